This design comes from an exercise in tuning for small area on the open sky130 flow, not from production work. Where RTL was checked, it was by simulation tests only, not by an equivalence proof against the original. Runs are listed by start time; runs that overlapped did not see each other's results, and the first one shown may already differ from the original design. Not every run is shown, and edits may drop behaviour that the tests do not exercise. The RTL of run 2 was laid out without a check of its function. No activity file was given, so power comes from the tool's default toggle rates.

[config.mk]
export PLATFORM = sky130hd
export DESIGN_NAME = exec
export DESIGN_NICKNAME = exec
export VERILOG_FILES = /design/flow/design.v
export SDC_FILE = /design/flow/constraint.sdc
export NUM_CORES = 4
export LEC_CHECK = 0
export CAP_MARGIN = 40
export CORE_MARGIN = 2
export CORE_UTILIZATION = 35
export SLEW_MARGIN = 40
[constraint.sdc]
create_clock -name core_clock -period 18.0 [get_ports {clk}]
set_input_delay 3.6000 -clock core_clock [delete_from_list [all_inputs] [get_ports {clk}]]
set_output_delay 3.6000 -clock core_clock [all_outputs]
set_load 0.01 [all_outputs]
[design.v]
module mux8_16(sel, in0, in1, in2, in3, in4, in5, in6, in7, out);
  input  [2:0]  sel;
  input  [15:0] in0, in1, in2, in3, in4, in5, in6, in7;
  output [15:0] out;
  reg    [15:0] out;
  always @(sel or in0 or in1 or in2 or in3 or in4 or in5 or in6 or in7)
    case(sel)
     3'd0:  out = in0;
     3'd1:  out = in1;
     3'd2:  out = in2;
     3'd3:  out = in3;
     3'd4:  out = in4;
     3'd5:  out = in5;
     3'd6:  out = in6;
     3'd7:  out = in7;
    endcase
endmodule
module mux8_1(sel, in0, in1, in2, in3, in4, in5, in6, in7, out);
  input  [2:0]  sel;
  input  in0, in1, in2, in3, in4, in5, in6, in7;
  output out;
  reg    out;
  always @(sel or in0 or in1 or in2 or in3 or in4 or in5 or in6 or in7)
    case(sel)
     3'd0:  out = in0;
     3'd1:  out = in1;
     3'd2:  out = in2;
     3'd3:  out = in3;
     3'd4:  out = in4;
     3'd5:  out = in5;
     3'd6:  out = in6;
     3'd7:  out = in7;
    endcase
endmodule
module mux4_16(sel, in0, in1, in2, in3, out);
  input  [1:0]  sel;
  input  [15:0] in0, in1, in2, in3;
  output [15:0] out;
  reg    [15:0] out;
  always @(sel or in0 or in1 or in2 or in3)
    case(sel)
     2'd0:  out = in0;
     2'd1:  out = in1;
     2'd2:  out = in2;
     2'd3:  out = in3;
    endcase
endmodule
module fulladd16 (
    input  [15:0] x,
    input  [15:0] y,
    input         ci,
    output        co,
    output [15:0] z,
    input         s
  );
  assign {co,z} = {1'b0, x} + {s, y} + ci;
endmodule
`timescale 1ns/10ps
module div_uu(clk, ena, z, d, q, s, div0, ovf);
	parameter z_width = 16;
	parameter d_width = z_width /2;
	input clk;                
	input ena;                
	input  [z_width -1:0] z;  
	input  [d_width -1:0] d;  
	output [d_width -1:0] q;  
	output [d_width -1:0] s;  
	output div0;
	output ovf;
	reg [d_width-1:0] q;
	reg [d_width-1:0] s;
	reg div0;
	reg ovf;
	function [z_width:0] gen_s;
		input [z_width:0] si;
		input [z_width:0] di;
	begin
	  if(si[z_width])
	    gen_s = {si[z_width-1:0], 1'b0} + di;
	  else
	    gen_s = {si[z_width-1:0], 1'b0} - di;
	end
	endfunction
	function [d_width-1:0] gen_q;
		input [d_width-1:0] qi;
		input [z_width:0] si;
	begin
	  gen_q = {qi[d_width-2:0], ~si[z_width]};
	end
	endfunction
	function [d_width-1:0] assign_s;
		input [z_width:0] si;
		input [z_width:0] di;
		reg [z_width:0] tmp;
	begin
	  if(si[z_width])
	    tmp = si + di;
	  else
	    tmp = si;
	  assign_s = tmp[z_width-1:z_width-d_width];
	end
	endfunction
	reg [d_width-1:0] q_pipe  [d_width-1:0];
	reg [z_width:0] s_pipe  [d_width:1];
	reg [z_width:0] d_pipe  [d_width:1];
	reg [d_width:1] div0_pipe, ovf_pipe;
	wire [z_width:0] d_pipe0    = {1'b0, d, {(z_width-d_width){1'b0}} };
	wire [z_width:0] s_pipe0    = {1'b0, z};
	wire             ovf_pipe0  = !(z[z_width-1:d_width] < d);
	wire             div0_pipe0 = ~|d;
	integer n0, n1, n2, n3;
	always @(posedge clk)
	  if(ena)
	  begin
	    d_pipe[1] <= d_pipe0;
	    for(n0=2; n0 <= d_width; n0=n0+1)
	       d_pipe[n0] <= d_pipe[n0-1];
	  end
	always @(posedge clk)
	  if(ena)
	  begin
	    s_pipe[1] <= gen_s(s_pipe0, d_pipe0);
	    for(n1=2; n1 <= d_width; n1=n1+1)
	       s_pipe[n1] <= gen_s(s_pipe[n1-1], d_pipe[n1-1]);
	  end
	always @(posedge clk)
	  q_pipe[0] <= 0;
	always @(posedge clk)
	  if(ena)
	    for(n2=1; n2 < d_width; n2=n2+1)
	       q_pipe[n2] <= gen_q(q_pipe[n2-1], s_pipe[n2]);
	always @(posedge clk)
	  if(ena)
	  begin
	    ovf_pipe[1]  <= ovf_pipe0;
	    div0_pipe[1] <= div0_pipe0;
	    for(n3=2; n3 <= d_width; n3=n3+1)
	    begin
	        ovf_pipe[n3] <= ovf_pipe[n3-1];
	        div0_pipe[n3] <= div0_pipe[n3-1];
	    end
	  end
	always @(posedge clk)
	  if(ena)
	    ovf <= ovf_pipe[d_width];
	always @(posedge clk)
	  if(ena)
	    div0 <= div0_pipe[d_width];
	always @(posedge clk)
	  if(ena)
	    q <= gen_q(q_pipe[d_width-1], s_pipe[d_width]);
	always @(posedge clk)
	  if(ena)
	    s <= assign_s(s_pipe[d_width], d_pipe[d_width]);
endmodule
`timescale 1ns/10ps
module div_su(clk, ena, z, d, q, s, div0, ovf);
  parameter z_width = 16;
  parameter d_width = z_width /2;
  input clk;               
  input ena;               
  input  [z_width-1:0] z;  
  input  [d_width-1:0] d;  
  output [d_width  :0] q;  
  output [d_width  :0] s;  
  output div0;
  output ovf;
  reg [d_width:0] q, s;
  reg div0;
  reg ovf;
  reg [z_width -1:0] iz;
  reg [d_width -1:0] id;
  reg [d_width +1:0] szpipe, sdpipe;
  wire [d_width -1:0] iq, is;
  wire                idiv0, iovf;
  always @(posedge clk)
    if (ena)
      if (d[d_width-1])
         id <= ~d +1'h1;
      else
         id <= d;
  always @(posedge clk)
    if (ena)
      if (z[z_width-1])
         iz <= ~z +1'h1;
      else
         iz <= z;
  integer n;
  always @(posedge clk)
    if(ena)
    begin
        szpipe[0] <= z[z_width-1];
        for(n=1; n <= d_width+1; n=n+1)
           szpipe[n] <= szpipe[n-1];
    end
  integer m;
  always @(posedge clk)
    if(ena)
    begin
        sdpipe[0] <= d[d_width-1];
        for(m=1; m <= d_width+1; m=m+1)
           sdpipe[m] <= sdpipe[m-1];
    end
  div_uu #(z_width, d_width)
  divider (
    .clk(clk),
    .ena(ena),
    .z(iz),
    .d(id),
    .q(iq),
    .s(is),
    .div0(idiv0),
    .ovf(iovf)
  );
  always @(posedge clk)
    if(ena)
      begin
         q <= (szpipe[d_width+1]^sdpipe[d_width+1]) ?
              ((~iq) + 1'h1) : ({1'b0, iq});
         s <= (szpipe[d_width+1]) ?
              ((~is) + 1'h1) : ({1'b0, is});
      end
  always @(posedge clk)
    if(ena)
    begin
        div0 <= idiv0;
        ovf  <= iovf;
    end
endmodule
`timescale 1ns/10ps
module mult (
    input                    clk,
    input      signed [16:0] a,
    input      signed [16:0] b,
    output reg signed [33:0] p
  );
  always @(posedge clk)
    p <= a * b;
endmodule
`timescale 1ns/10ps
module rotate (
    input  [15:0] x,
    input  [ 4:0] y,
    input  [ 1:0] func,   
    input         cfi,
    input         word_op,
    output [15:0] out,
    output        cfo,
    input         ofi,
    output        ofo
  );
  wire [4:0] ror16, rol16, rcr16, rcl16, rot16;
  wire [3:0] ror8, rol8, rcr8, rcl8, rot8;
  wire [7:0] out8;
  wire [15:0] out16;
  wire co8, co16;
  wire unchanged;
  rxr8 rxr8_0 (
    .x  (x[7:0]),
    .ci (cfi),
    .y  (rot8),
    .e  (func[1]),
    .w  (out8),
    .co (co8)
  );
  rxr16 rxr16_0 (
    .x  (x),
    .ci (cfi),
    .y  (rot16),
    .e  (func[1]),
    .w  (out16),
    .co (co16)
  );
  assign unchanged = word_op ? (y==5'b0) : (y[3:0]==4'b0);
  assign ror16 = { 1'b0, y[3:0] };
  assign rol16 = { 1'b0, -y[3:0] };
  assign ror8  = { 1'b0, y[2:0] };
  assign rol8  = { 1'b0, -y[2:0] };
  assign rcr16 = (y <= 5'd16) ? y : { 1'b0, y[3:0] - 4'b1 };
  assign rcl16 = (y <= 5'd17) ? 5'd17 - y : 6'd34 - y;
  assign rcr8  = y[3:0] <= 4'd8 ? y[3:0] : { 1'b0, y[2:0] - 3'b1 };
  assign rcl8  = y[3:0] <= 4'd9 ? 4'd9 - y[3:0] : 5'd18 - y[3:0];
  assign rot8 = func[1] ? (func[0] ? rcl8 : rcr8 )
                        : (func[0] ? rol8 : ror8 );
  assign rot16 = func[1] ? (func[0] ? rcl16 : rcr16 )
                         : (func[0] ? rol16 : ror16 );
  assign out = word_op ? out16 : { x[15:8], out8 };
  assign cfo = unchanged ? cfi : (func[1] ? (word_op ? co16 : co8)
                                          : (func[0] ? out[0]
                                            : (word_op ? out[15] : out[7])));
  assign ofo = unchanged ? ofi : (func[0] ?  
                         (word_op ? cfo^out[15] : cfo^out[7])
                       :  
                         (word_op ? out[15]^out[14] : out[7]^out[6]));
endmodule
module rxr16 (
    input      [15:0] x,
    input             ci,
    input      [ 4:0] y,
    input             e,
    output reg [15:0] w,
    output reg        co
  );
  always @(x or ci or y or e)
    case (y)
      default: {co,w} <= {ci,x};
      5'd01: {co,w} <= e ? {x[0], ci, x[15:1]} : {ci, x[0], x[15:1]};
      5'd02: {co,w} <= e ? {x[ 1:0], ci, x[15: 2]} : {ci, x[ 1:0], x[15: 2]};
      5'd03: {co,w} <= e ? {x[ 2:0], ci, x[15: 3]} : {ci, x[ 2:0], x[15: 3]};
      5'd04: {co,w} <= e ? {x[ 3:0], ci, x[15: 4]} : {ci, x[ 3:0], x[15: 4]};
      5'd05: {co,w} <= e ? {x[ 4:0], ci, x[15: 5]} : {ci, x[ 4:0], x[15: 5]};
      5'd06: {co,w} <= e ? {x[ 5:0], ci, x[15: 6]} : {ci, x[ 5:0], x[15: 6]};
      5'd07: {co,w} <= e ? {x[ 6:0], ci, x[15: 7]} : {ci, x[ 6:0], x[15: 7]};
      5'd08: {co,w} <= e ? {x[ 7:0], ci, x[15: 8]} : {ci, x[ 7:0], x[15: 8]};
      5'd09: {co,w} <= e ? {x[ 8:0], ci, x[15: 9]} : {ci, x[ 8:0], x[15: 9]};
      5'd10: {co,w} <= e ? {x[ 9:0], ci, x[15:10]} : {ci, x[ 9:0], x[15:10]};
      5'd11: {co,w} <= e ? {x[10:0], ci, x[15:11]} : {ci, x[10:0], x[15:11]};
      5'd12: {co,w} <= e ? {x[11:0], ci, x[15:12]} : {ci, x[11:0], x[15:12]};
      5'd13: {co,w} <= e ? {x[12:0], ci, x[15:13]} : {ci, x[12:0], x[15:13]};
      5'd14: {co,w} <= e ? {x[13:0], ci, x[15:14]} : {ci, x[13:0], x[15:14]};
      5'd15: {co,w} <= e ? {x[14:0], ci, x[15]} : {ci, x[14:0], x[15]};
      5'd16: {co,w} <= {x,ci};
    endcase
endmodule
module rxr8 (
    input      [7:0] x,
    input            ci,
    input      [3:0] y,
    input            e,
    output reg [7:0] w,
    output reg       co
  );
  always @(x or ci or y or e)
    case (y)
      default: {co,w} <= {ci,x};
      5'd01: {co,w} <= e ? {x[0], ci, x[7:1]} : {ci, x[0], x[7:1]};
      5'd02: {co,w} <= e ? {x[1:0], ci, x[7:2]} : {ci, x[1:0], x[7:2]};
      5'd03: {co,w} <= e ? {x[2:0], ci, x[7:3]} : {ci, x[2:0], x[7:3]};
      5'd04: {co,w} <= e ? {x[3:0], ci, x[7:4]} : {ci, x[3:0], x[7:4]};
      5'd05: {co,w} <= e ? {x[4:0], ci, x[7:5]} : {ci, x[4:0], x[7:5]};
      5'd06: {co,w} <= e ? {x[5:0], ci, x[7:6]} : {ci, x[5:0], x[7:6]};
      5'd07: {co,w} <= e ? {x[6:0], ci, x[7]} : {ci, x[6:0], x[7]};
      5'd08: {co,w} <= {x,ci};
    endcase
endmodule
`timescale 1ns/10ps
module alu (
    input  [31:0] x,
    input  [15:0] y,
    output [31:0] out,
    input  [ 2:0] t,
    input  [ 2:0] func,
    input  [15:0] iflags,
    output [ 8:0] oflags,
    input         word_op,
    input  [15:0] seg,
    input  [15:0] off,
    input         clk,
    output        div_exc
  );
  wire [15:0] add, log, shi, rot;
  wire  [8:0] othflags;
  wire [19:0] oth;
  wire [31:0] cnv, mul;
  wire af_add, af_cnv;
  wire cf_cnv, cf_add, cf_mul, cf_log, cf_shi, cf_rot;
  wire of_cnv, of_add, of_mul, of_log, of_shi, of_rot;
  wire ofi, sfi, zfi, afi, pfi, cfi;
  wire ofo, sfo, zfo, afo, pfo, cfo;
  wire flags_unchanged;
  wire dexc;
  addsub add1 (x[15:0], y, add, func, word_op, cfi, cf_add, af_add, of_add);
  conv cnv2 (
    .x      (x[15:0]),
    .func   (func),
    .out    (cnv),
    .iflags ({afi, cfi}),
    .oflags ({af_cnv, of_cnv, cf_cnv})
  );
  muldiv mul3 (
    .x       (x),
    .y       (y),
    .o       (mul),
    .f       (func),
    .word_op (word_op),
    .cfo     (cf_mul),
    .ofo     (of_mul),
    .clk     (clk),
    .exc     (dexc)
  );
  bitlog log4 (x[15:0], y, log, func, cf_log, of_log);
  shifts shi5 (x[15:0], y[4:0], shi, func[1:0], word_op, cfi, ofi, cf_shi, of_shi);
  rotate rot6 (x[15:0], y[4:0], func[1:0], cfi, word_op, rot, cf_rot, ofi, of_rot);
  othop  oth7 (x[15:0], y, seg, off, iflags, func, word_op, oth, othflags);
  mux8_16 m0(t, {8'd0, y[7:0]}, add, cnv[15:0],
             mul[15:0], log, shi, rot, oth[15:0], out[15:0]);
  mux8_16 m1(t, 16'd0, 16'd0, cnv[31:16], mul[31:16],
             16'd0, 16'd0, 16'd0, {12'b0,oth[19:16]}, out[31:16]);
  mux8_1  a1(t, 1'b0, cf_add, cf_cnv, cf_mul, cf_log, cf_shi, cf_rot, 1'b0, cfo);
  mux8_1  a2(t, 1'b0, af_add, af_cnv, 1'b0, 1'b0, 1'b0, afi, 1'b0, afo);
  mux8_1  a3(t, 1'b0, of_add, of_cnv, of_mul, of_log, of_shi, of_rot, 1'b0, ofo);
  assign pfo = flags_unchanged ? pfi : ^~ out[7:0];
  assign zfo = flags_unchanged ? zfi
             : ((word_op && (t!=3'd2)) ? ~|out[15:0] : ~|out[7:0]);
  assign sfo = flags_unchanged ? sfi
             : ((word_op && (t!=3'd2)) ? out[15] : out[7]);
  assign oflags = (t == 3'd7) ? othflags 
                 : { ofo, iflags[10:8], sfo, zfo, afo, pfo, cfo };
  assign ofi = iflags[11];
  assign sfi = iflags[7];
  assign zfi = iflags[6];
  assign afi = iflags[4];
  assign pfi = iflags[2];
  assign cfi = iflags[0];
  assign flags_unchanged = (t == 3'd4 && func == 3'd2
                         || t == 3'd5 && y[4:0] == 5'h0
                         || t == 3'd6);
  assign div_exc = func[1] && (t==3'd3) && dexc;
endmodule
module addsub (
    input  [15:0] x,
    input  [15:0] y,
    output [15:0] out,
    input  [ 2:0] f,
    input         word_op,
    input         cfi,
    output        cfo,
    output        afo,
    output        ofo
  );
  wire [15:0] op2;
  wire ci;
  wire cfoadd;
  wire xs, ys, os;
  fulladd16 fa0 (  
    .x  (x),       
    .y  (op2),
    .ci (ci),
    .co (cfoadd),
    .z  (out),
    .s  (f[2])
  );
  assign op2 = f[2] ? ~y
             : ((f[1:0]==2'b11) ? { 8'b0, y[7:0] } : y);
  assign ci  = f[2] & f[1] | f[2] & ~f[0] & ~cfi
             | f[2] & f[0] | (f==3'b0) & cfi;
  assign afo = f[1] ? (f[2] ? &out[3:0] : ~|out[3:0] )
                    : (x[4] ^ y[4] ^ out[4]);
  assign cfo = f[1] ? cfi  
             : (word_op ? cfoadd : (x[8]^y[8]^out[8]));
  assign xs  = word_op ? x[15] : x[7];
  assign ys  = word_op ? y[15] : y[7];
  assign os  = word_op ? out[15] : out[7];
  assign ofo = f[2] ? (~xs & ys & os | xs & ~ys & ~os)
                    : (~xs & ~ys & os | xs & ys & ~os);
endmodule
module conv (
    input  [15:0] x,
    input  [ 2:0] func,
    output [31:0] out,
    input  [ 1:0] iflags,  
    output [ 2:0] oflags   
  );
  wire        afi, cfi;
  wire        ofo, afo, cfo;
  wire [15:0] aaa, aas;
  wire [ 7:0] daa, tmpdaa, das, tmpdas;
  wire [15:0] cbw, cwd;
  wire        acond, dcond;
  wire        tmpcf;
  mux8_16 m0(func, cbw, aaa, aas, 16'd0,
                   cwd, {x[15:8], daa}, {x[15:8], das}, 16'd0, out[15:0]);
  assign aaa = (acond ? (x + 16'h0106) : x) & 16'hff0f;
  assign aas = (acond ? (x - 16'h0106) : x) & 16'hff0f;
  assign tmpdaa = acond ? (x[7:0] + 8'h06) : x[7:0];
  assign daa    = dcond ? (tmpdaa + 8'h60) : tmpdaa;
  assign tmpdas = acond ? (x[7:0] - 8'h06) : x[7:0];
  assign das    = dcond ? (tmpdas - 8'h60) : tmpdas;
  assign               cbw   = { { 8{x[ 7]}}, x[7:0] };
  assign { out[31:16], cwd } = { {16{x[15]}}, x      };
  assign acond = ((x[7:0] & 8'h0f) > 8'h09) | afi;
  assign dcond = (x[7:0] > 8'h99) | cfi;
  assign afi = iflags[1];
  assign cfi = iflags[0];
  assign afo = acond;
  assign ofo = 1'b0;
  assign tmpcf = (x[7:0] < 8'h06) | cfi;
  assign cfo = func[2] ? (dcond ? 1'b1 : (acond & tmpcf))
             : acond;
  assign oflags = { afo, ofo, cfo };
endmodule
module muldiv (
    input  [31:0] x,   
    input  [15:0] y,
    output [31:0] o,
    input  [ 2:0] f,
    input         word_op,
    output        cfo,
    output        ofo,
    input         clk,
    output        exc
  );
  wire as, bs, cfs, cfu;
  wire [16:0] a, b;
  wire [33:0] p;
  wire div0, over, ovf, mint;
  wire [33:0] zi;
  wire [16:0] di;
  wire [17:0] q;
  wire [17:0] s;
  mult signmul17 (
    .clk (clk),
    .a   (a),
    .b   (b),
    .p   (p)
  );
  div_su #(34) dut (
    .clk  (clk),
    .ena  (1'b1),
    .z    (zi),
    .d    (di),
    .q    (q),
    .s    (s),
    .ovf  (ovf),
    .div0 (div0)
  );
  assign as  = f[0] & (word_op ? x[15] : x[7]);
  assign bs  = f[0] & (word_op ? y[15] : y[7]);
  assign a   = word_op ? { as, x[15:0] }
                       : { {9{as}}, x[7:0] };
  assign b   = word_op ? { bs, y } : { {9{bs}}, y[7:0] };
  assign zi  = f[2] ? { 26'h0, x[7:0] }
               : (word_op ? (f[0] ? { {2{x[31]}}, x }
                               : { 2'b0, x })
                       : (f[0] ? { {18{x[15]}}, x[15:0] }
                               : { 18'b0, x[15:0] }));
  assign di  = word_op ? (f[0] ? { y[15], y } : { 1'b0, y })
                       : (f[0] ? { {9{y[7]}}, y[7:0] }
                               : { 9'h000, y[7:0] });
  assign o   = f[2] ? { 16'h0, q[7:0], s[7:0] }
               : (f[1] ? ( word_op ? {s[15:0], q[15:0]}
                                : {16'h0, s[7:0], q[7:0]})
                    : p[31:0]);
  assign ofo = f[1] ? 1'b0 : cfo;
  assign cfo = f[1] ? 1'b0 : !(f[0] ? cfs : cfu);
  assign cfu = word_op ? (o[31:16] == 16'h0)
                       : (o[15:8] == 8'h0);
  assign cfs = word_op ? (o[31:16] == {16{o[15]}})
                       : (o[15:8] == {8{o[7]}});
  assign over = f[2] ? 1'b0
              : (word_op ? (f[0] ? (q[17:16]!={2{q[15]}})
                                : (q[17:16]!=2'b0) )
                        : (f[0] ? (q[17:8]!={10{q[7]}})
                                : (q[17:8]!=10'h000)));
  assign mint = f[0] & (word_op ? (x==32'h80000000)
                                : (x==16'h8000));
  assign exc  = div0 | (!f[2] & ovf) | over | mint;
endmodule
module bitlog(x, y, out, func, cfo, ofo);
  input  [15:0] x, y;
  input  [2:0]  func;
  output [15:0] out;
  output        cfo, ofo;
  wire [15:0] and_n, or_n, not_n, xor_n;
  mux8_16 m0(func, and_n, or_n, not_n, xor_n, 16'd0, 16'd0, 16'd0, 16'd0, out);
  assign and_n  = x & y;
  assign or_n   = x | y;
  assign not_n  = ~x;
  assign xor_n  = x ^ y;
  assign cfo = 1'b0;
  assign ofo = 1'b0;
endmodule
module shifts(x, y, out, func, word_op, cfi, ofi, cfo, ofo);
  input  [15:0] x;
  input  [ 4:0] y;
  input   [1:0] func;
  input         word_op;
  output [15:0] out;
  output        cfo, ofo;
  input         cfi, ofi;
  wire [15:0] sal, sar, shr, sal16, sar16, shr16;
  wire [7:0]  sal8, sar8, shr8;
  wire ofo_shl, ofo_sar, ofo_shr;
  wire cfo_sal8, cfo_sal16, cfo_sar8, cfo_sar16, cfo_shr8, cfo_shr16;
  wire cfo16, cfo8;
  wire unchanged;
  mux4_16 m0(func, sal, sar, shr, 16'd0, out);
  assign { cfo_sal16, sal16 } = x << y;
  assign { sar16, cfo_sar16 } = (y > 5'd16) ? 17'h1ffff
    : (({x,1'b0} >> y) | (x[15] ? (17'h1ffff << (17 - y))
                                     : 17'h0));
  assign { shr16, cfo_shr16 } = ({x,1'b0} >> y);
  assign { cfo_sal8, sal8 } = x[7:0] << y;
  assign { sar8, cfo_sar8 } = (y > 5'd8) ? 9'h1ff
    : (({x[7:0],1'b0} >> y) | (x[7] ? (9'h1ff << (9 - y))
                                         : 9'h0));
  assign { shr8, cfo_shr8 } = ({x[7:0],1'b0} >> y);
  assign sal     = word_op ? sal16 : { 8'd0, sal8 };
  assign shr     = word_op ? shr16 : { 8'd0, shr8 };
  assign sar     = word_op ? sar16 : { {8{sar8[7]}}, sar8 };
  assign ofo = unchanged ? ofi
             : (func[1] ? ofo_shr : (func[0] ? ofo_sar : ofo_shl));
  assign cfo16 = func[1] ? cfo_shr16
               : (func[0] ? cfo_sar16 : cfo_sal16);
  assign cfo8  = func[1] ? cfo_shr8
               : (func[0] ? cfo_sar8 : cfo_sal8);
  assign cfo = unchanged ? cfi : (word_op ? cfo16 : cfo8);
  assign ofo_shl = word_op ? (out[15] != cfo) : (out[7] != cfo);
  assign ofo_sar = 1'b0;
  assign ofo_shr = word_op ? x[15] : x[7];
  assign unchanged = word_op ? (y==5'b0) : (y[3:0]==4'b0);
endmodule
module othop (x, y, seg, off, iflags, func, word_op, out, oflags);
  input [15:0] x, y, off, seg, iflags;
  input [2:0] func;
  input word_op;
  output [19:0] out;
  output [8:0] oflags;
  wire [15:0] deff, deff2, outf, clcm, setf, intf, strf;
  wire [19:0] dcmp, dcmp2; 
  wire dfi;
  mux8_16 m0(func, dcmp[15:0], dcmp2[15:0], deff, outf, clcm, setf, 
                   intf, strf, out[15:0]);
  assign out[19:16] = func ? dcmp2[19:16] : dcmp[19:16];
  assign dcmp  = (seg << 4) + deff;
  assign dcmp2 = (seg << 4) + deff2;
  assign deff  = x + y + off;
  assign deff2 = x + y + off + 16'd2;
  assign outf  = y;
  assign clcm  = y[2] ? (y[1] ?   {iflags[15:1], 1'b0} 
                         :   {iflags[15:11], 1'b0, iflags[9:0]})
                     : (y[1] ?   {iflags[15:10], 1'b0, iflags[8:0]}
                       :   {iflags[15:1], ~iflags[0]});
  assign setf  = y[2] ? (y[1] ?   {iflags[15:1], 1'b1} 
                         :   {iflags[15:11], 1'b1, iflags[9:0]})
                     : (y[1] ?   {iflags[15:10], 1'b1, iflags[8:0]}
                       :   iflags);
  assign intf = {iflags[15:10], 2'b0, iflags[7:0]};
  assign dfi  = iflags[10];
  assign strf = dfi ? (x - y) : (x + y);
  assign oflags = word_op ? { out[11:6], out[4], out[2], out[0] }
                           : { iflags[11:8], out[7:6], out[4], out[2], out[0] };
endmodule
`timescale 1ns/10ps
module regfile (
    output [15:0] a,
    output [15:0] b,
    output [15:0] c,
    output [15:0] cs,
    output [15:0] ip,
    input  [31:0] d,
    output [15:0] s,
    output reg [8:0] flags,
    input         wr,
    input         wrfl,
    input         wrhi,
    input         clk,
    input         rst,
    input  [ 3:0] addr_a,
    input  [ 3:0] addr_b,
    input  [ 3:0] addr_c,
    input  [ 3:0] addr_d,
    input  [ 1:0] addr_s,
    input  [ 8:0] iflags,
    input         word_op,
    input         a_byte,
    input         b_byte,
    input         c_byte,
    output        cx_zero,
    input         wr_ip0
  );
  reg [15:0] r[15:0];
  wire [7:0] a8, b8, c8;
  assign a = (a_byte & ~addr_a[3]) ? { {8{a8[7]}}, a8} : r[addr_a];
  assign a8 = addr_a[2] ? r[addr_a[1:0]][15:8] : r[addr_a][7:0];
  assign b = (b_byte & ~addr_b[3]) ? { {8{b8[7]}}, b8} : r[addr_b];
  assign b8 = addr_b[2] ? r[addr_b[1:0]][15:8] : r[addr_b][7:0];
  assign c = (c_byte & ~addr_c[3]) ? { {8{c8[7]}}, c8} : r[addr_c];
  assign c8 = addr_c[2] ? r[addr_c[1:0]][15:8] : r[addr_c][7:0];
  assign s = r[{2'b10,addr_s}];
  assign cs = r[9];
  assign cx_zero = (addr_d==4'd1) ? (d==16'd0) : (r[1]==16'd0);
  assign ip = r[15];
  always @(posedge clk)
    if (rst) begin
      r[0]  <= 16'd0; r[1]  <= 16'd0;
      r[2]  <= 16'd0; r[3]  <= 16'd0;
      r[4]  <= 16'd0; r[5]  <= 16'd0;
      r[6]  <= 16'd0; r[7]  <= 16'd0;
      r[8]  <= 16'd0; r[9]  <= 16'hf000;
      r[10] <= 16'd0; r[11] <= 16'd0;
      r[12] <= 16'd0; r[13] <= 16'd0;
      r[14] <= 16'd0; r[15] <= 16'hfff0;
      flags <= 9'd0;
    end else
      begin
        if (wr) begin
          if (word_op | addr_d[3:2]==2'b10)
             r[addr_d] <= word_op ? d[15:0] : {{8{d[7]}},d[7:0]};
          else if (addr_d[3]~^addr_d[2]) r[addr_d][7:0] <= d[7:0];
          else r[{2'b0,addr_d[1:0]}][15:8] <= d[7:0];
        end
        if (wrfl) flags <= iflags;
        if (wrhi) r[4'd2] <= d[31:16];
        if (wr_ip0) r[14] <= ip;
      end
endmodule
`timescale 1ns/10ps
module jmp_cond (
    input [4:0]  logic_flags,
    input [3:0]  cond,
    input        is_cx,
    input [15:0] cx,
    output reg   jmp
  );
  wire of, sf, zf, pf, cf;
  wire cx_zero;
  assign of = logic_flags[4];
  assign sf = logic_flags[3];
  assign zf = logic_flags[2];
  assign pf = logic_flags[1];
  assign cf = logic_flags[0];
  assign cx_zero = ~(|cx);
  always @(cond or is_cx or cx_zero or zf or of or cf or sf or pf)
    if (is_cx) case (cond)
        4'b0000: jmp <= cx_zero;          
        4'b0001: jmp <= ~cx_zero;         
        4'b0010: jmp <= zf & ~cx_zero;    
        default: jmp <= ~zf & ~cx_zero;  
      endcase
    else case (cond)
      4'b0000: jmp <= of;
      4'b0001: jmp <= ~of;
      4'b0010: jmp <= cf;
      4'b0011: jmp <= ~cf;
      4'b0100: jmp <= zf;
      4'b0101: jmp <= ~zf;
      4'b0110: jmp <= cf | zf;
      4'b0111: jmp <= ~cf & ~zf;
      4'b1000: jmp <= sf;
      4'b1001: jmp <= ~sf;
      4'b1010: jmp <= pf;
      4'b1011: jmp <= ~pf;
      4'b1100: jmp <= (sf ^ of);
      4'b1101: jmp <= (sf ^~ of);
      4'b1110: jmp <= zf | (sf ^ of);
      4'b1111: jmp <= ~zf & (sf ^~ of);
    endcase
endmodule
`timescale 1ns/10ps
module exec (
    input [36-1:0] ir,
    input [15:0]  off,
    input [15:0]  imm,
    output [15:0] cs,
    output [15:0] ip,
    output        of,
    output        zf,
    output        cx_zero,
    input         clk,
    input         rst,
    input [15:0]  memout,
    output [15:0] wr_data,
    output [19:0] addr,
    output        we,
    output        m_io,
    output        byteop,
    input         block,
    output        div_exc,
    input         wrip0,
    output        ifl
  );
  wire [15:0] c;
  wire [15:0] omemalu;
  wire [ 3:0] addr_c;
  wire [ 3:0] addr_d;
  wire  [8:0] flags;
  wire [15:0] a, b, s, alu_iflags, bus_b;
  wire [31:0] aluout;
  wire [3:0]  addr_a, addr_b;
  wire [2:0]  t, func;
  wire [1:0]  addr_s;
  wire        wrfl, high, memalu, r_byte, c_byte;
  wire        wr, wr_reg;
  wire        wr_cnd;
  wire        jmp;
  wire        b_imm;
  wire  [8:0] iflags, oflags;
  wire  [4:0] logic_flags;
  wire        alu_word;
  wire        a_byte;
  wire        b_byte;
  wire        wr_high;
  wire        dive;
  alu     alu0( {c, a }, bus_b, aluout, t, func, alu_iflags, oflags,
               alu_word, s, off, clk, dive);
  regfile reg0 (
    a, b, c, cs, ip, {aluout[31:16], omemalu}, s, flags, wr_reg, wrfl,
                wr_high, clk, rst, addr_a, addr_b, addr_c, addr_d, addr_s, iflags,
                ~byteop, a_byte, b_byte, c_byte, cx_zero, wrip0);
  jmp_cond jc0( logic_flags, addr_b, addr_c[0], c, jmp);
  assign addr_s = ir[1:0];
  assign addr_a = ir[5:2];
  assign addr_b = ir[9:6];
  assign addr_c = ir[13:10];
  assign addr_d = ir[17:14];
  assign wrfl   = ir[18];
  assign we     = ir[19];
  assign wr     = ir[20];
  assign wr_cnd = ir[21];
  assign high   = ir[22];
  assign t      = ir[25:23];
  assign func   = ir[28:26];
  assign byteop = ir[29];
  assign memalu = ir[30];
  assign m_io   = ir[32];
  assign b_imm  = ir[33];
  assign r_byte = ir[34];
  assign c_byte = ir[35];
  assign omemalu = memalu ? aluout[15:0] : memout;
  assign bus_b   = b_imm ? imm : b;
  assign addr = aluout[19:0];
  assign wr_data = c;
  assign wr_reg  = (wr | (jmp & wr_cnd)) && !block && !div_exc;
  assign wr_high = high && !block && !div_exc;
  assign of  = flags[8];
  assign ifl = flags[6];
  assign zf  = flags[3];
  assign iflags = oflags;
  assign alu_iflags = { 4'b0, flags[8:3], 1'b0, flags[2], 1'b0, flags[1],
                        1'b1, flags[0] };
  assign logic_flags = { flags[8], flags[4], flags[3], flags[1], flags[0] };
  assign alu_word = (t==3'b011) ? ~r_byte : ~byteop;
  assign a_byte = (t==3'b011 && func[1]) ? 1'b0 : r_byte;
  assign b_byte = r_byte;
  assign div_exc = dive && wr;
endmodule
[run.sh]
#!/bin/bash
# synth_recipe.tcl (not shown) runs the flow's synth.tcl, then flattens the netlist and writes it again
# the make line also repeats each setting of config.mk as NAME=value (left out here)
make -C /OpenROAD-flow-scripts/flow DESIGN_CONFIG=/design/flow/config.mk WORK_HOME=/design/flow/orfs CLKGATE_MAP_FILE= SYNTH_SCRIPT=/design/flow/synth_recipe.tcl finish
==> results of run 1 <==
-- registers in the layout (all words and copies together), names as in the netlist, 17 cells and up --
name,flops
alu0.mul3.signmul17.p,32
alu0.mul3.dut.q,18
alu0.mul3.dut.iz,34
alu0.mul3.dut.divider.div0_pipe,17
alu0.mul3.dut.id,17
alu0.mul3.dut.szpipe,19
alu0.mul3.dut.divider.d_pipe,288
alu0.mul3.dut.divider.q_pipe,136
alu0.mul3.dut.sdpipe,19
alu0.mul3.dut.divider.q,17
reg0.r,256
alu0.mul3.dut.divider.ovf_pipe,17
alu0.mul3.dut.divider.s_pipe,441
-- cell families after synthesis --
| family | synth area share [%] |
|---|---|
| other | 0.00439 |
| adders and majority gates | 15.1 |
| muxes | 8.08 |
| DFF | 34.8 |
| xor gates and xnor gates | 7.53 |
| AOI/OAI and AO/OA | 16.1 |
| and+or+nand+nor | 13.0 |
| buffers and inverters | 5.40 |
-- power breakdown --
part / switching [mW] / internal, mW / leakage, nW
registers: 0.584 / 4.15 / 11.9
clock network: 1.30 / 1.83 / 2.47
logic: 5.66 / 4.47 / 25.1
-- through the flow --
stage / hold WS [ps] / util (%) / instances / worst slack, ps / instance area [µm²]
2_1_floorplan: 310 / - / 9021 / 2440 / 85500
3_3_place_gp: 310 / 37.6 / 12239 / 1010 / 91500
3_5_place_dp: 312 / 37.7 / 12247 / 1000 / 91700
4_1_cts: 305 / 39.8 / 12520 / 905 / 96800
5_1_grt: 314 / 39.9 / 12527 / 186 / 96900
6_report: 297 / 39.9 / 12536 / 483 / 96900
-- cells in the mapped netlist (121+ instances only) --
cell type / number / share of area [%]
xor2_1: 248 / 2.5
clkbuf_1: 280 / 1.2
nor3_1: 206 / 1.2
mux4_2: 217 / 5.7
nand2_1: 714 / 3.1
o21ai_0: 355 / 2.1
dfxtp_1: 1100 / 26
edfxtp_1: 256 / 9.0
xnor2_1: 487 / 5.0
nand3_1: 121 / 0.71
fa_1: 305 / 7.1
ha_1: 539 / 7.9
a21oi_1: 583 / 3.4
nor2_1: 921 / 4.0
o21bai_1: 200 / 1.8
inv_1: 686 / 3.0
-- placed cells by master, fill, tap and decap left out, drive strengths merged, types with 39 or more instances in the layout --
master         instances
a21o                  76
or3                   51
nor2                 926
nand2b                55
a211oi                74
xor2                 248
o22ai                 69
a21oi                586
o211ai                62
o21ai                399
clkdlybuf4s50        148
buf                  322
fa                   305
and3                  39
dfxtp               1100
nand3                125
mux4                 217
a31oi                 94
o21bai               200
nand2                715
clkinv                55
a22oi                 41
edfxtp               256
nor3                 215
clkbuf               201
xnor2                487
ha                   539
mux2i                102
inv                  702
nor4                  78
nand4                 51
mux2                  88
nor2b                 54
-- final timing paths --
check	to	start	slack (ps)	depth (start not counted)
hold reg to reg	alu0.mul3.dut.divider.s_pipe[13][16]	alu0.mul3.dut.divider.s_pipe[12][15]	300	0
setup reg to reg	alu0.mul3.signmul17.p[31]	reg0.r[15][7]	7230	29
setup / recovery	cx_zero	ir[34]	480	38
hold / removal	alu0.mul3.dut.divider.s_pipe[13][16]	alu0.mul3.dut.divider.s_pipe[12][15]	300	0
-- area by class of cell --
cell class | count | area (µm²)
diodes | 12 | 30.0
clock buffers | 200 | 4130
clock inverters | 73 | 1010
fillers | 23728 | 146000
inverters | 708 | 2660
multi-input cells | 6513 | 51400
flip-flops and latches | 1356 | 29700
well taps | 3202 | 4010
repair buffers | 472 | 3950
-- per-layer routing --
metal  track usage (%)  vias to the layer above  part of all wire (%)
met4              12.8                       30                   5.6
met2              39.2                     3860                    43
met3              7.48                      895                    11
met1              33.9                    35257                    41
li1                  -                    32183                     -
met5                 0                        -                 0.060
==> impl_metrics.tcl, run 1 <==
set metrics [dict create \
    endpoint_kind "output port" \
    syn-cell-area_um2 85500 \
    synth.yosys.seq_area_share_pct 34.8 \
    core_um2 243000 \
    hold_viol 0 \
    cts_resized 0 \
    grt_pass1_vias 71196 \
    critPathMaxFanout 9 \
    first_iter_violations 8220 \
    fin_nets 10131 \
    criticalPathCategory "in -> out" \
    fmax_mhz 57.1 \
    async_reset_ff_share_pct 0 \
    grt_max_degree 74 \
    num_vias 72225 \
    drv_slew 0 \
    synth_warnings 13 \
    cp_num_buf_inv 6 \
    start_util_pct 35.2 \
    rsz0062_at_grt "no" \
    cts_buffers 148 \
    cts_sinks 1356 \
    die_h_um 498 \
    cp.arrival_ps 13920 \
    holdCritPathClass "reg -> reg" \
    path_delay_family "compound AO/OA/AOI/OAI gates" \
    hpwlAfterDp_um 255000 \
    holdBufCountCts 0 \
    drive_gt1_share_pct 11.1 \
    areaGrowthSynthToFinish_pct 13.4 \
    crit_path_max_incr_delay_ps 810 \
    clk_latency_ps 840 \
    drt_first_pass_iters 8 \
    crit_required_ps 14400 \
    p_per_area_nw_per_um2 186 \
    fp.dieW_um 498 \
    grt_pass1_wl_um 480000 \
    port_buffers 158 \
    setup_viol 0 \
    synth_cells 9019 \
    wl_per_cell_um 26.4 \
    ant_nets 0 \
    grtUsageTotal_pct 26.0 \
    ir_drop_uv 181 \
    critPathSlowestCell "clkdlybuf4s50_1" \
    ys.flop_type "dfxtp_1" \
    htreeDepth 4 \
    post-cts-setup-buffers 0 \
    cap_violations 0 \
    die_area_um2 248000 \
    syn-mean-instance-area_um2 9.47 \
    globalplace.congestion 1.03 \
    clock_path_buffers 3 \
    vias_per_cell 5.76 \
    drc 0 \
    drt_wl_total_um 331000 \
    slew_headroom_pct 29.9 \
    grt_antenna_before_repair 35 \
    tritoncts "built" \
    fin_crit_sh_pct 97.3 \
    status "no timing/DRC/antenna violations" \
    p_leak_nw 39.4 \
    fin_skew_ps 97.9 \
    layout_min_cycle_time_ps 17520 \
    grt_overflow 0 \
    root_buffer "clkbuf_16" \
    cp-start-kind "input port" \
    tightest_slew_ps 1040 \
    path_clk_slew_ps 60 \
    rows 181 \
    finalPower_mw 18.0 \
    yosys.cell_types.count 132 \
    pin_count 164 \
    synth_seq_cells 1356 \
    fin_setup_tns_ps 0 \
    synth_edf_count 256 \
]
==> inputs of run 2 (changes only) <==
--- a/design.v
+++ b/design.v
@@ -56,176 +56,112 @@
   assign {co,z} = {1'b0, x} + {s, y} + ci;
 endmodule
 `timescale 1ns/10ps
-module div_uu(clk, ena, z, d, q, s, div0, ovf);
-	parameter z_width = 16;
-	parameter d_width = z_width /2;
-	input clk;                
-	input ena;                
-	input  [z_width -1:0] z;  
-	input  [d_width -1:0] d;  
-	output [d_width -1:0] q;  
-	output [d_width -1:0] s;  
-	output div0;
-	output ovf;
-	reg [d_width-1:0] q;
-	reg [d_width-1:0] s;
-	reg div0;
-	reg ovf;
-	function [z_width:0] gen_s;
-		input [z_width:0] si;
-		input [z_width:0] di;
-	begin
-	  if(si[z_width])
-	    gen_s = {si[z_width-1:0], 1'b0} + di;
-	  else
-	    gen_s = {si[z_width-1:0], 1'b0} - di;
-	end
-	endfunction
-	function [d_width-1:0] gen_q;
-		input [d_width-1:0] qi;
-		input [z_width:0] si;
-	begin
-	  gen_q = {qi[d_width-2:0], ~si[z_width]};
-	end
-	endfunction
-	function [d_width-1:0] assign_s;
-		input [z_width:0] si;
-		input [z_width:0] di;
-		reg [z_width:0] tmp;
-	begin
-	  if(si[z_width])
-	    tmp = si + di;
-	  else
-	    tmp = si;
-	  assign_s = tmp[z_width-1:z_width-d_width];
-	end
-	endfunction
-	reg [d_width-1:0] q_pipe  [d_width-1:0];
-	reg [z_width:0] s_pipe  [d_width:1];
-	reg [z_width:0] d_pipe  [d_width:1];
-	reg [d_width:1] div0_pipe, ovf_pipe;
-	wire [z_width:0] d_pipe0    = {1'b0, d, {(z_width-d_width){1'b0}} };
-	wire [z_width:0] s_pipe0    = {1'b0, z};
-	wire             ovf_pipe0  = !(z[z_width-1:d_width] < d);
-	wire             div0_pipe0 = ~|d;
-	integer n0, n1, n2, n3;
-	always @(posedge clk)
-	  if(ena)
-	  begin
-	    d_pipe[1] <= d_pipe0;
-	    for(n0=2; n0 <= d_width; n0=n0+1)
-	       d_pipe[n0] <= d_pipe[n0-1];
-	  end
-	always @(posedge clk)
-	  if(ena)
-	  begin
-	    s_pipe[1] <= gen_s(s_pipe0, d_pipe0);
-	    for(n1=2; n1 <= d_width; n1=n1+1)
-	       s_pipe[n1] <= gen_s(s_pipe[n1-1], d_pipe[n1-1]);
-	  end
-	always @(posedge clk)
-	  q_pipe[0] <= 0;
-	always @(posedge clk)
-	  if(ena)
-	    for(n2=1; n2 < d_width; n2=n2+1)
-	       q_pipe[n2] <= gen_q(q_pipe[n2-1], s_pipe[n2]);
-	always @(posedge clk)
-	  if(ena)
-	  begin
-	    ovf_pipe[1]  <= ovf_pipe0;
-	    div0_pipe[1] <= div0_pipe0;
-	    for(n3=2; n3 <= d_width; n3=n3+1)
-	    begin
-	        ovf_pipe[n3] <= ovf_pipe[n3-1];
-	        div0_pipe[n3] <= div0_pipe[n3-1];
-	    end
-	  end
-	always @(posedge clk)
-	  if(ena)
-	    ovf <= ovf_pipe[d_width];
-	always @(posedge clk)
-	  if(ena)
-	    div0 <= div0_pipe[d_width];
-	always @(posedge clk)
-	  if(ena)
-	    q <= gen_q(q_pipe[d_width-1], s_pipe[d_width]);
-	always @(posedge clk)
-	  if(ena)
-	    s <= assign_s(s_pipe[d_width], d_pipe[d_width]);
+module rca #(parameter W = 16) (
+    input  [W-1:0] x,
+    input  [W-1:0] y,
+    input          ci,
+    output [W-1:0] z,
+    output         co
+  );
+  wire [W:0] c;
+  assign c[0] = ci;
+  genvar i;
+  generate
+    for (i = 0; i < W; i = i + 1) begin : b
+      assign z[i]   = x[i] ^ y[i] ^ c[i];
+      assign c[i+1] = (x[i] & y[i]) | (c[i] & (x[i] ^ y[i]));
+    end
+  endgenerate
+  assign co = c[W];
+endmodule
+module div_step (
+    input  [34:0] wi,
+    input  [15:0] d,
+    output [34:0] wo
+  );
+  wire        neg = wi[34];
+  wire [17:0] a   = {wi[33:17], wi[16]};
+  wire [17:0] b   = {{2{~neg}}, d ^ {16{~neg}}};
+  wire [17:0] h;
+  wire        co;
+  rca #(18) add (.x(a), .y(b), .ci(~neg), .z(h), .co(co));
+  assign wo = {h, wi[15:0], ~h[17]};
 endmodule
 `timescale 1ns/10ps
-module div_su(clk, ena, z, d, q, s, div0, ovf);
-  parameter z_width = 16;
-  parameter d_width = z_width /2;
-  input clk;               
-  input ena;               
-  input  [z_width-1:0] z;  
-  input  [d_width-1:0] d;  
-  output [d_width  :0] q;  
-  output [d_width  :0] s;  
-  output div0;
-  output ovf;
-  reg [d_width:0] q, s;
-  reg div0;
-  reg ovf;
-  reg [z_width -1:0] iz;
-  reg [d_width -1:0] id;
-  reg [d_width +1:0] szpipe, sdpipe;
-  wire [d_width -1:0] iq, is;
-  wire                idiv0, iovf;
-  always @(posedge clk)
-    if (ena)
-      if (d[d_width-1])
-         id <= ~d +1'h1;
-      else
-         id <= d;
-  always @(posedge clk)
-    if (ena)
-      if (z[z_width-1])
-         iz <= ~z +1'h1;
-      else
-         iz <= z;
-  integer n;
-  always @(posedge clk)
-    if(ena)
-    begin
-        szpipe[0] <= z[z_width-1];
-        for(n=1; n <= d_width+1; n=n+1)
-           szpipe[n] <= szpipe[n-1];
-    end
-  integer m;
-  always @(posedge clk)
-    if(ena)
-    begin
-        sdpipe[0] <= d[d_width-1];
-        for(m=1; m <= d_width+1; m=m+1)
-           sdpipe[m] <= sdpipe[m-1];
-    end
-  div_uu #(z_width, d_width)
-  divider (
-    .clk(clk),
-    .ena(ena),
-    .z(iz),
-    .d(id),
-    .q(iq),
-    .s(is),
-    .div0(idiv0),
-    .ovf(iovf)
-  );
-  always @(posedge clk)
-    if(ena)
-      begin
-         q <= (szpipe[d_width+1]^sdpipe[d_width+1]) ?
-              ((~iq) + 1'h1) : ({1'b0, iq});
-         s <= (szpipe[d_width+1]) ?
-              ((~is) + 1'h1) : ({1'b0, is});
+module div_su (
+    input         clk,
+    input  [31:0] x,
+    input  [15:0] y,
+    input         f0,        
+    input         f2,        
+    input         word_op,
+    output [15:0] q,
+    output [15:0] s,
+    output        div0,
+    output        ovfc0,     
+    output        ovfc1      
+  );
+  localparam K = 2;              
+  localparam NR = 16 / K;        
+  localparam L = 19 - NR;        
+  wire        zs = ~f2 & f0 & (word_op ? x[31] : x[15]);
+  wire [31:0] zv = f2 ? {24'h0, x[7:0]}
+                 : (word_op ? x : {{16{f0 & x[15]}}, x[15:0]});
+  wire        ds = f0 & (word_op ? y[15] : y[7]);
+  wire [15:0] dv = word_op ? y : {{8{ds}}, y[7:0]};
+  reg  [31:0] iz;
+  reg  [15:0] id;
+  reg         rzs, rqs;
+  always @(posedge clk) begin
+    iz  <= zs ? -zv : zv;
+    id  <= ds ? -dv : dv;
+    rzs <= zs;
+    rqs <= zs ^ ds;
+  end
+  wire iovf = ~({2'b00, iz[31:17]} < {1'b0, id});
+  wire [34:0] wc [1:17];
+  wire [34:0] wi [0:17];
+  wire [15:0] di [0:17];
+  wire [ 2:0] fi [0:17];    
+  assign wi[0] = {3'b000, iz};
+  assign di[0] = id;
+  assign fi[0] = {rzs, rqs, iovf};
+  genvar k;
+  generate
+    for (k = 1; k <= 17; k = k + 1) begin : st
+      div_step u (.wi(wi[k-1]), .d(di[k-1]), .wo(wc[k]));
+      if (k % K == 0 && k < 17) begin : r
+        reg [34:0] w;
+        reg [15:0] d;
+        reg [ 2:0] f;
+        always @(posedge clk) begin
+          w <= wc[k];
+          d <= di[k-1];
+          f <= fi[k-1];
+        end
+        assign wi[k] = w;
+        assign di[k] = d;
+        assign fi[k] = f;
+      end else begin : c
+        assign wi[k] = wc[k];
+        assign di[k] = di[k-1];
+        assign fi[k] = fi[k-1];
       end
-  always @(posedge clk)
-    if(ena)
-    begin
-        div0 <= idiv0;
-        ovf  <= iovf;
     end
+  endgenerate
+  wire [17:0] h17 = wi[17][34:17];
+  wire [16:0] uq  = wi[17][16:0];
+  wire [16:0] us  = h17[16:0] + (h17[17] ? {1'b0, di[17]} : 17'd0);
+  wire [17:0] sq  = fi[17][1] ? -{1'b0, uq} : {1'b0, uq};
+  wire [15:0] ss  = fi[17][2] ? -us[15:0] : us[15:0];
+  wire        ov  = fi[17][0];
+  wire        dz  = ~|di[17];
+  wire        c0  = ov | (sq[17:16] == 2'b00);
+  wire        c1  = ov | (sq[17:16] == 2'b11);
+  reg [35*L-1:0] dl;
+  always @(posedge clk)
+    dl <= {dl[35*L-36:0], sq[15:0], ss, dz, c0, c1};
+  assign {q, s, div0, ovfc0, ovfc1} = dl[35*L-1:35*L-35];
 endmodule
 `timescale 1ns/10ps
 module mult (
@@ -504,39 +440,32 @@
   wire [16:0] a, b;
   wire [33:0] p;
   wire div0, over, ovf, mint;
-  wire [33:0] zi;
-  wire [16:0] di;
-  wire [17:0] q;
-  wire [17:0] s;
+  wire [15:0] q, s;
+  wire        c0, c1;
   mult signmul17 (
     .clk (clk),
     .a   (a),
     .b   (b),
     .p   (p)
   );
-  div_su #(34) dut (
-    .clk  (clk),
-    .ena  (1'b1),
-    .z    (zi),
-    .d    (di),
-    .q    (q),
-    .s    (s),
-    .ovf  (ovf),
-    .div0 (div0)
+  div_su dut (
+    .clk     (clk),
+    .x       (x),
+    .y       (y),
+    .f0      (f[0]),
+    .f2      (f[2]),
+    .word_op (word_op),
+    .q       (q),
+    .s       (s),
+    .div0    (div0),
+    .ovfc0   (c0),
+    .ovfc1   (c1)
   );
   assign as  = f[0] & (word_op ? x[15] : x[7]);
   assign bs  = f[0] & (word_op ? y[15] : y[7]);
   assign a   = word_op ? { as, x[15:0] }
                        : { {9{as}}, x[7:0] };
   assign b   = word_op ? { bs, y } : { {9{bs}}, y[7:0] };
-  assign zi  = f[2] ? { 26'h0, x[7:0] }
-               : (word_op ? (f[0] ? { {2{x[31]}}, x }
-                               : { 2'b0, x })
-                       : (f[0] ? { {18{x[15]}}, x[15:0] }
-                               : { 18'b0, x[15:0] }));
-  assign di  = word_op ? (f[0] ? { y[15], y } : { 1'b0, y })
-                       : (f[0] ? { {9{y[7]}}, y[7:0] }
-                               : { 9'h000, y[7:0] });
   assign o   = f[2] ? { 16'h0, q[7:0], s[7:0] }
                : (f[1] ? ( word_op ? {s[15:0], q[15:0]}
                                 : {16'h0, s[7:0], q[7:0]})
@@ -547,11 +476,13 @@
                        : (o[15:8] == 8'h0);
   assign cfs = word_op ? (o[31:16] == {16{o[15]}})
                        : (o[15:8] == {8{o[7]}});
+  assign ovf  = c0 & c1;
   assign over = f[2] ? 1'b0
-              : (word_op ? (f[0] ? (q[17:16]!={2{q[15]}})
-                                : (q[17:16]!=2'b0) )
-                        : (f[0] ? (q[17:8]!={10{q[7]}})
-                                : (q[17:8]!=10'h000)));
+              : (word_op ? (f[0] ? !(q[15] ? c1 : c0)
+                                : !c0)
+                        : (f[0] ? !(q[7] ? (c1 && q[15:8]==8'hff)
+                                         : (c0 && q[15:8]==8'h00))
+                                : !(c0 && q[15:8]==8'h00)));
   assign mint = f[0] & (word_op ? (x==32'h80000000)
                                 : (x==16'h8000));
   assign exc  = div0 | (!f[2] & ovf) | over | mint;
==> run 2 against run 1 <==
Net effect:
- routed wire length down 17%
- non-clock buffer count down 69
- synthesized cell count down 22%
- global-route usage down 0.31 points
- hold slack worse by 31 ps
- area after synthesis down 15%
- clock power down 22%
- combinational power up 15%
- largest cell class unchanged
==> impl_metrics.tcl, run 2 <==
set metrics [dict create \
    status "no timing/DRC/antenna violations" \
    largest_reg_flops 385 \
    crit_required_ps 14400 \
    core_um2 207000 \
    grtUsageTotal_pct 25.7 \
    drt_first_pass_iters 9 \
    setup_viol 0 \
    hold_depth 0 \
    setup_ws_ps 961 \
    drt_wl_total_um 275000 \
    port_buffers 158 \
    cts_buffers 112 \
    cp_num_buf_inv 5 \
    grt_pass1_vias 57019 \
    cap_violations 0 \
    drv_slew 0 \
    cp-start-kind "input port" \
    globalplace.congestion 1.02 \
    regArea_um2 25900 \
    synth_edf_count 256 \
    crit_path_max_incr_delay_ps 780 \
    htreeDepth 3 \
    synth_area_leader_cell "dfxtp_1" \
    post-cts-setup-buffers 0 \
    p_leak_nw 32.4 \
    rows 167 \
    cts_resized 0 \
    first_iter_violations 7314 \
    critPathSlowestCell "nand4b_1" \
    holdBufCountCts 0 \
    clock_path_buffers 3 \
    critPathMaxFanout 8 \
    path_delay_family "compound AO/OA/AOI/OAI gates" \
    final_common_cell "dfxtp_1" \
    grt_overflow 0 \
    path_depth 38 \
    rsz0062_at_grt "no" \
    synth_area_leaders "dfxtp_1, fa_1, edfxtp_1, mux4_2, xnor2_1" \
    grt_max_degree 61 \
    fp.dieW_um 461 \
    criticalPathCategory "in -> out" \
    pin_count 164 \
    fin_nets 8018 \
    holdCritPathClass "reg -> reg" \
    vias_per_cell 5.75 \
    ant_nets 0 \
    hpwlAfterDp_um 209000 \
    most-common-layout-cells "dfxtp_1, nand2_1, nor2_1" \
    num_vias 57568 \
    areaGrowthSynthToFinish_pct 12.4 \
    cp.arrival_ps 13440 \
    die_area_um2 212000 \
    ir_drop_uv 190 \
    synth_seq_cells 1164 \
    yosys.cell_types.count 128 \
    root_buffer "clkbuf_16" \
    grt_antenna_before_repair 28 \
    grt_pass1_wl_um 398000 \
    synth_cells 7061 \
    dp_slack_ps 1260 \
    async_reset_ff_share_pct 0 \
    top_register "alu0.mul3.dut.dl" \
    syn-cell-area_um2 73000 \
    fin_skew_ps 85.7 \
    fin_setup_tns_ps 0 \
    cts_sinks 1164 \
    tightest_slew_ps 1010 \
    synth.yosys.seq_area_share_pct 35.4 \
    drc 0 \
    endpoint_kind "output port" \
    multi_input_area_um2 43400 \
    critical-path-top-cell-by-count "o21ai_0" \
    syn-mean-instance-area_um2 10.3 \
    ys_top_cells_by_count "dfxtp_1, nand2_1, nor2_1" \
    start_util_pct 35.2 \
    synth_top_cell_area_share_pct 24.9 \
    wl_per_cell_um 27.5 \
    fmax_mhz 58.7 \
    layout_min_cycle_time_ps 17040 \
    slew_headroom_pct 31.6 \
    path_clk_slew_ps 70 \
    clk_latency_ps 790 \
    synth.most_common_cell "dfxtp_1" \
    rr_worst_depth 44 \
    die_h_um 461 \
    synth_warnings 9 \
    reg.largest.list "alu0.mul3.dut.dl: 385 flops, alu0.mul3.dut.st.r.w: 280 flops, reg0.r: 256 flops" \
    ys.flop_type "dfxtp_1" \
    nFillCells 20257 \
    hold_viol 0 \
    p_per_area_nw_per_um2 223 \
    fin_crit_sh_pct 94.7 \
    drive_gt1_share_pct 12.0 \
    tritoncts "built" \
]
run 2: kinds of logic (layout without fill, tap and decap cells):
family / Yosys count / after routing / synth area share [%]
adder cells (fa/ha/maj): 800 / 800 / 19.5
flip-flops: 1164 / 1164 / 35.4
buffers and inverters: 977 / 1137 / 5.53
AND/OR/NAND/NOR: 1892 / 1892 / 11.8
AO/OA/AOI/OAI: 1316 / 1316 / 12.3
other: 0 / 11 / 0
multiplexers: 403 / 403 / 9.33
XOR/XNOR: 509 / 509 / 6.14
run 2: routing by layer:
| metal | share of wire [%] | global-route usage [%] |
|---|---|---|
| met5 | 0.040 | 0 |
| met4 | 6.2 | 14.2 |
| met3 | 12 | 7.01 |
| met2 | 44 | 39.1 |
| met1 | 39 | 33.0 |
run 2: path summary, 6_finish.rpt:
kind	startpoint	endpoint	slack [ps]
worst max-delay path	ir[25]	cx_zero	960
worst min-delay path	alu0.mul3.dut.st[14].r.f[1]	alu0.mul3.dut.st[16].r.f[1]	270
worst max register to register	alu0.mul3.dut.st[14].r.w[34]	alu0.mul3.dut.st[16].r.w[34]	2990
worst min register to register	alu0.mul3.dut.st[14].r.f[1]	alu0.mul3.dut.st[16].r.f[1]	270
run 2: power by group:
part / switching (mW) / internal (mW) / leakage, nW / total (mW)
sequential: 0.441 / 3.88 / 10.3 / 4.32
combinational: 6.60 / 4.95 / 20.3 / 11.6
clock: 1.04 / 1.39 / 1.88 / 2.43
total: 8.09 / 10.2 / 32.4 / 18.3
run 2: stage by stage:
step | total power [mW] | instance area [µm²] | hold WS [ps] | util, % | instances
final | 18.3 | 82100 | 267 | 39.6 | 10020
after global routing | 20.5 | 82000 | 258 | 39.6 | 10013
after CTS | 18.6 | 82000 | 246 | 39.5 | 10006
after detailed placement | 16.1 | 78100 | 312 | 37.7 | 9801
after global placement | 15.9 | 77900 | 310 | 37.6 | 9796
after floorplan | 12.9 | 73000 | 310 | - | 7061
run 2: layout make-up:
class / count / area share (%)
Antenna cell: 11 / 0.0335
Timing Repair Buffer: 403 / 4.19
Clock buffer: 158 / 3.87
Multi-Input combinational cell: 4920 / 52.8
Clock inverter: 47 / 0.852
Sequential cell: 1164 / 31.5
Tap cell: 2788 / 4.25
Inverter: 529 / 2.43
run 2: worst reg2reg max path: cells and delay by family (launching register included):
family	cells	cell delay, ps
buffers and inverters	6	660
xor gates and xnor gates	5	1020
AOI/OAI and AO/OA	1	230
DFF	1	640
adders and majority gates	32	12330
==> inputs of run 3 (changes only) <==
--- a/design.v
+++ b/design.v
@@ -165,13 +165,478 @@
 endmodule
 `timescale 1ns/10ps
 module mult (
-    input                    clk,
-    input      signed [16:0] a,
-    input      signed [16:0] b,
-    output reg signed [33:0] p
-  );
+    input             clk,
+    input      [16:0] a,
+    input      [16:0] b,
+    output reg [31:0] p
+  );
+  wire [18:0] bx = {b[16], b, 1'b0};
+  wire one0 = bx[1] ^ bx[0];
+  wire two0 = (bx[2] & ~bx[1] & ~bx[0]) | (~bx[2] & bx[1] & bx[0]);
+  wire neg0 = bx[2];
+  wire one1 = bx[3] ^ bx[2];
+  wire two1 = (bx[4] & ~bx[3] & ~bx[2]) | (~bx[4] & bx[3] & bx[2]);
+  wire neg1 = bx[4];
+  wire one2 = bx[5] ^ bx[4];
+  wire two2 = (bx[6] & ~bx[5] & ~bx[4]) | (~bx[6] & bx[5] & bx[4]);
+  wire neg2 = bx[6];
+  wire one3 = bx[7] ^ bx[6];
+  wire two3 = (bx[8] & ~bx[7] & ~bx[6]) | (~bx[8] & bx[7] & bx[6]);
+  wire neg3 = bx[8];
+  wire one4 = bx[9] ^ bx[8];
+  wire two4 = (bx[10] & ~bx[9] & ~bx[8]) | (~bx[10] & bx[9] & bx[8]);
+  wire neg4 = bx[10];
+  wire one5 = bx[11] ^ bx[10];
+  wire two5 = (bx[12] & ~bx[11] & ~bx[10]) | (~bx[12] & bx[11] & bx[10]);
+  wire neg5 = bx[12];
+  wire one6 = bx[13] ^ bx[12];
+  wire two6 = (bx[14] & ~bx[13] & ~bx[12]) | (~bx[14] & bx[13] & bx[12]);
+  wire neg6 = bx[14];
+  wire one7 = bx[15] ^ bx[14];
+  wire two7 = (bx[16] & ~bx[15] & ~bx[14]) | (~bx[16] & bx[15] & bx[14]);
+  wire neg7 = bx[16];
+  wire one8 = bx[17] ^ bx[16];
+  wire two8 = (bx[18] & ~bx[17] & ~bx[16]) | (~bx[18] & bx[17] & bx[16]);
+  wire neg8 = bx[18];
+  wire [18:0] ax = {a[16], a, 1'b0};
+  wire e0_0 = ((one0 & ax[1]) | (two0 & ax[0])) ^ neg0;
+  wire e0_1 = ((one0 & ax[2]) | (two0 & ax[1])) ^ neg0;
+  wire e0_2 = ((one0 & ax[3]) | (two0 & ax[2])) ^ neg0;
+  wire e0_3 = ((one0 & ax[4]) | (two0 & ax[3])) ^ neg0;
+  wire e0_4 = ((one0 & ax[5]) | (two0 & ax[4])) ^ neg0;
+  wire e0_5 = ((one0 & ax[6]) | (two0 & ax[5])) ^ neg0;
+  wire e0_6 = ((one0 & ax[7]) | (two0 & ax[6])) ^ neg0;
+  wire e0_7 = ((one0 & ax[8]) | (two0 & ax[7])) ^ neg0;
+  wire e0_8 = ((one0 & ax[9]) | (two0 & ax[8])) ^ neg0;
+  wire e0_9 = ((one0 & ax[10]) | (two0 & ax[9])) ^ neg0;
+  wire e0_10 = ((one0 & ax[11]) | (two0 & ax[10])) ^ neg0;
+  wire e0_11 = ((one0 & ax[12]) | (two0 & ax[11])) ^ neg0;
+  wire e0_12 = ((one0 & ax[13]) | (two0 & ax[12])) ^ neg0;
+  wire e0_13 = ((one0 & ax[14]) | (two0 & ax[13])) ^ neg0;
+  wire e0_14 = ((one0 & ax[15]) | (two0 & ax[14])) ^ neg0;
+  wire e0_15 = ((one0 & ax[16]) | (two0 & ax[15])) ^ neg0;
+  wire e0_16 = ((one0 & ax[17]) | (two0 & ax[16])) ^ neg0;
+  wire e0_17 = ~(((one0 & ax[17]) | (two0 & ax[17])) ^ neg0);
+  wire e1_0 = ((one1 & ax[1]) | (two1 & ax[0])) ^ neg1;
+  wire e1_1 = ((one1 & ax[2]) | (two1 & ax[1])) ^ neg1;
+  wire e1_2 = ((one1 & ax[3]) | (two1 & ax[2])) ^ neg1;
+  wire e1_3 = ((one1 & ax[4]) | (two1 & ax[3])) ^ neg1;
+  wire e1_4 = ((one1 & ax[5]) | (two1 & ax[4])) ^ neg1;
+  wire e1_5 = ((one1 & ax[6]) | (two1 & ax[5])) ^ neg1;
+  wire e1_6 = ((one1 & ax[7]) | (two1 & ax[6])) ^ neg1;
+  wire e1_7 = ((one1 & ax[8]) | (two1 & ax[7])) ^ neg1;
+  wire e1_8 = ((one1 & ax[9]) | (two1 & ax[8])) ^ neg1;
+  wire e1_9 = ((one1 & ax[10]) | (two1 & ax[9])) ^ neg1;
+  wire e1_10 = ((one1 & ax[11]) | (two1 & ax[10])) ^ neg1;
+  wire e1_11 = ((one1 & ax[12]) | (two1 & ax[11])) ^ neg1;
+  wire e1_12 = ((one1 & ax[13]) | (two1 & ax[12])) ^ neg1;
+  wire e1_13 = ((one1 & ax[14]) | (two1 & ax[13])) ^ neg1;
+  wire e1_14 = ((one1 & ax[15]) | (two1 & ax[14])) ^ neg1;
+  wire e1_15 = ((one1 & ax[16]) | (two1 & ax[15])) ^ neg1;
+  wire e1_16 = ((one1 & ax[17]) | (two1 & ax[16])) ^ neg1;
+  wire e1_17 = ~(((one1 & ax[17]) | (two1 & ax[17])) ^ neg1);
+  wire e2_0 = ((one2 & ax[1]) | (two2 & ax[0])) ^ neg2;
+  wire e2_1 = ((one2 & ax[2]) | (two2 & ax[1])) ^ neg2;
+  wire e2_2 = ((one2 & ax[3]) | (two2 & ax[2])) ^ neg2;
+  wire e2_3 = ((one2 & ax[4]) | (two2 & ax[3])) ^ neg2;
+  wire e2_4 = ((one2 & ax[5]) | (two2 & ax[4])) ^ neg2;
+  wire e2_5 = ((one2 & ax[6]) | (two2 & ax[5])) ^ neg2;
+  wire e2_6 = ((one2 & ax[7]) | (two2 & ax[6])) ^ neg2;
+  wire e2_7 = ((one2 & ax[8]) | (two2 & ax[7])) ^ neg2;
+  wire e2_8 = ((one2 & ax[9]) | (two2 & ax[8])) ^ neg2;
+  wire e2_9 = ((one2 & ax[10]) | (two2 & ax[9])) ^ neg2;
+  wire e2_10 = ((one2 & ax[11]) | (two2 & ax[10])) ^ neg2;
+  wire e2_11 = ((one2 & ax[12]) | (two2 & ax[11])) ^ neg2;
+  wire e2_12 = ((one2 & ax[13]) | (two2 & ax[12])) ^ neg2;
+  wire e2_13 = ((one2 & ax[14]) | (two2 & ax[13])) ^ neg2;
+  wire e2_14 = ((one2 & ax[15]) | (two2 & ax[14])) ^ neg2;
+  wire e2_15 = ((one2 & ax[16]) | (two2 & ax[15])) ^ neg2;
+  wire e2_16 = ((one2 & ax[17]) | (two2 & ax[16])) ^ neg2;
+  wire e2_17 = ~(((one2 & ax[17]) | (two2 & ax[17])) ^ neg2);
+  wire e3_0 = ((one3 & ax[1]) | (two3 & ax[0])) ^ neg3;
+  wire e3_1 = ((one3 & ax[2]) | (two3 & ax[1])) ^ neg3;
+  wire e3_2 = ((one3 & ax[3]) | (two3 & ax[2])) ^ neg3;
+  wire e3_3 = ((one3 & ax[4]) | (two3 & ax[3])) ^ neg3;
+  wire e3_4 = ((one3 & ax[5]) | (two3 & ax[4])) ^ neg3;
+  wire e3_5 = ((one3 & ax[6]) | (two3 & ax[5])) ^ neg3;
+  wire e3_6 = ((one3 & ax[7]) | (two3 & ax[6])) ^ neg3;
+  wire e3_7 = ((one3 & ax[8]) | (two3 & ax[7])) ^ neg3;
+  wire e3_8 = ((one3 & ax[9]) | (two3 & ax[8])) ^ neg3;
+  wire e3_9 = ((one3 & ax[10]) | (two3 & ax[9])) ^ neg3;
+  wire e3_10 = ((one3 & ax[11]) | (two3 & ax[10])) ^ neg3;
+  wire e3_11 = ((one3 & ax[12]) | (two3 & ax[11])) ^ neg3;
+  wire e3_12 = ((one3 & ax[13]) | (two3 & ax[12])) ^ neg3;
+  wire e3_13 = ((one3 & ax[14]) | (two3 & ax[13])) ^ neg3;
+  wire e3_14 = ((one3 & ax[15]) | (two3 & ax[14])) ^ neg3;
+  wire e3_15 = ((one3 & ax[16]) | (two3 & ax[15])) ^ neg3;
+  wire e3_16 = ((one3 & ax[17]) | (two3 & ax[16])) ^ neg3;
+  wire e3_17 = ~(((one3 & ax[17]) | (two3 & ax[17])) ^ neg3);
+  wire e4_0 = ((one4 & ax[1]) | (two4 & ax[0])) ^ neg4;
+  wire e4_1 = ((one4 & ax[2]) | (two4 & ax[1])) ^ neg4;
+  wire e4_2 = ((one4 & ax[3]) | (two4 & ax[2])) ^ neg4;
+  wire e4_3 = ((one4 & ax[4]) | (two4 & ax[3])) ^ neg4;
+  wire e4_4 = ((one4 & ax[5]) | (two4 & ax[4])) ^ neg4;
+  wire e4_5 = ((one4 & ax[6]) | (two4 & ax[5])) ^ neg4;
+  wire e4_6 = ((one4 & ax[7]) | (two4 & ax[6])) ^ neg4;
+  wire e4_7 = ((one4 & ax[8]) | (two4 & ax[7])) ^ neg4;
+  wire e4_8 = ((one4 & ax[9]) | (two4 & ax[8])) ^ neg4;
+  wire e4_9 = ((one4 & ax[10]) | (two4 & ax[9])) ^ neg4;
+  wire e4_10 = ((one4 & ax[11]) | (two4 & ax[10])) ^ neg4;
+  wire e4_11 = ((one4 & ax[12]) | (two4 & ax[11])) ^ neg4;
+  wire e4_12 = ((one4 & ax[13]) | (two4 & ax[12])) ^ neg4;
+  wire e4_13 = ((one4 & ax[14]) | (two4 & ax[13])) ^ neg4;
+  wire e4_14 = ((one4 & ax[15]) | (two4 & ax[14])) ^ neg4;
+  wire e4_15 = ((one4 & ax[16]) | (two4 & ax[15])) ^ neg4;
+  wire e4_16 = ((one4 & ax[17]) | (two4 & ax[16])) ^ neg4;
+  wire e4_17 = ~(((one4 & ax[17]) | (two4 & ax[17])) ^ neg4);
+  wire e5_0 = ((one5 & ax[1]) | (two5 & ax[0])) ^ neg5;
+  wire e5_1 = ((one5 & ax[2]) | (two5 & ax[1])) ^ neg5;
+  wire e5_2 = ((one5 & ax[3]) | (two5 & ax[2])) ^ neg5;
+  wire e5_3 = ((one5 & ax[4]) | (two5 & ax[3])) ^ neg5;
+  wire e5_4 = ((one5 & ax[5]) | (two5 & ax[4])) ^ neg5;
+  wire e5_5 = ((one5 & ax[6]) | (two5 & ax[5])) ^ neg5;
+  wire e5_6 = ((one5 & ax[7]) | (two5 & ax[6])) ^ neg5;
+  wire e5_7 = ((one5 & ax[8]) | (two5 & ax[7])) ^ neg5;
+  wire e5_8 = ((one5 & ax[9]) | (two5 & ax[8])) ^ neg5;
+  wire e5_9 = ((one5 & ax[10]) | (two5 & ax[9])) ^ neg5;
+  wire e5_10 = ((one5 & ax[11]) | (two5 & ax[10])) ^ neg5;
+  wire e5_11 = ((one5 & ax[12]) | (two5 & ax[11])) ^ neg5;
+  wire e5_12 = ((one5 & ax[13]) | (two5 & ax[12])) ^ neg5;
+  wire e5_13 = ((one5 & ax[14]) | (two5 & ax[13])) ^ neg5;
+  wire e5_14 = ((one5 & ax[15]) | (two5 & ax[14])) ^ neg5;
+  wire e5_15 = ((one5 & ax[16]) | (two5 & ax[15])) ^ neg5;
+  wire e5_16 = ((one5 & ax[17]) | (two5 & ax[16])) ^ neg5;
+  wire e5_17 = ~(((one5 & ax[17]) | (two5 & ax[17])) ^ neg5);
+  wire e6_0 = ((one6 & ax[1]) | (two6 & ax[0])) ^ neg6;
+  wire e6_1 = ((one6 & ax[2]) | (two6 & ax[1])) ^ neg6;
+  wire e6_2 = ((one6 & ax[3]) | (two6 & ax[2])) ^ neg6;
+  wire e6_3 = ((one6 & ax[4]) | (two6 & ax[3])) ^ neg6;
+  wire e6_4 = ((one6 & ax[5]) | (two6 & ax[4])) ^ neg6;
+  wire e6_5 = ((one6 & ax[6]) | (two6 & ax[5])) ^ neg6;
+  wire e6_6 = ((one6 & ax[7]) | (two6 & ax[6])) ^ neg6;
+  wire e6_7 = ((one6 & ax[8]) | (two6 & ax[7])) ^ neg6;
+  wire e6_8 = ((one6 & ax[9]) | (two6 & ax[8])) ^ neg6;
+  wire e6_9 = ((one6 & ax[10]) | (two6 & ax[9])) ^ neg6;
+  wire e6_10 = ((one6 & ax[11]) | (two6 & ax[10])) ^ neg6;
+  wire e6_11 = ((one6 & ax[12]) | (two6 & ax[11])) ^ neg6;
+  wire e6_12 = ((one6 & ax[13]) | (two6 & ax[12])) ^ neg6;
+  wire e6_13 = ((one6 & ax[14]) | (two6 & ax[13])) ^ neg6;
+  wire e6_14 = ((one6 & ax[15]) | (two6 & ax[14])) ^ neg6;
+  wire e6_15 = ((one6 & ax[16]) | (two6 & ax[15])) ^ neg6;
+  wire e6_16 = ((one6 & ax[17]) | (two6 & ax[16])) ^ neg6;
+  wire e6_17 = ~(((one6 & ax[17]) | (two6 & ax[17])) ^ neg6);
+  wire e7_0 = ((one7 & ax[1]) | (two7 & ax[0])) ^ neg7;
+  wire e7_1 = ((one7 & ax[2]) | (two7 & ax[1])) ^ neg7;
+  wire e7_2 = ((one7 & ax[3]) | (two7 & ax[2])) ^ neg7;
+  wire e7_3 = ((one7 & ax[4]) | (two7 & ax[3])) ^ neg7;
+  wire e7_4 = ((one7 & ax[5]) | (two7 & ax[4])) ^ neg7;
+  wire e7_5 = ((one7 & ax[6]) | (two7 & ax[5])) ^ neg7;
+  wire e7_6 = ((one7 & ax[7]) | (two7 & ax[6])) ^ neg7;
+  wire e7_7 = ((one7 & ax[8]) | (two7 & ax[7])) ^ neg7;
+  wire e7_8 = ((one7 & ax[9]) | (two7 & ax[8])) ^ neg7;
+  wire e7_9 = ((one7 & ax[10]) | (two7 & ax[9])) ^ neg7;
+  wire e7_10 = ((one7 & ax[11]) | (two7 & ax[10])) ^ neg7;
+  wire e7_11 = ((one7 & ax[12]) | (two7 & ax[11])) ^ neg7;
+  wire e7_12 = ((one7 & ax[13]) | (two7 & ax[12])) ^ neg7;
+  wire e7_13 = ((one7 & ax[14]) | (two7 & ax[13])) ^ neg7;
+  wire e7_14 = ((one7 & ax[15]) | (two7 & ax[14])) ^ neg7;
+  wire e7_15 = ((one7 & ax[16]) | (two7 & ax[15])) ^ neg7;
+  wire e7_16 = ((one7 & ax[17]) | (two7 & ax[16])) ^ neg7;
+  wire e7_17 = ~(((one7 & ax[17]) | (two7 & ax[17])) ^ neg7);
+  wire e8_0 = ((one8 & ax[1]) | (two8 & ax[0])) ^ neg8;
+  wire e8_1 = ((one8 & ax[2]) | (two8 & ax[1])) ^ neg8;
+  wire e8_2 = ((one8 & ax[3]) | (two8 & ax[2])) ^ neg8;
+  wire e8_3 = ((one8 & ax[4]) | (two8 & ax[3])) ^ neg8;
+  wire e8_4 = ((one8 & ax[5]) | (two8 & ax[4])) ^ neg8;
+  wire e8_5 = ((one8 & ax[6]) | (two8 & ax[5])) ^ neg8;
+  wire e8_6 = ((one8 & ax[7]) | (two8 & ax[6])) ^ neg8;
+  wire e8_7 = ((one8 & ax[8]) | (two8 & ax[7])) ^ neg8;
+  wire e8_8 = ((one8 & ax[9]) | (two8 & ax[8])) ^ neg8;
+  wire e8_9 = ((one8 & ax[10]) | (two8 & ax[9])) ^ neg8;
+  wire e8_10 = ((one8 & ax[11]) | (two8 & ax[10])) ^ neg8;
+  wire e8_11 = ((one8 & ax[12]) | (two8 & ax[11])) ^ neg8;
+  wire e8_12 = ((one8 & ax[13]) | (two8 & ax[12])) ^ neg8;
+  wire e8_13 = ((one8 & ax[14]) | (two8 & ax[13])) ^ neg8;
+  wire e8_14 = ((one8 & ax[15]) | (two8 & ax[14])) ^ neg8;
+  wire e8_15 = ((one8 & ax[16]) | (two8 & ax[15])) ^ neg8;
+  wire s1 = e0_16 ^ e1_14;
+  wire c1 = e0_16 & e1_14;
+  wire s2 = e0_17 ^ e1_15 ^ e2_13;
+  wire c2 = (e0_17 & e1_15) | (e0_17 & e2_13) | (e1_15 & e2_13);
+  wire s3 = e1_16 ^ e2_14;
+  wire c3 = e1_16 & e2_14;
+  wire s4 = e0_10 ^ e1_8;
+  wire c4 = e0_10 & e1_8;
+  wire s5 = e0_11 ^ e1_9;
+  wire c5 = e0_11 & e1_9;
+  wire s6 = e0_12 ^ e1_10 ^ e2_8;
+  wire c6 = (e0_12 & e1_10) | (e0_12 & e2_8) | (e1_10 & e2_8);
+  wire s7 = e3_6 ^ e4_4;
+  wire c7 = e3_6 & e4_4;
+  wire s8 = e0_13 ^ e1_11 ^ e2_9;
+  wire c8 = (e0_13 & e1_11) | (e0_13 & e2_9) | (e1_11 & e2_9);
+  wire s9 = e3_7 ^ e4_5;
+  wire c9 = e3_7 & e4_5;
+  wire s10 = e0_14 ^ e1_12 ^ e2_10;
+  wire c10 = (e0_14 & e1_12) | (e0_14 & e2_10) | (e1_12 & e2_10);
+  wire s11 = e3_8 ^ e4_6 ^ e5_4;
+  wire c11 = (e3_8 & e4_6) | (e3_8 & e5_4) | (e4_6 & e5_4);
+  wire s12 = e6_2 ^ e7_0;
+  wire c12 = e6_2 & e7_0;
+  wire s13 = e0_15 ^ e1_13 ^ e2_11;
+  wire c13 = (e0_15 & e1_13) | (e0_15 & e2_11) | (e1_13 & e2_11);
+  wire s14 = e3_9 ^ e4_7 ^ e5_5;
+  wire c14 = (e3_9 & e4_7) | (e3_9 & e5_5) | (e4_7 & e5_5);
+  wire s15 = e6_3 ^ e7_1;
+  wire c15 = e6_3 & e7_1;
+  wire s16 = s1 ^ e2_12 ^ e3_10;
+  wire c16 = (s1 & e2_12) | (s1 & e3_10) | (e2_12 & e3_10);
+  wire s17 = e4_8 ^ e5_6 ^ e6_4;
+  wire c17 = (e4_8 & e5_6) | (e4_8 & e6_4) | (e5_6 & e6_4);
+  wire s18 = e7_2 ^ e8_0 ^ neg8;
+  wire c18 = (e7_2 & e8_0) | (e7_2 & neg8) | (e8_0 & neg8);
+  wire s19 = c1 ^ s2 ^ e3_11;
+  wire c19 = (c1 & s2) | (c1 & e3_11) | (s2 & e3_11);
+  wire s20 = e4_9 ^ e5_7 ^ e6_5;
+  wire c20 = (e4_9 & e5_7) | (e4_9 & e6_5) | (e5_7 & e6_5);
+  wire s21 = e7_3 ^ e8_1 ^ 1'b1;
+  wire c21 = (e7_3 & e8_1) | (e7_3 & 1'b1) | (e8_1 & 1'b1);
+  wire s22 = c2 ^ s3 ^ e3_12;
+  wire c22 = (c2 & s3) | (c2 & e3_12) | (s3 & e3_12);
+  wire s23 = e4_10 ^ e5_8 ^ e6_6;
+  wire c23 = (e4_10 & e5_8) | (e4_10 & e6_6) | (e5_8 & e6_6);
+  wire s24 = e7_4 ^ e8_2 ^ 1'b1;
+  wire c24 = (e7_4 & e8_2) | (e7_4 & 1'b1) | (e8_2 & 1'b1);
+  wire s25 = c3 ^ e1_17 ^ e2_15;
+  wire c25 = (c3 & e1_17) | (c3 & e2_15) | (e1_17 & e2_15);
+  wire s26 = e3_13 ^ e4_11 ^ e5_9;
+  wire c26 = (e3_13 & e4_11) | (e3_13 & e5_9) | (e4_11 & e5_9);
+  wire s27 = e6_7 ^ e7_5 ^ e8_3;
+  wire c27 = (e6_7 & e7_5) | (e6_7 & e8_3) | (e7_5 & e8_3);
+  wire s28 = e2_16 ^ e3_14 ^ e4_12;
+  wire c28 = (e2_16 & e3_14) | (e2_16 & e4_12) | (e3_14 & e4_12);
+  wire s29 = e5_10 ^ e6_8 ^ e7_6;
+  wire c29 = (e5_10 & e6_8) | (e5_10 & e7_6) | (e6_8 & e7_6);
+  wire s30 = e8_4 ^ 1'b1;
+  wire c30 = e8_4 & 1'b1;
+  wire s31 = e2_17 ^ e3_15 ^ e4_13;
+  wire c31 = (e2_17 & e3_15) | (e2_17 & e4_13) | (e3_15 & e4_13);
+  wire s32 = e5_11 ^ e6_9 ^ e7_7;
+  wire c32 = (e5_11 & e6_9) | (e5_11 & e7_7) | (e6_9 & e7_7);
+  wire s33 = e3_16 ^ e4_14 ^ e5_12;
+  wire c33 = (e3_16 & e4_14) | (e3_16 & e5_12) | (e4_14 & e5_12);
+  wire s34 = e6_10 ^ e7_8;
+  wire c34 = e6_10 & e7_8;
+  wire s35 = e3_17 ^ e4_15 ^ e5_13;
+  wire c35 = (e3_17 & e4_15) | (e3_17 & e5_13) | (e4_15 & e5_13);
+  wire s36 = e4_16 ^ e5_14;
+  wire c36 = e4_16 & e5_14;
+  wire s37 = e0_6 ^ e1_4;
+  wire c37 = e0_6 & e1_4;
+  wire s38 = e0_7 ^ e1_5;
+  wire c38 = e0_7 & e1_5;
+  wire s39 = e0_8 ^ e1_6 ^ e2_4;
+  wire c39 = (e0_8 & e1_6) | (e0_8 & e2_4) | (e1_6 & e2_4);
+  wire s40 = e3_2 ^ e4_0;
+  wire c40 = e3_2 & e4_0;
+  wire s41 = e0_9 ^ e1_7 ^ e2_5;
+  wire c41 = (e0_9 & e1_7) | (e0_9 & e2_5) | (e1_7 & e2_5);
+  wire s42 = e3_3 ^ e4_1;
+  wire c42 = e3_3 & e4_1;
+  wire s43 = s4 ^ e2_6 ^ e3_4;
+  wire c43 = (s4 & e2_6) | (s4 & e3_4) | (e2_6 & e3_4);
+  wire s44 = e4_2 ^ e5_0 ^ neg5;
+  wire c44 = (e4_2 & e5_0) | (e4_2 & neg5) | (e5_0 & neg5);
+  wire s45 = c4 ^ s5 ^ e2_7;
+  wire c45 = (c4 & s5) | (c4 & e2_7) | (s5 & e2_7);
+  wire s46 = e3_5 ^ e4_3 ^ e5_1;
+  wire c46 = (e3_5 & e4_3) | (e3_5 & e5_1) | (e4_3 & e5_1);
+  wire s47 = c5 ^ s6 ^ s7;
+  wire c47 = (c5 & s6) | (c5 & s7) | (s6 & s7);
+  wire s48 = e5_2 ^ e6_0 ^ neg6;
+  wire c48 = (e5_2 & e6_0) | (e5_2 & neg6) | (e6_0 & neg6);
+  wire s49 = c6 ^ c7 ^ s8;
+  wire c49 = (c6 & c7) | (c6 & s8) | (c7 & s8);
+  wire s50 = s9 ^ e5_3 ^ e6_1;
+  wire c50 = (s9 & e5_3) | (s9 & e6_1) | (e5_3 & e6_1);
+  wire s51 = c8 ^ c9 ^ s10;
+  wire c51 = (c8 & c9) | (c8 & s10) | (c9 & s10);
+  wire s52 = s11 ^ s12 ^ neg7;
+  wire c52 = (s11 & s12) | (s11 & neg7) | (s12 & neg7);
+  wire s53 = c10 ^ c11 ^ c12;
+  wire c53 = (c10 & c11) | (c10 & c12) | (c11 & c12);
+  wire s54 = s13 ^ s14 ^ s15;
+  wire c54 = (s13 & s14) | (s13 & s15) | (s14 & s15);
+  wire s55 = c13 ^ c14 ^ c15;
+  wire c55 = (c13 & c14) | (c13 & c15) | (c14 & c15);
+  wire s56 = s16 ^ s17 ^ s18;
+  wire c56 = (s16 & s17) | (s16 & s18) | (s17 & s18);
+  wire s57 = c16 ^ c17 ^ c18;
+  wire c57 = (c16 & c17) | (c16 & c18) | (c17 & c18);
+  wire s58 = s19 ^ s20 ^ s21;
+  wire c58 = (s19 & s20) | (s19 & s21) | (s20 & s21);
+  wire s59 = c19 ^ c20 ^ c21;
+  wire c59 = (c19 & c20) | (c19 & c21) | (c20 & c21);
+  wire s60 = s22 ^ s23 ^ s24;
+  wire c60 = (s22 & s23) | (s22 & s24) | (s23 & s24);
+  wire s61 = c22 ^ c23 ^ c24;
+  wire c61 = (c22 & c23) | (c22 & c24) | (c23 & c24);
+  wire s62 = s25 ^ s26 ^ s27;
+  wire c62 = (s25 & s26) | (s25 & s27) | (s26 & s27);
+  wire s63 = c25 ^ c26 ^ c27;
+  wire c63 = (c25 & c26) | (c25 & c27) | (c26 & c27);
+  wire s64 = s28 ^ s29 ^ s30;
+  wire c64 = (s28 & s29) | (s28 & s30) | (s29 & s30);
+  wire s65 = c28 ^ c29 ^ c30;
+  wire c65 = (c28 & c29) | (c28 & c30) | (c29 & c30);
+  wire s66 = s31 ^ s32 ^ e8_5;
+  wire c66 = (s31 & s32) | (s31 & e8_5) | (s32 & e8_5);
+  wire s67 = c31 ^ c32 ^ s33;
+  wire c67 = (c31 & c32) | (c31 & s33) | (c32 & s33);
+  wire s68 = s34 ^ e8_6 ^ 1'b1;
+  wire c68 = (s34 & e8_6) | (s34 & 1'b1) | (e8_6 & 1'b1);
+  wire s69 = c33 ^ c34 ^ s35;
+  wire c69 = (c33 & c34) | (c33 & s35) | (c34 & s35);
+  wire s70 = e6_11 ^ e7_9 ^ e8_7;
+  wire c70 = (e6_11 & e7_9) | (e6_11 & e8_7) | (e7_9 & e8_7);
+  wire s71 = c35 ^ s36 ^ e6_12;
+  wire c71 = (c35 & s36) | (c35 & e6_12) | (s36 & e6_12);
+  wire s72 = e7_10 ^ e8_8 ^ 1'b1;
+  wire c72 = (e7_10 & e8_8) | (e7_10 & 1'b1) | (e8_8 & 1'b1);
+  wire s73 = c36 ^ e4_17 ^ e5_15;
+  wire c73 = (c36 & e4_17) | (c36 & e5_15) | (e4_17 & e5_15);
+  wire s74 = e6_13 ^ e7_11 ^ e8_9;
+  wire c74 = (e6_13 & e7_11) | (e6_13 & e8_9) | (e7_11 & e8_9);
+  wire s75 = e5_16 ^ e6_14 ^ e7_12;
+  wire c75 = (e5_16 & e6_14) | (e5_16 & e7_12) | (e6_14 & e7_12);
+  wire s76 = e8_10 ^ 1'b1;
+  wire c76 = e8_10 & 1'b1;
+  wire s77 = e5_17 ^ e6_15 ^ e7_13;
+  wire c77 = (e5_17 & e6_15) | (e5_17 & e7_13) | (e6_15 & e7_13);
+  wire s78 = e6_16 ^ e7_14;
+  wire c78 = e6_16 & e7_14;
+  wire s79 = e0_4 ^ e1_2;
+  wire c79 = e0_4 & e1_2;
+  wire s80 = e0_5 ^ e1_3;
+  wire c80 = e0_5 & e1_3;
+  wire s81 = s37 ^ e2_2 ^ e3_0;
+  wire c81 = (s37 & e2_2) | (s37 & e3_0) | (e2_2 & e3_0);
+  wire s82 = c37 ^ s38 ^ e2_3;
+  wire c82 = (c37 & s38) | (c37 & e2_3) | (s38 & e2_3);
+  wire s83 = c38 ^ s39 ^ s40;
+  wire c83 = (c38 & s39) | (c38 & s40) | (s39 & s40);
+  wire s84 = c39 ^ c40 ^ s41;
+  wire c84 = (c39 & c40) | (c39 & s41) | (c40 & s41);
+  wire s85 = c41 ^ c42 ^ s43;
+  wire c85 = (c41 & c42) | (c41 & s43) | (c42 & s43);
+  wire s86 = c43 ^ c44 ^ s45;
+  wire c86 = (c43 & c44) | (c43 & s45) | (c44 & s45);
+  wire s87 = c45 ^ c46 ^ s47;
+  wire c87 = (c45 & c46) | (c45 & s47) | (c46 & s47);
+  wire s88 = c47 ^ c48 ^ s49;
+  wire c88 = (c47 & c48) | (c47 & s49) | (c48 & s49);
+  wire s89 = c49 ^ c50 ^ s51;
+  wire c89 = (c49 & c50) | (c49 & s51) | (c50 & s51);
+  wire s90 = c51 ^ c52 ^ s53;
+  wire c90 = (c51 & c52) | (c51 & s53) | (c52 & s53);
+  wire s91 = c53 ^ c54 ^ s55;
+  wire c91 = (c53 & c54) | (c53 & s55) | (c54 & s55);
+  wire s92 = c55 ^ c56 ^ s57;
+  wire c92 = (c55 & c56) | (c55 & s57) | (c56 & s57);
+  wire s93 = c57 ^ c58 ^ s59;
+  wire c93 = (c57 & c58) | (c57 & s59) | (c58 & s59);
+  wire s94 = c59 ^ c60 ^ s61;
+  wire c94 = (c59 & c60) | (c59 & s61) | (c60 & s61);
+  wire s95 = c61 ^ c62 ^ s63;
+  wire c95 = (c61 & c62) | (c61 & s63) | (c62 & s63);
+  wire s96 = c63 ^ c64 ^ s65;
+  wire c96 = (c63 & c64) | (c63 & s65) | (c64 & s65);
+  wire s97 = c65 ^ c66 ^ s67;
+  wire c97 = (c65 & c66) | (c65 & s67) | (c66 & s67);
+  wire s98 = c67 ^ c68 ^ s69;
+  wire c98 = (c67 & c68) | (c67 & s69) | (c68 & s69);
+  wire s99 = c69 ^ c70 ^ s71;
+  wire c99 = (c69 & c70) | (c69 & s71) | (c70 & s71);
+  wire s100 = c71 ^ c72 ^ s73;
+  wire c100 = (c71 & c72) | (c71 & s73) | (c72 & s73);
+  wire s101 = c73 ^ c74 ^ s75;
+  wire c101 = (c73 & c74) | (c73 & s75) | (c74 & s75);
+  wire s102 = c75 ^ c76 ^ s77;
+  wire c102 = (c75 & c76) | (c75 & s77) | (c76 & s77);
+  wire s103 = c77 ^ s78 ^ e8_12;
+  wire c103 = (c77 & s78) | (c77 & e8_12) | (s78 & e8_12);
+  wire s104 = c78 ^ e6_17 ^ e7_15;
+  wire c104 = (c78 & e6_17) | (c78 & e7_15) | (e6_17 & e7_15);
+  wire s105 = e7_16 ^ e8_14;
+  wire c105 = e7_16 & e8_14;
+  wire s106 = e0_2 ^ e1_0;
+  wire c106 = e0_2 & e1_0;
+  wire s107 = e0_3 ^ e1_1;
+  wire c107 = e0_3 & e1_1;
+  wire s108 = s79 ^ e2_0 ^ neg2;
+  wire c108 = (s79 & e2_0) | (s79 & neg2) | (e2_0 & neg2);
+  wire s109 = c79 ^ s80 ^ e2_1;
+  wire c109 = (c79 & s80) | (c79 & e2_1) | (s80 & e2_1);
+  wire s110 = c80 ^ s81 ^ neg3;
+  wire c110 = (c80 & s81) | (c80 & neg3) | (s81 & neg3);
+  wire s111 = c81 ^ s82 ^ e3_1;
+  wire c111 = (c81 & s82) | (c81 & e3_1) | (s82 & e3_1);
+  wire s112 = c82 ^ s83 ^ neg4;
+  wire c112 = (c82 & s83) | (c82 & neg4) | (s83 & neg4);
+  wire s113 = c83 ^ s84 ^ s42;
+  wire c113 = (c83 & s84) | (c83 & s42) | (s84 & s42);
+  wire s114 = c84 ^ s85 ^ s44;
+  wire c114 = (c84 & s85) | (c84 & s44) | (s85 & s44);
+  wire s115 = c85 ^ s86 ^ s46;
+  wire c115 = (c85 & s86) | (c85 & s46) | (s86 & s46);
+  wire s116 = c86 ^ s87 ^ s48;
+  wire c116 = (c86 & s87) | (c86 & s48) | (s87 & s48);
+  wire s117 = c87 ^ s88 ^ s50;
+  wire c117 = (c87 & s88) | (c87 & s50) | (s88 & s50);
+  wire s118 = c88 ^ s89 ^ s52;
+  wire c118 = (c88 & s89) | (c88 & s52) | (s89 & s52);
+  wire s119 = c89 ^ s90 ^ s54;
+  wire c119 = (c89 & s90) | (c89 & s54) | (s90 & s54);
+  wire s120 = c90 ^ s91 ^ s56;
+  wire c120 = (c90 & s91) | (c90 & s56) | (s91 & s56);
+  wire s121 = c91 ^ s92 ^ s58;
+  wire c121 = (c91 & s92) | (c91 & s58) | (s92 & s58);
+  wire s122 = c92 ^ s93 ^ s60;
+  wire c122 = (c92 & s93) | (c92 & s60) | (s93 & s60);
+  wire s123 = c93 ^ s94 ^ s62;
+  wire c123 = (c93 & s94) | (c93 & s62) | (s94 & s62);
+  wire s124 = c94 ^ s95 ^ s64;
+  wire c124 = (c94 & s95) | (c94 & s64) | (s95 & s64);
+  wire s125 = c95 ^ s96 ^ s66;
+  wire c125 = (c95 & s96) | (c95 & s66) | (s96 & s66);
+  wire s126 = c96 ^ s97 ^ s68;
+  wire c126 = (c96 & s97) | (c96 & s68) | (s97 & s68);
+  wire s127 = c97 ^ s98 ^ s70;
+  wire c127 = (c97 & s98) | (c97 & s70) | (s98 & s70);
+  wire s128 = c98 ^ s99 ^ s72;
+  wire c128 = (c98 & s99) | (c98 & s72) | (s99 & s72);
+  wire s129 = c99 ^ s100 ^ s74;
+  wire c129 = (c99 & s100) | (c99 & s74) | (s100 & s74);
+  wire s130 = c100 ^ s101 ^ s76;
+  wire c130 = (c100 & s101) | (c100 & s76) | (s101 & s76);
+  wire s131 = c101 ^ s102 ^ e8_11;
+  wire c131 = (c101 & s102) | (c101 & e8_11) | (s102 & e8_11);
+  wire s132 = c102 ^ s103 ^ 1'b1;
+  wire c132 = (c102 & s103) | (c102 & 1'b1) | (s103 & 1'b1);
+  wire s133 = c103 ^ s104 ^ e8_13;
+  wire c133 = (c103 & s104) | (c103 & e8_13) | (s104 & e8_13);
+  wire s134 = c104 ^ s105 ^ 1'b1;
+  wire c134 = (c104 & s105) | (c104 & 1'b1) | (s105 & 1'b1);
+  wire s135 = c105 ^ e7_17 ^ e8_15;
+  wire c135 = (c105 & e7_17) | (c105 & e8_15) | (e7_17 & e8_15);
+  wire [31:0] r0 = {c134, c133, c132, c131, c130, c129, c128, c127, c126, c125, c124, c123, c122, c121, c120, c119, c118, c117, c116, c115, c114, c113, c112, c111, c110, c109, c108, c107, c106, s106, e0_1, e0_0};
+  wire [31:0] r1 = {s135, s134, s133, s132, s131, s130, s129, s128, s127, s126, s125, s124, s123, s122, s121, s120, s119, s118, s117, s116, s115, s114, s113, s112, s111, s110, s109, s108, s107, neg1, 1'b0, neg0};
+  wire [31:0] sum;
+  wire co;
+  rca #(20) fin (.x(r0[19:0]), .y(r1[19:0]), .ci(1'b0), .z(sum[19:0]), .co(co));
+  assign sum[31:20] = r0[31:20] + r1[31:20] + co;
   always @(posedge clk)
-    p <= a * b;
+    p <= sum;
 endmodule
 `timescale 1ns/10ps
 module rotate (
@@ -438,7 +903,7 @@
   );
   wire as, bs, cfs, cfu;
   wire [16:0] a, b;
-  wire [33:0] p;
+  wire [31:0] p;
   wire div0, over, ovf, mint;
   wire [15:0] q, s;
   wire        c0, c1;
@@ -573,6 +1038,44 @@
                            : { iflags[11:8], out[7:6], out[4], out[2], out[0] };
 endmodule
 `timescale 1ns/10ps
+module regrd (
+    input  [255:0] r,
+    input  [  3:0] addr,
+    input          byte_,
+    output [ 15:0] o
+  );
+  wire       bl = byte_ & ~addr[3];      
+  wire [15:0] hit;                       
+  genvar i, j;
+  generate
+    for (i = 0; i < 16; i = i + 1) begin : h
+      assign hit[i] = (addr == i);
+    end
+  endgenerate
+  wire [15:0] sl = hit & ~({8'h00, {4{bl}}, 4'h0});
+  wire [ 3:0] sh = hit[7:4] & {4{bl}};
+  wire [15:0] sw = hit & ~({8'h00, {8{bl}}});
+  generate
+    for (j = 0; j < 8; j = j + 1) begin : lo
+      wire [15:0] col;
+      wire [ 3:0] colh;
+      for (i = 0; i < 16; i = i + 1) begin : c
+        assign col[i] = r[16*i+j];
+      end
+      for (i = 0; i < 4; i = i + 1) begin : ch
+        assign colh[i] = r[16*i+8+j];
+      end
+      assign o[j] = |(col & sl) | |(colh & sh);
+    end
+    for (j = 8; j < 16; j = j + 1) begin : hi
+      wire [15:0] col;
+      for (i = 0; i < 16; i = i + 1) begin : c
+        assign col[i] = r[16*i+j];
+      end
+      assign o[j] = |(col & sw) | (bl & o[7]);
+    end
+  endgenerate
+endmodule
 module regfile (
     output [15:0] a,
     output [15:0] b,
@@ -600,41 +1103,45 @@
     output        cx_zero,
     input         wr_ip0
   );
-  reg [15:0] r[15:0];
-  wire [7:0] a8, b8, c8;
-  assign a = (a_byte & ~addr_a[3]) ? { {8{a8[7]}}, a8} : r[addr_a];
-  assign a8 = addr_a[2] ? r[addr_a[1:0]][15:8] : r[addr_a][7:0];
-  assign b = (b_byte & ~addr_b[3]) ? { {8{b8[7]}}, b8} : r[addr_b];
-  assign b8 = addr_b[2] ? r[addr_b[1:0]][15:8] : r[addr_b][7:0];
-  assign c = (c_byte & ~addr_c[3]) ? { {8{c8[7]}}, c8} : r[addr_c];
-  assign c8 = addr_c[2] ? r[addr_c[1:0]][15:8] : r[addr_c][7:0];
-  assign s = r[{2'b10,addr_s}];
+  reg  [15:0] r [0:15];
+  wire [255:0] rv;
+  genvar i;
+  generate
+    for (i = 0; i < 16; i = i + 1) begin : v
+      assign rv[16*i+15:16*i] = r[i];
+    end
+  endgenerate
+  regrd pa (.r(rv), .addr(addr_a), .byte_(a_byte), .o(a));
+  regrd pb (.r(rv), .addr(addr_b), .byte_(b_byte), .o(b));
+  regrd pc (.r(rv), .addr(addr_c), .byte_(c_byte), .o(c));
+  assign s  = r[{2'b10,addr_s}];
   assign cs = r[9];
-  assign cx_zero = (addr_d==4'd1) ? (d==16'd0) : (r[1]==16'd0);
   assign ip = r[15];
+  assign cx_zero = (addr_d==4'd1) ? (d==16'd0) : (r[1]==16'd0);
+  wire        full  = word_op | (addr_d[3:2] == 2'b10);   
+  wire        bhi   = ~word_op & (addr_d[3:2] == 2'b01);  
+  wire [ 7:0] hd    = word_op ? d[15:8] : (bhi ? d[7:0] : {8{d[7]}});
+  wire [ 7:0] lo_d  = rst ? 8'h00 : d[7:0];
+  wire [ 7:0] hi_d  = rst ? 8'h00 : hd;
+  wire [15:0] dec   = 16'h1 << addr_d;
+  wire [15:0] wlo   = {16{wr & ~bhi}} & dec;
+  wire [15:0] whi   = {16{wr}} & (({16{full}} & dec) | {12'h000, {4{bhi}} & dec[7:4]});
+  integer n;
+  always @(posedge clk) begin
+    for (n = 0; n < 16; n = n + 1) begin
+      if (rst | wlo[n]) r[n][7:0]  <= lo_d;
+      if (rst | whi[n]) r[n][15:8] <= hi_d;
+    end
+    if (rst | wlo[9])  r[9][7:0]   <= lo_d;
+    if (rst | whi[9])  r[9][15:8]  <= {hd[7:4] | {4{rst}}, hi_d[3:0]};
+    if (rst | wlo[15]) r[15][7:0]  <= {lo_d[7:4] | {4{rst}}, lo_d[3:0]};
+    if (rst | whi[15]) r[15][15:8] <= hd | {8{rst}};
+    if (~rst & wrhi)   r[2]  <= d[31:16];
+    if (~rst & wr_ip0) r[14] <= r[15];
+  end
   always @(posedge clk)
-    if (rst) begin
-      r[0]  <= 16'd0; r[1]  <= 16'd0;
-      r[2]  <= 16'd0; r[3]  <= 16'd0;
-      r[4]  <= 16'd0; r[5]  <= 16'd0;
-      r[6]  <= 16'd0; r[7]  <= 16'd0;
-      r[8]  <= 16'd0; r[9]  <= 16'hf000;
-      r[10] <= 16'd0; r[11] <= 16'd0;
-      r[12] <= 16'd0; r[13] <= 16'd0;
-      r[14] <= 16'd0; r[15] <= 16'hfff0;
-      flags <= 9'd0;
-    end else
-      begin
-        if (wr) begin
-          if (word_op | addr_d[3:2]==2'b10)
-             r[addr_d] <= word_op ? d[15:0] : {{8{d[7]}},d[7:0]};
-          else if (addr_d[3]~^addr_d[2]) r[addr_d][7:0] <= d[7:0];
-          else r[{2'b0,addr_d[1:0]}][15:8] <= d[7:0];
-        end
-        if (wrfl) flags <= iflags;
-        if (wrhi) r[4'd2] <= d[31:16];
-        if (wr_ip0) r[14] <= ip;
-      end
+    if (rst) flags <= 9'd0;
+    else if (wrfl) flags <= iflags;
 endmodule
 `timescale 1ns/10ps
 module jmp_cond (
--- a/config.mk
+++ b/config.mk
@@ -5,6 +5,7 @@
 export SDC_FILE = /design/flow/constraint.sdc
 export NUM_CORES = 4
 export LEC_CHECK = 0
+export ABC_AREA = 1
 export CAP_MARGIN = 40
 export CORE_MARGIN = 2
 export CORE_UTILIZATION = 35
==> run 3 against run 2 <==
Net effect:
- critical endpoint unchanged
- combinational power about the same
- design area down 5.5%
- global-route usage up 3.0 points
- critical path type unchanged
- clock skew down 7.2 ps
- clock power up 12%
- still clean on timing, DRC and antenna
==> impl_metrics.tcl, run 3 <==
set metrics [dict create \
    critPathSlowestCell "clkdlybuf4s50_1" \
    synth.yosys.seq_area_share_pct 38.1 \
    cts_resized 0 \
    top_register "alu0.mul3.dut.dl" \
    root_buffer "clkbuf_16" \
    synth-simple-area-share_pct 17.3 \
    nFillCells 19319 \
    place_area_um2 73000 \
    pwr-share-comb_pct 62.5 \
    synth_top_family_by_area "simple AND/OR/NAND/NOR gates" \
    clock_path_buffers 3 \
    grt_overflow 0 \
    cts_buffers 121 \
    tightest_slew_ps 1060 \
    synth_fa_ha_area_share_pct 15.5 \
    setup_viol 0 \
    port_buffers 158 \
    p_int_mw 10.4 \
    cp.arrival_ps 13860 \
    grt_antenna_before_repair 20 \
    drv_slew 0 \
    synth_area_leaders "dfxtp_1, fa_1, edfxtp_1, nand2_1, inv_1" \
    endpoint_kind "output port" \
    hold_viol 0 \
    p_per_area_nw_per_um2 246 \
    setup_ws_ps 538 \
    grt_max_degree 59 \
    fin_setup_tns_ps 0 \
    fmax_mhz 57.3 \
    holdWs_ps 278 \
    cts_sinks 1164 \
    p_leak_nw 33.6 \
    p_seq_share_pct 23.3 \
    drt_wl_total_um 289000 \
    fin_crit_sh_pct 97.0 \
    core_um2 193000 \
    grtUsageTotal_pct 28.7 \
    num_vias 60530 \
    swShare_pct 45.3 \
    crit_required_ps 14400 \
    yosys.cell_types.count 74 \
    ir_drop_uv 478 \
    synthMuxAreaShare_pct 0.0479 \
    tritoncts "built" \
    fin_skew_ps 78.4 \
    clk_latency_ps 790 \
    async_reset_ff_share_pct 0 \
    status "no timing/DRC/antenna violations" \
    start_util_pct 35.3 \
    synth_top_cell_area_share_pct 26.8 \
    synth_warnings 10 \
    die_area_um2 198000 \
    post-cts-setup-buffers 0 \
    drt_first_pass_iters 8 \
    ys.flop_type "dfxtp_1" \
    synth_seq_cells 1164 \
    rows 161 \
    path_clk_slew_ps 60 \
    p_switching_mw 8.62 \
    fp.dieW_um 444 \
    dp_slack_ps 934 \
    rsz0062_at_grt "no" \
    htreeDepth 3 \
    slew_headroom_pct 28.9 \
    pin_count 164 \
    p_clk_share_pct 14.3 \
    vias_per_cell 5.63 \
    cap_violations 0 \
    criticalPathCategory "in -> out" \
    synth_area_leader_cell "dfxtp_1" \
    syn-mean-instance-area_um2 8.56 \
    hpwlAfterDp_um 223000 \
    holdBufCountCts 0 \
    critPathMaxFanout 8 \
    cp-start-kind "input port" \
    fin_nets 8794 \
    first_iter_violations 7698 \
    layout_min_cycle_time_ps 17460 \
    globalplace.congestion 1.09 \
    largest_reg_flops 385 \
    critical-path-top-cell-by-count "nand2_1" \
    synth_edf_count 256 \
    most-common-layout-cells "nand2_1, inv_1, dfxtp_1" \
    wl_per_cell_um 26.9 \
    synth_xor_area_share_pct 7.68 \
    grt_pass1_wl_um 413000 \
    reg.largest.list "alu0.mul3.dut.dl: 385 flops, alu0.mul3.dut.st.r.w: 280 flops, reg0.r: 256 flops" \
    synth_compound_area_share_pct 13.4 \
    drc 0 \
    crit_path_max_incr_delay_ps 740 \
    final_common_cell "nand2_1" \
    syn-cell-area_um2 67900 \
    synth.most_common_cell "nand2_1" \
    grt_pass1_vias 58556 \
    holdCritPathClass "reg -> reg" \
    drive_gt1_share_pct 8.32 \
    areaGrowthSynthToFinish_pct 14.2 \
    ant_nets 0 \
    die_h_um 444 \
    ys_top_cells_by_count "nand2_1, inv_1, dfxtp_1" \
    synth_cells 7936 \
    fin_area_um2 77500 \
    finalPower_mw 19.0 \
]
[run 3: through the flow]
stage / cells / util, %
after floorplan: 7936 / -
after global placement: 10503 / 37.8
after detailed placement: 10507 / 37.9
after CTS: 10736 / 40.2
after global routing: 10737 / 40.2
final: 10746 / 40.2
[run 3: power groups by stage]
stage / clock, mW / sequential [mW] / combinational, mW
5_1_grt: 2.87 / 4.52 / 14.0
3_5_place_dp: 0 / 4.49 / 12.0
4_1_cts: 2.77 / 4.45 / 12.2
3_3_place_gp: 0 / 4.48 / 11.9
6_report: 2.71 / 4.43 / 11.9
2_1_floorplan: 0 / 4.28 / 8.70
[run 3: area by class of cell]
type	instances	area, µm²	area share (%)
Antenna cell	10	25.0	0.0323
Clock buffer	151	3320	4.29
Clock inverter	78	1110	1.44
Inverter	1036	3890	5.02
Multi-Input combinational cell	5400	36900	47.6
Sequential cell	1164	25900	33.4
Tap cell	2526	3160	4.08
Timing Repair Buffer	381	3240	4.18
[run 3: cell families after synthesis]
group,after synthesis
flops,1164
simple gates,2699
mux,3
compound gates,1503
buf+inv,1372
xor+xnor,593
fa+ha+maj,602
[run 3: worst paths after layout]
| kind | start | end | slack [ps] | cells after the start |
|---|---|---|---|---|
| hold / removal | alu0.mul3.dut.iz[9] | alu0.mul3.dut.st[2].r.w[11] | 280 | 0 |
| setup reg to reg | alu0.mul3.dut.st[2].r.w[34] | alu0.mul3.dut.st[4].r.w[0] | 2630 | 46 |
| hold reg to reg | alu0.mul3.dut.iz[9] | alu0.mul3.dut.st[2].r.w[11] | 280 | 0 |
| setup / recovery | ir[9] | cx_zero | 540 | 53 |
[run 3: routing by layer]
layer  GRT usage (%)  wire (µm)  up-vias
met5               0         50        -
met4            19.0      22900        6
met3            7.79      33200      917
met2            41.6     119000     3757
met1            37.3     114000    29140
li1                -          -    26710
[run 3: worst max-delay path, delay by kind of cell]
kind	cells	cell delay (ps)
buffers and inverters	9	2200
and+or+nand+nor	24	3810
adders and majority gates	3	880
xor gates and xnor gates	2	320
AOI/OAI and AO/OA	15	3040
==> inputs of run 4 (changes only) <==
--- a/design.v
+++ b/design.v
@@ -642,7 +642,8 @@
 module rotate (
     input  [15:0] x,
     input  [ 4:0] y,
-    input  [ 1:0] func,   
+    input  [ 1:0] func,
+    input         rot,
     input         cfi,
     input         word_op,
     output [15:0] out,
@@ -650,99 +651,59 @@
     input         ofi,
     output        ofo
   );
-  wire [4:0] ror16, rol16, rcr16, rcl16, rot16;
-  wire [3:0] ror8, rol8, rcr8, rcl8, rot8;
-  wire [7:0] out8;
-  wire [15:0] out16;
-  wire co8, co16;
-  wire unchanged;
-  rxr8 rxr8_0 (
-    .x  (x[7:0]),
-    .ci (cfi),
-    .y  (rot8),
-    .e  (func[1]),
-    .w  (out8),
-    .co (co8)
-  );
-  rxr16 rxr16_0 (
-    .x  (x),
-    .ci (cfi),
-    .y  (rot16),
-    .e  (func[1]),
-    .w  (out16),
-    .co (co16)
-  );
-  assign unchanged = word_op ? (y==5'b0) : (y[3:0]==4'b0);
-  assign ror16 = { 1'b0, y[3:0] };
-  assign rol16 = { 1'b0, -y[3:0] };
-  assign ror8  = { 1'b0, y[2:0] };
-  assign rol8  = { 1'b0, -y[2:0] };
-  assign rcr16 = (y <= 5'd16) ? y : { 1'b0, y[3:0] - 4'b1 };
-  assign rcl16 = (y <= 5'd17) ? 5'd17 - y : 6'd34 - y;
-  assign rcr8  = y[3:0] <= 4'd8 ? y[3:0] : { 1'b0, y[2:0] - 3'b1 };
-  assign rcl8  = y[3:0] <= 4'd9 ? 4'd9 - y[3:0] : 5'd18 - y[3:0];
-  assign rot8 = func[1] ? (func[0] ? rcl8 : rcr8 )
-                        : (func[0] ? rol8 : ror8 );
-  assign rot16 = func[1] ? (func[0] ? rcl16 : rcr16 )
-                         : (func[0] ? rol16 : ror16 );
-  assign out = word_op ? out16 : { x[15:8], out8 };
-  assign cfo = unchanged ? cfi : (func[1] ? (word_op ? co16 : co8)
-                                          : (func[0] ? out[0]
-                                            : (word_op ? out[15] : out[7])));
-  assign ofo = unchanged ? ofi : (func[0] ?  
-                         (word_op ? cfo^out[15] : cfo^out[7])
-                       :  
-                         (word_op ? out[15]^out[14] : out[7]^out[6]));
-endmodule
-module rxr16 (
-    input      [15:0] x,
-    input             ci,
-    input      [ 4:0] y,
-    input             e,
-    output reg [15:0] w,
-    output reg        co
-  );
-  always @(x or ci or y or e)
-    case (y)
-      default: {co,w} <= {ci,x};
-      5'd01: {co,w} <= e ? {x[0], ci, x[15:1]} : {ci, x[0], x[15:1]};
-      5'd02: {co,w} <= e ? {x[ 1:0], ci, x[15: 2]} : {ci, x[ 1:0], x[15: 2]};
-      5'd03: {co,w} <= e ? {x[ 2:0], ci, x[15: 3]} : {ci, x[ 2:0], x[15: 3]};
-      5'd04: {co,w} <= e ? {x[ 3:0], ci, x[15: 4]} : {ci, x[ 3:0], x[15: 4]};
-      5'd05: {co,w} <= e ? {x[ 4:0], ci, x[15: 5]} : {ci, x[ 4:0], x[15: 5]};
-      5'd06: {co,w} <= e ? {x[ 5:0], ci, x[15: 6]} : {ci, x[ 5:0], x[15: 6]};
-      5'd07: {co,w} <= e ? {x[ 6:0], ci, x[15: 7]} : {ci, x[ 6:0], x[15: 7]};
-      5'd08: {co,w} <= e ? {x[ 7:0], ci, x[15: 8]} : {ci, x[ 7:0], x[15: 8]};
-      5'd09: {co,w} <= e ? {x[ 8:0], ci, x[15: 9]} : {ci, x[ 8:0], x[15: 9]};
-      5'd10: {co,w} <= e ? {x[ 9:0], ci, x[15:10]} : {ci, x[ 9:0], x[15:10]};
-      5'd11: {co,w} <= e ? {x[10:0], ci, x[15:11]} : {ci, x[10:0], x[15:11]};
-      5'd12: {co,w} <= e ? {x[11:0], ci, x[15:12]} : {ci, x[11:0], x[15:12]};
-      5'd13: {co,w} <= e ? {x[12:0], ci, x[15:13]} : {ci, x[12:0], x[15:13]};
-      5'd14: {co,w} <= e ? {x[13:0], ci, x[15:14]} : {ci, x[13:0], x[15:14]};
-      5'd15: {co,w} <= e ? {x[14:0], ci, x[15]} : {ci, x[14:0], x[15]};
-      5'd16: {co,w} <= {x,ci};
-    endcase
-endmodule
-module rxr8 (
-    input      [7:0] x,
-    input            ci,
-    input      [3:0] y,
-    input            e,
-    output reg [7:0] w,
-    output reg       co
-  );
-  always @(x or ci or y or e)
-    case (y)
-      default: {co,w} <= {ci,x};
-      5'd01: {co,w} <= e ? {x[0], ci, x[7:1]} : {ci, x[0], x[7:1]};
-      5'd02: {co,w} <= e ? {x[1:0], ci, x[7:2]} : {ci, x[1:0], x[7:2]};
-      5'd03: {co,w} <= e ? {x[2:0], ci, x[7:3]} : {ci, x[2:0], x[7:3]};
-      5'd04: {co,w} <= e ? {x[3:0], ci, x[7:4]} : {ci, x[3:0], x[7:4]};
-      5'd05: {co,w} <= e ? {x[4:0], ci, x[7:5]} : {ci, x[4:0], x[7:5]};
-      5'd06: {co,w} <= e ? {x[5:0], ci, x[7:6]} : {ci, x[5:0], x[7:6]};
-      5'd07: {co,w} <= e ? {x[6:0], ci, x[7]} : {ci, x[6:0], x[7]};
-      5'd08: {co,w} <= {x,ci};
-    endcase
+  wire        w   = word_op;
+  wire [ 4:0] n   = y;
+  wire        sl  = ~rot & (func == 2'b00);
+  wire        sar = ~rot & (func == 2'b01);
+  wire        shr = ~rot & func[1];
+  wire        rox = rot & ~func[1];
+  wire        rcx = rot & func[1];
+  wire        nle16 = (n <= 5'd16);
+  wire        fill  = w ? (x[15] | ~nle16) : (x[7] | (n > 5'd8));
+  wire [15:0] xs    = x & {16{nle16}};
+  reg  [34:0] f;
+  always @* begin
+    f = 35'd0;
+    if (sl)
+      f[32:17] = w ? xs : {8'h00, xs[7:0]};
+    else if (w) begin
+      f[16:1] = x;
+      if (sar)      f[34:17] = {18{fill}};
+      else if (rox) f[32:17] = x;
+      else if (rcx) f[34:17] = {cfi, x, cfi};
+    end else begin
+      f[8:1] = x[7:0];
+      if (sar)      f[34:9]  = {26{fill}};
+      else if (rox) f[16:9]  = x[7:0];
+      else if (rcx) f[18:9]  = {cfi, x[7:0], cfi};
+    end
+  end
+  wire [4:0] k17 = nle16 ? n : n - 5'd17;
+  wire [3:0] k9  = (n[3:0] <= 4'd8) ? n[3:0] : n[3:0] - 4'd9;
+  reg  [4:0] a;
+  always @*
+    if (sl)       a = 5'd16 - n;
+    else if (rox) a = w ? (func[0] ? 5'd16 - n[3:0] : {1'b0, n[3:0]})
+                        : (func[0] ? 5'd8 - n[2:0] : {2'b0, n[2:0]});
+    else if (rcx) a = w ? (func[0] ? 5'd17 - k17 : k17)
+                        : (func[0] ? 5'd9 - k9 : {1'b0, k9});
+    else          a = (n > 5'd17) ? 5'd17 : n;
+  wire [34:0] sh = f >> a;
+  wire [17:0] r  = sh[17:0];
+  wire zero = ~rot & (func == 2'b11);
+  assign out = zero ? 16'h0000
+             : (w ? r[16:1]
+                  : (rot ? {x[15:8], r[8:1]}
+                         : {{8{sar & r[8]}}, r[8:1]}));
+  wire unchanged = w ? (n == 5'd0) : (n[3:0] == 4'd0);
+  wire cl  = w ? r[17] : r[9];                   
+  wire cr  = rot ? (func[1] ? cl : (func[0] ? out[0] : (w ? out[15] : out[7])))
+                 : (sl ? cl : r[0]);
+  assign cfo = unchanged ? cfi : cr;
+  wire hi  = w ? out[15] : out[7];
+  wire ofs = func[1] ? (w ? x[15] : x[7]) : (func[0] ? 1'b0 : (hi != cfo));
+  wire ofr = func[0] ? (cfo ^ hi) : (w ? out[15] ^ out[14] : out[7] ^ out[6]);
+  assign ofo = unchanged ? ofi : (rot ? ofr : ofs);
 endmodule
 `timescale 1ns/10ps
 module alu (
@@ -770,7 +731,8 @@
   wire ofo, sfo, zfo, afo, pfo, cfo;
   wire flags_unchanged;
   wire dexc;
-  addsub add1 (x[15:0], y, add, func, word_op, cfi, cf_add, af_add, of_add);
+  wire [2:0] func_add = (t == 3'd7) ? {iflags[10], 2'b01} : func;
+  addsub add1 (x[15:0], y, add, func_add, word_op, cfi, cf_add, af_add, of_add);
   conv cnv2 (
     .x      (x[15:0]),
     .func   (func),
@@ -790,9 +752,11 @@
     .exc     (dexc)
   );
   bitlog log4 (x[15:0], y, log, func, cf_log, of_log);
-  shifts shi5 (x[15:0], y[4:0], shi, func[1:0], word_op, cfi, ofi, cf_shi, of_shi);
-  rotate rot6 (x[15:0], y[4:0], func[1:0], cfi, word_op, rot, cf_rot, ofi, of_rot);
-  othop  oth7 (x[15:0], y, seg, off, iflags, func, word_op, oth, othflags);
+  rotate rot6 (x[15:0], y[4:0], func[1:0], t[1], cfi, word_op, rot, cf_rot, ofi, of_rot);
+  assign shi    = rot;
+  assign cf_shi = cf_rot;
+  assign of_shi = of_rot;
+  othop  oth7 (x[15:0], y, seg, off, iflags, func, word_op, add, oth, othflags);
   mux8_16 m0(t, {8'd0, y[7:0]}, add, cnv[15:0],
              mul[15:0], log, shi, rot, oth[15:0], out[15:0]);
   mux8_16 m1(t, 16'd0, 16'd0, cnv[31:16], mul[31:16],
@@ -966,62 +930,21 @@
   assign cfo = 1'b0;
   assign ofo = 1'b0;
 endmodule
-module shifts(x, y, out, func, word_op, cfi, ofi, cfo, ofo);
-  input  [15:0] x;
-  input  [ 4:0] y;
-  input   [1:0] func;
-  input         word_op;
-  output [15:0] out;
-  output        cfo, ofo;
-  input         cfi, ofi;
-  wire [15:0] sal, sar, shr, sal16, sar16, shr16;
-  wire [7:0]  sal8, sar8, shr8;
-  wire ofo_shl, ofo_sar, ofo_shr;
-  wire cfo_sal8, cfo_sal16, cfo_sar8, cfo_sar16, cfo_shr8, cfo_shr16;
-  wire cfo16, cfo8;
-  wire unchanged;
-  mux4_16 m0(func, sal, sar, shr, 16'd0, out);
-  assign { cfo_sal16, sal16 } = x << y;
-  assign { sar16, cfo_sar16 } = (y > 5'd16) ? 17'h1ffff
-    : (({x,1'b0} >> y) | (x[15] ? (17'h1ffff << (17 - y))
-                                     : 17'h0));
-  assign { shr16, cfo_shr16 } = ({x,1'b0} >> y);
-  assign { cfo_sal8, sal8 } = x[7:0] << y;
-  assign { sar8, cfo_sar8 } = (y > 5'd8) ? 9'h1ff
-    : (({x[7:0],1'b0} >> y) | (x[7] ? (9'h1ff << (9 - y))
-                                         : 9'h0));
-  assign { shr8, cfo_shr8 } = ({x[7:0],1'b0} >> y);
-  assign sal     = word_op ? sal16 : { 8'd0, sal8 };
-  assign shr     = word_op ? shr16 : { 8'd0, shr8 };
-  assign sar     = word_op ? sar16 : { {8{sar8[7]}}, sar8 };
-  assign ofo = unchanged ? ofi
-             : (func[1] ? ofo_shr : (func[0] ? ofo_sar : ofo_shl));
-  assign cfo16 = func[1] ? cfo_shr16
-               : (func[0] ? cfo_sar16 : cfo_sal16);
-  assign cfo8  = func[1] ? cfo_shr8
-               : (func[0] ? cfo_sar8 : cfo_sal8);
-  assign cfo = unchanged ? cfi : (word_op ? cfo16 : cfo8);
-  assign ofo_shl = word_op ? (out[15] != cfo) : (out[7] != cfo);
-  assign ofo_sar = 1'b0;
-  assign ofo_shr = word_op ? x[15] : x[7];
-  assign unchanged = word_op ? (y==5'b0) : (y[3:0]==4'b0);
-endmodule
-module othop (x, y, seg, off, iflags, func, word_op, out, oflags);
-  input [15:0] x, y, off, seg, iflags;
+module othop (x, y, seg, off, iflags, func, word_op, strf, out, oflags);
+  input [15:0] x, y, off, seg, iflags, strf;
   input [2:0] func;
   input word_op;
   output [19:0] out;
   output [8:0] oflags;
-  wire [15:0] deff, deff2, outf, clcm, setf, intf, strf;
-  wire [19:0] dcmp, dcmp2; 
-  wire dfi;
-  mux8_16 m0(func, dcmp[15:0], dcmp2[15:0], deff, outf, clcm, setf, 
+  wire [15:0] deff, deff2, da, outf, clcm, setf, intf;
+  wire [19:0] dcmp;
+  mux8_16 m0(func, dcmp[15:0], dcmp[15:0], deff, outf, clcm, setf,
                    intf, strf, out[15:0]);
-  assign out[19:16] = func ? dcmp2[19:16] : dcmp[19:16];
-  assign dcmp  = (seg << 4) + deff;
-  assign dcmp2 = (seg << 4) + deff2;
+  assign out[19:16] = dcmp[19:16];
   assign deff  = x + y + off;
-  assign deff2 = x + y + off + 16'd2;
+  assign deff2 = deff + 16'd2;
+  assign da    = (func == 3'd0) ? deff : deff2;
+  assign dcmp  = {seg, 4'h0} + {4'h0, da};
   assign outf  = y;
   assign clcm  = y[2] ? (y[1] ?   {iflags[15:1], 1'b0} 
                          :   {iflags[15:11], 1'b0, iflags[9:0]})
@@ -1032,8 +955,6 @@
                      : (y[1] ?   {iflags[15:10], 1'b1, iflags[8:0]}
                        :   iflags);
   assign intf = {iflags[15:10], 2'b0, iflags[7:0]};
-  assign dfi  = iflags[10];
-  assign strf = dfi ? (x - y) : (x + y);
   assign oflags = word_op ? { out[11:6], out[4], out[2], out[0] }
                            : { iflags[11:8], out[7:6], out[4], out[2], out[0] };
 endmodule
--- a/config.mk
+++ b/config.mk
@@ -6,7 +6,7 @@
 export NUM_CORES = 4
 export LEC_CHECK = 0
 export ABC_AREA = 1
-export CAP_MARGIN = 40
+export CAP_MARGIN = 20
 export CORE_MARGIN = 2
-export CORE_UTILIZATION = 35
-export SLEW_MARGIN = 40
+export CORE_UTILIZATION = 45
+export SLEW_MARGIN = 20
==> run 4 against run 3 <==
Net effect:
- still clean on timing, DRC and antenna
- design area decreased by 6.2%
- routed wire length is 3.9% lower
- global-route usage up 9.5 points
- worst setup slack better by 290 ps
- cell count fell by 14%
- sequential power up 2%
- via count down 11%
- core utilization up 12 points
- die area down 27%
- clock skew rose by 16 ps
- combinational power up 6%
- area after synthesis is 6.8% lower
- largest cell class unchanged
==> impl_metrics.tcl, run 4 <==
set metrics [dict create \
    synth.yosys.seq_area_share_pct 40.9 \
    nFillCells 13087 \
    ant_nets 0 \
    grt_antenna_before_repair 15 \
    fin_crit_sh_pct 95.4 \
    vias_per_cell 5.81 \
    p_leak_nw 31.3 \
    port_buffers 158 \
    layout_min_cycle_time_ps 17170 \
    fin_skew_ps 94.5 \
    grt_pass1_wl_um 384000 \
    grt_overflow 0 \
    syn-cell-area_um2 63300 \
    final_common_cell "nand2_1" \
    drive_gt1_share_pct 9.96 \
    drv_slew 0 \
    post-cts-setup-buffers 0 \
    ys.flop_type "dfxtp_1" \
    fin_cells 9246 \
    yosys.cell_types.count 69 \
    synth_warnings 8 \
    grt_pass1_vias 50888 \
    tritoncts "built" \
    critical-path-top-cell-by-count "nand2_1" \
    num_vias 53695 \
    critPathSlowestCell "nor4_2" \
    p_per_area_nw_per_um2 271 \
    grt_max_degree 59 \
    holdCritPathClass "reg -> reg" \
    drt_first_pass_iters 8 \
    cp-start-kind "input port" \
    path_clk_slew_ps 60 \
    grtUsageTotal_pct 38.2 \
    wl_per_cell_um 30.0 \
    holdBufCountCts 0 \
    tightest_slew_ps 1370 \
    cp.arrival_ps 13570 \
    fin_nets 7934 \
    crit_path_max_incr_delay_ps 960 \
    rsz0062_at_grt "no" \
    synth_cells 6948 \
    endpoint_kind "output port" \
    cap_violations 0 \
    hold_viol 0 \
    ir_drop_uv 327 \
    multi_input_area_um2 32900 \
    areaGrowthSynthToFinish_pct 14.9 \
    place_area_um2 68500 \
    criticalPathCategory "in -> out" \
    async_reset_ff_share_pct 0 \
    synth_seq_cells 1164 \
    fmax_mhz 58.2 \
    setup_viol 0 \
    top_register "alu0.mul3.dut.dl" \
    globalplace.congestion 1.14 \
    most-common-layout-cells "nand2_1, dfxtp_1, inv_1" \
    finalPower_mw 19.7 \
    setup_ws_ps 826 \
    fp.dieW_um 379 \
    fin_util_pct 52.1 \
    reg.largest.list "alu0.mul3.dut.dl: 385 flops, alu0.mul3.dut.st.r.w: 280 flops, reg0.r: 256 flops" \
    hpwlAfterDp_um 218000 \
    largest_reg_flops 385 \
    synth.most_common_cell "nand2_1" \
    cts_resized 0 \
    drt_wl_total_um 277000 \
    ys_top_cells_by_count "nand2_1, dfxtp_1, inv_1" \
    first_iter_violations 7210 \
    rr_worst_depth 42 \
    drc 0 \
    synth_area_leader_cell "dfxtp_1" \
    status "no timing/DRC/antenna violations" \
    clk_latency_ps 800 \
    crit_required_ps 14400 \
    cts_sinks 1164 \
    fin_area_um2 72700 \
    rows 137 \
    cts_buffers 116 \
    root_buffer "clkbuf_16" \
    pin_count 164 \
    synth_edf_count 256 \
    core_um2 140000 \
    critPathMaxFanout 12 \
    synth_area_leaders "dfxtp_1, fa_1, edfxtp_1, nand2_1, xor2_1" \
    holdWs_ps 283 \
    slew_headroom_pct 7.61 \
    die_h_um 379 \
    dp_cells 9016 \
    die_area_um2 144000 \
    start_util_pct 45.3 \
    dp_slack_ps 1260 \
    hold_depth 0 \
    regArea_um2 25900 \
    fin_setup_tns_ps 0 \
    syn-mean-instance-area_um2 9.10 \
    synth_top_cell_area_share_pct 28.7 \
    clock_path_buffers 3 \
    htreeDepth 3 \
]
==> run 4: cell count changes after synthesis, sizes merged, moves of 17 or more <==
cell    delta
o22ai     -74
or2       -17
nand4     -52
nor4      -17
a21oi     -54
nand3     -70
nor3      -23
clkbuf    -28
inv      -139
nand2    -278
nor2     -131
o21ai     -29
ha        -28
==> run 4: layout make-up <==
| class | count | area share, % |
|---|---|---|
| Multi-Input combinational cell | 4600 | 45.3 |
| Sequential cell | 1164 | 35.6 |
| Timing Repair Buffer | 486 | 5.57 |
| Inverter | 892 | 4.61 |
| Clock buffer | 150 | 4.48 |
| Tap cell | 1876 | 3.23 |
| Clock inverter | 69 | 1.21 |
| Antenna cell | 9 | 0.0310 |
==> run 4: final timing paths <==
| kind | start | end | slack [ps] |
|---|---|---|---|
| setup / recovery | ir[9] | cx_zero | 830 |
| hold reg to reg | alu0.mul3.dut.iz[3] | alu0.mul3.dut.st[2].r.w[5] | 280 |
| hold / removal | alu0.mul3.dut.iz[3] | alu0.mul3.dut.st[2].r.w[5] | 280 |
| setup reg to reg | alu0.mul3.dut.st[8].r.w[34] | alu0.mul3.dut.st[10].r.w[33] | 2260 |
==> run 4: power breakdown <==
part | internal, mW | switching, mW
Clock | 1.47 | 1.10
Combinational | 5.11 | 7.48
Sequential | 4.01 | 0.535
Total | 10.6 | 9.12
==> run 4: logic make-up after synthesis <==
kind of cell	count (synthesis)	share of synthesized area, %
simple gates	2104	14.3
compound gates	1322	12.7
buf+inv	1184	7.47
flops	1164	40.9
fa+ha+maj	586	16.5
xor+xnor	585	8.11
mux	3	0.0514
==> run 4: layer usage <==
metal / vias to the layer above / global-route usage, % / share of wire (%)
li1: 23666 / - / -
met1: 26187 / 52.4 / 42
met2: 3244 / 53.8 / 40
met3: 590 / 12.2 / 12
met4: 8 / 18.8 / 5.9
met5: - / 0 / 0.018
==> run 4: critical path: cells and delay by family <==
| kind | cells | cell delay [ps] |
|---|---|---|
| buffers and inverters | 8 | 2230 |
| xor gates and xnor gates | 1 | 300 |
| and+or+nand+nor | 17 | 4180 |
| AOI/OAI and AO/OA | 12 | 2090 |
| adders and majority gates | 3 | 1140 |
==> inputs of run 5 (changes only) <==
--- a/design.v
+++ b/design.v
@@ -131,15 +131,15 @@
     for (k = 1; k <= 17; k = k + 1) begin : st
       div_step u (.wi(wi[k-1]), .d(di[k-1]), .wo(wc[k]));
       if (k % K == 0 && k < 17) begin : r
-        reg [34:0] w;
+        reg [33:0] w;
         reg [15:0] d;
         reg [ 2:0] f;
         always @(posedge clk) begin
-          w <= wc[k];
+          w <= wc[k][34:1];
           d <= di[k-1];
           f <= fi[k-1];
         end
-        assign wi[k] = w;
+        assign wi[k] = {w, ~w[33]};
         assign di[k] = d;
         assign fi[k] = f;
       end else begin : c
@@ -688,8 +688,11 @@
     else if (rcx) a = w ? (func[0] ? 5'd17 - k17 : k17)
                         : (func[0] ? 5'd9 - k9 : {1'b0, k9});
     else          a = (n > 5'd17) ? 5'd17 : n;
-  wire [34:0] sh = f >> a;
-  wire [17:0] r  = sh[17:0];
+  wire [32:0] s16 = a[4] ? {14'd0, f[34:16]} : f[32:0];
+  wire [24:0] s8  = a[3] ? s16[32:8] : s16[24:0];
+  wire [20:0] s4  = a[2] ? s8[24:4]  : s8[20:0];
+  wire [18:0] s2  = a[1] ? s4[20:2]  : s4[18:0];
+  wire [17:0] r   = a[0] ? s2[18:1]  : s2[17:0];
   wire zero = ~rot & (func == 2'b11);
   assign out = zero ? 16'h0000
              : (w ? r[16:1]
@@ -731,11 +734,16 @@
   wire ofo, sfo, zfo, afo, pfo, cfo;
   wire flags_unchanged;
   wire dexc;
-  wire [2:0] func_add = (t == 3'd7) ? {iflags[10], 2'b01} : func;
-  addsub add1 (x[15:0], y, add, func_add, word_op, cfi, cf_add, af_add, of_add);
+  wire [15:0] cnv_k;
+  wire [ 2:0] func_add = (t == 3'd7) ? {iflags[10], 2'b01}
+                       : ((t == 3'd2) ? {func[1], 2'b01} : func);
+  wire [15:0] y_add    = (t == 3'd2) ? cnv_k : y;
+  addsub add1 (x[15:0], y_add, add, func_add, word_op, cfi, cf_add, af_add, of_add);
   conv cnv2 (
     .x      (x[15:0]),
     .func   (func),
+    .sum    (add),
+    .k      (cnv_k),
     .out    (cnv),
     .iflags ({afi, cfi}),
     .oflags ({af_cnv, of_cnv, cf_cnv})
@@ -822,25 +830,23 @@
 module conv (
     input  [15:0] x,
     input  [ 2:0] func,
+    input  [15:0] sum,     
+    output [15:0] k,
     output [31:0] out,
     input  [ 1:0] iflags,  
     output [ 2:0] oflags   
   );
   wire        afi, cfi;
   wire        ofo, afo, cfo;
-  wire [15:0] aaa, aas;
-  wire [ 7:0] daa, tmpdaa, das, tmpdas;
-  wire [15:0] cbw, cwd;
+  wire [15:0] aaa, daa, cbw, cwd;
   wire        acond, dcond;
   wire        tmpcf;
-  mux8_16 m0(func, cbw, aaa, aas, 16'd0,
-                   cwd, {x[15:8], daa}, {x[15:8], das}, 16'd0, out[15:0]);
-  assign aaa = (acond ? (x + 16'h0106) : x) & 16'hff0f;
-  assign aas = (acond ? (x - 16'h0106) : x) & 16'hff0f;
-  assign tmpdaa = acond ? (x[7:0] + 8'h06) : x[7:0];
-  assign daa    = dcond ? (tmpdaa + 8'h60) : tmpdaa;
-  assign tmpdas = acond ? (x[7:0] - 8'h06) : x[7:0];
-  assign das    = dcond ? (tmpdas - 8'h60) : tmpdas;
+  mux8_16 m0(func, cbw, aaa, aaa, 16'd0,
+                   cwd, daa, daa, 16'd0, out[15:0]);
+  assign k   = func[2] ? {9'h000, dcond, dcond, 2'b00, acond, acond, 1'b0}
+                       : {7'h00, acond, 5'h00, acond, acond, 1'b0};
+  assign aaa = sum & 16'hff0f;
+  assign daa = {x[15:8], sum[7:0]};
   assign               cbw   = { { 8{x[ 7]}}, x[7:0] };
   assign { out[31:16], cwd } = { {16{x[15]}}, x      };
   assign acond = ((x[7:0] & 8'h0f) > 8'h09) | afi;
@@ -1024,21 +1030,21 @@
     output        cx_zero,
     input         wr_ip0
   );
-  reg  [15:0] r [0:15];
+  reg  [15:0] rn [0:15];    
   wire [255:0] rv;
   genvar i;
   generate
     for (i = 0; i < 16; i = i + 1) begin : v
-      assign rv[16*i+15:16*i] = r[i];
+      assign rv[16*i+15:16*i] = ~rn[i];
     end
   endgenerate
   regrd pa (.r(rv), .addr(addr_a), .byte_(a_byte), .o(a));
   regrd pb (.r(rv), .addr(addr_b), .byte_(b_byte), .o(b));
   regrd pc (.r(rv), .addr(addr_c), .byte_(c_byte), .o(c));
-  assign s  = r[{2'b10,addr_s}];
-  assign cs = r[9];
-  assign ip = r[15];
-  assign cx_zero = (addr_d==4'd1) ? (d==16'd0) : (r[1]==16'd0);
+  assign s  = ~rn[{2'b10,addr_s}];
+  assign cs = ~rn[9];
+  assign ip = ~rn[15];
+  assign cx_zero = (addr_d==4'd1) ? (d==16'd0) : (rn[1]==16'hffff);
   wire        full  = word_op | (addr_d[3:2] == 2'b10);   
   wire        bhi   = ~word_op & (addr_d[3:2] == 2'b01);  
   wire [ 7:0] hd    = word_op ? d[15:8] : (bhi ? d[7:0] : {8{d[7]}});
@@ -1050,15 +1056,15 @@
   integer n;
   always @(posedge clk) begin
     for (n = 0; n < 16; n = n + 1) begin
-      if (rst | wlo[n]) r[n][7:0]  <= lo_d;
-      if (rst | whi[n]) r[n][15:8] <= hi_d;
+      if (rst | wlo[n]) rn[n][7:0]  <= ~lo_d;
+      if (rst | whi[n]) rn[n][15:8] <= ~hi_d;
     end
-    if (rst | wlo[9])  r[9][7:0]   <= lo_d;
-    if (rst | whi[9])  r[9][15:8]  <= {hd[7:4] | {4{rst}}, hi_d[3:0]};
-    if (rst | wlo[15]) r[15][7:0]  <= {lo_d[7:4] | {4{rst}}, lo_d[3:0]};
-    if (rst | whi[15]) r[15][15:8] <= hd | {8{rst}};
-    if (~rst & wrhi)   r[2]  <= d[31:16];
-    if (~rst & wr_ip0) r[14] <= r[15];
+    if (rst | wlo[9])  rn[9][7:0]   <= ~lo_d;
+    if (rst | whi[9])  rn[9][15:8]  <= ~{hd[7:4] | {4{rst}}, hi_d[3:0]};
+    if (rst | wlo[15]) rn[15][7:0]  <= ~{lo_d[7:4] | {4{rst}}, lo_d[3:0]};
+    if (rst | whi[15]) rn[15][15:8] <= ~(hd | {8{rst}});
+    if (~rst & wrhi)   rn[2]  <= ~d[31:16];
+    if (~rst & wr_ip0) rn[14] <= rn[15];
   end
   always @(posedge clk)
     if (rst) flags <= 9'd0;
--- a/config.mk
+++ b/config.mk
@@ -9,4 +9,7 @@
 export CAP_MARGIN = 20
 export CORE_MARGIN = 2
 export CORE_UTILIZATION = 45
+export CTS_CLUSTER_DIAMETER = 80
+export CTS_CLUSTER_SIZE = 22
+export GPL_TIMING_DRIVEN = 0
 export SLEW_MARGIN = 20
==> run 5 against run 4 <==
Net effect:
- clock skew increased by 1.2 ps
- die area decreased by 2.8%
- hold slack got worse by 28 ps
- count of clock-buffer cells in the layout decreased by 67
- sequential cell count decreased by 8
- routed wire length decreased by 0.33%
- synthesized cell count decreased by 5.4%
- critical path depth increased by 4
- sequential share of layout area increased by 2.0 points
==> impl_metrics.tcl, run 5 <==
set metrics [dict create \
    synth.yosys.seq_area_share_pct 41.8 \
    grtUsageTotal_pct 38.6 \
    synthMuxAreaShare_pct 0.118 \
    criticalPathCategory "in -> out" \
    ir_drop_uv 993 \
    synth_xor_area_share_pct 8.24 \
    synth_top_family_by_area "adder cells" \
    hold_end "alu0.mul3.dut.dl[97]" \
    syn-mean-instance-area_um2 9.35 \
    clock_path_buffers 3 \
    grt_pass1_vias 50591 \
    grt_max_degree 24 \
    endpoint_kind "output port" \
    synth_fa_ha_area_share_pct 16.9 \
    synth.most_common_cell "nand2_1" \
    die_h_um 374 \
    final_common_cell "nand2_1" \
    crit_required_ps 14400 \
    rrSetupSlack_ps 880 \
    p_per_area_nw_per_um2 254 \
    grt_pass1_wl_um 381000 \
    synth_top_cell_area_share_pct 29.3 \
    start_util_pct 45.4 \
    rows 135 \
    cts_sinks 1156 \
    synth-simple-area-share_pct 14.6 \
    synth_warnings 8 \
    fin_crit_sh_pct 98.6 \
    num_vias 52090 \
    port_buffers 153 \
    globalplace.congestion 1.03 \
    cp-start-kind "input port" \
    path_clk_slew_ps 90 \
    top_register "alu0.mul3.dut.dl" \
    layout_min_cycle_time_ps 17740 \
    vias_per_cell 6.00 \
    drive_gt1_share_pct 6.03 \
    grt_overflow 0 \
    cp.arrival_ps 14140 \
    synth_cells 6570 \
    pin_count 164 \
    rr_worst_depth 40 \
    drc 0 \
    synth_area_leaders "dfxtp_1, fa_1, edfxtp_1, nand2_1, o22ai_1" \
    cp_num_buf_inv 10 \
    finalPower_mw 17.4 \
    holdCritPathClass "reg -> reg" \
    slew_headroom_pct 14.4 \
    drt_first_pass_iters 7 \
    cts_buffers 76 \
    wl_per_cell_um 31.9 \
    synth_compound_area_share_pct 11.9 \
    synth_area_leader_cell "dfxtp_1" \
    critPathSlowestCell "clkdlybuf4s50_1" \
    grt_antenna_before_repair 15 \
    ys_top_cells_by_count "nand2_1, dfxtp_1, inv_1" \
    yosys.cell_types.count 73 \
    synth_edf_count 256 \
    drv_slew 0 \
    async_reset_ff_share_pct 0 \
    root_buffer "clkbuf_16" \
    fin_util_pct 50.5 \
    hold_viol 0 \
    tritoncts "built" \
    core_um2 135000 \
    tightest_slew_ps 1280 \
    die_area_um2 140000 \
    syn-cell-area_um2 61500 \
    min_from "alu0.mul3.dut.dl[62]" \
    fp.dieW_um 374 \
    fin_skew_ps 95.7 \
    rr_endpoint "alu0.mul3.dut.st[10].r.w[33]" \
    crit_path_max_incr_delay_ps 760 \
    htreeDepth 3 \
    ys.flop_type "dfxtp_1" \
    largest_reg_flops 385 \
    hold_depth 0 \
    synth_seq_cells 1156 \
    cap_violations 0 \
    r2r-start "alu0.mul3.dut.st[8].r.w[33]" \
    setup_viol 0 \
    reg.largest.list "alu0.mul3.dut.dl: 385 flops, alu0.mul3.dut.st.r.w: 272 flops, reg0.rn: 256 flops" \
    holdBufCountCts 0 \
    hpwlAfterDp_um 223000 \
    first_iter_violations 6559 \
    most-common-layout-cells "nand2_1, dfxtp_1, inv_1" \
    clk_latency_ps 730 \
    fin_setup_tns_ps 0 \
    holdWs_ps 255 \
    p_leak_nw 28.5 \
    areaGrowthSynthToFinish_pct 11.4 \
    status "no timing/DRC/antenna violations" \
    path_delay_family "buffers and inverters" \
    fin_nets 7516 \
    ant_nets 0 \
    critPathMaxFanout 10 \
    fmax_mhz 56.4 \
    drt_wl_total_um 276000 \
]
[run 5: cell count changes after synthesis, sizes merged, moves of 23 or more]
cell	change
nand2	-149
inv	-122
o21ai	-110
xor2	-75
nand3	+74
xnor2	+68
a21oi	-66
o22ai	+58
buf	-53
nor2	-39
a221oi	-28
a22oi	+25
nor4	+23
[run 5: worst max-delay path by stage]
stage,start,cells past startpoint,end,slack [ps]
after floorplan,alu0.mul3.dut.st[2].r.w[33],43,alu0.mul3.dut.st[4].r.w[33],2030
after global placement,ir[4],46,cx_zero,-1060
after detailed placement,ir[2],46,cx_zero,-710
after CTS,ir[2],50,cx_zero,0.3
after global routing,ir[5],47,cx_zero,-10
final,ir[34],45,cx_zero,260
[run 5: metal layers]
metal / up-vias / wire length, µm / track usage (%)
met5: - / 81 / 0
met4: 12 / 20400 / 23.1
met3: 796 / 29300 / 9.69
met2: 3166 / 118000 / 58.1
met1: 25523 / 109000 / 50.3
li1: 22593 / - / -
[run 5: timing repair]
action | in CTS | in global routing
setup buffers | 0 | 12
cloned | 0 | 1
gates resized for setup | 14 | 46
pin swaps | 0 | 5
setup endpoints to repair | 2 | 3
[run 5: cell type report]
class | instances | area, µm²
repair buffers | 202 | 1910
fillers | 12814 | 67000
multi-input cells | 4389 | 32200
diodes | 8 | 20.0
inverters | 771 | 2900
plain buffers | 249 | 1060
flip-flops and latches | 1156 | 25700
well taps | 1781 | 2230
clock buffers | 83 | 1950
clock inverters | 36 | 523
[run 5: per-stage QoR]
stage | setup slack, ps | std cells | cell area [µm²]
2_1_floorplan | 2030 | 6570 | 61500
3_3_place_gp | -1060 | 8504 | 65200
3_5_place_dp | -713 | 8540 | 65700
4_1_cts | 0.277 | 8655 | 68200
5_1_grt | -13.7 | 8667 | 68400
6_report | 257 | 8675 | 68500
[run 5: cells by family (layout without fill, tap and decap cells)]
logic type,count (synthesis),after routing
xor gates and xnor gates,578,578
adders and majority gates,583,583
muxes,7,7
buffers and inverters,1026,1341
DFF,1156,1156
AOI/OAI and AO/OA,1181,1181
and+or+nand+nor,2039,2040
other,0,8
[run 5: report_power, final]
part	switching (mW)	leakage, nW	internal (mW)
clock	0.975	1.19	0.853
combinational	6.57	17.4	4.55
sequential	0.513	9.84	3.94
total	8.06	28.5	9.34
==> inputs of run 6 (changes only) <==
==> flow/run.sh (new file) <==
#!/bin/bash
# The standard layout (standard.sh, standard synthesis unchanged),
# with smaller port buffers and a clock tree built without dummy loads.
# ORFS writes each step's log under orfs/logs; make's own output goes to
# make_flow.log.
set -euo pipefail
export BUFFER_PORTS_ARGS="-buffer_cell sky130_fd_sc_hd__buf_2"
export CTS_ARGS="-sink_clustering_enable -repair_clock_nets -dont_use_dummy_load -sink_clustering_size 22 -sink_clustering_max_diameter 80"
bash standard.sh finish > make_flow.log 2>&1
==> standard.sh (new file) <==
#!/bin/bash
# synth_recipe.tcl (not shown) runs the flow's synth.tcl, then flattens the netlist and writes it again
# the make line also repeats each setting of config.mk as NAME=value (left out here)
make -C /OpenROAD-flow-scripts/flow DESIGN_CONFIG=/design/flow/config.mk WORK_HOME=/design/flow/orfs CLKGATE_MAP_FILE= SYNTH_SCRIPT=/design/flow/synth_recipe.tcl "${@:-finish}"
removed: run.sh
==> run 6 against run 5 <==
Net effect:
- combinational power about the same
- still clean
- core utilization down 1.0 points
- critical endpoint is now alu0.mul3.signmul17.p[31]
- count of clock-buffer cells in the layout shrank 5
==> impl_metrics.tcl, run 6 <==
set metrics [dict create \
    synth_seq_cells 1156 \
    min_from "alu0.mul3.dut.dl[277]" \
    critical-path-top-cell-by-count "fa_1" \
    port_buffers 153 \
    synth.yosys.seq_area_share_pct 41.8 \
    synth_area_leaders "dfxtp_1, fa_1, edfxtp_1, nand2_1, o22ai_1" \
    holdCritPathClass "reg -> reg" \
    grt_antenna_before_repair 30 \
    crit_required_ps 18550 \
    slew_headroom_pct 15.2 \
    num_vias 51985 \
    regArea_um2 25700 \
    drv_slew 0 \
    ant_nets 0 \
    synth_edf_count 256 \
    nFillCells 12837 \
    synth_cells 6570 \
    fp.dieW_um 374 \
    multi_input_area_um2 32100 \
    clock_path_buffers 3 \
    syn-cell-area_um2 61500 \
    r2r-start "alu0.mul3.dut.st[2].r.w[33]" \
    first_iter_violations 7064 \
    holdBufCountCts 0 \
    cts_buffers 78 \
    cts_sinks 1156 \
    crit_path_max_incr_delay_ps 920 \
    critPathSlowestCell "clkdlybuf4s15_1" \
    largest_reg_flops 385 \
    top_register "alu0.mul3.dut.dl" \
    status "no timing/DRC/antenna violations" \
    p_per_area_nw_per_um2 258 \
    syn-mean-instance-area_um2 9.35 \
    clk_latency_ps 710 \
    drc 0 \
    tritoncts "built" \
    setup_ws_ps 258 \
    start_util_pct 45.4 \
    final_common_cell "nand2_1" \
    cap_violations 0 \
    drive_gt1_share_pct 7.40 \
    fin_area_um2 67100 \
    die_h_um 374 \
    areaGrowthSynthToFinish_pct 9.20 \
    drt_wl_total_um 277000 \
    p_leak_nw 28.2 \
    ys.flop_type "dfxtp_1" \
    synth_area_leader_cell "dfxtp_1" \
    vias_per_cell 6.02 \
    fin_crit_sh_pct 98.6 \
    async_reset_ff_share_pct 0 \
    fin_nets 7515 \
    cp.arrival_ps 18290 \
    synth.most_common_cell "nand2_1" \
    wl_per_cell_um 32.1 \
    synth_top_cell_area_share_pct 29.3 \
    yosys.cell_types.count 73 \
    grt_pass1_vias 50378 \
    core_um2 135000 \
    place_area_um2 65100 \
    ys_top_cells_by_count "nand2_1, dfxtp_1, inv_1" \
    root_buffer "clkbuf_16" \
    rsz0062_at_grt "no" \
    cp-start-kind "input port" \
    dp_slack_ps -523 \
    synth_warnings 8 \
    hold_viol 0 \
    reg.largest.list "alu0.mul3.dut.dl: 385 flops, alu0.mul3.dut.st.r.w: 272 flops, reg0.rn: 256 flops" \
    rows 135 \
    setup_viol 0 \
    globalplace.congestion 1.06 \
    fmax_mhz 56.4 \
    hpwlAfterDp_um 223000 \
    drt_first_pass_iters 7 \
    endpoint_kind "flip-flop" \
    grtUsageTotal_pct 39.0 \
    die_area_um2 140000 \
    grt_max_degree 23 \
    layout_min_cycle_time_ps 17740 \
    rrSetupSlack_ps 940 \
    criticalPathCategory "in -> reg" \
    fin_skew_ps 138 \
    tightest_slew_ps 1260 \
    most-common-layout-cells "nand2_1, dfxtp_1, inv_1" \
    grt_pass1_wl_um 384000 \
    htreeDepth 3 \
    pin_count 164 \
    critPathMaxFanout 13 \
    path_clk_slew_ps 90 \
    grt_overflow 0 \
    ir_drop_uv 571 \
    cp-startpoint "ir[2]" \
]
-- run 6: kinds of logic after synthesis --
group,synth area share [%]
XOR/XNOR,8.24
AO/OA/AOI/OAI,11.9
flip-flops,41.8
adder cells (fa/ha/maj),16.9
buffers and inverters,6.41
AND/OR/NAND/NOR,14.6
multiplexers,0.118
-- run 6: per-stage QoR --
| stage | power (mW) | cells | TNS (ps) | util, % | hold WS, ps |
|---|---|---|---|---|---|
| 6_report | 17.3 | 8631 | 0 | 49.5 | 241 |
| 5_1_grt | 19.3 | 8627 | 0 | 49.5 | 247 |
| 4_1_cts | 17.6 | 8622 | 0 | 49.5 | 232 |
| 3_5_place_dp | 15.9 | 8544 | -983 | 48.1 | 312 |
| 3_3_place_gp | 15.6 | 8504 | -3670 | 47.6 | 310 |
| 2_1_floorplan | 12.2 | 6570 | 0 | - | 310 |
-- run 6: path summary, 6_finish.rpt --
check / endpoint / cells after the start
setup / recovery: alu0.mul3.signmul17.p[31] / 51
hold reg to reg: alu0.mul3.dut.dl[312] / 0
setup reg to reg: alu0.mul3.dut.st[4].r.w[33] / 43
hold / removal: alu0.mul3.dut.dl[312] / 0
-- run 6: cell type report --
type	count	share of cell area [%]
Sequential cell	1156	38.3
Inverter	771	4.31
Buffer	255	1.59
Antenna cell	8	0.0298
Clock buffer	78	2.91
Multi-Input combinational cell	4388	47.8
Timing Repair Buffer	194	1.69
Tap cell	1781	3.32
-- run 6: worst max-delay path, delay by kind of cell --
family	cells	cell delay, ps
AOI/OAI and AO/OA	8	1510
xor gates and xnor gates	3	860
adders and majority gates	20	7180
buffers and inverters	12	3200
and+or+nand+nor	8	1910
-- run 6: what timing repair did --
| action | in CTS | in global routing |
|---|---|---|
| buffers inserted | 0 | 0 |
| hold endpoints to repair | 0 | 0 |
| gates resized for setup | 0 | 4 |
| setup endpoints to repair | 0 | 4 |
-- run 6: layer usage --
layer / up-vias / GRT usage [%] / part of all wire, %
met5: - / 0 / 0.032
met4: 14 / 24.3 / 7.5
met3: 768 / 10.3 / 11
met2: 3281 / 57.5 / 42
met1: 25380 / 51.1 / 40
li1: 22542 / - / -
-- run 6: power by group --
| part | leakage, nW | internal, mW | switching (mW) |
|---|---|---|---|
| registers | 9.84 | 3.94 | 0.527 |
| logic | 17.4 | 4.53 | 6.75 |
| clock network | 0.961 | 0.765 | 0.841 |
==> inputs of run 7 (changes only) <==
--- a/design.v
+++ b/design.v
@@ -151,7 +151,9 @@
   endgenerate
   wire [17:0] h17 = wi[17][34:17];
   wire [16:0] uq  = wi[17][16:0];
-  wire [16:0] us  = h17[16:0] + (h17[17] ? {1'b0, di[17]} : 17'd0);
+  wire [16:0] us;
+  wire        usc;
+  rca #(17) rst (.x(h17[16:0]), .y({1'b0, di[17] & {16{h17[17]}}}), .ci(1'b0), .z(us), .co(usc));
   wire [17:0] sq  = fi[17][1] ? -{1'b0, uq} : {1'b0, uq};
   wire [15:0] ss  = fi[17][2] ? -us[15:0] : us[15:0];
   wire        ov  = fi[17][0];
@@ -927,12 +929,15 @@
   input  [2:0]  func;
   output [15:0] out;
   output        cfo, ofo;
-  wire [15:0] and_n, or_n, not_n, xor_n;
-  mux8_16 m0(func, and_n, or_n, not_n, xor_n, 16'd0, 16'd0, 16'd0, 16'd0, out);
-  assign and_n  = x & y;
-  assign or_n   = x | y;
-  assign not_n  = ~x;
-  assign xor_n  = x ^ y;
+  wire [3:0] k = func[2] ? 4'b0000
+               : (func[1] ? (func[0] ? 4'b0110 : 4'b0011)
+                          : (func[0] ? 4'b1110 : 4'b1000));
+  genvar i;
+  generate
+    for (i = 0; i < 16; i = i + 1) begin : b
+      assign out[i] = x[i] ? (y[i] ? k[3] : k[2]) : (y[i] ? k[1] : k[0]);
+    end
+  endgenerate
   assign cfo = 1'b0;
   assign ofo = 1'b0;
 endmodule
==> run 7 against run 6 <==
Net effect:
- now fails the layout checks on setup timing
- routed wire length is 3.0% lower
- combinational power about the same
- via count fell by 1.3%
- sequential cell count stayed put
- count of clock-buffer cells in the layout is 2 lower
==> impl_metrics.tcl, run 7 <==
set metrics [dict create \
    ir_drop_uv 833 \
    synth_area_leader_cell "dfxtp_1" \
    globalplace.congestion 1.13 \
    vias_per_cell 6.08 \
    htreeDepth 3 \
    syn-cell-area_um2 60400 \
    dp_slack_ps -884 \
    grt_pass1_wl_um 371000 \
    fp.dieW_um 370 \
    pwr-share-comb_pct 64.9 \
    synth_edf_count 256 \
    synth_cells 6382 \
    reg.largest.list "alu0.mul3.dut.dl: 385 flops, alu0.mul3.dut.st.r.w: 272 flops, reg0.rn: 256 flops" \
    rows 134 \
    cts_sinks 1156 \
    hold_viol 0 \
    largest_reg_flops 385 \
    p_clk_share_pct 9.2 \
    holdWs_ps 267 \
    finalPower_mw 17.3 \
    synth.most_common_cell "dfxtp_1" \
    clock_path_buffers 3 \
    cp_num_buf_inv 9 \
    first_iter_violations 7708 \
    place_area_um2 64000 \
    cts_buffers 76 \
    synth_area_leaders "dfxtp_1, fa_1, edfxtp_1, nand2_1, inv_1" \
    rr_worst_depth 43 \
    synth_seq_cells 1156 \
    path_clk_slew_ps 80 \
    root_buffer "clkbuf_16" \
    top_layer "met5" \
    drt_wl_total_um 269000 \
    most-common-layout-cells "dfxtp_1, nand2_1, inv_1" \
    endpoint_kind "output port" \
    final_common_cell "dfxtp_1" \
    crit_path_max_incr_delay_ps 750 \
    p_switching_mw 8.03 \
    tightest_slew_ps 1350 \
    holdBufCountCts 0 \
    fin_crit_sh_pct 100 \
    cp-start-kind "input port" \
    syn-mean-instance-area_um2 9.46 \
    fin_cells 8434 \
    fin_setup_tns_ps -87.4 \
    pin_count 164 \
    tritoncts "built" \
    drt_first_pass_iters 9 \
    p_seq_share_pct 25.8 \
    areaGrowthSynthToFinish_pct 9.37 \
    setup_viol 1 \
    status "failed layout checks" \
    critical-path-top-cell-by-count "nand2_1" \
    p_per_area_nw_per_um2 262 \
    top_register "alu0.mul3.dut.dl" \
    path_depth 38 \
    rsz0062_at_grt "yes" \
    drv_slew 0 \
    die_area_um2 137000 \
    p_leak_nw 27.7 \
    dp_cells 8348 \
    layout_min_cycle_time_ps 18090 \
    post-cts-setup-buffers 0 \
    async_reset_ff_share_pct 0 \
    setup_ws_ps -87.4 \
    wl_per_cell_um 31.9 \
    crit_required_ps 14400 \
    fin_skew_ps 121 \
    cap_violations 0 \
    die_h_um 370 \
    critPathMaxFanout 12 \
    yosys.cell_types.count 66 \
    fin_util_pct 49.5 \
    synth_top_cell_area_share_pct 29.8 \
    wl_met2_um 104000 \
    grt_pass1_vias 48991 \
    critPathSlowestCell "o311ai_1" \
    p_int_mw 9.24 \
    grt_antenna_before_repair 25 \
    fmax_mhz 55.3 \
    wl_met3_um 36300 \
    start_util_pct 45.3 \
    check.faults "setup timing" \
    num_vias 51317 \
    port_buffers 157 \
    path_delay_family "simple AND/OR/NAND/NOR gates" \
    cp.arrival_ps 14490 \
    clk_latency_ps 730 \
    synth.yosys.seq_area_share_pct 42.6 \
    holdCritPathClass "reg -> reg" \
    ys_top_cells_by_count "dfxtp_1, nand2_1, inv_1" \
    swShare_pct 46.5 \
    hold_depth 0 \
    ant_nets 0 \
    criticalPathCategory "in -> out" \
    core_um2 133000 \
    fin_area_um2 66000 \
    grtUsageTotal_pct 38.6 \
    hpwlAfterDp_um 216000 \
    fin_nets 7293 \
    slew_headroom_pct 9.73 \
    synth_warnings 8 \
    grt_max_degree 23 \
    grt_overflow 0 \
    wl_met1_um 111000 \
    drive_gt1_share_pct 7.59 \
    ys.flop_type "dfxtp_1" \
    drc 0 \
]
## run 7: metal layers
| metal | global-route usage, % | vias to the layer above |
|---|---|---|
| li1 | - | 21919 |
| met1 | 53.4 | 25095 |
| met2 | 52.2 | 3505 |
| met3 | 14.5 | 786 |
| met4 | 19.9 | 12 |
| met5 | 0 | - |
## run 7: path summary, 6_finish.rpt
kind	from	endpoint	slack (ps)
setup / recovery	ir[5]	cx_zero	-90
hold / removal	alu0.mul3.dut.iz[7]	alu0.mul3.dut.st[2].r.w[8]	270
setup reg to reg	alu0.mul3.dut.st[10].r.w[33]	alu0.mul3.dut.st[12].r.w[33]	1070
hold reg to reg	alu0.mul3.dut.iz[7]	alu0.mul3.dut.st[2].r.w[8]	270
## run 7: logic make-up (layout without fill, tap and decap cells)
| family | count (synthesis) | after routing | share of synthesized area (%) |
|---|---|---|---|
| buffers and inverters | 1036 | 1307 | 6.58 |
| AO/OA/AOI/OAI | 1200 | 1200 | 12.2 |
| other | 0 | 13 | 0 |
| XOR/XNOR | 572 | 572 | 8.30 |
| flip-flops | 1156 | 1156 | 42.6 |
| AND/OR/NAND/NOR | 1860 | 1860 | 13.5 |
| multiplexers | 8 | 8 | 0.137 |
| adder cells (fa/ha/maj) | 550 | 550 | 16.7 |
## run 7: repair_timing
action	4_1_cts	5_1_grt
pin swaps	0	1
resized for setup	8	33
setup endpoints to repair	2	4
cloned	0	0
## run 7: worst reg2reg max path: cells and delay by family (launching register included)
family / cells / cell delay, ps
simple gates: 2 / 680
buf+inv: 4 / 1710
fa+ha+maj: 32 / 13330
flops: 1 / 310
compound gates: 1 / 170
xor+xnor: 4 / 690
## run 7: area by class of cell
type	count	area, µm²
diodes	13	32.5
plain buffers	240	1020
clock buffers	76	1900
fillers	12713	67300
inverters	792	2980
multi-input cells	4190	31000
flip-flops and latches	1156	25700
well taps	1768	2210
repair buffers	199	1140
## run 7: power by group through the flow
stage	clock (mW)	combinational, mW	sequential (mW)
3_3_place_gp	0	11.0	4.48
4_1_cts	1.62	11.4	4.45
2_1_floorplan	0	7.74	4.21
3_5_place_dp	0	11.3	4.49
6_report	1.60	11.2	4.46
5_1_grt	1.71	12.8	4.53
==> inputs of run 8 (changes only) <==
--- a/design.v
+++ b/design.v
@@ -635,8 +635,8 @@
   wire [31:0] r1 = {s135, s134, s133, s132, s131, s130, s129, s128, s127, s126, s125, s124, s123, s122, s121, s120, s119, s118, s117, s116, s115, s114, s113, s112, s111, s110, s109, s108, s107, neg1, 1'b0, neg0};
   wire [31:0] sum;
   wire co;
-  rca #(20) fin (.x(r0[19:0]), .y(r1[19:0]), .ci(1'b0), .z(sum[19:0]), .co(co));
-  assign sum[31:20] = r0[31:20] + r1[31:20] + co;
+  rca #(16) fin (.x(r0[15:0]), .y(r1[15:0]), .ci(1'b0), .z(sum[15:0]), .co(co));
+  assign sum[31:16] = r0[31:16] + r1[31:16] + co;
   always @(posedge clk)
     p <= sum;
 endmodule
@@ -952,8 +952,10 @@
   mux8_16 m0(func, dcmp[15:0], dcmp[15:0], deff, outf, clcm, setf,
                    intf, strf, out[15:0]);
   assign out[19:16] = dcmp[19:16];
-  assign deff  = x + y + off;
-  assign deff2 = deff + 16'd2;
+  wire [15:0] s3 = x ^ y ^ off;
+  wire [15:0] c3 = (x & y) | (x & off) | (y & off);
+  assign deff  = s3 + {c3[14:0], 1'b0};
+  assign deff2 = {s3[15:1] + c3[14:0] + 15'd1, s3[0]};
   assign da    = (func == 3'd0) ? deff : deff2;
   assign dcmp  = {seg, 4'h0} + {4'h0, da};
   assign outf  = y;
==> flow/run.sh (replaced) <==
#!/bin/bash
# The standard layout (standard.sh, standard synthesis unchanged),
# with smaller port buffers, the buffers of synthesis removed before
# placement (repair_design adds back those needed), and a clock tree built
# without dummy loads. ORFS writes each step's log under orfs/logs; make's
# own output goes to make_flow.log.
set -euo pipefail
export REMOVE_ABC_BUFFERS=1
export BUFFER_PORTS_ARGS="-buffer_cell sky130_fd_sc_hd__buf_2"
export CTS_ARGS="-sink_clustering_enable -repair_clock_nets -dont_use_dummy_load -sink_clustering_size 25 -sink_clustering_max_diameter 85"
bash standard.sh finish > make_flow.log 2>&1
--- a/config.mk
+++ b/config.mk
@@ -9,7 +9,8 @@
 export CAP_MARGIN = 20
 export CORE_MARGIN = 2
 export CORE_UTILIZATION = 45
-export CTS_CLUSTER_DIAMETER = 80
-export CTS_CLUSTER_SIZE = 22
+export CTS_CLUSTER_DIAMETER = 85
+export CTS_CLUSTER_SIZE = 25
 export GPL_TIMING_DRIVEN = 0
+export SETUP_SLACK_MARGIN = 0.3
 export SLEW_MARGIN = 20
==> run 8 against run 7 <==
Net effect:
- the run now finishes clean
- worst setup slack better by 470 ps
- core utilization fell by 0.41 points
- maximum frequency is 2.7% higher
- global-route usage is 4.0 points lower
- critical endpoint unchanged
- largest power group unchanged
- combinational power decreased by 4%
==> impl_metrics.tcl, run 8 <==
set metrics [dict create \
    cts_buffers 69 \
    critical-path-top-cell-by-count "nand2_1" \
    die_h_um 371 \
    hpwlAfterDp_um 185000 \
    cp-startpoint "ir[24]" \
    start_util_pct 45.4 \
    fp.dieW_um 371 \
    largest_reg_flops 385 \
    min_from "alu0.mul3.dut.st[8].r.w[6]" \
    tritoncts "built" \
    grt_pass1_vias 48169 \
    finalPower_mw 16.6 \
    r2r-start "alu0.mul3.dut.st[6].r.w[33]" \
    grt_overflow 0 \
    synth_top_cell_area_share_pct 29.7 \
    port_buffers 158 \
    synth_compound_area_share_pct 13.0 \
    grt_pass1_wl_um 341000 \
    setup_viol 0 \
    post-cts-setup-buffers 0 \
    fin_util_pct 49.1 \
    dp_cells 8141 \
    regArea_um2 25700 \
    areaGrowthSynthToFinish_pct 8.23 \
    clock_path_buffers 3 \
    num_vias 49881 \
    synth-simple-area-share_pct 12.9 \
    ir_drop_uv 313 \
    ys.flop_type "dfxtp_1" \
    drc 0 \
    rsz0062_at_grt "no" \
    fin_cells 8215 \
    cap_violations 0 \
    synth_top_family_by_area "adder cells" \
    synth_edf_count 256 \
    drv_slew 0 \
    wl_per_cell_um 29.2 \
    drt_first_pass_iters 8 \
    status "no timing/DRC/antenna violations" \
    synthMuxAreaShare_pct 0.116 \
    drt_wl_total_um 240000 \
    endpoint_kind "output port" \
    drive_gt1_share_pct 7.74 \
    synth_area_leader_cell "dfxtp_1" \
    hold_viol 0 \
    cts_sinks 1156 \
    final_common_cell "dfxtp_1" \
    fmax_mhz 56.8 \
    slew_headroom_pct 13.5 \
    pin_count 164 \
    synth_warnings 8 \
    most-common-layout-cells "dfxtp_1, nand2_1, inv_1" \
    synth_xor_area_share_pct 8.50 \
    vias_per_cell 6.07 \
    multi_input_area_um2 31400 \
    fin_crit_sh_pct 97.9 \
    cp-start-kind "input port" \
    cp.arrival_ps 14010 \
    p_per_area_nw_per_um2 253 \
    grt_antenna_before_repair 22 \
    fin_skew_ps 79.8 \
    core_um2 133000 \
    ant_nets 0 \
    grt_max_degree 73 \
    nFillCells 12692 \
    top_register "alu0.mul3.dut.dl" \
    syn-cell-area_um2 60600 \
    rows 134 \
    fin_area_um2 65600 \
    criticalPathCategory "in -> out" \
    tightest_slew_ps 1290 \
    critPathMaxFanout 19 \
    critPathSlowestCell "nand2_1" \
    synth_fa_ha_area_share_pct 16.6 \
    ys_top_cells_by_count "dfxtp_1, nand2_1, inv_1" \
    path_clk_slew_ps 90 \
    syn-mean-instance-area_um2 9.48 \
    grtUsageTotal_pct 34.6 \
    p_leak_nw 27.3 \
    fin_setup_tns_ps 0 \
    fin_nets 7085 \
    htreeDepth 3 \
    yosys.cell_types.count 67 \
    globalplace.congestion 1.04 \
    place_area_um2 63800 \
    synth_cells 6392 \
    synth_seq_cells 1156 \
    crit_required_ps 14400 \
    holdCritPathClass "reg -> reg" \
    layout_min_cycle_time_ps 17610 \
    reg.largest.list "alu0.mul3.dut.dl: 385 flops, alu0.mul3.dut.st.r.w: 272 flops, reg0.rn: 256 flops" \
    die_area_um2 138000 \
    synth_area_leaders "dfxtp_1, fa_1, edfxtp_1, nand2_1, o22ai_1" \
    synth.yosys.seq_area_share_pct 42.4 \
    crit_path_max_incr_delay_ps 730 \
    root_buffer "clkbuf_16" \
    clk_latency_ps 700 \
    first_iter_violations 6787 \
    async_reset_ff_share_pct 0 \
    synth.most_common_cell "dfxtp_1" \
]
-- run 8: layout make-up --
type,instances,share of cell area [%]
Tap cell,1768,3.37
Multi-Input combinational cell,4213,47.9
Timing Repair Buffer,226,2.42
Sequential cell,1156,39.2
Timing Repair inverter,1,0.00763
Clock buffer,69,2.63
Inverter,778,4.48
Antenna cell,4,0.0153
-- run 8: cells by family after synthesis --
kind of cell	after synthesis
buffers and inverters	1023
DFF	1156
AOI/OAI and AO/OA	1276
and+or+nand+nor	1790
muxes	7
adders and majority gates	552
xor gates and xnor gates	588
-- run 8: per-stage QoR --
stage	hold slack, ps	setup slack (ps)
3_5_place_dp	312	394
3_3_place_gp	310	-8180
5_1_grt	303	316
2_1_floorplan	310	735
4_1_cts	293	392
6_report	292	386
-- run 8: path summary, 6_finish.rpt --
path	slack [ps]	end	cells after the start
setup / recovery	390	cx_zero	46
hold / removal	290	alu0.mul3.dut.st[10].r.w[8]	0
hold reg to reg	290	alu0.mul3.dut.st[10].r.w[8]	0
setup reg to reg	1430	alu0.mul3.dut.st[8].r.w[33]	42
-- run 8: what timing repair did --
action	CTS	global route
hold buffers	0	0
endpoints found under the setup margin	0	2
resized for setup	0	7
-- run 8: worst max-delay path, delay by kind of cell --
kind | cells | cell delay (ps)
simple gates | 23 | 4300
compound gates | 13 | 3060
buf+inv | 6 | 1500
fa+ha+maj | 2 | 860
xor+xnor | 2 | 590
-- run 8: routing by layer --
metal	up-vias	track usage (%)	routed length, µm
li1	21575	-	-
met1	24450	45.2	94900
met2	3086	50.7	101000
met3	752	10.8	28400
met4	18	19.5	16200
met5	-	0	111
-- run 8: power by group --
part	switching [mW]	internal (mW)
registers	0.480	3.94
clock network	0.825	0.682
logic	6.11	4.56
total	7.41	9.19
==> inputs of run 9 (changes only) <==
--- a/config.mk
+++ b/config.mk
@@ -8,7 +8,7 @@
 export ABC_AREA = 1
 export CAP_MARGIN = 20
 export CORE_MARGIN = 2
-export CORE_UTILIZATION = 45
+export CORE_UTILIZATION = 55
 export CTS_CLUSTER_DIAMETER = 85
 export CTS_CLUSTER_SIZE = 25
 export GPL_TIMING_DRIVEN = 0
==> run 9 against run 8 <==
Net effect:
- cell count down 4.3%
- routed wire length down 1.4%
- via count up 1.5%
- highest routed layer unchanged
- critical path depth down 4
- still clean on timing, DRC and antenna
- hold slack better by 9.3 ps
- area after synthesis unchanged
- core utilization up 10 points
- count of clock-buffer cells in the layout down 9
- largest power group unchanged
- largest cell class unchanged
- sequential share of layout area up 0.44 points
- global-route usage up 6.8 points
==> impl_metrics.tcl, run 9 <==
set metrics [dict create \
    status "no timing/DRC/antenna violations" \
    yosys.cell_types.count 67 \
    syn-cell-area_um2 60600 \
    areaGrowthSynthToFinish_pct 7.04 \
    synth_area_leaders "dfxtp_1, fa_1, edfxtp_1, nand2_1, o22ai_1" \
    async_reset_ff_share_pct 0 \
    final_common_cell "dfxtp_1" \
    drc 0 \
    ys.flop_type "dfxtp_1" \
    regArea_um2 25700 \
    critPathSlowestCell "nand2_1" \
    slew_headroom_pct 14.2 \
    hpwlAfterDp_um 180000 \
    holdCritPathClass "reg -> reg" \
    synth_top_cell_area_share_pct 29.7 \
    cts_buffers 60 \
    p_leak_nw 27.2 \
    cap_violations 0 \
    pin_count 164 \
    hold_viol 0 \
    root_buffer "clkbuf_16" \
    fp.dieW_um 336 \
    use_met2_pct 61.4 \
    endpoint_kind "output port" \
    multi_input_area_um2 31400 \
    num_vias 50641 \
    fmax_mhz 57.0 \
    port_buffers 158 \
    synth_edf_count 256 \
    synth_warnings 8 \
    layout_min_cycle_time_ps 17540 \
    grt_pass1_wl_um 336000 \
    critPathMaxFanout 18 \
    clock_path_buffers 3 \
    path_clk_slew_ps 90 \
    drt_wl_total_um 237000 \
    rsz0062_at_grt "no" \
    grtUsageMet1_pct 51.0 \
    rr_worst_depth 40 \
    most-common-layout-cells "dfxtp_1, nand2_1, inv_1" \
    grt_use_met3_pct 15.2 \
    dp_cells 7778 \
    holdWs_ps 301 \
    r2r-start "alu0.mul3.dut.st[2].r.w[33]" \
    tightest_slew_ps 1280 \
    fin_cells 7858 \
    synth_seq_cells 1156 \
    syn-mean-instance-area_um2 9.48 \
    fin_nets 7070 \
    crit_required_ps 14400 \
    grt_overflow 0 \
    core_um2 109000 \
    largest_reg_flops 385 \
    fin_skew_ps 65.1 \
    fin_crit_sh_pct 97.5 \
    reg.largest.list "alu0.mul3.dut.dl: 385 flops, alu0.mul3.dut.st.r.w: 272 flops, reg0.rn: 256 flops" \
    first_iter_violations 7293 \
    wl_per_cell_um 30.1 \
    grt_antenna_before_repair 23 \
    setup_viol 0 \
    fin_util_pct 59.5 \
    grt.busiest_layer "met2" \
    holdBufCountCts 0 \
    ant_nets 0 \
    synth_area_leader_cell "dfxtp_1" \
    cts_sinks 1156 \
    criticalPathCategory "in -> out" \
    min_from "alu0.mul3.dut.st[4].r.w[10]" \
    rrSetupSlack_ps 1240 \
    start_util_pct 55.6 \
    synth.yosys.seq_area_share_pct 42.4 \
    critical-path-top-cell-by-count "nand2_1" \
    crit_path_max_incr_delay_ps 680 \
    rows 121 \
    grtUsageTotal_pct 41.4 \
    hold_end "alu0.mul3.dut.st[6].r.w[12]" \
    ir_drop_uv 403 \
    hold_depth 0 \
    tritoncts "built" \
    synth_cells 6392 \
    drive_gt1_share_pct 7.45 \
    clk_latency_ps 720 \
    top_register "alu0.mul3.dut.dl" \
    drt_first_pass_iters 7 \
    nFillCells 9420 \
    globalplace.congestion 1.08 \
    synth.most_common_cell "dfxtp_1" \
    rr_endpoint "alu0.mul3.dut.st[4].r.w[33]" \
    die_area_um2 113000 \
    cp-start-kind "input port" \
    grt_pass1_vias 48658 \
    grt_max_degree 73 \
    p_per_area_nw_per_um2 257 \
    die_h_um 336 \
    ys_top_cells_by_count "dfxtp_1, nand2_1, inv_1" \
    htreeDepth 2 \
    drv_slew 0 \
    vias_per_cell 6.44 \
    cp.arrival_ps 13940 \
]
run 9: through the flow:
stage,power [mW],setup TNS (ps),area [µm²],setup slack (ps)
finish,16.7,0,64800,456
global route,18.5,0,64800,348
CTS,16.7,0,64700,545
detailed placement,15.2,0,63200,531
global placement,14.7,-1025980,62100,-8670
floorplan,12.3,0,59600,735
run 9: worst max path at each step:
stage	startpoint	slack, ps	depth (start not counted)	endpoint
2_1_floorplan	ir[25]	740	42	alu0.mul3.signmul17.p[30]
3_3_place_gp	ir[24]	-8670	42	alu0.mul3.signmul17.p[30]
3_5_place_dp	ir[24]	530	45	cx_zero
4_1_cts	ir[24]	550	45	cx_zero
5_1_grt	ir[6]	350	47	cx_zero
6_report	ir[24]	460	42	cx_zero
run 9: power breakdown:
part | total (mW) | leakage, nW | switching, mW | internal [mW]
sequential | 4.46 | 9.85 | 0.520 | 3.95
combinational | 10.8 | 16.6 | 6.22 | 4.59
clock | 1.40 | 0.739 | 0.811 | 0.589
total | 16.7 | 27.2 | 7.55 | 9.12
run 9: final cells by class:
type	count	share of cell area, %
repair inverters	1	0.00772
inverters	778	4.53
well taps	1414	2.73
diodes	16	0.0617
multi-input cells	4213	48.4
clock buffers	60	2.32
flip-flops and latches	1156	39.6
repair buffers	220	2.36
run 9: per-layer routing:
layer / vias to the layer above / wire, µm
met5: - / 477
met1: 24373 / 85500
met4: 28 / 19100
li1: 21549 / -
met3: 1046 / 32500
met2: 3645 / 99100
run 9: logic make-up (layout without fill, tap and decap cells):
logic type	after synthesis	after routing	share of synthesized area, %
XOR/XNOR	588	588	8.50
other	0	16	0
adder cells (fa/ha/maj)	552	552	16.6
multiplexers	7	7	0.116
AND/OR/NAND/NOR	1790	1790	12.9
buffers and inverters	1023	1059	6.47
flip-flops	1156	1156	42.4
AO/OA/AOI/OAI	1276	1276	13.0
run 9: timing repair:
item / 4_1_cts / 5_1_grt
gates resized for setup: 0 / 5
setup buffers: 0 / 3
endpoints found under the setup margin: 0 / 2
run 9: worst max-delay path: cells and delay by family:
family                     cells  cell delay, ps
buffers and inverters          4            1040
and+or+nand+nor               22            4720
xor gates and xnor gates       1             390
AOI/OAI and AO/OA             12            2760
adders and majority gates      3            1360
==> inputs of run 10 (changes only) <==
--- a/config.mk
+++ b/config.mk
@@ -6,11 +6,11 @@
 export NUM_CORES = 4
 export LEC_CHECK = 0
 export ABC_AREA = 1
-export CAP_MARGIN = 20
+export CAP_MARGIN = 10
 export CORE_MARGIN = 2
-export CORE_UTILIZATION = 55
+export CORE_UTILIZATION = 45
 export CTS_CLUSTER_DIAMETER = 85
 export CTS_CLUSTER_SIZE = 25
 export GPL_TIMING_DRIVEN = 0
 export SETUP_SLACK_MARGIN = 0.3
-export SLEW_MARGIN = 20
+export SLEW_MARGIN = 10
==> run 10 against run 9 <==
Net effect:
- now fails the layout checks on capacitance limit, slew limit
- largest power group unchanged
- cell count increased by 4.5%
- clock skew grew 15 ps
- area after synthesis is the same
==> impl_metrics.tcl, run 10 <==
set metrics [dict create \
    status "failed layout checks" \
    check.faults "capacitance limit, slew limit" \
    globalplace.congestion 1.04 \
    syn-cell-area_um2 60600 \
    start_util_pct 45.4 \
    ys_top_cells_by_count "dfxtp_1, nand2_1, inv_1" \
    hold_viol 0 \
    rows 134 \
    top_register "alu0.mul3.dut.dl" \
    tightest_slew_ps 1560 \
    synth_seq_cells 1156 \
    vias_per_cell 6.03 \
    first_iter_violations 6624 \
    ys.flop_type "dfxtp_1" \
    die_h_um 371 \
    tritoncts "built" \
    post-cts-setup-buffers 0 \
    holdCritPathClass "reg -> reg" \
    grtUsageTotal_pct 34.7 \
    root_buffer "clkbuf_16" \
    async_reset_ff_share_pct 0 \
    wl_per_cell_um 29.3 \
    cp-start-kind "input port" \
    cts_buffers 68 \
    r2r-start "alu0.mul3.dut.st[6].r.w[33]" \
    drive_gt1_share_pct 7.56 \
    critPathMaxFanout 19 \
    hold_depth 0 \
    regArea_um2 25700 \
    fin_crit_sh_pct 98.6 \
    nFillCells 12677 \
    crit_required_ps 14400 \
    place_area_um2 63700 \
    holdWs_ps 297 \
    rr_worst_depth 42 \
    reg.largest.list "alu0.mul3.dut.dl: 385 flops, alu0.mul3.dut.st.r.w: 272 flops, reg0.rn: 256 flops" \
    min_from "alu0.mul3.dut.dl[129]" \
    clk_latency_ps 710 \
    grt_pass1_wl_um 342000 \
    synth_area_leaders "dfxtp_1, fa_1, edfxtp_1, nand2_1, o22ai_1" \
    rsz0062_at_grt "no" \
    grt_max_degree 73 \
    p_per_area_nw_per_um2 253 \
    hold_end "alu0.mul3.dut.dl[164]" \
    fmax_mhz 56.4 \
    critPathSlowestCell "nor4_1" \
    htreeDepth 3 \
    dp_slack_ps -248 \
    fp.dieW_um 371 \
    synth_warnings 8 \
    areaGrowthSynthToFinish_pct 8.07 \
    fin_area_um2 65500 \
    port_buffers 158 \
    drv_slew 4 \
    hpwlAfterDp_um 186000 \
    cap_violations 1 \
    rrSetupSlack_ps 1410 \
    drt_wl_total_um 241000 \
    path_clk_slew_ps 90 \
    num_vias 49543 \
    final_common_cell "dfxtp_1" \
    core_um2 133000 \
    cts_sinks 1156 \
    setup_viol 0 \
    ant_nets 0 \
    critical-path-top-cell-by-count "nand2_1" \
    fin_nets 7085 \
    holdBufCountCts 0 \
    drc 0 \
    synth_area_leader_cell "dfxtp_1" \
    clock_path_buffers 3 \
    endpoint_kind "output port" \
    drt_first_pass_iters 9 \
    cp.arrival_ps 14140 \
    die_area_um2 138000 \
    criticalPathCategory "in -> out" \
    largest_reg_flops 385 \
    grt_pass1_vias 48163 \
    fin_setup_tns_ps 0 \
    layout_min_cycle_time_ps 17740 \
    yosys.cell_types.count 67 \
    rr_endpoint "alu0.mul3.dut.st[8].r.w[33]" \
    synth_cells 6392 \
    synth.yosys.seq_area_share_pct 42.4 \
    synth_edf_count 256 \
    multi_input_area_um2 31300 \
    grt_overflow 0 \
    grt_antenna_before_repair 25 \
    syn-mean-instance-area_um2 9.48 \
    setup_ws_ps 260 \
    crit_path_max_incr_delay_ps 1090 \
    synth.most_common_cell "dfxtp_1" \
    slew_headroom_pct -3.79 \
    fin_skew_ps 79.9 \
    pin_count 164 \
    ir_drop_uv 303 \
    most-common-layout-cells "dfxtp_1, nand2_1, inv_1" \
    p_leak_nw 27.3 \
    synth_top_cell_area_share_pct 29.7 \
]
==> run 10: cell counts after synthesis <==
Identical to the previous run, type by type.
==> run 10: cell families after synthesis <==
family,after synthesis,share of synthesized area [%]
xor gates and xnor gates,588,8.50
muxes,7,0.116
AOI/OAI and AO/OA,1276,13.0
adders and majority gates,552,16.6
buffers and inverters,1023,6.47
and+or+nand+nor,1790,12.9
DFF,1156,42.4
==> run 10: final cells by class <==
cell class                 count  area share, %
multi-input combinational   4213           47.8
timing repair buffer         228           2.47
sequential                  1156           39.3
clock buffer                  68           2.60
inverter                     778           4.48
antenna                        3         0.0115
tap                         1768           3.38
==> run 10: worst max-delay path by stage <==
stage | start | end
2_1_floorplan | ir[25] | alu0.mul3.signmul17.p[30]
3_3_place_gp | ir[24] | alu0.mul3.signmul17.p[31]
3_5_place_dp | ir[24] | cx_zero
4_1_cts | ir[24] | cx_zero
5_1_grt | ir[5] | cx_zero
6_report | ir[3] | cx_zero
==> run 10: timing repair <==
item,in CTS,in global routing
gates resized for setup,2,8
pin swaps,0,0
setup endpoints to repair,2,1
==> run 10: per-layer routing <==
layer	GRT usage (%)	part of all wire, %
met1	44.5	39
met2	50.2	42
met5	0.0350	0.052
met4	20.0	7.0
met3	12.6	13
==> run 10: stage by stage <==
step | total power, mW | instances | utilization [%]
after detailed placement | 15.3 | 8139 | 47.7
after CTS | 16.8 | 8207 | 49.0
after global routing | 18.5 | 8211 | 49.0
after global placement | 15.0 | 8073 | 46.9
after floorplan | 12.3 | 6147 | -
final | 16.6 | 8214 | 49.1
==> run 10: critical path: cells and delay by family <==
kind,cells,cell delay (ps)
and+or+nand+nor,21,4390
adders and majority gates,2,680
xor gates and xnor gates,2,520
buffers and inverters,8,1860
AOI/OAI and AO/OA,13,3000
==> run 10: report_power, final <==
group          total, mW  internal (mW)  switching [mW]
Sequential          4.42           3.94           0.481
Clock               1.49          0.672           0.822
Combinational       10.7           4.55            6.10
Total               16.6           9.17            7.41

## what the ideal ports hide
In the flow no input, the clock included, has a driving cell. The finished layouts below were timed again as built, in two steps. Step 1: set_driving_cell puts a clkbuf_16 on clk and a buf_2 on each other input, an assumption about the parent block. Step 2 times the ports against the registers' clock, not the clock port: input delays grow and output delays shrink by t, the midpoint of the rising clock arrivals with the driver on. Three values: ideal, step 1, step 2; two values: the first two.
run | shift t [ns] | setup WS [ns] | worst setup path at the end
run 1 | 0.889 | 0.483 / 0.454 / 0.454 | input to output
run 2 | 0.832 | 0.961 / 0.939 / 0.939 | input to output
run 3 | 0.844 | 0.538 / 0.510 / 0.510 | input to output
run 4 | 0.827 | 0.826 / 0.803 / 0.803 | input to output
run 5 | 0.760 | 0.257 / 0.186 / -0.383 | input to register
run 6 | 0.720 | 0.258 / 0.222 / -0.498 | input to register
run 7 | 0.749 | -0.087 / -0.109 / -0.638 | input to register
run 8 | 0.744 | 0.386 / 0.282 / 0.282 | input to output
run 9 | 0.762 | 0.456 / 0.400 / 0.400 | input to output
run 10 | 0.745 | 0.260 / 0.218 / 0.218 | input to output
Met with ideal ports but missed after step 2: setup timing in run 5 and run 6. The setup slack of run 6, which loses most, moves by -0.036 ns with the drivers and by -0.756 ns with both steps.
